Source: an optimization exercise on an open RTL-to-GDS flow (aim: a short achievable clock period and few clock cycles). Production flows keep margins and buffers that such runs may drop.
RTL that was checked went through simulation tests only; none was proved equivalent to the original.
Runs are listed by start time; runs that overlapped did not see each other's results, and the first one shown may already differ from the original design.
Not every run is shown, and edits may drop behaviour that the tests do not exercise.
The RTL of runs 2 to 5 and 8 was laid out without a check of its function.
Power figures rest on the tool's default switching activity, not on a simulated workload.

`flow/run.sh`:
```
#!/bin/bash
# synth_recipe.tcl (not shown) runs the flow's synth.tcl, then flattens the netlist and writes it again
# the make line also repeats each setting of config.mk as NAME=value (left out here)
make -C /OpenROAD-flow-scripts/flow DESIGN_CONFIG=/design/flow/config.mk WORK_HOME=/design/flow/orfs CLKGATE_MAP_FILE= SYNTH_SCRIPT=/design/flow/synth_recipe.tcl finish
```
`flow/config.mk`:
```
export PLATFORM = sky130hd
export DESIGN_NAME = Pipelined_CPU
export DESIGN_NICKNAME = Pipelined_CPU
export VERILOG_FILES = /design/flow/design.v
export SDC_FILE = /design/flow/constraint.sdc
export NUM_CORES = 4
export LEC_CHECK = 0
export CAP_MARGIN = 20
export CORE_MARGIN = 2
export CORE_UTILIZATION = 40
export SLEW_MARGIN = 20
```
`flow/constraint.sdc`:
```
create_clock -name core_clock -period 9.0 [get_ports {clk}]
set_input_delay 1.8000 -clock core_clock [delete_from_list [all_inputs] [get_ports {clk}]]
set_output_delay 1.8000 -clock core_clock [all_outputs]
set_load 0.01 [all_outputs]
```
`flow/design.v`:
```
`timescale 1ns / 1ps
module ALU(
    input [31:0] num1,
    input [31:0] num2,
	 input [31:0] pc,
    input [10:0] ALU_op,
    output reg[31:0] out,
	 output reg[0:0] branch
    );
	always@(*)begin
		branch = 1'b0;
		out    = 32'd0;
		case(ALU_op[6:0])
			7'b0110111 : out = num2;  
			7'b0010111 : out = pc + num2;  
			7'b1101111, 7'b1100111 : out = pc + 32'h00000004;  
			7'b0010011, 7'b0110011 :begin  
												case(ALU_op[9:7])
													3'b000 : begin
																	if(ALU_op[10]&ALU_op[5] == 1)begin
																		out = num1 - num2;
																	end
																	else begin
																		out = num1 + num2;
																	end
																end
													3'b010 : begin
																	if($signed(num1)<$signed(num2))begin
																		out = 1;
																	end
																	else begin
																		out = 0;
																	end
																end 
													3'b011 : begin
																	if(num1<num2)begin
																		out = 1;
																	end
																	else begin
																		out = 0;
																	end
																end
													3'b100 : out = num1^num2;
													3'b110 : out = num1|num2;
													3'b111 : out = num1&num2;
													3'b001 : out = num1<<num2[4:0];
													3'b101 : begin
																	if(ALU_op[10] == 0)begin
																		out = num1>>num2[4:0];
																	end
																	else begin
																		out = $signed(num1)>>>num2[4:0];
																	end
																end
												endcase
											end
			7'b0000011, 7'b0100011 : out = num1 + num2;  
			7'b1100011 : case(ALU_op[9:7])  
								3'b000:begin
											if(num1 == num2)begin
												branch = 1'b1;
											end
										 end
								3'b001:begin
											if(num1 != num2)begin
												branch = 1'b1;
											end
										 end
								3'b100:begin
											if($signed(num1) < $signed(num2))begin
												branch = 1'b1;
											end
										 end
								3'b101:begin
											if($signed(num1) >= $signed(num2))begin
												branch = 1'b1;
											end
										 end
								3'b110:begin
											if(num1 < num2)begin
												branch = 1'b1;
											end
										 end
								3'b111:begin
											if(num1 >= num2)begin
												branch = 1'b1;
											end
										 end
							endcase
		endcase
	end
endmodule
`timescale 1ns / 1ps
module Decoder(
    input [31:0] instr,
	 output reg[6:0] opcode, 
    output reg[4:0] rs1,
    output reg[4:0] rs2,
    output reg[4:0] rd,
    output reg[31:0] imm,
	 output reg[0:0] ALUsrc,
    output reg[10:0] alu_op  
    );
	always@(*)begin
		rd         = instr[11:7];
		rs1        = instr[19:15];
		rs2        = instr[24:20];
		opcode     = instr[6:0];
		alu_op     = {instr[30], instr[14:12], instr[6:0]};
		ALUsrc     = 1'b0;
		imm        = 32'd0;
		case(instr[6:0])
			7'b0110111             : imm = {instr[31:12], {12{1'b0}}};      
			7'b0010111             : imm = {instr[31:12], {12{1'b0}}};   
			7'b1101111             : imm = {{11{instr[31]}}, 
			                                    instr[31],
                         							instr[19:12],
															instr[20],
															instr[30:21],
															{1{1'b0}}};  
			7'b1100111             : imm = {{20{instr[31]}}, instr[31:20]};  
			7'b1100011             : begin   
												imm = { {19{instr[31]}},    
															 instr[31],
															 instr[7], 
															 instr[30:25], 
															 instr[11:8], 
															 {1{1'b0}}  };
												ALUsrc = 1'b1;
											 end
			7'b0000011, 7'b0010011 : imm = {{20{instr[31]}}, instr[31:20]};  
			7'b0100011             : imm = { {20{instr[31]}},   
															instr[31:25],
															instr[11:7] };
			7'b0110011             : ALUsrc = 1'b1;
		endcase
	end
endmodule
`timescale 1ns / 1ps
module we_generator(
    input [31:0] instr,
	 input [1:0] out,
	 input [31:0] rv2,
    output reg[3:0] we,
    output reg[31:0] dwdata
    );
	 always@(*)begin
		dwdata = rv2;
		we     = 4'b0000;
		case(instr[6:0])
			7'b0100011 : begin  
								case(instr[14:12])
								3'b000 : begin
											we = {out[1]&out[0], out[1]&~out[0],
								               ~out[1]&out[0], ~out[1]&~out[0] };
											dwdata = {rv2[7:0], rv2[7:0], rv2[7:0], rv2[7:0]};
											end
								3'b001 :	begin
											we = {out[1], out[1], ~out[1], ~out[1]};
											dwdata = {rv2[15:0], rv2[15:0]};
											end
								3'b010 : we = 4'b1111;
							   endcase
							 end
		endcase
	end
endmodule
`timescale 1ns / 1ps
module reg_write_generator(
    input [31:0] drdata,
	 input [31:0] alu_out,
	 input [31:0] instr,
	 output reg[31:0] indata,
	 output reg[0:0] Reg_Write
	 );
	always@(*)begin
		indata = alu_out;
		Reg_Write = 1'b0;
		case(instr[6:0])
			7'b0000011 : 	begin
								Reg_Write = 1'b1;
								case(instr[14:12])  
									3'b000 : begin
													case(alu_out[1:0])
														2'b00 : indata = {{24{drdata[7]}},  drdata[7:0]};
														2'b01 : indata = {{24{drdata[15]}}, drdata[15:8]};
														2'b10 : indata = {{24{drdata[23]}}, drdata[23:16]};
														2'b11 : indata = {{24{drdata[31]}}, drdata[31:24]};
													endcase
												end
									3'b001 : begin
													case(alu_out[1])
														1'b0 : indata = {{16{drdata[15]}}, drdata[15:0]};
														1'b1 : indata = {{16{drdata[31]}}, drdata[31:16]};
													endcase
												end
									3'b010 : begin
													indata = drdata;
												end
									3'b100 : begin
													case(alu_out[1:0])
														2'b00 : indata = {{24{1'b0}}, drdata[7:0]};
														2'b01 : indata = {{24{1'b0}}, drdata[15:8]};
														2'b10 : indata = {{24{1'b0}}, drdata[23:16]};
														2'b11 : indata = {{24{1'b0}}, drdata[31:24]};
													endcase
												end
									3'b101 : begin
													case(alu_out[1])
														1'b0 : indata = {{16{1'b0}}, drdata[15:0]};
														1'b1 : indata = {{16{1'b0}}, drdata[31:16]};
													endcase
												end			
								endcase
								end
			7'b0010011, 7'b0110011,
			7'b0110111, 7'b0010111,
			7'b1101111, 7'b1100111 : Reg_Write = 1'b1;   
		endcase
	end
endmodule
`timescale 1ns / 1ps
module Register_file(
    input [4:0] rs1,
    input [4:0] rs2,
    input [4:0] rd,
    output[31:0] rv1,
    output[31:0] rv2,
    input [31:0] indata,
    input [0:0] we,
	 input [0:0] clk
    );
	reg [31:0] reg_file [31:0];
	assign rv1 = (rs1 == 5'd0) ? 32'd0 : reg_file[rs1];
	assign rv2 = (rs2 == 5'd0) ? 32'd0 : reg_file[rs2];
	always@(posedge clk)begin
		if((rd!=0)&&(we==1))begin
			reg_file[rd] <= indata;
		end
	end
endmodule
`timescale 1ns / 1ps
module Stall_signal_generator(
    input [31:0] instr2,
    input [31:0] instr1,
	 input [0:0] instr1_validity,
    output reg [0:0] stall
    );
	 always@(*)begin
		stall = 1'b0;
		if( instr1[6:0] == 7'b0000011 )begin  
			case(instr2[6:0])
				7'b0110011 : if(( instr2[19:15] == instr1[11:7] )  
				              ||( instr2[24:20] == instr1[11:7] ))
								 begin
									stall = (1'b1)&instr1_validity;
								 end
				7'b0010011 : if( instr2[19:15] == instr1[11:7] )begin  
									stall = (1'b1)&instr1_validity;
								 end
				7'b0100011 : if(( instr2[19:15] == instr1[11:7] )  
				              ||( instr2[24:20] == instr1[11:7] ))
								 begin
									stall = (1'b1)&instr1_validity;
								 end
				7'b1100011 : if(( instr2[19:15] == instr1[11:7] )  
				              ||( instr2[24:20] == instr1[11:7] ))
								 begin
									stall = (1'b1)&instr1_validity;
								 end
				7'b0000011 : if( instr2[19:15] == instr1[11:7] )begin  
									stall = (1'b1)&instr1_validity;
								 end
				7'b1100111 : if( instr2[19:15] == instr1[11:7] )begin  
									stall = (1'b1)&instr1_validity;
								 end
			endcase
		end
	 end
endmodule
`timescale 1ns / 1ps
module forward_signal_generator(
	 input [31:0] ex_instr1,
	 input [4:0] ex_rd,
    input [0:0] ex_validity,
    input [31:0] mem_instr1,
	 input [4:0] mem_rd,
    input [0:0] mem_validity,
	 input [31:0] instr2,
	 input [4:0] rs1,
	 input [4:0] rs2,
	 input [0:0] id_validity,
	 input [31:0] ex_instr2,
	 input [4:0] ex_rs1,
	 input [4:0] ex_rs2,
	 output reg [1:0] f_ex,
	 output reg [1:0] f_mem,
	 output reg [0:0] to_mem,  
	 output reg [1:0] str_fwd
 	 );
	 always@(*)begin
	 f_ex    = 2'b00;
	 f_mem   = 2'b00;
	 to_mem  = 1'b0;
	 str_fwd = 2'b00;
		case(ex_validity & (ex_rd != 5'd0))
			1'b1 : case( ex_instr1[6:0] ) 
						7'b0110011,
						7'b0010011,
						7'b0110111,
						7'b0010111,
						7'b1101111,
						7'b1100111 : case( instr2[6:0] ) 
											7'b0110011,
											7'b1100011	: begin   
																if( rs1 == ex_rd )begin
																	f_ex[1] = 1'b1;
																end
																if( rs2 == ex_rd )begin
																	f_ex[0] = 1'b1;
																end
															 end
											7'b0010011,
											7'b0000011	: begin   
																if( rs1 == ex_rd )begin
																	f_ex[1] = 1'b1;
																end
															 end
											7'b0100011 : begin  
																if( rs1 == ex_rd )begin
																	f_ex[1] = 1'b1;
																end
																if( rs2 == ex_rd )begin
																	str_fwd[1] = 1'b1;
																end
															 end
											7'b1100111 : begin  
																if( rs1 == ex_rd )begin
																	f_ex[1] = 1'b1;
																end
															 end
										 endcase
					 endcase
		endcase
		case(mem_validity & (mem_rd != 5'd0))
			1'b1 : case( mem_instr1[6:0] ) 
						7'b0110011,
						7'b0010011,
						7'b0110111,
						7'b0010111,
						7'b1101111,
						7'b1100111 : case( instr2[6:0] ) 
											7'b0110011,
											7'b1100011	: begin   
																if( rs1 == mem_rd )begin
																	f_mem[1] = (1'b1)^f_ex[1];
																end
																if( rs2 == mem_rd )begin
																	f_mem[0] = (1'b1)^f_ex[0];
																end
															 end
											7'b0010011,
											7'b0000011	: begin   
																if( rs1 == mem_rd )begin
																	f_mem[1] = (1'b1)^f_ex[1];
																end
															 end
											7'b0100011 : begin  
																if( rs1 == mem_rd )begin
																	f_mem[1] = (1'b1)^f_ex[1];
																end
																if( rs2 == mem_rd )begin
																	str_fwd[0] = (1'b1)^str_fwd[1];
																end
															 end
											7'b1100111	: begin   
																if( rs1 == mem_rd )begin
																	f_mem[1] = (1'b1)^f_ex[1];
																end
															 end
										 endcase
					   7'b0000011 : begin  
										 case(instr2[6:0])  
											7'b0110011,
											7'b1100011 : begin  
																if( rs1 == mem_rd )begin
																	f_mem[1] = (1'b1)^f_ex[1];
																end
																if( rs2 == mem_rd )begin
																	f_mem[0] = (1'b1)^f_ex[0];
																end
															 end
											7'b0010011 : begin  
																if( rs1 == mem_rd )begin
																	f_mem[1] = (1'b1)^f_ex[1];
																end
															 end
											7'b0100011 : begin  
																if( rs1 == mem_rd )begin
																	f_mem[1] = (1'b1)^f_ex[1];
																end
																if( rs2 == mem_rd )begin
																	str_fwd[0] = (1'b1)^str_fwd[1];
																end
															 end
											7'b0000011 : begin  
																if( rs1 == mem_rd)begin
																	f_mem[1] = (1'b1)^f_ex[1];
																end
															 end
											7'b1100111 : begin  
																if( rs1 == mem_rd)begin
																	f_mem[1] = (1'b1)^f_ex[1];
																end
															 end
										 endcase
										 end
					 endcase
		endcase
	 end
endmodule
`timescale 1ns / 1ps
module generate_next_PC(
    input [31:0] instr,
    input [31:0] pc,
    input [0:0] branch,
    input [31:0] id_instr,
	 input [31:0] alu_out,
	 input [31:0] id_pc,
	 input [0:0] id_validity,
	 output reg[0:0] wrong_jump,
	 output reg[0:0] jalr,
    output reg[31:0] next_PC
    );
	 always@(*)begin
		wrong_jump = 1'b0;
		jalr       = 1'b0;
		if(( id_instr[6:0] == 7'b1100011 )&&( branch == 1'b0 )&&(id_validity == 1'b1))begin
			next_PC    = id_pc + 32'h00000004;  
			wrong_jump = 1'b1;
		end
		else if(( id_instr[6:0] == 7'b1100111 )&&(id_validity == 1'b1))begin
			next_PC = alu_out;
			jalr    = 1'b1;
		end
		else begin
			next_PC = pc + 4;
			case(instr[6:0])
				7'b1101111 : next_PC = pc +      
															{{11{instr[31]}}, 
			                                    instr[31],
                         							instr[19:12],
															instr[20],
															instr[30:21],
															{1{1'b0}}};
				7'b1100111 : next_PC = pc + 32'h00000004;  
				7'b1100011 : next_PC = pc + { {19{instr[31]}},    
															 instr[31],    
															 instr[7],     
															 instr[30:25], 
															 instr[11:8], 
															 {1{1'b0}}  };
			endcase
		end
	 end
endmodule
`timescale 1ns / 1ps
module IF(
    input [31:0] pc,
	 input [31:0] idata,
	 input [0:0] clk,
	 output reg[31:0] instr,
	 output reg[31:0] pc_propogate,  
	 input [0:0] valid,
	 output reg[0:0] valid_propogate
	 );
	 always@(posedge clk)begin
		instr           <= idata;
		pc_propogate    <= pc;
		valid_propogate <= valid;
	 end
endmodule
`timescale 1ns / 1ps
module ID(
	 input [0:0] clk,
    input [31:0] instr,
    input [31:0] pc,
	 input [31:0] rv1_rf,  
	 input [31:0] rv2_rf,  
	output reg [4:0] rs1,
	output reg [4:0] rs2,
	 output reg[31:0] instr_propogate,
	 output reg[31:0] pc_propogate,
    output reg[10:0] alu_opcode,
    output reg[4:0]  rd,
    output reg[6:0]  opcode,
	 output reg[31:0] rv1,
	 output reg[31:0] rv2,
	 output reg[31:0] alu_in,
	 output reg[31:0] imm,
	 output reg[4:0] id_rs1,
	 output reg[4:0] id_rs2,
	input [0:0] valid,
	output reg[0:0] valid_propogate
    );
	 wire[10:0] walu_opcode;
    wire[4:0]  wrs1;
    wire[4:0]  wrs2;
    wire[4:0] wrd;
    wire[0:0] wALUsrc;
    wire[6:0] wopcode;
	 wire[31:0] wimm;
	 Decoder d1 (
    .instr(instr), 
    .opcode(wopcode), 
    .rs1(wrs1), 
    .rs2(wrs2), 
    .rd(wrd), 
    .imm(wimm), 
    .ALUsrc(wALUsrc), 
    .alu_op(walu_opcode)
    );
	 always@(*)begin
		rs1 = wrs1;
		rs2 = wrs2;
	 end
	always@(posedge clk)begin
	 instr_propogate <= instr;
	 pc_propogate    <= pc;
    alu_opcode      <= walu_opcode;
    rd              <= wrd;
    opcode          <= wopcode;
	 imm             <= wimm;
	 rv1             <= rv1_rf;
	 rv2             <= rv2_rf;
	 alu_in          <= ({32{wALUsrc}}&rv2_rf)|({32{~wALUsrc}}&wimm);
	 id_rs1          <= wrs1;
	 id_rs2          <= wrs2;
	 valid_propogate <= valid;
	end
endmodule
`timescale 1ns / 1ps
module EX(
	input [0:0] clk,
   input [31:0] instr,
   input [31:0] pc,
	input [31:0] num1,
   input [31:0] num2,
	input [31:0] rv2,
	input [31:0] imm,
   input [10:0] ALU_op,
	input [4:0]  rd,
   input [6:0]  opcode,
	input [4:0] rs1,
	input [4:0] rs2,
	output reg [31:0] alu_out_comb,
	output reg [31:0] alu_out,
	output reg [3:0]  we,
	output reg [31:0] daddr,
	output reg [31:0] dwdata,
	output reg[31:0] instr_propogate,
	output reg[31:0] pc_propogate,
	output reg[4:0] rd_propogate,
	output reg[0:0] branch,
	output reg[31:0] offset,
	output reg[4:0] ex_rs1,
	output reg[4:0] ex_rs2,
	input [0:0] valid,
	output reg[0:0] valid_propogate
    );
	wire [31:0] out;
	wire [0:0]  wbranch;
	 ALU a1 (
    .num1(num1), 
    .num2(num2),
	 .pc(pc),
    .ALU_op(ALU_op), 
    .out(out), 
    .branch(wbranch)
    );
	wire [3:0]wwe;
	wire [31:0]wdwdata;
	we_generator w1 (
    .instr(instr), 
    .out(out[1:0]), 
    .rv2(rv2), 
    .we(wwe), 
    .dwdata(wdwdata)
    );
	always@(*)begin
		offset  = imm;
		branch = wbranch;
		alu_out_comb = out;
		if( instr[6:0] == 7'b1100111 )begin
			alu_out_comb = (num1 + imm)&(32'hfffffffe);
		end
	end
	always@(posedge clk)begin
		instr_propogate <= instr;
		pc_propogate    <= pc;
		daddr           <= out;
		dwdata          <= wdwdata;
		we              <= wwe;
		alu_out         <= out;
		rd_propogate    <= rd;
		ex_rs1          <= rs1;
		ex_rs2          <= rs2;
		valid_propogate <= valid;
	end
endmodule
`timescale 1ns / 1ps
module MEM(
	 input [0:0] clk,
	 input [31:0] drdata,
	 input [31:0] alu_out,
    input [31:0] instr,
	 input [4:0] rd,
	 output reg[31:0]instr_propogate,
	 output reg[31:0]indata,
	 output reg[4:0]rd_propogate,
	 output reg[0:0]Reg_Write,
	 output reg[31:0] c_indata,
	 output reg[4:0]  c_rd,
	 output reg[0:0]  c_reg_write,
	input [0:0] valid,
	output reg[0:0] valid_propogate
    );
	wire [31:0] windata;
	wire [0:0] wReg_Write;
	reg_write_generator reg_gene (
    .drdata(drdata), 
    .alu_out(alu_out), 
    .instr(instr), 
    .indata(windata), 
    .Reg_Write(wReg_Write)
    );
	always@(*)begin
		c_indata    = windata;
		c_rd        = rd;
		c_reg_write = wReg_Write&valid;
	end
	always@(posedge clk)begin
		instr_propogate <= instr;
		indata          <= windata ;
		Reg_Write       <= wReg_Write&valid;
		rd_propogate    <= rd;
		valid_propogate <= valid;
	end
endmodule
`timescale 1ns / 1ps
module Pipelined_CPU(
input clk,
    input reset,
    output reg[31:0] iaddr,   
    input [31:0] idata,    
    output reg[31:0] daddr,   
    input [31:0] drdata,   
    output reg[31:0] dwdata,  
    output reg[3:0] we,       
    output reg[31:0] pc
    );
	wire [31:0] if_instr;
	wire [31:0] if_pc;
	wire [0:0] stall;
	wire [0:0] if_valid;
	wire [0:0] wrong_jump;  
	wire [0:0] jalr;  
	IF if_id (
    .pc(pc), 
    .idata(idata), 
    .clk(clk), 
    .instr(if_instr), 
    .pc_propogate(if_pc), 
    .valid( (~stall)&(~wrong_jump)&(~jalr) ), 
    .valid_propogate(if_valid)
    );
	 Stall_signal_generator stall_gen (
    .instr2(idata), 
    .instr1(if_instr),
	 .instr1_validity(if_valid),
    .stall(stall)
    );
	wire [4:0] rs1;
	wire [4:0] rs2;
	wire [4:0] rd;
	wire [31:0] rv1;
	wire [31:0] rv2;
	wire [31:0] indata;
	wire [1:0] f_ex;
	wire [1:0] f_mem;
	wire [0:0] to_mem;
	wire [31:0] mem_indata;
	wire [4:0] mem_rd;
	wire [0:0] mem_Reg_Write;
	wire [31:0] reg_indata;
	wire [4:0]  reg_rd;
	wire [0:0]  reg_write;
	Register_file reg_file (
    .rs1(rs1),   
    .rs2(rs2),   
    .rd(reg_rd),     
    .rv1(rv1),   
    .rv2(rv2),   
    .indata(reg_indata),  
    .we(reg_write),     
    .clk(clk)
    );
	wire [31:0] id_instr;
	wire [31:0] id_pc;
	wire [10:0] id_alu_opcode;
   wire [4:0]  id_rd;
   wire [6:0]  id_opcode;
	wire [31:0] id_rv1;
	wire [31:0] id_rv2;
	wire [31:0] id_alu_in;
	wire [0:0] id_valid;
	wire [31:0] id_imm;
	wire [4:0] id_rs1;
	wire [4:0] id_rs2;
	ID id_ex (
    .clk(clk), 
    .instr(if_instr), 
    .pc(if_pc), 
    .rv1_rf(rv1), 
    .rv2_rf(rv2), 
    .rs1(rs1), 
    .rs2(rs2), 
    .instr_propogate(id_instr), 
    .pc_propogate(id_pc), 
    .alu_opcode(id_alu_opcode), 
    .rd(id_rd), 
    .opcode(id_opcode), 
    .rv1(id_rv1), 
    .rv2(id_rv2), 
    .alu_in(id_alu_in),
	 .imm(id_imm),
	 .valid(if_valid&(~wrong_jump)&(~jalr)), 
    .valid_propogate(id_valid),
	 .id_rs1(id_rs1),
	 .id_rs2(id_rs2)
    );
	wire [31:0] ex_alu_out; 
   wire [3:0] ex_we; 
   wire [31:0] ex_daddr; 
   wire [31:0] ex_dwdata;
   wire [31:0] ex_instr; 
   wire [31:0] ex_pc; 
   wire [31:0] ex_rd;
	wire [0:0] ex_valid;
	wire [0:0] ex_branch;
	wire [31:0] ex_offset;
	wire [4:0] ex_rs1;
	wire [4:0] ex_rs2;
	wire [1:0] str_fwd;
	wire [31:0] ex_alu_out_comb;
	EX ex_mem (
    .clk(clk), 
    .instr(id_instr), 
    .pc(id_pc), 
    .num1( (ex_alu_out&{32{f_ex[1]}})|
           (mem_indata&{32{f_mem[1]}})|
			  (id_rv1&{32{(~f_ex[1]&~f_mem[1])}}) ), 
    .num2( (ex_alu_out&{32{f_ex[0]}})|
           (mem_indata&{32{f_mem[0]}})|
			  (id_alu_in&{32{(~f_ex[0]&~f_mem[0])}}) ),
	 .imm(id_imm),
    .rv2( ((id_rv2)&{32{~str_fwd[0]&~str_fwd[1]}})|((ex_alu_out)&{32{str_fwd[1]}})|((mem_indata)&{32{str_fwd[0]}})  ), 
    .ALU_op(id_alu_opcode), 
    .rd(id_rd), 
    .opcode(id_opcode),
	 .rs1(id_rs1),
	 .rs2(id_rs2),
	 .alu_out_comb(ex_alu_out_comb),
    .alu_out(ex_alu_out), 
    .we(ex_we), 
    .daddr(ex_daddr), 
    .dwdata(ex_dwdata), 
    .instr_propogate(ex_instr), 
    .pc_propogate(ex_pc), 
    .rd_propogate(ex_rd),
	 .branch(ex_branch), 
	 .offset(ex_offset),
	 .ex_rs1(ex_rs1),
	 .ex_rs2(ex_rs2),
	 .valid(id_valid), 
    .valid_propogate(ex_valid)
    );
	wire [31:0] mem_instr;
	wire [0:0] mem_valid;
	MEM mem_wb (
    .clk(clk), 
    .drdata(drdata), 
    .alu_out(ex_alu_out), 
    .instr(ex_instr), 
    .rd(ex_rd), 
    .instr_propogate(mem_instr), 
    .indata(mem_indata), 
    .rd_propogate(mem_rd), 
    .Reg_Write(mem_Reg_Write), 
	 .c_indata(reg_indata),
	 .c_rd(reg_rd),
	 .c_reg_write(reg_write),
    .valid(ex_valid), 
    .valid_propogate(mem_valid)
    );
	forward_signal_generator fwd_gen (
    .ex_instr1(ex_instr), 
    .ex_rd(ex_rd), 
    .ex_validity(ex_valid), 
    .mem_instr1(mem_instr), 
    .mem_rd(mem_rd), 
    .mem_validity(mem_valid), 
    .instr2(id_instr), 
    .rs1(id_rs1), 
    .rs2(id_rs2),
	 .id_validity(id_valid),
    .ex_instr2(ex_instr), 
    .ex_rs1(ex_rs1), 
    .ex_rs2(ex_rs2), 
    .f_ex(f_ex), 
    .f_mem(f_mem), 
    .to_mem(to_mem),
	 .str_fwd(str_fwd)
    );
	 wire [31:0] next_PC;
	generate_next_PC nexPC (
    .instr(idata), 
    .pc(pc), 
    .branch(ex_branch), 
    .id_instr(id_instr),
	 .alu_out(ex_alu_out_comb),
    .id_pc(id_pc),
	 .id_validity(id_valid),
	 .wrong_jump(wrong_jump),
	 .jalr(jalr),
    .next_PC(next_PC)
    );
	 always@(*)begin
		daddr  = ex_daddr;
		dwdata = ex_dwdata;
		we     = ex_we&{4{ex_valid}};
		iaddr  = pc;
	end
	 always@(posedge clk)begin
		if( reset == 1)begin
			pc <= 0;
		end
		else if((wrong_jump == 1)||(jalr == 1'b1))begin
			pc <= next_PC;
		end
		else if(stall == 1'b1)begin
			pc <= pc;
		end 
		else begin
			pc <= next_PC;
		end
	 end
endmodule
```
==> results.toml, run 1 <==
[worst_setup_path]
r2r_cells = 22
path_max_fanout = 39
regToRegStartpoint = "ex_mem.rd_propogate[0]"
reg2reg_slack_ns = 1.00
r2r_end = "pc[26]"
critPathCaptureType = "flip-flop"
arrival_ns = 8.67
worstSetupPathType = "reg -> reg"
crit_start = "ex_mem.rd_propogate[0]"
start_kind = "flip-flop"
crit_required_ns = 9.67

[yosys]
syn_inst = 5771
syn_avg_cell_area_um2 = 13.2
yosysUniqueCellTypes = 98
synth_common_cells = "edfxtp_1 (1,024), mux4_2 (647), nor2_1 (431)"
synth_area_leaders = "edfxtp_1 (40%), mux4_2 (19%), dfxtp_1 (11%)"
yosysSeqAreaShare_pct = 51.1
synthArstFlopShare_pct = 0
yosysWarningCount = 16
synth-main-ff-cell = "edfxtp_1"
ys_ff_latch = 1437
yosysTopAreaCell = "edfxtp_1"
synth_top_cell_area_share_pct = 40.2
syn-cell-area_mm2 = 0.0764
yosysMostFrequentCell = "edfxtp_1"
synth-edff-count = 1024

[timing]
slew_viol_final = 0
finClkSkew_ns = 0.0662
worst_slack_ns = 1.00
holdWs_ns = 0.315
hold_viol_final = 0
fin_crit_ns = 8.00
setup_tns_ns = 0
finalSetupViolations = 0
relSlewSlack_pct = 17.5
rsz0062_at_grt = "false"
layout_worst_path_cycle_share_pct = 88.8
fmaxAchievable_mhz = 125
tightest_slew_ns = 1.22

[place]
hpwl_um = 206000
gp_congestion = 1.04
dp.cells = 8267
dp_slack_ns = 1.15
io_buffers = 197
placed_cell_area_mm2 = 0.0817

[clock_tree]
post_cts.resized_instances = 0
clock_tree.buffer_depth = 3
hold_buffers = 0
cts_buffers = 157
clock-root-buffer = "clkbuf_16"
h-tree-depth = 4
cts_tree = "done"
postCtsSetupRepairBufs = 0
cts.reportedPaths.clkPinSlew_ns = 0.06
clk_latency_ns = 0.82
clock-sinks = 1437

[floorplanning]
fp-row-count = 160
fp.dieW_um = 441
fp.dieH_um = 441
coreArea_mm2 = 0.190
pin_count = 198
start_util_pct = 40.2
die_area_mm2 = 0.195

[cells_and_area]
syn_to_final_growth_pct = 14.0
drive_gt1_share_pct = 20.3
fin_cells = 8561
fin_util_pct = 45.9
nNetsFinal = 6176
fin_area_mm2 = 0.0871

[routing]
vias = 55341
wl_per_cell_um = 35.3
final_antenna_net_count = 0
viasPerCell = 6.46
first_pass_iters = 8
drtIter0Drc = 7635
wirelength_um = 302000
drc = 0

[pwr]
fin_total_pwr_mw = 16.1
peakVddDrop_mv = 0.160
power.density_mw_per_mm2 = 185
power_leakage_nw = 30.8

[outcome]
status = "complete, no violations"

[grt]
grt_max_degree = 96
grt.overflow.total = 0
grt_pass1_wl_um = 419000
grt_util_all_layers_pct = 30.7
first_global_vias = 54282
antenna_found_initial = 21

[min_path]
holdPathStages = 0
min_to = "id_ex.pc_propogate[17]"
hold_path.class = "reg -> reg"
min-delay-start = "if_id.pc_propogate[17]"

[flow_run]
cap_violations = 0
[how the worst max path moves through the flow]
stage | slack, ns | depth (start not counted) | to
floorplan | 2.87 | 19 | pc[31]
global placement | 1.18 | 22 | pc[26]
detailed placement | 1.15 | 23 | pc[26]
CTS | 1.13 | 23 | pc[26]
global route | 0.50 | 23 | pc[26]
finish | 1.00 | 22 | pc[26]
[flip-flops by register name, indices dropped and copies added, names as in the netlist, 7 cells and up]
register	flops
if_id.pc_propogate	32
mem_wb.indata	32
id_ex.rv2	32
mem_wb.instr_propogate	7
id_ex.imm	32
ex_mem.instr_propogate	11
id_ex.instr_propogate	10
ex_mem.dwdata	32
id_ex.rv1	32
pc	32
ex_mem.daddr	32
id_ex.alu_in	32
id_ex.pc_propogate	32
if_id.instr	32
reg_file.reg_file	1024
[area by class of cell]
type,instances,area (um^2)
diodes,4,10.0
clock buffers,199,4240
clock inverters,91,1120
fillers,16763,103000
inverters,152,576
multi-input cells,3787,35500
flip-flops and latches,1437,39100
well taps,2511,3140
repair buffers,380,3440
[critical path, stage by stage, from the launching register on]
cell	delay, ns
dfxtp_1	0.37
or2_1	0.52
o41ai_4	0.46
or4_4	0.52
nand2b_1	0.13
buf_4	0.28
o22a_1	0.28
o22ai_1	0.88
inv_1	0.33
ha_1	0.51
inv_1	0.16
nand3_1	0.11
nand4b_1	0.24
nor4_1	0.44
nor2_1	0.09
a41o_1	0.25
o211ai_1	0.36
buf_4	0.45
and2_1	0.19
buf_4	0.18
nand2_1	0.54
o221ai_1	0.43
a21oi_1	0.06
[cell usage in the layout (no fill, tap or decap), types with 29 or more instances in the layout]
master	instances
a211oi_1	56
a21o_1	92
a21oi_1	335
a221oi_1	29
a22oi_1	40
and2_1	41
and3_1	49
buf_4	174
clkbuf_1	31
clkbuf_16	161
clkdlybuf4s50_1	197
conb_1	32
dfxtp_1	402
edfxtp_1	1024
ha_1	190
inv_1	146
mux2i_1	177
mux4_2	647
nand2_1	331
nand3_1	93
nor2_1	381
nor2_4	39
nor3_1	67
o211ai_1	49
o21ai_0	263
o221ai_1	41
o22a_1	48
o22ai_1	91
xnor2_1	115
xor2_1	102
[logic make-up (layout without fill, tap and decap cells)]
logic type | count (synthesis) | in the layout | share of synthesized area, %
buf+inv | 578 | 822 | 3.17
other cells | 1 | 36 | 0.00491
flops | 1437 | 1437 | 51.1
fa+ha+maj | 195 | 195 | 3.24
xor+xnor | 217 | 217 | 2.49
compound gates | 1295 | 1295 | 11.0
mux | 856 | 856 | 21.9
simple gates | 1192 | 1192 | 7.16
[metal layers]
layer	vias up	GRT usage, %	routed length [um]
met5	-	0	80
met4	12	20.5	24100
met3	842	6.17	27800
met2	3262	48.4	140000
met1	28259	38.3	110000
li1	22966	-	-
[report_power, final]
part	total (mW)	switching [mW]	internal (mW)
clock network	6.71	2.82	3.89
logic	2.11	1.29	0.816
registers	7.31	0.166	7.15
total	16.1	4.28	11.9
Testbench counts, summed over its fixed seeds: cycles 64,819.
==> inputs of run 2 (changes only) <==
==> flow/design.v (replaced) <==
`timescale 1ns / 1ps
module Pipelined_CPU(
    input clk,
    input reset,
    output reg [31:0] iaddr,
    input [31:0] idata,
    output reg [31:0] daddr,
    input [31:0] drdata,
    output reg [31:0] dwdata,
    output reg [3:0] we,
    output reg [31:0] pc
    );
    reg [31:0] pc_r;
    reg        d_valid;
    reg [31:0] d_ir;
    reg [31:0] d_pc;
    reg        e_valid;
    reg [31:0] e_a;         
    reg [31:0] e_b;         
    reg [31:0] e_sd;        
    reg [31:0] e_imm;
    reg [31:0] e_pre;       
    reg [31:0] e_alt;       
    reg [4:0]  e_rd;
    reg        e_wen;
    reg        e_load;
    reg        e_store;
    reg        e_br;
    reg        e_jalr;
    reg        e_pred;
    reg [2:0]  e_f3;
    reg        e_sub;
    reg        e_arith;
    reg [8:0]  e_sel;       
    reg        e_fa1, e_fa2, e_fb1, e_fb2, e_fs1, e_fs2;
    reg        m_wen;
    reg        m_load;
    reg [4:0]  m_rd;
    reg [31:0] m_res;
    reg [2:0]  m_f3;
    reg        w_wen;
    reg [4:0]  w_rd;
    reg [31:0] w_res;
    reg [31:0] rf [1:31];
    wire [6:0] op = d_ir[6:0];
    wire [4:0] rs1 = d_ir[19:15];
    wire [4:0] rs2 = d_ir[24:20];
    wire [4:0] rd  = d_ir[11:7];
    wire [2:0] f3  = d_ir[14:12];
    wire is_lui   = (op == 7'b0110111);
    wire is_auipc = (op == 7'b0010111);
    wire is_jal   = (op == 7'b1101111);
    wire is_jalr  = (op == 7'b1100111);
    wire is_br    = (op == 7'b1100011);
    wire is_load  = (op == 7'b0000011);
    wire is_store = (op == 7'b0100011);
    wire is_alui  = (op == 7'b0010011);
    wire is_alur  = (op == 7'b0110011);
    wire use_rs1 = is_jalr | is_br | is_load | is_store | is_alui | is_alur;
    wire use_rs2 = is_br | is_store | is_alur;
    wire rs2_alu = is_br | is_alur;      
    wire wen     = (is_lui | is_auipc | is_jal | is_jalr | is_load | is_alui | is_alur) & (rd != 5'd0);
    wire [31:0] imm_i = {{20{d_ir[31]}}, d_ir[31:20]};
    wire [31:0] imm_s = {{20{d_ir[31]}}, d_ir[31:25], d_ir[11:7]};
    wire [31:0] imm_b = {{19{d_ir[31]}}, d_ir[31], d_ir[7], d_ir[30:25], d_ir[11:8], 1'b0};
    wire [31:0] imm_u = {d_ir[31:12], 12'd0};
    wire [31:0] imm_j = {{11{d_ir[31]}}, d_ir[31], d_ir[19:12], d_ir[20], d_ir[30:21], 1'b0};
    wire [31:0] imm = is_store ? imm_s :
                      (is_lui | is_auipc) ? imm_u : imm_i;
    wire [31:0] poff = is_br ? imm_b : is_jal ? imm_j : imm_u;
    wire [31:0] psum = d_pc + poff;
    wire [31:0] pc4  = d_pc + 32'd4;
    wire [31:0] rf1 = (rs1 == 5'd0) ? 32'd0 : rf[rs1];
    wire [31:0] rf2 = (rs2 == 5'd0) ? 32'd0 : rf[rs2];
    wire [31:0] rv1 = (w_wen && w_rd == rs1) ? w_res : rf1;
    wire [31:0] rv2 = (w_wen && w_rd == rs2) ? w_res : rf2;
    wire hz1 = use_rs1 && e_load && e_wen && (e_rd == rs1);
    wire hz2 = use_rs2 && e_load && e_wen && (e_rd == rs2);
    wire stall = d_valid && e_valid && (hz1 || hz2);
    wire pred = is_jal | (is_br & d_ir[31]);
    wire x1 = e_valid && e_wen;        
    wire x2 = m_wen;                   
    wire fa1 = use_rs1 && x1 && (e_rd == rs1);
    wire fa2 = use_rs1 && x2 && (m_rd == rs1) && !fa1;
    wire fr1 = use_rs2 && x1 && (e_rd == rs2);
    wire fr2 = use_rs2 && x2 && (m_rd == rs2) && !fr1;
    wire alu_sub = (is_alur & d_ir[30] & (f3 == 3'b000)) |
                   ((is_alur | is_alui) & (f3 == 3'b010 || f3 == 3'b011)) |
                   is_br;
    wire alu_op = is_alur | is_alui;
    wire [8:0] sel;
    assign sel[0] = (alu_op & f3 == 3'b000) | is_load | is_store;
    assign sel[1] = alu_op & f3 == 3'b010;
    assign sel[2] = alu_op & f3 == 3'b011;
    assign sel[3] = alu_op & f3 == 3'b100;
    assign sel[4] = alu_op & f3 == 3'b110;
    assign sel[5] = alu_op & f3 == 3'b111;
    assign sel[6] = alu_op & f3 == 3'b001;
    assign sel[7] = alu_op & f3 == 3'b101;
    assign sel[8] = is_lui | is_auipc | is_jal | is_jalr;
    wire [31:0] pre = is_lui ? imm_u : is_auipc ? psum : pc4;
    wire [31:0] a  = e_fa1 ? m_res : e_fa2 ? w_res : e_a;
    wire [31:0] b  = e_fb1 ? m_res : e_fb2 ? w_res : e_b;
    wire [31:0] sd = e_fs1 ? m_res : e_fs2 ? w_res : e_sd;
    wire [31:0] bx = e_sub ? ~b : b;
    wire [32:0] sum = {1'b0, a} + {1'b0, bx} + {32'd0, e_sub};
    wire        ltu = ~sum[32];
    wire        lts = (a[31] ^ b[31]) ? a[31] : sum[31];
    wire        eq  = (a == b);
    wire [31:0] sll = a << b[4:0];
    wire [31:0] srl = $signed({e_arith & a[31], a}) >>> b[4:0];
    wire [31:0] res =
        ({32{e_sel[0]}} & sum[31:0]) |
        ({32{e_sel[1]}} & {31'd0, lts}) |
        ({32{e_sel[2]}} & {31'd0, ltu}) |
        ({32{e_sel[3]}} & (a ^ b)) |
        ({32{e_sel[4]}} & (a | b)) |
        ({32{e_sel[5]}} & (a & b)) |
        ({32{e_sel[6]}} & sll) |
        ({32{e_sel[7]}} & srl) |
        ({32{e_sel[8]}} & e_pre);
    reg taken;
    always @(*) begin
        case (e_f3)
            3'b000: taken = eq;
            3'b001: taken = ~eq;
            3'b100: taken = lts;
            3'b101: taken = ~lts;
            3'b110: taken = ltu;
            3'b111: taken = ~ltu;
            default: taken = 1'b0;
        endcase
    end
    wire mispred = e_valid && e_br && (taken != e_pred);
    wire jump    = e_valid && e_jalr;
    wire ex_redirect = mispred || jump;
    wire [31:0] ex_target = e_jalr ? {sum[31:1], 1'b0} : e_alt;
    reg [3:0]  st_we;
    reg [31:0] st_data;
    always @(*) begin
        st_data = sd;
        st_we   = 4'b0000;
        case (e_f3)
            3'b000: begin
                st_we   = 4'b0001 << sum[1:0];
                st_data = {4{sd[7:0]}};
            end
            3'b001: begin
                st_we   = sum[1] ? 4'b1100 : 4'b0011;
                st_data = {2{sd[15:0]}};
            end
            3'b010: st_we = 4'b1111;
            default: st_we = 4'b0000;
        endcase
    end
    reg [31:0] ld;
    wire [1:0] la = m_res[1:0];
    always @(*) begin
        case (m_f3)
            3'b000: case (la)
                        2'b00: ld = {{24{drdata[7]}},  drdata[7:0]};
                        2'b01: ld = {{24{drdata[15]}}, drdata[15:8]};
                        2'b10: ld = {{24{drdata[23]}}, drdata[23:16]};
                        default: ld = {{24{drdata[31]}}, drdata[31:24]};
                    endcase
            3'b001: ld = la[1] ? {{16{drdata[31]}}, drdata[31:16]} : {{16{drdata[15]}}, drdata[15:0]};
            3'b100: case (la)
                        2'b00: ld = {24'd0, drdata[7:0]};
                        2'b01: ld = {24'd0, drdata[15:8]};
                        2'b10: ld = {24'd0, drdata[23:16]};
                        default: ld = {24'd0, drdata[31:24]};
                    endcase
            3'b101: ld = la[1] ? {16'd0, drdata[31:16]} : {16'd0, drdata[15:0]};
            default: ld = drdata;
        endcase
    end
    wire id_redirect = d_valid && pred && !stall;
    wire [31:0] pc_seq = stall ? pc_r : id_redirect ? psum : pc_r + 32'd4;
    wire [31:0] pc_next = ex_redirect ? ex_target : pc_seq;
    always @(*) begin
        iaddr  = pc_r;
        pc     = pc_r;
        daddr  = m_res;
    end
    always @(posedge clk) begin
        if (reset) pc_r <= 32'd0;
        else       pc_r <= pc_next;
        if (reset || ex_redirect || id_redirect)
            d_valid <= 1'b0;
        else if (!stall)
            d_valid <= 1'b1;
        if (!stall) begin
            d_ir <= idata;
            d_pc <= pc_r;
        end
        if (reset || ex_redirect || stall || !d_valid)
            e_valid <= 1'b0;
        else
            e_valid <= 1'b1;
        e_a     <= rv1;
        e_b     <= rs2_alu ? rv2 : imm;
        e_sd    <= rv2;
        e_imm   <= imm;
        e_pre   <= pre;
        e_alt   <= pred ? pc4 : psum;
        e_rd    <= rd;
        e_wen   <= wen;
        e_load  <= is_load;
        e_store <= is_store;
        e_br    <= is_br;
        e_jalr  <= is_jalr;
        e_pred  <= pred;
        e_f3    <= f3;
        e_sub   <= alu_sub;
        e_arith <= d_ir[30];
        e_sel   <= sel;
        e_fa1   <= fa1;
        e_fa2   <= fa2;
        e_fb1   <= fr1 & rs2_alu;
        e_fb2   <= fr2 & rs2_alu;
        e_fs1   <= fr1;
        e_fs2   <= fr2;
        m_wen  <= !reset && e_valid && e_wen;
        m_load <= e_load;
        m_rd   <= e_rd;
        m_res  <= res;
        m_f3   <= e_f3;
        we     <= (!reset && e_valid && e_store) ? st_we : 4'b0000;
        dwdata <= st_data;
        w_wen <= !reset && m_wen;
        w_rd  <= m_rd;
        w_res <= m_load ? ld : m_res;
        if (w_wen) rf[w_rd] <= w_res;
    end
endmodule
==> run 2 against run 1 <==
  * Power is 4.3% lower
  * Critical endpoint is now pc_r[16]
  * Critical path depth fell by 6
  * Via count decreased by 9.9%
  * Highest routed layer unchanged
  * Synthesized area is 5.7% lower
==> results.toml, run 2 <==
[clock_tree]
h-tree-depth = 4
clock-root-buffer = "clkbuf_16"
clock-sinks = 1407
cts_buffers = 152
cts_tree = "done"
clock_tree.buffer_depth = 3
post_cts.resized_instances = 0
hold_buffers = 0
postCtsSetupRepairBufs = 0
clk_latency_ns = 0.83
cts.reportedPaths.clkPinSlew_ns = 0.06

[cells_and_area]
final_cell_mix = "edfxtp_1 (1,056), mux4_2 (553), nand2_1 (431)"
syn_to_final_growth_pct = 13.3
drive_gt1_share_pct = 18.7
nNetsFinal = 5621
fin_util_pct = 45.7
largest_reg_flops = 992
final_common_cell = "edfxtp_1"
top_register = "rf"
n_fill_cell = 15706

[worst_setup_path]
start_kind = "flip-flop"
arrival_ns = 7.03
r2r_end = "pc_r[16]"
crit_required_ns = 9.74
r2r_cells = 16
worstSetupPathType = "reg -> reg"
critPathCaptureType = "flip-flop"
path_max_fanout = 32
cp_cell_sequence = "buf_4 -> mux2_2 -> mux2i_1 -> inv_1 -> ha_1 -> and3_1 -> nand2_1 -> or2_2 -> o22ai_1 -> nor3_1 -> mux2_2 -> a2111oi_2 -> o31a_1 -> buf_4 -> a2111oi_0 -> a211oi_1"
critPathSlowestCell = "o31a_1"
max_stage_delay_ns = 0.82
regToRegStartpoint = "e_fa2"
crit_start = "e_fa2"
reg2reg_slack_ns = 2.72

[min_path]
hold_path.class = "reg -> reg"
min_to = "m_load"
min-delay-start = "e_load"
holdPathStages = 0

[yosys]
synth_common_cells = "edfxtp_1 (1,056), mux4_2 (553), nand2_1 (432)"
syn_inst = 5369
yosysSeqAreaShare_pct = 53.8
synth_top_cell_area_share_pct = 44.0
synthArstFlopShare_pct = 0
ys_ff_latch = 1407
yosysTopAreaCell = "edfxtp_1"
synth_area_leaders = "edfxtp_1 (44%), mux4_2 (17%), dfxtp_1 (9.8%)"
yosysMostFrequentCell = "edfxtp_1"
synth-main-ff-cell = "edfxtp_1"
yosysUniqueCellTypes = 87
synth-edff-count = 1056
syn_avg_cell_area_um2 = 13.4
yosysWarningCount = 1
syn-cell-area_mm2 = 0.0721

[routing]
viasPerCell = 6.30
drtIter0Drc = 6127
wl_per_cell_um = 34.1
drc = 0
final_antenna_net_count = 0
wirelength_um = 270000
first_pass_iters = 8
vias = 49838

[pwr]
p_int_mw = 11.3
p_sw_mw = 4.16
power_leakage_nw = 28.5
pwr-share-comb_pct = 12.8
seqPwrFrac_pct = 46.5
power.density_mw_per_mm2 = 189
clockPowerShare_pct = 40.7
switching_share_pct = 26.9
peakVddDrop_mv = 0.183
fin_total_pwr_mw = 15.4

[floorplanning]
fp-row-count = 155
pin_count = 198
start_util_pct = 40.3
fp.dieW_um = 428
fp.dieH_um = 428
die_area_mm2 = 0.184
coreArea_mm2 = 0.179

[grt]
grt.overflow.total = 0
grt_pass1_wl_um = 375000
grt_max_degree = 111
grt_util_all_layers_pct = 28.9
antenna_found_initial = 12
first_global_vias = 48914

[timing]
layout_worst_path_cycle_share_pct = 69.8
relSlewSlack_pct = 10.5
hold_viol_final = 0
tightest_slew_ns = 1.34
fin_crit_ns = 6.28
rsz0062_at_grt = "false"
finalSetupViolations = 0
finClkSkew_ns = 0.0462
slew_viol_final = 0
fmaxAchievable_mhz = 159
setup_tns_ns = 0

[place]
gp_congestion = 1.01
hpwl_um = 176000
io_buffers = 197

[flow_run]
cap_violations = 0

[outcome]
status = "complete, no violations"
-- run 2: changes by cell type in the layout (fill, tap and decap cells not counted), moves of 34 or more --
cell,change
buf_4,-46
nor2_1,-38
ha_1,-62
mux2i_1,+178
mux4_2,-94
o221ai_1,-34
dfxtp_1,-84
xor2_1,-46
a211oi_1,+73
inv_1,-40
o22a_1,-48
nand2_1,+100
o22ai_1,-72
-- run 2: cell type report --
cell class                      instances  area (um^2)  share of cell area, %
Inverter                              112          422                  0.516
Clock buffer                          201         4190                   5.13
Sequential cell                      1407        38800                   47.5
Clock inverter                         78          813                  0.996
Timing Repair Buffer                  332         3070                   3.76
Antenna cell                            5         12.5                 0.0153
Tap cell                             2355         2950                   3.61
Multi-Input combinational cell       3420        31400                   38.5
-- run 2: how the worst max path moves through the flow --
stage	to	slack [ns]
2_1_floorplan	pc_r[16]	3.90
3_3_place_gp	pc_r[11]	2.79
3_5_place_dp	pc_r[16]	2.79
4_1_cts	pc_r[16]	2.80
5_1_grt	pc_r[11]	2.32
6_report	pc_r[16]	2.72
-- run 2: cell families (layout without fill, tap and decap cells) --
kind of cell / Yosys count / after routing / share of synthesized area (%)
xor+xnor: 148 / 148 / 1.80
buf+inv: 542 / 723 / 3.05
compound gates: 1090 / 1090 / 9.75
fa+ha+maj: 130 / 130 / 2.28
flops: 1407 / 1407 / 53.8
simple gates: 1126 / 1126 / 6.86
other cells: 0 / 5 / 0
mux: 926 / 926 / 22.5
-- run 2: worst max-delay path, delay by kind of cell (launching register included) --
kind            cells  cell delay, ns
compound gates      5            2.07
fa+ha+maj           1            0.59
flops               1            0.31
simple gates        4            0.82
buf+inv             3            1.02
mux                 3            1.35
-- run 2: power by group through the flow --
stage	registers [mW]	clock network, mW	logic [mW]
6_report	7.18	6.29	1.98
3_3_place_gp	7.31	0	1.96
4_1_cts	7.17	6.36	1.95
2_1_floorplan	7.23	0	1.18
5_1_grt	7.18	6.61	2.07
3_5_place_dp	7.31	0	1.94
-- run 2: layer usage --
| metal | global-route usage, % | share of wire [%] |
|---|---|---|
| met1 | 35.9 | 38 |
| met2 | 47.0 | 48 |
| met3 | 4.96 | 7.8 |
| met4 | 17.7 | 6.9 |
| met5 | 0 | 0.0074 |
-- run 2: stage by stage --
step           std cells  area (um^2)  setup slack (ns)  hold WS [ns]
2_1_floorplan       5369        72100              3.90         0.329
3_3_place_gp        7626        76600              2.79         0.371
3_5_place_dp        7626        76600              2.79         0.374
4_1_cts             7905        81600              2.80         0.381
5_1_grt             7906        81600              2.32         0.389
6_report            7910        81600              2.72         0.381
==> inputs of run 3 (changes only) <==
--- a/flow/config.mk
+++ b/flow/config.mk
@@ -7,2 +7,3 @@
 export LEC_CHECK = 0
+export ABC_CLOCK_PERIOD_IN_PS = 3000
 export CAP_MARGIN = 20
@@ -10,2 +11,3 @@
 export CORE_UTILIZATION = 40
+export SETUP_SLACK_MARGIN = 5
 export SLEW_MARGIN = 20
==> run 3 against run 2 <==
  * Still clean on timing, DRC and antenna
  * Sequential share of layout area shrank 2.1 points
  * Register-to-register slack gained 1.6 ns
  * Utilization grew 2.2 points
  * Sequential power is essentially flat
  * Global-route usage grew 0.78 points
  * Non-clock buffer count grew 160
  * Critical path type unchanged
  * Highest routed layer unchanged
==> results.toml, run 3 <==
[floorplanning]
pin_count = 198
fp.dieH_um = 428
die_area_mm2 = 0.184
coreArea_mm2 = 0.179
start_util_pct = 40.3
fp-row-count = 155
fp.dieW_um = 428

[timing]
finClkSkew_ns = 0.0417
slew_viol_final = 0
hold_viol_final = 0
tightest_slew_ns = 1.27
finalSetupViolations = 0
rsz0062_at_grt = "true"
fin_crit_ns = 4.68
relSlewSlack_pct = 14.8
fmaxAchievable_mhz = 214
layout_worst_path_cycle_share_pct = 52.0
setup_tns_ns = 0

[outcome]
status = "complete, no violations"

[pwr]
peakVddDrop_mv = 0.215
switching_share_pct = 26.5
seqPwrFrac_pct = 45.1
power.density_mw_per_mm2 = 186
p_sw_mw = 4.22
clockPowerShare_pct = 41.1
power_leakage_nw = 30.0
p_int_mw = 11.7
pwr-share-comb_pct = 13.8

[yosys]
yosysUniqueCellTypes = 87
yosysTopAreaCell = "edfxtp_1"
synth_compound_area_share_pct = 9.75
yosysWarningCount = 1
syn-cell-area_mm2 = 0.0721
yosysSeqAreaShare_pct = 53.8
synth_top_cell_area_share_pct = 44.0
synth-edff-count = 1056
yosys.area_share.simple_pct = 6.86
ys_ff_latch = 1407
synthAdderAreaFrac_pct = 2.28
synthMuxAreaShare_pct = 22.5
synth_xor_area_share_pct = 1.80
synth_top_family_by_area = "multiplexers"
synthArstFlopShare_pct = 0
syn_avg_cell_area_um2 = 13.4
synth-main-ff-cell = "edfxtp_1"
synth_area_leaders = "edfxtp_1 (44%), mux4_2 (17%), dfxtp_1 (9.8%)"
yosysMostFrequentCell = "edfxtp_1"
syn_inst = 5369
synth_common_cells = "edfxtp_1 (1,056), mux4_2 (553), nand2_1 (432)"

[grt]
grt_pass1_wl_um = 386000
first_global_vias = 50136
grt_util_all_layers_pct = 29.6
antenna_found_initial = 13
grt_max_degree = 139
grt.overflow.total = 0

[worst_setup_path]
crit_top_cell = "buf_12"
crit_required_ns = 9.68
worstSetupPathType = "reg -> reg"
path_max_fanout = 36
critPathSlowestCell = "dfxtp_4"
cp_cell_sequence = "buf_12 -> mux2_4 -> o21ai_4 -> buf_4 -> inv_2 -> buf_8 -> o221ai_2 -> nand3_2 -> a211oi_4 -> mux2_4 -> a2111oi_4 -> buf_4 -> o31ai_4 -> buf_12 -> buf_12 -> a211oi_1 -> a211oi_2"
arrival_ns = 5.35
r2r_cells = 17
critPathCaptureType = "flip-flop"
max_stage_delay_ns = 0.45
start_kind = "flip-flop"

[routing]
drc = 0
final_antenna_net_count = 0
wirelength_um = 278000
drtIter0Drc = 6620
wl_per_cell_um = 34.4
first_pass_iters = 6
viasPerCell = 6.39
vias = 51559

[cells_and_area]
final_common_cell = "edfxtp_1"
final_cell_mix = "edfxtp_1 (1,056), mux4_2 (553), nand2_1 (422)"
nNetsFinal = 5785
largest_reg_flops = 992
syn_to_final_growth_pct = 18.7
fin_util_pct = 47.8
top_register = "rf"
fin_area_mm2 = 0.0855
drive_gt1_share_pct = 25.8
n_fill_cell = 15437

[clock_tree]
clock-sinks = 1407
clk_latency_ns = 0.84
clock_tree.buffer_depth = 3
cts.reportedPaths.clkPinSlew_ns = 0.06
clock-root-buffer = "clkbuf_16"
cts_buffers = 155
h-tree-depth = 4
cts_tree = "done"

[flow_run]
cap_violations = 0

[min_path]
hold_path.class = "reg -> reg"
holdPathStages = 0

[place]
placed_cell_area_mm2 = 0.0769
gp_congestion = 1.04
io_buffers = 197
hpwl_um = 176000
## run 3: logic make-up (layout without fill, tap and decap cells)
logic type / count (synthesis) / in the layout
flops: 1407 / 1407
simple gates: 1126 / 1126
compound gates: 1090 / 1091
mux: 926 / 926
buf+inv: 542 / 884
xor+xnor: 148 / 148
fa+ha+maj: 130 / 130
other cells: 0 / 4
## run 3: final timing paths
check	from	endpoint	slack, ns
setup / recovery	e_fb2	pc_r[5]	4.32
setup reg to reg	e_fb2	pc_r[5]	4.32
hold / removal	e_load	m_load	0.39
hold reg to reg	e_load	m_load	0.39
## run 3: what timing repair did
| action | in CTS | in global routing |
|---|---|---|
| pin swaps | 72 | 86 |
| setup buffers | 97 | 49 |
| hold buffers | 0 | 0 |
| resized for setup | 275 | 138 |
| endpoints found under the setup margin | 177 | 151 |
| cloned | 15 | 1 |
## run 3: worst max-delay path: cells and delay by family (launching register included)
kind	cells	cell delay (ns)
AOI/OAI and AO/OA	7	1.73
DFF	1	0.45
muxes	2	0.67
buffers and inverters	7	1.43
and+or+nand+nor	1	0.19
## run 3: area by class of cell
class	instances	area, um^2	area share [%]
sequential	1407	38900	45.4
inverter	112	432	0.505
timing repair buffer	492	4900	5.73
clock inverter	80	891	1.04
antenna	4	10.0	0.0117
tap	2355	2950	3.45
multi-input combinational	3421	33200	38.8
clock buffer	200	4300	5.03
## run 3: metrics by stage
step / total power, mW / instances / setup WS, ns / hold WS [ns]
after CTS: 15.9 / 8017 / 4.36 / 0.390
final: 15.9 / 8071 / 4.32 / 0.394
after global routing: 16.3 / 8068 / 4.22 / 0.396
after global placement: 9.26 / 7624 / 2.97 / 0.367
after detailed placement: 9.25 / 7625 / 3.04 / 0.380
after floorplan: 8.43 / 5369 / 4.83 / 0.329
## run 3: power by group through the flow
stage	Combinational (mW)	Clock (mW)	Sequential [mW]
final	2.20	6.55	7.18
after global routing	2.28	6.87	7.18
after CTS	2.07	6.62	7.18
after detailed placement	1.94	0	7.32
after global placement	1.94	0	7.32
after floorplan	1.20	0	7.23
## run 3: layer usage
layer | vias to the layer above | GRT usage (%) | wire [um] | part of all wire (%)
met5 | - | 0 | 43 | 0.015
met4 | 6 | 17.7 | 19400 | 7.0
met3 | 734 | 5.57 | 24600 | 8.9
met2 | 2939 | 46.3 | 127000 | 46
met1 | 26459 | 38.5 | 106000 | 38
li1 | 21421 | - | - | -
==> inputs of run 4 (changes only) <==
==> flow/design.v (replaced) <==
`timescale 1ns / 1ps
module Pipelined_CPU(
    input clk,
    input reset,
    output reg [31:0] iaddr,
    input [31:0] idata,
    output reg [31:0] daddr,
    input [31:0] drdata,
    output reg [31:0] dwdata,
    output reg [3:0] we,
    output reg [31:0] pc
    );
    reg [31:0] pc_r;
    reg        d_valid;
    reg [31:0] d_ir;
    reg [31:0] d_pc;
    reg [31:0] d_pc4;
    reg [31:0] d_tb;        
    reg        d_pred;      
    reg        e_valid;
    reg [31:0] e_a;         
    reg [31:0] e_b;         
    reg [31:0] e_sd;        
    reg [31:0] e_pre;       
    reg [31:0] e_alt;       
    reg [4:0]  e_rd;
    reg        e_wen;       
    reg        e_load;
    reg        e_store;
    reg        e_ispre;
    reg        e_jalr;      
    reg [2:0]  e_f3;
    reg        e_sub;
    reg        e_arith;
    reg [7:0]  e_sel;       
    reg        e_m_eq, e_m_ne, e_m_lt, e_m_ge, e_m_ltu, e_m_geu;
    reg        e_am, e_aw, e_ar;
    reg        e_bm, e_bw, e_br;
    reg        e_sm, e_sw, e_sr;
    reg        m_wen;
    reg        m_load;
    reg [4:0]  m_rd;
    reg [31:0] m_res;
    reg [2:0]  m_f3;
    reg        w_wen;
    reg [4:0]  w_rd;
    reg [31:0] w_res;
    reg [31:0] rf [1:31];
    wire [6:0] op = d_ir[6:0];
    wire [4:0] rs1 = d_ir[19:15];
    wire [4:0] rs2 = d_ir[24:20];
    wire [4:0] rd  = d_ir[11:7];
    wire [2:0] f3  = d_ir[14:12];
    wire is_lui   = (op == 7'b0110111);
    wire is_auipc = (op == 7'b0010111);
    wire is_jal   = (op == 7'b1101111);
    wire is_jalr  = (op == 7'b1100111);
    wire is_br    = (op == 7'b1100011);
    wire is_load  = (op == 7'b0000011);
    wire is_store = (op == 7'b0100011);
    wire is_alui  = (op == 7'b0010011);
    wire is_alur  = (op == 7'b0110011);
    wire use_rs1 = is_jalr | is_br | is_load | is_store | is_alui | is_alur;
    wire use_rs2 = is_br | is_store | is_alur;
    wire rs2_alu = is_br | is_alur;      
    wire wen     = (is_lui | is_auipc | is_jal | is_jalr | is_load | is_alui | is_alur) & (rd != 5'd0);
    wire ispre   = is_lui | is_auipc | is_jal | is_jalr;
    wire [31:0] imm_i = {{20{d_ir[31]}}, d_ir[31:20]};
    wire [31:0] imm_s = {{20{d_ir[31]}}, d_ir[31:25], d_ir[11:7]};
    wire [31:0] imm   = is_store ? imm_s : imm_i;
    wire [19:0] auipc_hi = d_pc[31:12] + d_ir[31:12];
    wire [31:0] rf1 = (rs1 == 5'd0) ? 32'd0 : rf[rs1];
    wire [31:0] rf2 = (rs2 == 5'd0) ? 32'd0 : rf[rs2];
    wire w1 = w_wen && (w_rd == rs1);
    wire w2 = w_wen && (w_rd == rs2);
    wire [31:0] rv1 = w1 ? w_res : rf1;
    wire [31:0] rv2 = w2 ? w_res : rf2;
    wire x1a = e_wen && (e_rd == rs1);
    wire x2a = m_wen && (m_rd == rs1);
    wire x1b = e_wen && (e_rd == rs2);
    wire x2b = m_wen && (m_rd == rs2);
    wire stall = d_valid && e_load && ((use_rs1 && x1a) || (use_rs2 && x1b));
    wire jr_rdy = x1a ? e_ispre :
                  x2a ? !m_load :
                  ((rs1 == 5'd0) || w1);
    wire [31:0] jr_base = x1a ? e_pre : x2a ? m_res : (rs1 == 5'd0) ? 32'd0 : w_res;
    wire [31:0] jr_sum  = jr_base + imm_i;
    wire id_jr = d_valid && is_jalr && jr_rdy && !stall;
    wire alu_op  = is_alur | is_alui;
    wire alu_sub = is_alur & d_ir[30] & (f3 == 3'b000);
    wire [7:0] sel;
    assign sel[0] = (alu_op & f3 == 3'b000) | is_load | is_store;
    assign sel[1] = alu_op & f3 == 3'b010;
    assign sel[2] = alu_op & f3 == 3'b011;
    assign sel[3] = alu_op & f3 == 3'b100;
    assign sel[4] = alu_op & f3 == 3'b110;
    assign sel[5] = alu_op & f3 == 3'b111;
    assign sel[6] = alu_op & f3 == 3'b001;
    assign sel[7] = alu_op & f3 == 3'b101;
    wire [31:0] pre = is_lui ? {d_ir[31:12], 12'd0} :
                      is_auipc ? {auipc_hi, d_pc[11:0]} : d_pc4;
    wire bv = d_valid && is_br && !stall;
    wire mt = bv && !d_pred;    
    wire mn = bv && d_pred;     
    wire [31:0] a  = ({32{e_am}} & m_res) | ({32{e_aw}} & w_res) | ({32{e_ar}} & e_a);
    wire [31:0] b  = ({32{e_bm}} & m_res) | ({32{e_bw}} & w_res) | ({32{e_br}} & e_b);
    wire [31:0] sd = ({32{e_sm}} & m_res) | ({32{e_sw}} & w_res) | ({32{e_sr}} & e_sd);
    wire [31:0] bx = e_sub ? ~b : b;
    wire [32:0] sum = {1'b0, a} + {1'b0, bx} + {32'd0, e_sub};
    wire        eq   = (a == b);
    wire        cltu = (a < b);
    wire        clts = ($signed(a) < $signed(b));
    wire [31:0] sll = a << b[4:0];
    wire [31:0] srl = $signed({e_arith & a[31], a}) >>> b[4:0];
    wire [31:0] res =
        ({32{e_sel[0]}} & sum[31:0]) |
        ({32{e_sel[1]}} & {31'd0, clts}) |
        ({32{e_sel[2]}} & {31'd0, cltu}) |
        ({32{e_sel[3]}} & (a ^ b)) |
        ({32{e_sel[4]}} & (a | b)) |
        ({32{e_sel[5]}} & (a & b)) |
        ({32{e_sel[6]}} & sll) |
        ({32{e_sel[7]}} & srl) |
        ({32{e_ispre}}  & e_pre);
    wire mispred = (e_m_eq & eq) | (e_m_ne & ~eq) |
                   (e_m_lt & clts) | (e_m_ge & ~clts) |
                   (e_m_ltu & cltu) | (e_m_geu & ~cltu);
    wire jump    = e_valid && e_jalr;
    wire ex_redirect = mispred || jump;
    wire [31:0] ex_target = e_jalr ? {sum[31:1], 1'b0} : e_alt;
    reg [3:0]  st_we;
    reg [31:0] st_data;
    always @(*) begin
        st_data = sd;
        st_we   = 4'b0000;
        case (e_f3)
            3'b000: begin
                st_we   = 4'b0001 << sum[1:0];
                st_data = {4{sd[7:0]}};
            end
            3'b001: begin
                st_we   = sum[1] ? 4'b1100 : 4'b0011;
                st_data = {2{sd[15:0]}};
            end
            3'b010: st_we = 4'b1111;
            default: st_we = 4'b0000;
        endcase
    end
    reg [31:0] ld;
    wire [1:0] la = m_res[1:0];
    always @(*) begin
        case (m_f3)
            3'b000: case (la)
                        2'b00: ld = {{24{drdata[7]}},  drdata[7:0]};
                        2'b01: ld = {{24{drdata[15]}}, drdata[15:8]};
                        2'b10: ld = {{24{drdata[23]}}, drdata[23:16]};
                        default: ld = {{24{drdata[31]}}, drdata[31:24]};
                    endcase
            3'b001: ld = la[1] ? {{16{drdata[31]}}, drdata[31:16]} : {{16{drdata[15]}}, drdata[15:0]};
            3'b100: case (la)
                        2'b00: ld = {24'd0, drdata[7:0]};
                        2'b01: ld = {24'd0, drdata[15:8]};
                        2'b10: ld = {24'd0, drdata[23:16]};
                        default: ld = {24'd0, drdata[31:24]};
                    endcase
            3'b101: ld = la[1] ? {16'd0, drdata[31:16]} : {16'd0, drdata[15:0]};
            default: ld = drdata;
        endcase
    end
    wire f_jal = (idata[6:0] == 7'b1101111);
    wire f_br  = (idata[6:0] == 7'b1100011);
    wire f_pred = f_jal | (f_br & (idata[31] | idata[12]));
    wire [31:0] f_imm_j = {{11{idata[31]}}, idata[31], idata[19:12], idata[20], idata[30:21], 1'b0};
    wire [31:0] f_imm_b = {{19{idata[31]}}, idata[31], idata[7], idata[30:25], idata[11:8], 1'b0};
    wire [31:0] f_tj  = pc_r + f_imm_j;
    wire [31:0] f_tb  = pc_r + f_imm_b;
    wire [31:0] f_pc4 = pc_r + 32'd4;
    wire [31:0] f_target = idata[3] ? f_tj : f_tb;
    wire [31:0] pc_seq = stall ? pc_r :
                         id_jr ? {jr_sum[31:1], 1'b0} :
                         f_pred ? f_target : f_pc4;
    wire [31:0] pc_next = ex_redirect ? ex_target : pc_seq;
    always @(*) begin
        iaddr  = pc_r;
        pc     = pc_r;
        daddr  = m_res;
    end
    wire e_go = !reset && !ex_redirect && d_valid && !stall;
    always @(posedge clk) begin
        if (reset) pc_r <= 32'd0;
        else       pc_r <= pc_next;
        if (reset || ex_redirect || id_jr)
            d_valid <= 1'b0;
        else if (!stall)
            d_valid <= 1'b1;
        if (!stall) begin
            d_ir   <= idata;
            d_pc   <= pc_r;
            d_pc4  <= f_pc4;
            d_tb   <= f_tb;
            d_pred <= f_pred;
        end
        e_valid <= e_go;
        e_a     <= rv1;
        e_b     <= rs2_alu ? rv2 : imm;
        e_sd    <= rv2;
        e_pre   <= pre;
        e_alt   <= d_pred ? d_pc4 : d_tb;
        e_rd    <= rd;
        e_wen   <= e_go && wen;
        e_load  <= e_go && is_load;
        e_store <= e_go && is_store;
        e_ispre <= ispre;
        e_jalr  <= is_jalr && !jr_rdy;
        e_f3    <= f3;
        e_sub   <= alu_sub;
        e_arith <= d_ir[30];
        e_sel   <= sel;
        e_m_eq  <= e_go && ((mt && f3 == 3'b000) || (mn && f3 == 3'b001));
        e_m_ne  <= e_go && ((mt && f3 == 3'b001) || (mn && f3 == 3'b000));
        e_m_lt  <= e_go && ((mt && f3 == 3'b100) || (mn && f3 == 3'b101));
        e_m_ge  <= e_go && ((mt && f3 == 3'b101) || (mn && f3 == 3'b100));
        e_m_ltu <= e_go && ((mt && f3 == 3'b110) || (mn && f3 == 3'b111));
        e_m_geu <= e_go && ((mt && f3 == 3'b111) || (mn && f3 == 3'b110));
        e_am    <= use_rs1 && x1a;
        e_aw    <= use_rs1 && !x1a && x2a;
        e_ar    <= !(use_rs1 && (x1a || x2a));
        e_bm    <= rs2_alu && x1b;
        e_bw    <= rs2_alu && !x1b && x2b;
        e_br    <= !(rs2_alu && (x1b || x2b));
        e_sm    <= use_rs2 && x1b;
        e_sw    <= use_rs2 && !x1b && x2b;
        e_sr    <= !(use_rs2 && (x1b || x2b));
        m_wen  <= !reset && e_wen;
        m_load <= e_load;
        m_rd   <= e_rd;
        m_res  <= res;
        m_f3   <= e_f3;
        we     <= (!reset && e_store) ? st_we : 4'b0000;
        dwdata <= st_data;
        w_wen <= !reset && m_wen;
        w_rd  <= m_rd;
        w_res <= m_load ? ld : m_res;
        if (w_wen) rf[w_rd] <= w_res;
    end
endmodule
==> run 4 against run 3 <==
  * Synthesized area grew 7.7%
  * Still clean
  * Highest routed layer unchanged
  * Wire length grew 11%
  * Via count grew 13%
  * Sequential power grew 5.3%
  * Critical endpoint is now pc_r[28]
  * Clock-buffer cell count grew 32
==> results.toml, run 4 <==
[floorplanning]
fp.dieH_um = 444
pin_count = 198
start_util_pct = 40.3
fp.dieW_um = 444
fp-row-count = 161
die_area_mm2 = 0.198
coreArea_mm2 = 0.193

[pwr]
peakVddDrop_mv = 0.200
fin_total_pwr_mw = 16.9
power.density_mw_per_mm2 = 182
power_leakage_nw = 33.4

[clock_tree]
clock_tree.buffer_depth = 3
hold_buffers = 0
h-tree-depth = 4
clk_latency_ns = 0.84
cts_tree = "done"
clock-root-buffer = "clkbuf_16"
cts.reportedPaths.clkPinSlew_ns = 0.06
cts_buffers = 164
clock-sinks = 1476

[grt]
antenna_found_initial = 21
grt_max_degree = 128
use_met3_pct = 6.15
use_met1_pct = 43.4
use_met2_pct = 43.3
grt_util_all_layers_pct = 30.2
grt_pass1_wl_um = 423000
first_global_vias = 54931
grt.overflow.total = 0
top_usage_layer = "met1"

[worst_setup_path]
crit_family = "compound AO/OA/AOI/OAI gates"
crit_top_cell = "or4_4"
critPathSlowestCell = "or4_4"
critPathCaptureType = "flip-flop"
start_kind = "flip-flop"
crit_required_ns = 9.68
path_max_fanout = 6
cp_num_buf_inv = 1
arrival_ns = 5.59
cp_cell_sequence = "or4_4 -> buf_12 -> or2_4 -> nand2_1 -> nor2_1 -> a21oi_2 -> o21ai_1 -> ha_1 -> o21a_1 -> a2111oi_4 -> o21ai_2 -> a41oi_2 -> a21o_1 -> a311oi_2 -> a31oi_2 -> nor2b_4 -> or4_4 -> a31oi_4 -> or4_4 -> a21oi_1"
max_stage_delay_ns = 0.62
worstSetupPathType = "reg -> reg"

[cells_and_area]
final_common_cell = "edfxtp_1"
top_register = "rf"
final_cell_mix = "edfxtp_1 (1,118), mux4_2 (549), nand2_1 (525)"
nNetsFinal = 6592
fin_area_mm2 = 0.0926
drive_gt1_share_pct = 26.1
multi_input_area_mm2 = 0.0367
seq_area_mm2 = 0.0409
syn_to_final_growth_pct = 19.4
largest_reg_flops = 992
n_fill_cell = 16799

[timing]
layout_worst_path_cycle_share_pct = 54.5
slew_viol_final = 0
fmaxAchievable_mhz = 204
finClkSkew_ns = 0.0657
setup_tns_ns = 0
tightest_slew_ns = 1.30
worst_slack_ns = 4.10
rsz0062_at_grt = "true"
hold_viol_final = 0
fin_crit_ns = 4.90
relSlewSlack_pct = 12.4
finalSetupViolations = 0

[yosys]
synthArstFlopShare_pct = 0
syn_avg_cell_area_um2 = 12.9
syn-cell-area_mm2 = 0.0776
yosysWarningCount = 1
yosysUniqueCellTypes = 101
synth_area_leaders = "edfxtp_1 (43%), mux4_2 (16%), dfxtp_1 (9.2%)"
synth_top_cell_area_share_pct = 43.3
synth_common_cells = "edfxtp_1 (1,118), mux4_2 (549), nand2_1 (540)"
yosysTopAreaCell = "edfxtp_1"
syn_inst = 5999
synth-edff-count = 1118
synth-main-ff-cell = "edfxtp_1"
ys_ff_latch = 1476
yosysMostFrequentCell = "edfxtp_1"
yosysSeqAreaShare_pct = 52.5

[min_path]
hold_path.class = "reg -> reg"

[routing]
wirelength_um = 307000
viasPerCell = 6.49
drtIter0Drc = 9763
vias = 58257
final_antenna_net_count = 0
first_pass_iters = 11
wl_per_cell_um = 34.2
drc = 0

[outcome]
status = "complete, no violations"

[place]
hpwl_um = 194000
gp_congestion = 1.04
dp_slack_ns = 3.15
placed_cell_area_mm2 = 0.0827
io_buffers = 197

[flow_run]
cap_violations = 0
-- run 4: cell count changes in the layout (fill, tap and decap cells not counted), sizes merged, moves of 35 or more --
cell / previous run / this run
mux2i: 355 / 192
nand2: 432 / 541
buf: 291 / 393
ha: 128 / 220
o21ai: 254 / 343
nor2: 376 / 446
a222oi: 1 / 66
edfxtp: 1056 / 1118
mux2: 18 / 65
a22oi: 18 / 54
xnor2: 92 / 128
clkbuf: 202 / 237
-- run 4: per-layer routing --
metal	wire length, um	up-vias
met5	89	-
met4	17300	10
met3	35600	687
met2	131000	3950
met1	122000	29630
li1	-	23980
-- run 4: cell type report --
type                            instances  share of cell area, %
Multi-Input combinational cell       3917                   39.6
Tap cell                             2526                   3.41
Timing Repair Buffer                  599                   6.26
Sequential cell                      1476                   44.1
Clock inverter                         74                  0.957
Inverter                              143                  0.607
Antenna cell                           16                 0.0432
Clock buffer                          232                   4.96
-- run 4: repair_timing --
item,in CTS,in global routing
buffers inserted,154,64
resized for setup,269,208
pin swaps,110,103
gates cloned,14,7
endpoints found under the setup margin,134,87
-- run 4: worst paths after layout --
| check | startpoint | end | slack (ns) | cells after the start |
|---|---|---|---|---|
| worst min-delay path | e_load | m_load | 0.37 | 0 |
| worst min register to register | e_load | m_load | 0.37 | 0 |
| worst max-delay path | d_ir[16] | pc_r[28] | 4.10 | 20 |
| worst max register to register | d_ir[16] | pc_r[28] | 4.10 | 20 |
-- run 4: report_power, final --
part           switching, mW  total (mW)  internal [mW]
Clock                   2.93        6.87           3.94
Combinational           1.51        2.47          0.962
Sequential             0.163        7.56           7.39
-- run 4: per-stage QoR --
step | std cells | hold slack (ns) | utilization (%)
after floorplan | 5999 | 0.329 | -
after global placement | 8422 | 0.361 | 43.0
after detailed placement | 8422 | 0.351 | 43.0
after CTS | 8896 | 0.366 | 47.2
after global routing | 8975 | 0.371 | 48.1
final | 8983 | 0.373 | 48.1
-- run 4: cell families (layout without fill, tap and decap cells) --
| kind of cell | Yosys count | count (layout) | synth area share, % |
|---|---|---|---|
| compound gates | 1368 | 1369 | 11.7 |
| xor+xnor | 213 | 213 | 2.40 |
| fa+ha+maj | 225 | 225 | 3.68 |
| buf+inv | 616 | 1048 | 3.19 |
| flops | 1476 | 1476 | 52.5 |
| mux | 800 | 806 | 19.3 |
| other cells | 0 | 16 | 0 |
| simple gates | 1301 | 1304 | 7.30 |
==> inputs of run 5 (changes only) <==
==> flow/flow/run.sh (new file) <==
#!/bin/bash
set -euo pipefail
bash standard.sh SETUP_SLACK_MARGIN=6.2 finish > standard_make.log 2>&1
==> flow/standard.sh (new file) <==
#!/bin/bash
# synth_recipe.tcl (not shown) runs the flow's synth.tcl, then flattens the netlist and writes it again
# the make line also repeats each setting of config.mk as NAME=value (left out here)
make -C /OpenROAD-flow-scripts/flow DESIGN_CONFIG=/design/flow/config.mk WORK_HOME=/design/flow/orfs CLKGATE_MAP_FILE= SYNTH_SCRIPT=/design/flow/synth_recipe.tcl "${@:-finish}"
--- a/flow/config.mk
+++ b/flow/config.mk
@@ -11,3 +11,2 @@
 export CORE_UTILIZATION = 40
-export SETUP_SLACK_MARGIN = 5
 export SLEW_MARGIN = 20
removed: flow/run.sh
==> run 5 against run 4 <==
  * Still clean
  * Clock skew is 0.017 ns lower
  * Power is 4.0% higher
  * Synthesized cell count unchanged
  * Via count is 6.5% higher
  * Sequential cell count did not move
  * Combinational power increased by 21%
  * Utilization up 4.6 points
  * Clock power rose by 3%
  * Setup slack gained 0.067 ns
  * Wire length grew 11%
  * Critical path depth fell by 6
  * Clock-buffer cell count fell by 33
  * Largest cell class unchanged
  * Largest power group unchanged
==> results.toml, run 5 <==
[clock_tree]
h-tree-depth = 4
cts_tree = "done"
hold_buffers = 0
clk_latency_ns = 0.85
clock-root-buffer = "clkbuf_16"
cts_buffers = 161
cts.reportedPaths.clkPinSlew_ns = 0.06
clock_tree.buffer_depth = 3
clock-sinks = 1476

[cells_and_area]
largest_reg_flops = 992
top_register = "rf"
fin_area_mm2 = 0.101
fin_cells = 9446
final_cell_mix = "edfxtp_1 (1,118), mux4_2 (549), buf_4 (521)"
drive_gt1_share_pct = 39.0
syn_to_final_growth_pct = 30.7
nNetsFinal = 7050
final_common_cell = "edfxtp_1"

[worst_setup_path]
path_max_fanout = 6
critPathCaptureType = "flip-flop"
max_stage_delay_ns = 0.63
worstSetupPathType = "in -> reg"
critPathSlowestCell = "clkdlybuf4s50_1"
crit_required_ns = 9.70
start_kind = "primary input"
cp_cell_sequence = "clkdlybuf4s50_1 -> ha_1 -> a21o_1 -> a211oi_1 -> o211ai_1 -> nand3_1 -> a31oi_1 -> o21ai_1 -> a31oi_4 -> a31oi_1 -> xor2_1 -> nor2_1 -> a2111oi_2 -> a221oi_1"
crit_top_cell = "a31oi_1"
arrival_ns = 5.53

[timing]
fmaxAchievable_mhz = 207
finClkSkew_ns = 0.0491
rsz0062_at_grt = "true"
holdWs_ns = 0.368
hold_viol_final = 0
fin_crit_ns = 4.84
layout_worst_path_cycle_share_pct = 53.7
relSlewSlack_pct = 15.2
setup_tns_ns = 0
finalSetupViolations = 0
tightest_slew_ns = 1.27
slew_viol_final = 0

[place]
placed_cell_area_mm2 = 0.0831
hpwl_um = 197000
dp.cells = 8427
gp_congestion = 0.996
io_buffers = 197

[floorplanning]
fp-row-count = 161
start_util_pct = 40.3
die_area_mm2 = 0.198
fp.dieW_um = 444
coreArea_mm2 = 0.193
pin_count = 198
fp.dieH_um = 444

[routing]
drc = 0
drtIter0Drc = 10407
viasPerCell = 6.57
first_pass_iters = 12
vias = 62015
final_antenna_net_count = 0
wl_per_cell_um = 36.1
wirelength_um = 341000

[pwr]
power.density_mw_per_mm2 = 173
fin_total_pwr_mw = 17.6
power_leakage_nw = 37.5
peakVddDrop_mv = 0.174

[yosys]
yosysMostFrequentCell = "edfxtp_1"
synth-edff-count = 1118
yosysUniqueCellTypes = 101
synth_area_leaders = "edfxtp_1 (43%), mux4_2 (16%), dfxtp_1 (9.2%)"
synthArstFlopShare_pct = 0
yosysSeqAreaShare_pct = 52.5
synth_top_cell_area_share_pct = 43.3
yosysTopAreaCell = "edfxtp_1"
syn-cell-area_mm2 = 0.0776
synth-main-ff-cell = "edfxtp_1"
synth_common_cells = "edfxtp_1 (1,118), mux4_2 (549), nand2_1 (540)"
ys_ff_latch = 1476
syn_avg_cell_area_um2 = 12.9
syn_inst = 5999
yosysWarningCount = 1

[grt]
grt_max_degree = 77
antenna_found_initial = 21
grt.overflow.total = 0
grt_pass1_wl_um = 459000
grt_util_all_layers_pct = 33.2
first_global_vias = 58257

[min_path]
hold_path.class = "reg -> reg"

[flow_run]
cap_violations = 0

[outcome]
status = "complete, no violations"
-- run 5: worst paths after layout --
kind	from	endpoint	slack (ns)	depth (start not counted)
hold / removal	e_load	m_load	0.37	0
setup / recovery	idata[20]	pc_r[30]	4.16	14
setup reg to reg	d_ir[16]	pc_r[30]	4.27	21
hold reg to reg	e_load	m_load	0.37	0
-- run 5: cells by family after synthesis --
kind of cell	count (synthesis)	synth area share [%]
and+or+nand+nor	1301	7.30
muxes	800	19.3
buffers and inverters	616	3.19
DFF	1476	52.5
AOI/OAI and AO/OA	1368	11.7
xor gates and xnor gates	213	2.40
adders and majority gates	225	3.68
-- run 5: what timing repair did --
item	in CTS	in global routing
gates resized for setup	1553	507
pin swaps	219	151
endpoints found under the setup margin	537	935
gates cloned	57	28
setup buffers	426	183
-- run 5: metal layers --
| metal | routed length, um | global-route usage [%] | vias to the layer above |
|---|---|---|---|
| met1 | 129000 | 45.1 | 31430 |
| met5 | 103 | 0.195 | - |
| met2 | 144000 | 47.4 | 4733 |
| li1 | - | - | 24962 |
| met3 | 45600 | 9.57 | 880 |
| met4 | 22700 | 19.0 | 10 |
-- run 5: cell type report --
cell class                 instances  area, um^2
inverter                         143         604
clock inverter                   104        1190
tap                             2526        3160
sequential                      1476       41100
antenna                           21        52.6
timing repair buffer            1053       11800
clock buffer                     199        4450
fill                           15878       91100
multi-input combinational       3921       39100
timing repair inverter             3        33.8
-- run 5: where the power goes --
part / switching (mW) / total, mW / internal (mW)
logic: 1.76 / 2.98 / 1.22
clock network: 3.03 / 7.05 / 4.02
registers: 0.150 / 7.53 / 7.38
-- run 5: worst max-delay path: cells and delay by family --
kind | cells | cell delay (ns)
XOR/XNOR | 1 | 0.31
AND/OR/NAND/NOR | 2 | 0.24
AO/OA/AOI/OAI | 9 | 2.18
buffers and inverters | 1 | 0.63
adder cells (fa/ha/maj) | 1 | 0.37
-- run 5: stage by stage --
| step | worst slack [ns] | utilization [%] |
|---|---|---|
| 2_1_floorplan | 4.41 | - |
| 3_3_place_gp | 2.90 | 43.2 |
| 3_5_place_dp | 2.94 | 43.2 |
| 4_1_cts | 4.27 | 50.6 |
| 5_1_grt | 4.12 | 52.7 |
| 6_report | 4.16 | 52.7 |
==> inputs of run 6 (changes only) <==
==> flow/design.v (replaced) <==
`timescale 1ns / 1ps
module ks_add #(parameter W = 32) (
    input  [W-1:0] a,
    input  [W-1:0] b,
    input          cin,
    output [W-1:0] s,
    output         cout
    );
    reg [W-1:0] x, g, p, gn, pn, c;
    integer d;
    always @(*) begin
        x = a ^ b;
        g = a & b;
        g[0] = g[0] | (x[0] & cin);
        p = x;
        for (d = 1; d < W; d = d * 2) begin
            gn = g | (p & (g << d));
            pn = p & ((p << d) | ((1 << d) - 1));
            g = gn;
            p = pn;
        end
        c = {g[W-2:0], cin};
    end
    assign s = x ^ c;
    assign cout = g[W-1];
endmodule
module lt_tree #(parameter W = 32) (
    input  [W-1:0] a,
    input  [W-1:0] b,
    output         lt
    );
    reg [W-1:0] l, e;
    integer n, k;
    always @(*) begin
        l = ~a & b;
        e = ~(a ^ b);
        for (n = W / 2; n >= 1; n = n / 2) begin
            for (k = 0; k < n; k = k + 1) begin
                l[k] = l[2*k + 1] | (e[2*k + 1] & l[2*k]);
                e[k] = e[2*k + 1] & e[2*k];
            end
        end
    end
    assign lt = l[0];
endmodule
`timescale 1ns / 1ps
module Pipelined_CPU(
    input clk,
    input reset,
    output reg [31:0] iaddr,
    input [31:0] idata,
    output reg [31:0] daddr,
    input [31:0] drdata,
    output reg [31:0] dwdata,
    output reg [3:0] we,
    output reg [31:0] pc
    );
    reg [31:0] pc_r;
    reg        x_kill;      
    reg [31:0] x_a;         
    reg [31:0] x_b;         
    reg [31:0] x_sd;        
    reg [31:0] x_pre;       
    reg [31:0] x_alt;       
    reg [4:0]  x_rd;
    reg        x_wen;       
    reg        x_load;
    reg        x_store;
    reg        x_ispre;
    reg        x_jalr;
    reg [2:0]  x_f3;
    reg        x_sub;
    reg        x_arith;
    reg        x_sadd, x_sslt, x_ssltu, x_sxor, x_sor, x_sand, x_ssll, x_ssr;
    reg        x_m_eq, x_m_ne, x_m_lt, x_m_ge, x_m_ltu, x_m_geu;
    reg        x_fa, x_fb, x_fs;
    reg        m_wen;
    reg        m_load;
    reg [4:0]  m_rd;
    reg [31:0] m_res;
    reg [2:0]  m_f3;
    reg [31:0] daddr_r;
    reg        w_wen;
    reg [4:0]  w_rd;
    reg [31:0] w_res;
    reg [31:0] rf [1:31];
    wire ev = ~x_kill;
    wire [31:0] a  = x_fa ? m_res : x_a;
    wire [31:0] b  = x_fb ? m_res : x_b;
    wire [31:0] sd = x_fs ? m_res : x_sd;
    wire [31:0] bx = x_sub ? ~b : b;
    wire [31:0] sum;
    wire        sum_co;
    ks_add #(32) u_add (.a(a), .b(bx), .cin(x_sub), .s(sum), .cout(sum_co));
    wire        eq = ~|(a ^ b);
    wire        ltu, lts;
    lt_tree #(32) u_ltu (.a(a), .b(b), .lt(ltu));
    lt_tree #(32) u_lts (.a({~a[31], a[30:0]}), .b({~b[31], b[30:0]}), .lt(lts));
    wire [31:0] sll = a << b[4:0];
    wire [31:0] srl = $signed({x_arith & a[31], a}) >>> b[4:0];
    wire [31:0] other =
        ({32{x_sslt}}  & {31'd0, lts}) |
        ({32{x_ssltu}} & {31'd0, ltu}) |
        ({32{x_sxor}}  & (a ^ b)) |
        ({32{x_sor}}   & (a | b)) |
        ({32{x_sand}}  & (a & b)) |
        ({32{x_ssll}}  & sll) |
        ({32{x_ssr}}   & srl) |
        ({32{x_ispre}} & x_pre);
    wire [31:0] res = x_sadd ? sum : other;
    wire mispred = ev & ((x_m_eq & eq) | (x_m_ne & ~eq) |
                         (x_m_lt & lts) | (x_m_ge & ~lts) |
                         (x_m_ltu & ltu) | (x_m_geu & ~ltu));
    wire jump = ev & x_jalr;
    wire x_redirect = mispred | jump;
    wire [31:0] x_target = x_jalr ? {sum[31:1], 1'b0} : x_alt;
    reg [3:0]  st_we;
    reg [31:0] st_data;
    always @(*) begin
        st_data = sd;
        st_we   = 4'b0000;
        case (x_f3)
            3'b000: begin
                st_we   = 4'b0001 << sum[1:0];
                st_data = {4{sd[7:0]}};
            end
            3'b001: begin
                st_we   = sum[1] ? 4'b1100 : 4'b0011;
                st_data = {2{sd[15:0]}};
            end
            3'b010: st_we = 4'b1111;
            default: st_we = 4'b0000;
        endcase
    end
    reg [31:0] ld;
    wire [1:0] la = m_res[1:0];
    always @(*) begin
        case (m_f3)
            3'b000: case (la)
                        2'b00: ld = {{24{drdata[7]}},  drdata[7:0]};
                        2'b01: ld = {{24{drdata[15]}}, drdata[15:8]};
                        2'b10: ld = {{24{drdata[23]}}, drdata[23:16]};
                        default: ld = {{24{drdata[31]}}, drdata[31:24]};
                    endcase
            3'b001: ld = la[1] ? {{16{drdata[31]}}, drdata[31:16]} : {{16{drdata[15]}}, drdata[15:0]};
            3'b100: case (la)
                        2'b00: ld = {24'd0, drdata[7:0]};
                        2'b01: ld = {24'd0, drdata[15:8]};
                        2'b10: ld = {24'd0, drdata[23:16]};
                        default: ld = {24'd0, drdata[31:24]};
                    endcase
            3'b101: ld = la[1] ? {16'd0, drdata[31:16]} : {16'd0, drdata[15:0]};
            default: ld = drdata;
        endcase
    end
    wire [31:0] m_val = m_load ? ld : m_res;    
    wire [31:0] ir = idata;
    wire [6:0] op  = ir[6:0];
    wire [4:0] rs1 = ir[19:15];
    wire [4:0] rs2 = ir[24:20];
    wire [4:0] rd  = ir[11:7];
    wire [2:0] f3  = ir[14:12];
    wire is_lui   = (op == 7'b0110111);
    wire is_auipc = (op == 7'b0010111);
    wire is_jal   = (op == 7'b1101111);
    wire is_jalr  = (op == 7'b1100111);
    wire is_br    = (op == 7'b1100011);
    wire is_load  = (op == 7'b0000011);
    wire is_store = (op == 7'b0100011);
    wire is_alui  = (op == 7'b0010011);
    wire is_alur  = (op == 7'b0110011);
    wire use_rs1 = is_jalr | is_br | is_load | is_store | is_alui | is_alur;
    wire use_rs2 = is_br | is_store | is_alur;
    wire rs2_alu = is_br | is_alur;      
    wire wen     = (is_lui | is_auipc | is_jal | is_jalr | is_load | is_alui | is_alur) & (rd != 5'd0);
    wire ispre   = is_lui | is_auipc | is_jal | is_jalr;
    wire [31:0] imm_i = {{20{ir[31]}}, ir[31:20]};
    wire [31:0] imm_s = {{20{ir[31]}}, ir[31:25], ir[11:7]};
    wire [31:0] imm_b = {{19{ir[31]}}, ir[31], ir[7], ir[30:25], ir[11:8], 1'b0};
    wire [31:0] imm_j = {{11{ir[31]}}, ir[31], ir[19:12], ir[20], ir[30:21], 1'b0};
    wire [31:0] imm   = is_store ? imm_s : imm_i;
    wire [31:0] f_tj, f_tb, f_pc4;
    wire [19:0] auipc_hi;
    wire        f_c1, f_c2, f_c3, f_c4;
    ks_add #(32) u_tj (.a(pc_r), .b(imm_j), .cin(1'b0), .s(f_tj), .cout(f_c1));
    ks_add #(32) u_tb (.a(pc_r), .b(imm_b), .cin(1'b0), .s(f_tb), .cout(f_c2));
    ks_add #(30) u_p4 (.a(pc_r[31:2]), .b(30'd1), .cin(1'b0), .s(f_pc4[31:2]), .cout(f_c3));
    assign f_pc4[1:0] = pc_r[1:0];
    ks_add #(20) u_au (.a(pc_r[31:12]), .b(ir[31:12]), .cin(1'b0), .s(auipc_hi), .cout(f_c4));
    wire f_pred = is_jal | (is_br & (ir[31] | ir[12]));
    wire [31:0] f_target = ir[3] ? f_tj : f_tb;
    wire xw  = x_wen & ev;
    wire p1a = xw && (x_rd == rs1);
    wire p1b = xw && (x_rd == rs2);
    wire p2a = m_wen && (m_rd == rs1);
    wire p2b = m_wen && (m_rd == rs2);
    wire p3a = w_wen && (w_rd == rs1);
    wire p3b = w_wen && (w_rd == rs2);
    wire stall = x_load && ev && ((use_rs1 && p1a) || (use_rs2 && p1b));
    wire [31:0] rf1 = (rs1 == 5'd0) ? 32'd0 : rf[rs1];
    wire [31:0] rf2 = (rs2 == 5'd0) ? 32'd0 : rf[rs2];
    wire [31:0] rv1 = p2a ? m_val : p3a ? w_res : rf1;
    wire [31:0] rv2 = p2b ? m_val : p3b ? w_res : rf2;
    wire alu_op = is_alur | is_alui;
    wire bt = is_br & ~f_pred;    
    wire bn = is_br & f_pred;     
    wire [31:0] pre = is_lui ? {ir[31:12], 12'd0} :
                      is_auipc ? {auipc_hi, pc_r[11:0]} : f_pc4;
    wire [31:0] pc_seq  = stall ? pc_r : f_pred ? f_target : f_pc4;
    wire [31:0] pc_next = x_redirect ? x_target : pc_seq;
    always @(*) begin
        iaddr = pc_r;
        pc    = pc_r;
        daddr = daddr_r;
    end
    wire go = !reset && !stall;    
    always @(posedge clk) begin
        if (reset) pc_r <= 32'd0;
        else       pc_r <= pc_next;
        x_kill  <= x_redirect;
        x_a     <= rv1;
        x_b     <= rs2_alu ? rv2 : imm;
        x_sd    <= rv2;
        x_pre   <= pre;
        x_alt   <= f_pred ? f_pc4 : f_tb;
        x_rd    <= rd;
        x_wen   <= go && wen;
        x_load  <= go && is_load;
        x_store <= go && is_store;
        x_jalr  <= go && is_jalr;
        x_ispre <= ispre;
        x_f3    <= f3;
        x_sub   <= is_alur & ir[30] & (f3 == 3'b000);
        x_arith <= ir[30];
        x_sadd  <= (alu_op & f3 == 3'b000) | is_load | is_store;
        x_sslt  <= alu_op & f3 == 3'b010;
        x_ssltu <= alu_op & f3 == 3'b011;
        x_sxor  <= alu_op & f3 == 3'b100;
        x_sor   <= alu_op & f3 == 3'b110;
        x_sand  <= alu_op & f3 == 3'b111;
        x_ssll  <= alu_op & f3 == 3'b001;
        x_ssr   <= alu_op & f3 == 3'b101;
        x_m_eq  <= go && ((bt && f3 == 3'b000) || (bn && f3 == 3'b001));
        x_m_ne  <= go && ((bt && f3 == 3'b001) || (bn && f3 == 3'b000));
        x_m_lt  <= go && ((bt && f3 == 3'b100) || (bn && f3 == 3'b101));
        x_m_ge  <= go && ((bt && f3 == 3'b101) || (bn && f3 == 3'b100));
        x_m_ltu <= go && ((bt && f3 == 3'b110) || (bn && f3 == 3'b111));
        x_m_geu <= go && ((bt && f3 == 3'b111) || (bn && f3 == 3'b110));
        x_fa    <= use_rs1 && p1a;
        x_fb    <= rs2_alu && p1b;
        x_fs    <= use_rs2 && p1b;
        m_wen   <= !reset && xw;
        m_load  <= x_load;
        m_rd    <= x_rd;
        m_res   <= res;
        m_f3    <= x_f3;
        daddr_r <= sum;
        we      <= (!reset && x_store && ev) ? st_we : 4'b0000;
        dwdata  <= st_data;
        w_wen <= !reset && m_wen;
        w_rd  <= m_rd;
        w_res <= m_val;
        if (w_wen) rf[w_rd] <= w_res;
    end
endmodule
==> flow/run.sh (new file) <==
#!/bin/bash
# synth_recipe.tcl (not shown) runs the flow's synth.tcl, then flattens the netlist and writes it again
# the make line also repeats each setting of config.mk as NAME=value (left out here)
make -C /OpenROAD-flow-scripts/flow DESIGN_CONFIG=/design/flow/config.mk WORK_HOME=/design/flow/orfs CLKGATE_MAP_FILE= SYNTH_SCRIPT=/design/flow/synth_recipe.tcl finish
--- a/flow/config.mk
+++ b/flow/config.mk
@@ -11,2 +11,3 @@
 export CORE_UTILIZATION = 40
+export SETUP_SLACK_MARGIN = 5
 export SLEW_MARGIN = 20
removed: flow/flow/run.sh
removed: flow/standard.sh
==> run 6 against run 5 <==
  * Maximum frequency grew 19%
  * Via count shrank 16%
  * Sequential cell count shrank 111
  * Highest routed layer unchanged
  * Setup slack gained 0.79 ns
  * Final area shrank 15%
==> results.toml, run 6 <==
[yosys]
syn_inst = 5514
yosysTopAreaCell = "edfxtp_1"
syn-cell-area_mm2 = 0.0719
synth_area_leaders = "edfxtp_1 (41%), mux4_2 (17%), dfxtp_1 (10%)"
synth_common_cells = "edfxtp_1 (992), mux4_2 (549), nor2_1 (447)"
yosysSeqAreaShare_pct = 51.8
synth-edff-count = 992
synthArstFlopShare_pct = 0
syn_avg_cell_area_um2 = 13.0
yosysMostFrequentCell = "edfxtp_1"
synth_top_cell_area_share_pct = 41.4
yosysUniqueCellTypes = 86
synth-main-ff-cell = "edfxtp_1"
yosysWarningCount = 5
ys_ff_latch = 1365

[cells_and_area]
final_cell_mix = "edfxtp_1 (992), mux4_2 (549), nor2_1 (403)"
top_register = "rf"
n_fill_cell = 15378
fin_cells = 8169
largest_reg_flops = 992
nNetsFinal = 5947
final_common_cell = "edfxtp_1"
syn_to_final_growth_pct = 19.2
multi_input_area_mm2 = 0.0349
fin_util_pct = 48.0
seq_area_mm2 = 0.0373
fin_area_mm2 = 0.0857
drive_gt1_share_pct = 25.7

[routing]
viasPerCell = 6.36
highest_layer = "met5"
final_antenna_net_count = 0
drtIter0Drc = 6894
vias = 51981
drc = 0
dr_wl_met2_um = 127000
wirelength_um = 271000
drt-met1-wl_um = 100000
first_pass_iters = 6
wl_per_cell_um = 33.1
dr_wl_met3_um = 23900

[grt]
grt_max_degree = 129
grt_util_all_layers_pct = 28.5
first_global_vias = 50164
antenna_found_initial = 12
grt.overflow.total = 0
grt_pass1_wl_um = 375000

[floorplanning]
fp-row-count = 155
start_util_pct = 40.3
fp.dieW_um = 428
coreArea_mm2 = 0.179
fp.dieH_um = 428
die_area_mm2 = 0.183
pin_count = 198

[outcome]
status = "complete, no violations"

[timing]
tightest_slew_ns = 1.11
relSlewSlack_pct = 25.9
holdWs_ns = 0.348
worst_slack_ns = 4.95
slew_viol_final = 0
fin_crit_ns = 4.05
hold_viol_final = 0
finalSetupViolations = 0
layout_worst_path_cycle_share_pct = 45.0
setup_tns_ns = 0
rsz0062_at_grt = "true"
finClkSkew_ns = 0.0341
fmaxAchievable_mhz = 247

[worst_setup_path]
start_kind = "primary input"
worstSetupPathType = "in -> reg"
r2r_end = "pc_r[31]"
path_max_fanout = 128
regToRegStartpoint = "x_fb"
r2r_cells = 16
arrival_ns = 4.70
critPathCaptureType = "flip-flop"
reg2reg_slack_ns = 4.98
crit_required_ns = 9.65

[place]
dp_slack_ns = 3.05
dp.cells = 7736
placed_cell_area_mm2 = 0.0765
hpwl_um = 168000
io_buffers = 197
gp_congestion = 1.02

[pwr]
peakVddDrop_mv = 0.228
fin_total_pwr_mw = 15.7
power.density_mw_per_mm2 = 184
power_leakage_nw = 29.8

[flow_run]
cap_violations = 0

[clock_tree]
clock-root-buffer = "clkbuf_16"
clk_latency_ns = 0.82
cts_tree = "done"
clock-sinks = 1365
cts_buffers = 149
cts.reportedPaths.clkPinSlew_ns = 0.06
clock_tree.buffer_depth = 3
hold_buffers = 0
h-tree-depth = 4

[min_path]
min_to = "m_load"
min-delay-start = "x_load"
holdPathStages = 0
hold_path.class = "reg -> reg"
==> run 6: changes by cell type after synthesis, moves of 41 or more <==
cell,delta
a22oi_1,-41
a222oi_1,-54
edfxtp_1,-126
o21ai_0,-98
a21oi_1,+81
a211oi_1,-61
mux2i_1,+114
nand2_1,-207
==> run 6: cell families after synthesis <==
family                   Yosys count  share of synthesized area [%]
AO/OA/AOI/OAI                   1149                           10.0
XOR/XNOR                         184                           2.24
adder cells (fa/ha/maj)          187                           3.29
buffers and inverters            601                           3.38
flip-flops                      1365                           51.8
multiplexers                     918                           22.5
AND/OR/NAND/NOR                 1110                           6.82
==> run 6: critical path: stages <==
cell,delay (ns)
buf_16,0.18
buf_12,0.43
mux4_2,0.43
mux4_2,0.49
mux2i_1,0.51
o211ai_1,0.17
o21ai_0,0.16
o21ai_0,0.13
==> run 6: report_power, final <==
group / leakage (nW) / internal, mW / switching, mW
combinational: 15.2 / 1.11 / 1.57
sequential: 12.3 / 6.85 / 0.130
clock: 2.34 / 3.48 / 2.59
total: 29.8 / 11.4 / 4.29
==> run 6: cell type report <==
class                           instances  area share, %
Sequential cell                      1365           43.5
Multi-Input combinational cell       3550           40.7
Timing Repair Buffer                  460           5.99
Clock buffer                          201           4.89
Tap cell                             2355           3.44
Inverter                              166          0.769
Clock inverter                         65          0.682
Timing Repair inverter                  2         0.0263
Antenna cell                            5         0.0146
==> run 6: timing repair <==
| item | in CTS | in global routing |
|---|---|---|
| cloned | 15 | 12 |
| buffers inserted | 68 | 66 |
| setup endpoints to repair | 229 | 94 |
| endpoints found under the hold margin | 0 | 0 |
| resized for setup | 361 | 188 |
| pin swaps | 33 | 70 |
==> run 6: how the worst max path moves through the flow <==
stage,startpoint,to,cells after the start
2_1_floorplan,idata[22],pc_r[31],14
3_3_place_gp,x_fb,pc_r[27],16
3_5_place_dp,x_fb,pc_r[31],15
4_1_cts,x_fb,pc_r[31],17
5_1_grt,x_fb,pc_r[31],15
6_report,idata[21],x_b[22],8
==> run 6: metal layers <==
layer	up-vias	global-route usage, %
li1	21811	-
met1	26513	36.1
met2	2989	45.6
met3	662	5.45
met4	6	17.0
met5	-	0
Testbench counts for the RTL of run 6, summed over its fixed seeds: cycles 61,859.
==> inputs of run 7 (changes only) <==
==> flow/flow/run.sh (new file) <==
#!/bin/bash
set -euo pipefail
bash standard.sh SETUP_SLACK_MARGIN=6 finish > standard_make.log 2>&1
==> flow/standard.sh (new file) <==
#!/bin/bash
# synth_recipe.tcl (not shown) runs the flow's synth.tcl, then flattens the netlist and writes it again
# the make line also repeats each setting of config.mk as NAME=value (left out here)
make -C /OpenROAD-flow-scripts/flow DESIGN_CONFIG=/design/flow/config.mk WORK_HOME=/design/flow/orfs CLKGATE_MAP_FILE= SYNTH_SCRIPT=/design/flow/synth_recipe.tcl "${@:-finish}"
--- a/flow/config.mk
+++ b/flow/config.mk
@@ -7,3 +7,2 @@
 export LEC_CHECK = 0
-export ABC_CLOCK_PERIOD_IN_PS = 3000
 export CAP_MARGIN = 20
@@ -11,3 +10,2 @@
 export CORE_UTILIZATION = 40
-export SETUP_SLACK_MARGIN = 5
 export SLEW_MARGIN = 20
removed: flow/run.sh
==> run 7 against run 6 <==
  * Sequential power hardly changed
  * Critical path type is now reg -> reg
  * Highest routed layer unchanged
  * Still clean
  * Combinational power is 31% higher
  * Largest cell class is now multi-input combinational cells
  * Sequential cell count stayed put
==> results.toml, run 7 <==
[place]
gp_congestion = 1.01
io_buffers = 197
dp_slack_ns = 2.69
hpwl_um = 176000

[yosys]
yosys.area_share.simple_pct = 6.82
yosysSeqAreaShare_pct = 51.8
ys_ff_latch = 1365
synth_xor_area_share_pct = 2.24
yosysUniqueCellTypes = 86
synth-edff-count = 992
syn_avg_cell_area_um2 = 13.0
synth_top_cell_area_share_pct = 41.4
syn_inst = 5514
syn-cell-area_mm2 = 0.0719
synth_compound_area_share_pct = 10.0
yosysWarningCount = 5
synth_area_leaders = "edfxtp_1 (41%), mux4_2 (17%), dfxtp_1 (10%)"
synth-main-ff-cell = "edfxtp_1"
yosysMostFrequentCell = "edfxtp_1"
synthMuxAreaShare_pct = 22.5
yosysTopAreaCell = "edfxtp_1"
synthArstFlopShare_pct = 0
synth_top_family_by_area = "multiplexers"
synth_common_cells = "edfxtp_1 (992), mux4_2 (549), nor2_1 (447)"
synthAdderAreaFrac_pct = 3.29

[clock_tree]
cts.reportedPaths.clkPinSlew_ns = 0.07
hold_buffers = 0
clk_latency_ns = 0.85
clock-root-buffer = "clkbuf_16"
cts_tree = "done"
h-tree-depth = 4
clock_tree.buffer_depth = 3
cts_buffers = 149
clock-sinks = 1365

[min_path]
min_to = "m_load"
holdPathStages = 0
min-delay-start = "x_load"
hold_path.class = "reg -> reg"

[cells_and_area]
seq_area_mm2 = 0.0375
largest_reg_flops = 992
final_common_cell = "edfxtp_1"
drive_gt1_share_pct = 41.6
multi_input_area_mm2 = 0.0385
syn_to_final_growth_pct = 35.2
final_cell_mix = "edfxtp_1 (992), mux4_2 (549), buf_4 (374)"
n_fill_cell = 14155
nNetsFinal = 6489
top_register = "rf"

[floorplanning]
coreArea_mm2 = 0.179
pin_count = 198
start_util_pct = 40.3
fp-row-count = 155
fp.dieH_um = 428
fp.dieW_um = 428
die_area_mm2 = 0.183

[grt]
grt_max_degree = 63
grt.overflow.total = 0
first_global_vias = 55258
grt_pass1_wl_um = 431000
antenna_found_initial = 13
grt_util_all_layers_pct = 33.3

[routing]
wirelength_um = 316000
first_pass_iters = 10
vias = 56941
drtIter0Drc = 8261
final_antenna_net_count = 0
viasPerCell = 6.53
drc = 0
wl_per_cell_um = 36.2

[worst_setup_path]
critPathCaptureType = "flip-flop"
arrival_ns = 5.22
regToRegStartpoint = "x_fb"
reg2reg_slack_ns = 4.50
worstSetupPathType = "reg -> reg"
r2r_cells = 17
r2r_end = "pc_r[10]"
start_kind = "flip-flop"
crit_required_ns = 9.72
path_max_fanout = 8

[flow_run]
cap_violations = 0

[outcome]
status = "complete, no violations"

[timing]
tightest_slew_ns = 1.25
slew_viol_final = 0
fmaxAchievable_mhz = 222
finalSetupViolations = 0
setup_tns_ns = 0
relSlewSlack_pct = 15.9
hold_viol_final = 0
rsz0062_at_grt = "true"
layout_worst_path_cycle_share_pct = 50.0
fin_crit_ns = 4.50
finClkSkew_ns = 0.0620
worst_slack_ns = 4.50

[pwr]
peakVddDrop_mv = 0.209
power.density_mw_per_mm2 = 172
power_leakage_nw = 34.9
==> run 7: worst max-delay path, stage by stage (launching register included) <==
cell	delay, ns
dfxtp_4	0.38
buf_12	0.14
buf_12	0.11
buf_16	0.15
mux2i_4	0.32
ha_4	0.25
or4_4	0.58
nor4_4	0.29
buf_4	0.20
buf_6	0.11
a21oi_4	0.07
nor2_4	0.17
mux2i_4	0.10
buf_6	0.16
buf_8	0.15
o211ai_1	0.71
o211ai_1	0.31
a21oi_1	0.21
==> run 7: worst max path at each step <==
stage | startpoint | to | slack [ns] | depth (start not counted)
after CTS | x_fb | pc_r[15] | 5.07 | 19
final | x_fb | pc_r[10] | 4.50 | 17
after detailed placement | x_fb | pc_r[31] | 2.69 | 15
after floorplan | idata[22] | pc_r[31] | 4.87 | 14
after global placement | x_fb | pc_r[31] | 2.71 | 15
after global routing | x_fa | pc_r[10] | 4.49 | 19
==> run 7: cell type report <==
class / count / share of cell area [%]
multi-input cells: 3574 / 39.6
flip-flops and latches: 1365 / 38.6
repair buffers: 976 / 13.1
clock buffers: 191 / 4.14
well taps: 2355 / 3.03
clock inverters: 79 / 0.821
inverters: 166 / 0.662
repair inverters: 4 / 0.0592
diodes: 12 / 0.0309
==> run 7: cells by family (layout without fill, tap and decap cells) <==
kind of cell	after synthesis	after routing
mux	918	918
simple gates	1110	1134
other cells	0	12
compound gates	1149	1151
xor+xnor	184	184
buf+inv	601	1416
flops	1365	1365
fa+ha+maj	187	187
==> run 7: per-stage QoR <==
step | util [%] | total power [mW] | area (um^2) | hold WS [ns] | instances
after floorplan | - | 8.53 | 75100 | 0.331 | 5514
after global placement | 43.5 | 9.50 | 77700 | 0.357 | 7738
after detailed placement | 43.5 | 9.49 | 77800 | 0.354 | 7740
after CTS | 52.4 | 16.3 | 93600 | 0.366 | 8542
after global routing | 54.4 | 17.1 | 97200 | 0.381 | 8715
final | 54.4 | 16.7 | 97200 | 0.368 | 8722
==> run 7: timing repair <==
action                                  4_1_cts  5_1_grt
cloned                                      120       11
endpoints found under the setup margin      445      674
setup buffers                               412      156
gates resized for setup                    1628      503
hold endpoints to repair                      0        0
pin swaps                                   190      200
==> run 7: routing by layer <==
layer / global-route usage, % / wire length, um
met4: 25.1 / 30100
met5: 0 / 35
met3: 7.72 / 31700
met1: 39.8 / 111000
met2: 52.3 / 143000
==> run 7: report_power, final <==
part	internal, mW	total (mW)	switching [mW]
clock	3.47	6.16	2.69
sequential	6.85	7.00	0.151
combinational	1.60	3.52	1.92
total	11.9	16.7	4.76
==> inputs of run 8 (changes only) <==
--- a/flow/design.v
+++ b/flow/design.v
@@ -58,2 +58,3 @@
     reg [31:0] pc_r;
+    reg [31:0] pc_o;        
     reg        x_kill;      
@@ -63,2 +64,5 @@
     reg [31:0] x_pre;       
+    reg [31:0] x_pc;
+    reg [19:0] x_uimm;      
+    reg        x_auipc;
     reg [31:0] x_alt;       
@@ -76,2 +80,4 @@
     reg        x_fa, x_fb, x_fs;
+    reg        x_addi;
+    reg [31:0] x_nimm;
     reg        m_wen;
@@ -90,10 +96,21 @@
     wire [31:0] sd = x_fs ? m_res : x_sd;
-    wire [31:0] bx = x_sub ? ~b : b;
     wire [31:0] sum;
     wire        sum_co;
-    ks_add #(32) u_add (.a(a), .b(bx), .cin(x_sub), .s(sum), .cout(sum_co));
-    wire        eq = ~|(a ^ b);
-    wire        ltu, lts;
-    lt_tree #(32) u_ltu (.a(a), .b(b), .lt(ltu));
-    lt_tree #(32) u_lts (.a({~a[31], a[30:0]}), .b({~b[31], b[30:0]}), .lt(lts));
+    ks_add #(32) u_add (.a(a), .b(b), .cin(x_sub), .s(sum), .cout(sum_co));
+    wire eq_ab = ~|(x_a ^ x_b);
+    wire eq_mb = ~|(m_res ^ x_b);
+    wire eq_am = ~|(x_a ^ m_res);
+    wire ltu_ab, ltu_mb, ltu_am, lts_ab, lts_mb, lts_am;
+    lt_tree #(32) u_ltu_ab (.a(x_a),   .b(x_b),   .lt(ltu_ab));
+    lt_tree #(32) u_ltu_mb (.a(m_res), .b(x_b),   .lt(ltu_mb));
+    lt_tree #(32) u_ltu_am (.a(x_a),   .b(m_res), .lt(ltu_am));
+    lt_tree #(32) u_lts_ab (.a({~x_a[31], x_a[30:0]}),     .b({~x_b[31], x_b[30:0]}),     .lt(lts_ab));
+    lt_tree #(32) u_lts_mb (.a({~m_res[31], m_res[30:0]}), .b({~x_b[31], x_b[30:0]}),     .lt(lts_mb));
+    lt_tree #(32) u_lts_am (.a({~x_a[31], x_a[30:0]}),     .b({~m_res[31], m_res[30:0]}), .lt(lts_am));
+    wire eq  = x_fa ? (x_fb | eq_mb) : (x_fb ? eq_am : eq_ab);
+    wire ltu = x_fa ? (~x_fb & ltu_mb) : (x_fb ? ltu_am : ltu_ab);
+    wire lts = x_fa ? (~x_fb & lts_mb) : (x_fb ? lts_am : lts_ab);
+    wire [19:0] auipc_hi;
+    wire        auipc_co;
+    ks_add #(20) u_au (.a(x_pc[31:12]), .b(x_uimm), .cin(1'b0), .s(auipc_hi), .cout(auipc_co));
     wire [31:0] sll = a << b[4:0];
@@ -108,3 +125,4 @@
         ({32{x_ssr}}   & srl) |
-        ({32{x_ispre}} & x_pre);
+        ({32{x_ispre}} & x_pre) |
+        ({32{x_auipc}} & {auipc_hi, x_pc[11:0]});
     wire [31:0] res = x_sadd ? sum : other;
@@ -175,3 +193,3 @@
     wire wen     = (is_lui | is_auipc | is_jal | is_jalr | is_load | is_alui | is_alur) & (rd != 5'd0);
-    wire ispre   = is_lui | is_auipc | is_jal | is_jalr;
+    wire ispre   = is_lui | is_jal | is_jalr;
     wire [31:0] imm_i = {{20{ir[31]}}, ir[31:20]};
@@ -182,10 +200,26 @@
     wire [31:0] f_tj, f_tb, f_pc4;
-    wire [19:0] auipc_hi;
-    wire        f_c1, f_c2, f_c3, f_c4;
-    ks_add #(32) u_tj (.a(pc_r), .b(imm_j), .cin(1'b0), .s(f_tj), .cout(f_c1));
-    ks_add #(32) u_tb (.a(pc_r), .b(imm_b), .cin(1'b0), .s(f_tb), .cout(f_c2));
+    wire        f_c3;
+    wire [12:0] tb_lo;
+    wire [20:0] tj_lo;
+    wire [18:0] pb_inc, pb_dec;
+    wire [10:0] pj_inc, pj_dec;
+    wire        cb_lo, cj_lo, cb_i, cb_d, cj_i, cj_d;
+    ks_add #(13) u_tb (.a(pc_r[12:0]), .b(imm_b[12:0]), .cin(1'b0), .s(tb_lo), .cout(cb_lo));
+    ks_add #(21) u_tj (.a(pc_r[20:0]), .b(imm_j[20:0]), .cin(1'b0), .s(tj_lo), .cout(cj_lo));
+    ks_add #(19) u_bi (.a(pc_r[31:13]), .b(19'd1), .cin(1'b0), .s(pb_inc), .cout(cb_i));
+    ks_add #(19) u_bd (.a(pc_r[31:13]), .b({19{1'b1}}), .cin(1'b0), .s(pb_dec), .cout(cb_d));
+    ks_add #(11) u_ji (.a(pc_r[31:21]), .b(11'd1), .cin(1'b0), .s(pj_inc), .cout(cj_i));
+    ks_add #(11) u_jd (.a(pc_r[31:21]), .b({11{1'b1}}), .cin(1'b0), .s(pj_dec), .cout(cj_d));
+    wire [18:0] tb_hi = (ir[31] == cb_lo) ? pc_r[31:13] : cb_lo ? pb_inc : pb_dec;
+    wire [10:0] tj_hi = (ir[31] == cj_lo) ? pc_r[31:21] : cj_lo ? pj_inc : pj_dec;
+    assign f_tb = {tb_hi, tb_lo};
+    assign f_tj = {tj_hi, tj_lo};
     ks_add #(30) u_p4 (.a(pc_r[31:2]), .b(30'd1), .cin(1'b0), .s(f_pc4[31:2]), .cout(f_c3));
     assign f_pc4[1:0] = pc_r[1:0];
-    ks_add #(20) u_au (.a(pc_r[31:12]), .b(ir[31:12]), .cin(1'b0), .s(auipc_hi), .cout(f_c4));
-    wire f_pred = is_jal | (is_br & (ir[31] | ir[12]));
+    wire eqz_r = ~|(x_a ^ x_nimm);
+    wire eqz_m = ~|(m_res ^ x_nimm);
+    wire addi_zero = x_fa ? eqz_m : eqz_r;
+    wire fuse = is_br && (f3[2:1] == 2'b00) && x_addi && ev &&
+                (((rs1 == x_rd) && (rs2 == 5'd0)) || ((rs2 == x_rd) && (rs1 == 5'd0)));
+    wire f_pred = is_jal | (is_br & (fuse ? (addi_zero ^ f3[0]) : (ir[31] | ir[12])));
     wire [31:0] f_target = ir[3] ? f_tj : f_tb;
@@ -198,7 +232,21 @@
     wire p3b = w_wen && (w_rd == rs2);
-    wire stall = x_load && ev && ((use_rs1 && p1a) || (use_rs2 && p1b));
-    wire [31:0] rf1 = (rs1 == 5'd0) ? 32'd0 : rf[rs1];
-    wire [31:0] rf2 = (rs2 == 5'd0) ? 32'd0 : rf[rs2];
-    wire [31:0] rv1 = p2a ? m_val : p3a ? w_res : rf1;
-    wire [31:0] rv2 = p2b ? m_val : p3b ? w_res : rf2;
+    wire is_sub = is_alur & ir[30] & (f3 == 3'b000);
+    wire stall = (x_load && ev && ((use_rs1 && p1a) || (use_rs2 && p1b))) ||
+                 (is_sub && p1b);
+    wire [31:0] dec1 = 32'd1 << rs1;
+    wire [31:0] dec2 = 32'd1 << rs2;
+    wire        rfo1 = ~(p2a | p3a);
+    wire        rfo2 = ~(p2b | p3b);
+    reg  [31:0] rf1, rf2;
+    integer k;
+    always @(*) begin
+        rf1 = 32'd0;
+        rf2 = 32'd0;
+        for (k = 1; k < 32; k = k + 1) begin
+            rf1 = rf1 | ({32{dec1[k] & rfo1}} & rf[k]);
+            rf2 = rf2 | ({32{dec2[k] & rfo2}} & rf[k]);
+        end
+    end
+    wire [31:0] rv1 = rf1 | ({32{p2a}} & m_val) | ({32{p3a & ~p2a}} & w_res);
+    wire [31:0] rv2 = rf2 | ({32{p2b}} & m_val) | ({32{p3b & ~p2b}} & w_res);
     wire alu_op = is_alur | is_alui;
@@ -206,4 +254,3 @@
     wire bn = is_br & f_pred;     
-    wire [31:0] pre = is_lui ? {ir[31:12], 12'd0} :
-                      is_auipc ? {auipc_hi, pc_r[11:0]} : f_pc4;
+    wire [31:0] pre = is_lui ? {ir[31:12], 12'd0} : f_pc4;
     wire [31:0] pc_seq  = stall ? pc_r : f_pred ? f_target : f_pc4;
@@ -211,4 +258,4 @@
     always @(*) begin
-        iaddr = pc_r;
-        pc    = pc_r;
+        iaddr = pc_o;
+        pc    = pc_o;
         daddr = daddr_r;
@@ -219,7 +266,11 @@
         else       pc_r <= pc_next;
+        pc_o <= pc_next & {32{~reset}};
         x_kill  <= x_redirect;
         x_a     <= rv1;
-        x_b     <= rs2_alu ? rv2 : imm;
+        x_b     <= rs2_alu ? (rv2 ^ {32{is_sub}}) : imm;
         x_sd    <= rv2;
         x_pre   <= pre;
+        x_pc    <= pc_r;
+        x_uimm  <= ir[31:12];
+        x_auipc <= is_auipc;
         x_alt   <= f_pred ? f_pc4 : f_tb;
@@ -232,3 +283,5 @@
         x_f3    <= f3;
-        x_sub   <= is_alur & ir[30] & (f3 == 3'b000);
+        x_sub   <= is_sub;
+        x_addi  <= go && wen && is_alui && (f3 == 3'b000);
+        x_nimm  <= ~imm_i + 32'd1;
         x_arith <= ir[30];
==> flow/run.sh (new file) <==
#!/bin/bash
# synth_recipe.tcl (not shown) runs the flow's synth.tcl, then flattens the netlist and writes it again
# the make line also repeats each setting of config.mk as NAME=value (left out here)
make -C /OpenROAD-flow-scripts/flow DESIGN_CONFIG=/design/flow/config.mk WORK_HOME=/design/flow/orfs CLKGATE_MAP_FILE= SYNTH_SCRIPT=/design/flow/synth_recipe.tcl finish
--- a/flow/config.mk
+++ b/flow/config.mk
@@ -7,2 +7,3 @@
 export LEC_CHECK = 0
+export ABC_CLOCK_PERIOD_IN_PS = 3000
 export CAP_MARGIN = 20
@@ -10,2 +11,3 @@
 export CORE_UTILIZATION = 40
+export SETUP_SLACK_MARGIN = 5
 export SLEW_MARGIN = 20
removed: flow/flow/run.sh
removed: flow/standard.sh
==> run 8 against run 7 <==
  * Still clean on timing, DRC and antenna
  * First-iteration DRC count up 69%
  * Maximum frequency up 2.8%
  * Wire length up 26%
  * Sequential power up 9.6%
  * Via count up 20%
  * Global-route usage up 7.9 points
  * Synthesized area about the same
  * Non-clock buffer count down 145
  * Sequential cell count up 110
==> results.toml, run 8 <==
[yosys]
synth_area_leaders = "edfxtp_1 (41%), dfxtp_1 (13%), a22oi_1 (5.1%)"
syn_avg_cell_area_um2 = 11.3
synth_compound_area_share_pct = 20.8
syn_inst = 6346
synth_top_family_by_area = "compound AO/OA/AOI/OAI gates"
synthMuxAreaShare_pct = 3.12
synth_top_cell_area_share_pct = 41.4
synth-edff-count = 992
synth-main-ff-cell = "edfxtp_1"
synth_xor_area_share_pct = 2.89
yosysUniqueCellTypes = 90
syn-cell-area_mm2 = 0.0719
synth_common_cells = "edfxtp_1 (992), a22oi_1 (492), dfxtp_1 (483)"
yosysWarningCount = 9
ys_ff_latch = 1475
synthArstFlopShare_pct = 0
yosys.area_share.simple_pct = 10.2
yosysTopAreaCell = "edfxtp_1"
yosysSeqAreaShare_pct = 54.9
synthAdderAreaFrac_pct = 4.10
yosysMostFrequentCell = "edfxtp_1"

[timing]
setup_tns_ns = 0
fin_crit_ns = 4.38
fmaxAchievable_mhz = 228
rsz0062_at_grt = "true"
finalSetupViolations = 0
relSlewSlack_pct = 19.9
tightest_slew_ns = 1.17
finClkSkew_ns = 0.0751
hold_viol_final = 0
slew_viol_final = 0
layout_worst_path_cycle_share_pct = 48.7
worst_slack_ns = 4.62

[worst_setup_path]
path_max_fanout = 32
r2r_end = "pc_o[25]"
crit_start = "idata[22]"
r2r_cells = 10
crit_required_ns = 9.67
reg2reg_slack_ns = 4.81
start_kind = "primary input"
regToRegStartpoint = "pc_r[2]"
critPathCaptureType = "flip-flop"
arrival_ns = 5.05
worstSetupPathType = "in -> reg"

[cells_and_area]
nNetsFinal = 7173
final_cell_mix = "edfxtp_1 (992), a22oi_1 (453), buf_4 (419)"
top_register = "rf"
fin_util_pct = 51.6
largest_reg_flops = 992
drive_gt1_share_pct = 23.8
final_common_cell = "edfxtp_1"
syn_to_final_growth_pct = 28.2
fin_cells = 9379

[min_path]
min-delay-start = "x_load"
hold_path.class = "reg -> reg"
holdPathStages = 0
min_to = "m_load"

[routing]
wirelength_um = 398000
drc = 0
wl_per_cell_um = 42.5
first_pass_iters = 19
drtIter0Drc = 13930
viasPerCell = 7.27
final_antenna_net_count = 0
vias = 68162

[clock_tree]
cts_tree = "done"
cts_buffers = 158
clock-sinks = 1475
clock-root-buffer = "clkbuf_16"
h-tree-depth = 4
clock_tree.buffer_depth = 3
cts.reportedPaths.clkPinSlew_ns = 0.07
clk_latency_ns = 0.90

[floorplanning]
start_util_pct = 40.3
fp.dieH_um = 428
fp-row-count = 155
fp.dieW_um = 428
die_area_mm2 = 0.183
pin_count = 198
coreArea_mm2 = 0.179

[grt]
grt.overflow.total = 0
grt_util_all_layers_pct = 41.2
grt_pass1_wl_um = 525000
antenna_found_initial = 22
grt_max_degree = 56
first_global_vias = 63097

[place]
io_buffers = 197
dp.cells = 8631
hpwl_um = 232000
gp_congestion = 1.01
dp_slack_ns = 1.98

[flow_run]
cap_violations = 0

[outcome]
status = "complete, no violations"

[pwr]
peakVddDrop_mv = 0.181
power.density_mw_per_mm2 = 188
power_leakage_nw = 32.5
run 8: cell count changes in the layout (fill, tap and decap cells not counted), moves of 92 or more:
| cell | delta |
|---|---|
| a221oi_2 | +99 |
| clkdlybuf4s50_1 | +135 |
| a221oi_1 | +122 |
| ha_1 | +93 |
| nand3_1 | +92 |
| buf_6 | -176 |
| mux4_2 | -547 |
| nor2_1 | -118 |
| dfxtp_1 | +156 |
| a22o_1 | +205 |
| nand4_1 | +152 |
| a22oi_1 | +448 |
run 8: final cells by class:
type                            instances  area (um^2)
Multi-Input combinational cell       4201        34300
Clock inverter                         96         1130
Antenna cell                           13         32.5
Timing Repair inverter                  1         8.76
Timing Repair Buffer                  831         9090
Inverter                              208          836
Fill cell                           15291        86400
Tap cell                             2355         2950
Clock buffer                          199         4250
Sequential cell                      1475        39600
run 8: worst max-delay path: stages:
cell      delay [ns]
buf_6           0.10
buf_12          0.14
xor2_2          0.19
nor4_2          0.31
and3_4          0.31
buf_12          0.15
buf_12          0.13
nor4_4          0.05
buf_12          0.20
a222oi_1        0.62
nand4_1         0.23
a211o_4         0.42
xnor2_1         0.15
o21ai_1         0.08
run 8: kinds of logic after synthesis:
kind of cell | Yosys count
and+or+nand+nor | 1467
xor gates and xnor gates | 237
buffers and inverters | 683
muxes | 218
AOI/OAI and AO/OA | 2033
DFF | 1475
adders and majority gates | 233
run 8: power by group:
group          internal [mW]  switching, mW
Combinational           1.08           1.74
Clock                   3.88           2.99
Sequential              7.39          0.283
run 8: how the worst max path moves through the flow:
stage	end	slack, ns	cells past startpoint
3_3_place_gp	x_a[21]	2.07	12
6_report	x_b[23]	4.62	14
5_1_grt	x_b[17]	4.58	16
4_1_cts	pc_o[24]	4.84	16
2_1_floorplan	pc_o[27]	4.50	14
3_5_place_dp	x_a[21]	1.98	12
run 8: metal layers:
| metal | track usage [%] | vias up | part of all wire [%] |
|---|---|---|---|
| li1 | - | 26150 | - |
| met1 | 47.4 | 32841 | 33 |
| met2 | 59.5 | 6757 | 41 |
| met3 | 16.6 | 2381 | 15 |
| met4 | 35.6 | 33 | 12 |
| met5 | 0.260 | - | 0.12 |
run 8: what timing repair did:
| action | in CTS | in global routing |
|---|---|---|
| gates cloned | 31 | 10 |
| buffers inserted | 264 | 134 |
| pin swaps | 187 | 190 |
| hold buffers | 0 | 0 |
| gates resized for setup | 701 | 322 |
| setup endpoints to repair | 263 | 155 |
run 8: through the flow:
stage | instance area (um^2) | hold WS (ns) | total power [mW]
after CTS | 89300 | 0.362 | 17.1
after floorplan | 73900 | 0.324 | 8.84
after global routing | 92200 | 0.373 | 17.7
after detailed placement | 78000 | 0.355 | 10.0
final | 92200 | 0.368 | 17.4
after global placement | 78000 | 0.363 | 10.0
==> inputs of run 9 (changes only) <==
==> flow/design.v: back to that of run 6 <==
==> flow/flow/run.sh (new file) <==
#!/bin/bash
set -euo pipefail
bash standard.sh SETUP_SLACK_MARGIN=5.5 finish > standard_make.log 2>&1
==> flow/standard.sh (new file) <==
#!/bin/bash
# synth_recipe.tcl (not shown) runs the flow's synth.tcl, then flattens the netlist and writes it again
# the make line also repeats each setting of config.mk as NAME=value (left out here)
make -C /OpenROAD-flow-scripts/flow DESIGN_CONFIG=/design/flow/config.mk WORK_HOME=/design/flow/orfs CLKGATE_MAP_FILE= SYNTH_SCRIPT=/design/flow/synth_recipe.tcl "${@:-finish}"
--- a/flow/config.mk
+++ b/flow/config.mk
@@ -7,3 +7,2 @@
 export LEC_CHECK = 0
-export ABC_CLOCK_PERIOD_IN_PS = 3000
 export CAP_MARGIN = 20
@@ -11,3 +10,2 @@
 export CORE_UTILIZATION = 40
-export SETUP_SLACK_MARGIN = 5
 export SLEW_MARGIN = 20
removed: flow/run.sh
==> run 9 against run 8 <==
  * Sequential power down 9.0%
  * Setup slack better by 0.31 ns
  * Still clean
  * Clock skew down 0.0021 ns
  * Sequential share of layout area down 2.2 points
  * Critical path depth up 4
  * Via count down 20%
  * Utilization down 0.18 points
  * Die area about the same
==> results.toml, run 9 <==
[worst_setup_path]
max_stage_delay_ns = 0.45
arrival_ns = 4.77
start_kind = "flip-flop"
cp_cell_sequence = "buf_12 -> buf_12 -> mux2i_4 -> buf_6 -> ha_4 -> nor4_4 -> nand3_2 -> a21oi_4 -> a2111oi_4 -> a31o_4 -> nand3b_1 -> mux2i_4 -> o21ai_4 -> buf_6 -> inv_8 -> buf_6 -> mux2_4 -> a211oi_2"
path_max_fanout = 5
worstSetupPathType = "reg -> reg"
crit_required_ns = 9.70
crit_top_cell = "buf_6"
crit_family = "multiplexers"
cp_num_buf_inv = 6
regToRegStartpoint = "x_fb"
crit_start = "x_fb"
critPathSlowestCell = "dfxtp_4"
critPathCaptureType = "flip-flop"

[grt]
antenna_found_initial = 11
first_global_vias = 52802
grt_util_all_layers_pct = 30.9
grt.overflow.total = 0
grt_pass1_wl_um = 403000
grt_max_degree = 63

[timing]
setup_tns_ns = 0
relSlewSlack_pct = 19.2
slew_viol_final = 0
fin_crit_ns = 4.07
layout_worst_path_cycle_share_pct = 45.2
finalSetupViolations = 0
hold_viol_final = 0
fmaxAchievable_mhz = 246
holdWs_ns = 0.367
finClkSkew_ns = 0.0731
rsz0062_at_grt = "true"
worst_slack_ns = 4.93
tightest_slew_ns = 1.21

[floorplanning]
fp.dieH_um = 428
coreArea_mm2 = 0.179
pin_count = 198
start_util_pct = 40.3
fp.dieW_um = 428
die_area_mm2 = 0.183
fp-row-count = 155

[pwr]
fin_total_pwr_mw = 16.5
power_leakage_nw = 32.8
power.density_mw_per_mm2 = 180
peakVddDrop_mv = 0.179

[cells_and_area]
n_fill_cell = 14735
nNetsFinal = 6249
multi_input_area_mm2 = 0.0369
top_register = "rf"
fin_util_pct = 51.4
final_common_cell = "edfxtp_1"
seq_area_mm2 = 0.0374
final_cell_mix = "edfxtp_1 (992), mux4_2 (549), nor2_1 (383)"
largest_reg_flops = 992
syn_to_final_growth_pct = 27.7
drive_gt1_share_pct = 33.9

[yosys]
synthArstFlopShare_pct = 0
synthAdderAreaFrac_pct = 3.29
syn_inst = 5514
yosysUniqueCellTypes = 86
yosysTopAreaCell = "edfxtp_1"
synth_top_family_by_area = "multiplexers"
yosysSeqAreaShare_pct = 51.8
synth-edff-count = 992
synth_common_cells = "edfxtp_1 (992), mux4_2 (549), nor2_1 (447)"
syn-cell-area_mm2 = 0.0719
synth-main-ff-cell = "edfxtp_1"
yosys.area_share.simple_pct = 6.82
syn_avg_cell_area_um2 = 13.0
synth_xor_area_share_pct = 2.24
synth_area_leaders = "edfxtp_1 (41%), mux4_2 (17%), dfxtp_1 (10%)"
yosysMostFrequentCell = "edfxtp_1"
ys_ff_latch = 1365
synth_compound_area_share_pct = 10.0
yosysWarningCount = 5
synthMuxAreaShare_pct = 22.5
synth_top_cell_area_share_pct = 41.4

[clock_tree]
clk_latency_ns = 0.80
clock-sinks = 1365
cts_buffers = 151
clock_tree.buffer_depth = 3
h-tree-depth = 4
cts_tree = "done"
clock-root-buffer = "clkbuf_16"
hold_buffers = 0
cts.reportedPaths.clkPinSlew_ns = 0.06

[min_path]
hold_path.class = "reg -> reg"
min-delay-start = "x_load"

[routing]
drc = 0
final_antenna_net_count = 0
drtIter0Drc = 7722
vias = 54456
wl_per_cell_um = 35.0
wirelength_um = 297000
viasPerCell = 6.42
first_pass_iters = 6

[outcome]
status = "complete, no violations"

[place]
dp_slack_ns = 2.49
hpwl_um = 173000
gp_congestion = 1.04
io_buffers = 197

[flow_run]
cap_violations = 0
==> run 9: changes by cell type in the layout (fill, tap and decap cells not counted), sizes merged, moves of 110 or more <==
cell    previous run  this run
a21oi            250       423
a221oi           252        40
a22o             215         8
a22oi            492        13
dfxtp            483       373
mux2i            189       308
mux4               2       549
nand4            173        21
nor2             326       449
==> run 9: final timing paths <==
| kind | end | slack (ns) | depth (start not counted) |
|---|---|---|---|
| hold / removal | m_load | 0.37 | 0 |
| setup / recovery | pc_r[15] | 4.93 | 18 |
| hold reg to reg | m_load | 0.37 | 0 |
| setup reg to reg | pc_r[15] | 4.93 | 18 |
==> run 9: kinds of logic (layout without fill, tap and decap cells) <==
kind of cell               after synthesis  count (layout)
AOI/OAI and AO/OA                     1149            1151
xor gates and xnor gates               184             184
adders and majority gates              187             187
buffers and inverters                  601            1194
DFF                                   1365            1365
muxes                                  918             919
other                                    0               5
and+or+nand+nor                       1110            1117
==> run 9: final cells by class <==
class | count | share of cell area, %
Tap cell | 2355 | 3.21
Timing Repair Buffer | 750 | 9.69
Clock buffer | 195 | 4.49
Clock inverter | 79 | 0.944
Timing Repair inverter | 4 | 0.0654
Inverter | 166 | 0.716
Multi-Input combinational cell | 3558 | 40.1
Antenna cell | 5 | 0.0136
Sequential cell | 1365 | 40.7
==> run 9: what timing repair did <==
action,in CTS,in global routing
setup endpoints to repair,338,190
gates resized for setup,831,360
buffers inserted,240,135
pin swaps,170,162
cloned,58,20
==> run 9: worst register-to-register path: stages, from the launching register on <==
cell	delay, ns
dfxtp_4	0.45
buf_12	0.16
buf_12	0.11
mux2i_4	0.33
buf_6	0.16
ha_4	0.21
nor4_4	0.32
nand3_2	0.20
a21oi_4	0.21
a2111oi_4	0.06
a31o_4	0.29
nand3b_1	0.24
mux2i_4	0.34
o21ai_4	0.10
buf_6	0.15
inv_8	0.07
buf_6	0.11
mux2_4	0.30
a211oi_2	0.17
==> run 9: per-stage QoR <==
stage          cells  instance area, um^2
2_1_floorplan   5514                73900
3_3_place_gp    7745                77000
3_5_place_dp    7745                77000
4_1_cts         8317                88700
5_1_grt         8474                91900
6_report        8477                91900
==> run 9: layer usage <==
metal | vias up | GRT usage (%) | share of wire, %
met1 | 27666 | 38.6 | 36
met4 | 4 | 19.1 | 7.6
met3 | 852 | 6.38 | 9.6
li1 | 22429 | - | -
met2 | 3505 | 49.2 | 47
met5 | - | 0 | 0.0078
==> run 9: power by group <==
part / switching (mW) / total (mW) / internal, mW
registers: 0.139 / 6.98 / 6.84
clock network: 2.68 / 6.32 / 3.63
logic: 1.80 / 3.21 / 1.41
Testbench counts for the RTL of run 9, summed over its fixed seeds: cycles 61,859.
==> inputs of run 10 (changes only) <==
==> flow/flow/run.sh (replaced) <==
#!/bin/bash
set -euo pipefail
bash standard.sh SETUP_SLACK_MARGIN=5.25 finish > standard_make.log 2>&1
==> run 10 against run 9 <==
  * Clock-buffer cell count down 4
  * Via count down 0.80%
  * Critical endpoint is now pc_r[27]
  * Non-clock buffer count down 148
  * Synthesized area unchanged
  * Still clean on timing, DRC and antenna
==> results.toml, run 10 <==
[grt]
grt.overflow.total = 0
grt_max_degree = 123
antenna_found_initial = 12
grt_pass1_wl_um = 393000
grt_util_all_layers_pct = 29.9
first_global_vias = 51851

[timing]
rsz0062_at_grt = "true"
setup_tns_ns = 0
fmaxAchievable_mhz = 239
slew_viol_final = 0
finClkSkew_ns = 0.0467
hold_viol_final = 0
layout_worst_path_cycle_share_pct = 46.5
finalSetupViolations = 0
fin_crit_ns = 4.18
tightest_slew_ns = 1.14
relSlewSlack_pct = 23.9
holdWs_ns = 0.368

[worst_setup_path]
crit_required_ns = 9.64
critPathSlowestCell = "mux2i_2"
crit_top_cell = "a2111oi_2"
critPathCaptureType = "flip-flop"
cp_num_buf_inv = 4
cp_cell_sequence = "mux2i_2 -> ha_1 -> nor4_4 -> nand3_2 -> a21oi_2 -> a2111oi_2 -> a31o_4 -> nand3b_1 -> buf_4 -> mux2i_4 -> buf_6 -> buf_12 -> buf_8 -> o21ai_1 -> o32ai_2 -> a2111oi_2"
r2r_cells = 16
crit_cells = 16
reg2reg_slack_ns = 4.82
r2r_end = "pc_r[27]"
crit_family = "compound AO/OA/AOI/OAI gates"
crit_start = "x_fa"
max_stage_delay_ns = 0.59
start_kind = "flip-flop"
crit_path_end = "pc_r[27]"
regToRegStartpoint = "x_fa"
path_max_fanout = 7
arrival_ns = 4.83
worstSetupPathType = "reg -> reg"

[floorplanning]
fp.dieW_um = 428
pin_count = 198
fp-row-count = 155
die_area_mm2 = 0.183
fp.dieH_um = 428
coreArea_mm2 = 0.179
start_util_pct = 40.3

[yosys]
synth_area_leaders = "edfxtp_1 (41%), mux4_2 (17%), dfxtp_1 (10%)"
synth_top_cell_area_share_pct = 41.4
synthAdderAreaFrac_pct = 3.29
syn_inst = 5514
synth-edff-count = 992
syn_avg_cell_area_um2 = 13.0
yosys.area_share.simple_pct = 6.82
yosysSeqAreaShare_pct = 51.8
yosysMostFrequentCell = "edfxtp_1"
ys_ff_latch = 1365
syn-cell-area_mm2 = 0.0719
synthMuxAreaShare_pct = 22.5
synth_top_family_by_area = "multiplexers"
synth_compound_area_share_pct = 10.0
synthArstFlopShare_pct = 0
yosysWarningCount = 5
yosysTopAreaCell = "edfxtp_1"
synth_common_cells = "edfxtp_1 (992), mux4_2 (549), nor2_1 (447)"
synth_xor_area_share_pct = 2.24
synth-main-ff-cell = "edfxtp_1"
yosysUniqueCellTypes = 86

[clock_tree]
cts.reportedPaths.clkPinSlew_ns = 0.06
clock-root-buffer = "clkbuf_16"
cts_buffers = 147
clk_latency_ns = 0.80
hold_buffers = 0
cts_tree = "done"
h-tree-depth = 4
clock-sinks = 1365
clock_tree.buffer_depth = 3

[flow_run]
cap_violations = 0

[cells_and_area]
n_fill_cell = 15127
final_cell_mix = "edfxtp_1 (992), mux4_2 (549), nor2_1 (396)"
largest_reg_flops = 992
seq_area_mm2 = 0.0374
multi_input_area_mm2 = 0.0355
top_register = "rf"
drive_gt1_share_pct = 29.5
fin_util_pct = 49.3
syn_to_final_growth_pct = 22.5
nNetsFinal = 6096
final_common_cell = "edfxtp_1"

[routing]
vias = 54018
drtIter0Drc = 7817
first_pass_iters = 8
drc = 0
final_antenna_net_count = 0
viasPerCell = 6.49
wirelength_um = 284000
wl_per_cell_um = 34.1

[pwr]
peakVddDrop_mv = 0.212
power.density_mw_per_mm2 = 181
power_leakage_nw = 31.0

[place]
io_buffers = 197
hpwl_um = 167000
gp_congestion = 1.05

[min_path]
hold_path.class = "reg -> reg"

[outcome]
status = "complete, no violations"
## run 10: cell counts after synthesis
No cell type changed its count.
## run 10: how the worst min path moves through the flow
stage,from,end,depth (start not counted)
after floorplan,x_load,m_load,0
after global placement,x_load,m_load,0
after detailed placement,x_load,m_load,0
after CTS,x_load,m_load,0
after global routing,x_load,m_load,0
final,x_load,m_load,0
## run 10: metrics by stage
step / cells / area (um^2) / setup WS, ns / power, mW
2_1_floorplan: 5514 / 73500 / 4.87 / 8.45
3_3_place_gp: 7765 / 77000 / 2.02 / 9.41
3_5_place_dp: 7765 / 77000 / 2.31 / 9.41
4_1_cts: 8202 / 86000 / 4.99 / 15.7
5_1_grt: 8323 / 88100 / 4.82 / 16.3
6_report: 8327 / 88100 / 4.82 / 15.9
## run 10: power by group
part           switching, mW  internal [mW]  total [mW]
clock                   2.64           3.46        6.10
combinational           1.66           1.20        2.86
sequential             0.137           6.85        6.98
total                   4.44           11.5        15.9
## run 10: cell families (layout without fill, tap and decap cells)
| kind of cell | count (synthesis) | count (layout) |
|---|---|---|
| mux | 918 | 918 |
| simple gates | 1110 | 1117 |
| flops | 1365 | 1365 |
| buf+inv | 601 | 1041 |
| compound gates | 1149 | 1152 |
| other cells | 0 | 8 |
| fa+ha+maj | 187 | 187 |
| xor+xnor | 184 | 184 |
## run 10: final cells by class
class	count	area share, %
Tap cell	2355	3.34
Sequential cell	1365	42.4
Timing Repair Buffer	602	7.65
Multi-Input combinational cell	3558	40.3
Clock inverter	79	0.900
Timing Repair inverter	3	0.0497
Inverter	166	0.741
Clock buffer	191	4.58
Antenna cell	8	0.0227
## run 10: what timing repair did
action,4_1_cts,5_1_grt
endpoints found under the hold margin,0,0
endpoints found under the setup margin,310,157
buffers inserted,128,104
pin swaps,105,102
gates resized for setup,525,212
gates cloned,39,12
## run 10: metal layers
layer | track usage [%] | share of wire (%)
met3 | 6.16 | 10
met2 | 46.8 | 46
met5 | 0 | 0.012
met4 | 18.1 | 7.7
met1 | 38.1 | 36
==> inputs of run 11 (changes only) <==
--- a/flow/design.v
+++ b/flow/design.v
@@ -76,2 +76,5 @@
     reg        x_fa, x_fb, x_fs;
+    reg        x_addi;
+    reg [31:0] x_nimm;
+    reg [19:0] x_pre_p1, x_pre_m1;
     reg        m_wen;
@@ -189,3 +192,19 @@
     ks_add #(20) u_au (.a(pc_r[31:12]), .b(ir[31:12]), .cin(1'b0), .s(auipc_hi), .cout(f_c4));
-    wire f_pred = is_jal | (is_br & (ir[31] | ir[12]));
+    wire [19:0] pc_hi_m1, au_p1, au_m1, lui_p1, lui_m1, pc4_p1, pc4_m1;
+    wire        cx1, cx2, cx3, cx4, cx5, cx6, cx7;
+    ks_add #(20) u_pcm (.a(pc_r[31:12]), .b({20{1'b1}}), .cin(1'b0), .s(pc_hi_m1), .cout(cx1));
+    ks_add #(20) u_aup (.a(pc_r[31:12]), .b(ir[31:12]),  .cin(1'b1), .s(au_p1),    .cout(cx2));
+    ks_add #(20) u_aum (.a(pc_hi_m1),    .b(ir[31:12]),  .cin(1'b0), .s(au_m1),    .cout(cx3));
+    ks_add #(20) u_lup (.a(ir[31:12]),   .b(20'd1),      .cin(1'b0), .s(lui_p1),   .cout(cx4));
+    ks_add #(20) u_lum (.a(ir[31:12]),   .b({20{1'b1}}), .cin(1'b0), .s(lui_m1),   .cout(cx5));
+    ks_add #(20) u_p4p (.a(f_pc4[31:12]), .b(20'd1),      .cin(1'b0), .s(pc4_p1),   .cout(cx6));
+    ks_add #(20) u_p4m (.a(f_pc4[31:12]), .b({20{1'b1}}), .cin(1'b0), .s(pc4_m1),   .cout(cx7));
+    wire [19:0] pre_p1 = is_lui ? lui_p1 : is_auipc ? au_p1 : pc4_p1;
+    wire [19:0] pre_m1 = is_lui ? lui_m1 : is_auipc ? au_m1 : pc4_m1;
+    wire eqz_r = ~|(x_a ^ x_nimm);
+    wire eqz_m = ~|(m_res ^ x_nimm);
+    wire addi_zero = x_fa ? eqz_m : eqz_r;
+    wire fuse = is_br && (f3[2:1] == 2'b00) && x_addi && ev &&
+                (((rs1 == x_rd) && (rs2 == 5'd0)) || ((rs2 == x_rd) && (rs1 == 5'd0)));
+    wire f_pred = is_jal | (is_br & (fuse ? (addi_zero ^ f3[0]) : (ir[31] | ir[12])));
     wire [31:0] f_target = ir[3] ? f_tj : f_tb;
@@ -208,3 +227,9 @@
                       is_auipc ? {auipc_hi, pc_r[11:0]} : f_pc4;
-    wire [31:0] pc_seq  = stall ? pc_r : f_pred ? f_target : f_pc4;
+    wire        jf = is_jalr && x_ispre && p1a;
+    wire [11:0] jf_lo;
+    wire        jf_c;
+    ks_add #(12) u_jf (.a(x_pre[11:0]), .b(ir[31:20]), .cin(1'b0), .s(jf_lo), .cout(jf_c));
+    wire [19:0] jf_hi = (ir[31] == jf_c) ? x_pre[31:12] : jf_c ? x_pre_p1 : x_pre_m1;
+    wire [31:0] jf_target = {jf_hi, jf_lo[11:1], 1'b0};
+    wire [31:0] pc_seq  = stall ? pc_r : jf ? jf_target : f_pred ? f_target : f_pc4;
     wire [31:0] pc_next = x_redirect ? x_target : pc_seq;
@@ -224,2 +249,6 @@
         x_pre   <= pre;
+        x_pre_p1 <= pre_p1;
+        x_pre_m1 <= pre_m1;
+        x_addi  <= go && wen && is_alui && (f3 == 3'b000);
+        x_nimm  <= ~imm_i + 32'd1;
         x_alt   <= f_pred ? f_pc4 : f_tb;
@@ -229,3 +258,3 @@
         x_store <= go && is_store;
-        x_jalr  <= go && is_jalr;
+        x_jalr  <= go && is_jalr && !jf;
         x_ispre <= ispre;
==> flow/run.sh (new file) <==
#!/bin/bash
# synth_recipe.tcl (not shown) runs the flow's synth.tcl, then flattens the netlist and writes it again
# the make line also repeats each setting of config.mk as NAME=value (left out here)
make -C /OpenROAD-flow-scripts/flow DESIGN_CONFIG=/design/flow/config.mk WORK_HOME=/design/flow/orfs CLKGATE_MAP_FILE= SYNTH_SCRIPT=/design/flow/synth_recipe.tcl finish
--- a/flow/config.mk
+++ b/flow/config.mk
@@ -7,2 +7,3 @@
 export LEC_CHECK = 0
+export ABC_CLOCK_PERIOD_IN_PS = 3000
 export CAP_MARGIN = 20
@@ -10,2 +11,3 @@
 export CORE_UTILIZATION = 40
+export SETUP_SLACK_MARGIN = 5
 export SLEW_MARGIN = 20
removed: flow/flow/run.sh
removed: flow/standard.sh
==> run 11 against run 10 <==
  * Cell count is 14% higher
  * Sequential share of layout area is 2.0 points lower
  * Via count is 12% higher
  * Wire length is 14% higher
  * Worst hold slack worse by 0.010 ns
  * Maximum frequency is 3.8% lower
  * Die area is 9.7% higher
  * Critical path depth is 1 higher
  * Combinational power is about 10% higher
==> results.toml, run 11 <==
[routing]
vias = 60685
wirelength_um = 323000
drtIter0Drc = 8029
first_pass_iters = 10
wl_per_cell_um = 33.9
final_antenna_net_count = 0
drc = 0
viasPerCell = 6.37

[clock_tree]
clock_tree.buffer_depth = 3
clk_latency_ns = 0.86
h-tree-depth = 4
clock-root-buffer = "clkbuf_16"
cts.reportedPaths.clkPinSlew_ns = 0.06
cts_buffers = 157
cts_tree = "done"
clock-sinks = 1435

[yosys]
yosysUniqueCellTypes = 89
syn-cell-area_mm2 = 0.0789
yosysSeqAreaShare_pct = 49.0
yosysWarningCount = 6
synthArstFlopShare_pct = 0
ys_ff_latch = 1435
syn_inst = 6488
synth_common_cells = "edfxtp_1 (992), mux4_2 (545), a21oi_1 (509)"
synth-edff-count = 992
yosysMostFrequentCell = "edfxtp_1"
yosysTopAreaCell = "edfxtp_1"
synth_top_cell_area_share_pct = 37.7
synth-main-ff-cell = "edfxtp_1"
syn_avg_cell_area_um2 = 12.2
synth_area_leaders = "edfxtp_1 (38%), mux4_2 (16%), dfxtp_1 (11%)"

[grt]
grt_max_degree = 86
grt_pass1_wl_um = 445000
antenna_found_initial = 13
grt_util_all_layers_pct = 31.3
first_global_vias = 59099
grt.overflow.total = 0

[floorplanning]
fp.dieW_um = 448
fp.dieH_um = 448
start_util_pct = 40.1
fp-row-count = 163
coreArea_mm2 = 0.197
die_area_mm2 = 0.201
pin_count = 198

[worst_setup_path]
worstSetupPathType = "reg -> reg"
crit_path_end = "pc_r[22]"
arrival_ns = 5.08
crit_required_ns = 9.73
regToRegStartpoint = "x_fb"
path_max_fanout = 6
reg2reg_slack_ns = 4.65
crit_start = "x_fb"
r2r_end = "pc_r[22]"
r2r_cells = 17
critPathCaptureType = "flip-flop"
start_kind = "flip-flop"

[min_path]
hold_path.class = "reg -> reg"
min-delay-start = "x_load"

[outcome]
status = "complete, no violations"

[timing]
fin_crit_ns = 4.35
hold_viol_final = 0
finClkSkew_ns = 0.0921
finalSetupViolations = 0
rsz0062_at_grt = "true"
layout_worst_path_cycle_share_pct = 48.3
slew_viol_final = 0
tightest_slew_ns = 1.18
setup_tns_ns = 0
relSlewSlack_pct = 20.2
fmaxAchievable_mhz = 230

[cells_and_area]
largest_reg_flops = 992
syn_to_final_growth_pct = 21.3
top_register = "rf"
nNetsFinal = 7056
final_cell_mix = "edfxtp_1 (992), mux4_2 (545), a21oi_1 (458)"
drive_gt1_share_pct = 26.1
final_common_cell = "edfxtp_1"
fin_util_pct = 48.7
fin_area_mm2 = 0.0958

[place]
hpwl_um = 207000
io_buffers = 197
gp_congestion = 1.05
placed_cell_area_mm2 = 0.0840

[flow_run]
cap_violations = 0

[pwr]
power_leakage_nw = 34.2
power.density_mw_per_mm2 = 181
peakVddDrop_mv = 0.220
==> run 11: where the power goes <==
| part | total, mW | switching [mW] | internal (mW) |
|---|---|---|---|
| sequential | 7.39 | 0.205 | 7.19 |
| combinational | 3.15 | 1.86 | 1.29 |
| clock | 6.76 | 2.87 | 3.89 |
| total | 17.3 | 4.94 | 12.4 |
==> run 11: stage by stage <==
stage / setup slack (ns) / hold WS [ns] / instances / power (mW)
after global routing: 4.55 / 0.369 / 9520 / 17.7
after CTS: 4.77 / 0.356 / 9449 / 17.1
after detailed placement: 2.73 / 0.342 / 8982 / 10.1
after global placement: 2.80 / 0.346 / 8979 / 10.1
after floorplan: 4.04 / 0.331 / 6488 / 9.01
final: 4.65 / 0.358 / 9524 / 17.3
==> run 11: final cells by class <==
type                    instances  area (um^2)
fillers                     17075       101000
multi-input cells            4363        40700
flip-flops and latches       1435        38700
repair buffers                601         6920
clock buffers                 221         4430
well taps                    2640         3300
clock inverters                68         1000
inverters                     191          747
diodes                          4         10.0
repair inverters                1         7.51
==> run 11: how the worst min path moves through the flow <==
stage,end,depth (start not counted)
detailed placement,m_load,0
global route,m_load,0
global placement,m_load,0
CTS,m_load,0
floorplan,m_load,0
finish,m_load,0
==> run 11: metal layers <==
layer  track usage [%]  vias to the layer above  part of all wire, %
met2              48.8                     3817                   45
met3              6.50                      973                  9.7
met5                 0                        -               0.0065
met4              21.7                        4                  8.6
met1              38.9                    30502                   37
li1                  -                    25389                    -
==> run 11: worst max-delay path, cell delays in order (launching register included) <==
cell,delay (ns)
dfxtp_4,0.39
buf_12,0.13
buf_16,0.14
mux2i_4,0.29
ha_4,0.25
nor4_4,0.33
nand4_1,0.23
or4b_4,0.56
o211ai_1,0.44
mux2i_1,0.30
buf_4,0.15
buf_6,0.08
and4_4,0.29
buf_6,0.14
nor2_4,0.04
buf_12,0.15
o221a_4,0.11
a22o_1,0.17
==> run 11: cell families (layout without fill, tap and decap cells) <==
logic type               Yosys count  in the layout  synth area share, %
AO/OA/AOI/OAI                   1455           1457                 11.6
XOR/XNOR                         383            383                 4.25
adder cells (fa/ha/maj)          240            240                 3.87
buffers and inverters            696           1082                 3.60
flip-flops                      1435           1435                 49.0
multiplexers                     846            846                 19.5
other                              0              4                    0
AND/OR/NAND/NOR                 1433           1437                 8.23
==> run 11: what timing repair did <==
action,4_1_cts,5_1_grt
hold buffers,0,0
endpoints found under the setup margin,277,160
setup buffers,144,61
pin swaps,115,110
gates cloned,34,9
endpoints found under the hold margin,0,0
gates resized for setup,530,213
Testbench counts for the RTL of run 11, summed over its fixed seeds: cycles 59,984.
==> inputs of run 12 (changes only) <==
--- a/flow/design.v
+++ b/flow/design.v
@@ -58,2 +58,3 @@
     reg [31:0] pc_r;
+    reg [31:0] pc_o;        
     reg        x_kill;      
@@ -236,4 +237,4 @@
     always @(*) begin
-        iaddr = pc_r;
-        pc    = pc_r;
+        iaddr = pc_o;
+        pc    = pc_o;
         daddr = daddr_r;
@@ -244,2 +245,3 @@
         else       pc_r <= pc_next;
+        pc_o <= pc_next & {32{~reset}};
         x_kill  <= x_redirect;
==> flow/flow/run.sh (new file) <==
#!/bin/bash
set -euo pipefail
bash standard.sh SETUP_SLACK_MARGIN=5.5 finish > standard_make.log 2>&1
==> flow/standard.sh (new file) <==
#!/bin/bash
# synth_recipe.tcl (not shown) runs the flow's synth.tcl, then flattens the netlist and writes it again
# the make line also repeats each setting of config.mk as NAME=value (left out here)
make -C /OpenROAD-flow-scripts/flow DESIGN_CONFIG=/design/flow/config.mk WORK_HOME=/design/flow/orfs CLKGATE_MAP_FILE= SYNTH_SCRIPT=/design/flow/synth_recipe.tcl "${@:-finish}"
--- a/flow/config.mk
+++ b/flow/config.mk
@@ -7,3 +7,2 @@
 export LEC_CHECK = 0
-export ABC_CLOCK_PERIOD_IN_PS = 3000
 export CAP_MARGIN = 20
@@ -11,3 +10,2 @@
 export CORE_UTILIZATION = 40
-export SETUP_SLACK_MARGIN = 5
 export SLEW_MARGIN = 20
removed: flow/run.sh
==> run 12 against run 11 <==
  * Still clean on timing, DRC and antenna
  * Die area is 2.1% higher
  * Sequential power up 8.3%
  * Worst hold slack better by 0.036 ns
  * Critical path type unchanged
  * Critical endpoint is now m_res[30]
  * Highest routed layer unchanged
==> results.toml, run 12 <==
[outcome]
status = "complete, no violations"

[timing]
fin_crit_ns = 4.23
slew_viol_final = 0
setup_tns_ns = 0
hold_viol_final = 0
finClkSkew_ns = 0.0628
tightest_slew_ns = 1.14
layout_worst_path_cycle_share_pct = 47.0
fmaxAchievable_mhz = 237
rsz0062_at_grt = "true"
relSlewSlack_pct = 23.5
finalSetupViolations = 0

[worst_setup_path]
worstSetupPathType = "reg -> reg"
cp_num_buf_inv = 6
max_stage_delay_ns = 0.46
crit_required_ns = 9.71
start_kind = "flip-flop"
path_max_fanout = 7
critPathSlowestCell = "dfxtp_4"
critPathCaptureType = "flip-flop"
crit_family = "compound AO/OA/AOI/OAI gates"
r2r_cells = 16
arrival_ns = 4.93
regToRegStartpoint = "x_fb"
crit_top_cell = "buf_4"
cp_cell_sequence = "buf_8 -> buf_4 -> mux2i_4 -> buf_4 -> xnor2_1 -> ha_1 -> a21o_1 -> o311a_1 -> o311a_1 -> o31ai_4 -> buf_6 -> a311o_1 -> o211ai_1 -> buf_4 -> buf_4 -> mux2_4"
r2r_end = "m_res[30]"
reg2reg_slack_ns = 4.77

[pwr]
peakVddDrop_mv = 0.158
power_leakage_nw = 38.1
fin_total_pwr_mw = 21.8
power.density_mw_per_mm2 = 209

[routing]
vias = 65246
first_pass_iters = 6
viasPerCell = 6.51
wl_per_cell_um = 34.6
wirelength_um = 347000
drtIter0Drc = 9449
drc = 0
final_antenna_net_count = 0

[floorplanning]
fp-row-count = 164
die_area_mm2 = 0.205
start_util_pct = 40.3
fp.dieW_um = 453
pin_count = 198
coreArea_mm2 = 0.200
fp.dieH_um = 453

[yosys]
syn_inst = 6632
yosysMostFrequentCell = "edfxtp_1"
yosysSeqAreaShare_pct = 48.8
synth_top_cell_area_share_pct = 37.0
syn_avg_cell_area_um2 = 12.2
synth_area_leaders = "edfxtp_1 (37%), mux4_2 (15%), dfxtp_1 (12%)"
ys_ff_latch = 1467
synth-edff-count = 992
yosysWarningCount = 6
yosysUniqueCellTypes = 101
synth-main-ff-cell = "edfxtp_1"
synth_common_cells = "edfxtp_1 (992), mux4_2 (550), nand2_1 (511)"
syn-cell-area_mm2 = 0.0806
yosysTopAreaCell = "edfxtp_1"
synthArstFlopShare_pct = 0

[clock_tree]
clock-sinks = 1467
cts_tree = "done"
hold_buffers = 0
clock_tree.buffer_depth = 3
clk_latency_ns = 0.87
h-tree-depth = 4
cts_buffers = 158
cts.reportedPaths.clkPinSlew_ns = 0.07
clock-root-buffer = "clkbuf_16"

[min_path]
hold_path.class = "reg -> reg"
holdPathStages = 0
min_to = "m_rd[3]"
min-delay-start = "x_rd[3]"

[grt]
antenna_found_initial = 10
first_global_vias = 63149
grt_max_degree = 77
grt.overflow.total = 0
grt_util_all_layers_pct = 32.7
grt_pass1_wl_um = 478000

[cells_and_area]
n_fill_cell = 16602
syn_to_final_growth_pct = 29.7
final_cell_mix = "edfxtp_1 (992), mux4_2 (550), nand2_1 (446)"
final_common_cell = "edfxtp_1"
largest_reg_flops = 992
nNetsFinal = 7537
top_register = "rf"
drive_gt1_share_pct = 33.9

[place]
io_buffers = 197
gp_congestion = 1.03
hpwl_um = 209000

[flow_run]
cap_violations = 0
==> run 12: cell types whose count changed in the layout (fill, tap and decap cells not counted), moves of 38 or more <==
cell / change
o21ai_0: -38
buf_4: +173
clkdlybuf4s50_1: -138
buf_16: +48
dlygate4sd2_1: +135
ha_1: -41
mux2i_1: +55
nand2_2: +46
a21oi_1: -79
buf_6: +55
==> run 12: metrics by stage <==
stage          cell area (um^2)  hold WS [ns]  std cells  setup WS, ns  util, %
2_1_floorplan             82600         0.346       6632          4.04        -
3_3_place_gp              86500         0.387       9170          2.81     43.3
3_5_place_dp              86600         0.382       9170          2.81     43.3
4_1_cts                  101000         0.390       9860          4.91     50.7
5_1_grt                  105000         0.404      10020          4.71     52.3
6_report                 105000         0.394      10022          4.77     52.3
==> run 12: layout make-up <==
class | count | area (um^2) | area share, %
sequential | 1467 | 39400 | 37.7
timing repair buffer | 938 | 11300 | 10.8
antenna | 5 | 12.5 | 0.0120
clock inverter | 94 | 1230 | 1.18
multi-input combinational | 4471 | 44300 | 42.4
inverter | 195 | 807 | 0.772
tap | 2656 | 3320 | 3.18
clock buffer | 196 | 4240 | 4.06
==> run 12: cell families (layout without fill, tap and decap cells) <==
logic type | count (synthesis) | in the layout | share of synthesized area [%]
simple gates | 1479 | 1485 | 8.31
compound gates | 1467 | 1468 | 11.7
fa+ha+maj | 240 | 240 | 3.79
mux | 895 | 895 | 19.8
buf+inv | 701 | 1423 | 3.55
other cells | 0 | 5 | 0
flops | 1467 | 1467 | 48.8
xor+xnor | 383 | 383 | 4.17
==> run 12: how the worst max path moves through the flow <==
stage | slack, ns | start | depth (start not counted) | to
after floorplan | 4.04 | idata[20] | 16 | pc_o[23]
final | 4.77 | x_fb | 16 | m_res[30]
after global placement | 2.81 | idata[3] | 11 | pc_o[23]
after global routing | 4.71 | x_fb | 19 | pc_r[30]
after CTS | 4.91 | x_fb | 15 | pc_o[23]
after detailed placement | 2.81 | idata[3] | 11 | pc_o[23]
==> run 12: where the power goes <==
part           total [mW]  switching [mW]  internal, mW
combinational        6.92            3.89          3.03
sequential           8.00           0.456          7.54
clock                6.89            2.95          3.94
==> run 12: timing repair <==
action	CTS	global route
endpoints found under the setup margin	486	259
pin swaps	230	189
gates resized for setup	1209	375
cloned	77	13
buffers inserted	323	144
==> run 12: metal layers <==
layer / vias to the layer above / share of wire (%) / GRT usage, %
li1: 26648 / - / -
met1: 32739 / 35 / 39.8
met4: 4 / 9.1 / 23.5
met5: - / 0.0081 / 0
met3: 1237 / 10 / 7.07
met2: 4618 / 45 / 51.4
==> run 12: worst reg2reg max path, cell delays in order (launching register included) <==
cell and delay [ns]:
dfxtp_4 0.46, buf_8 0.16, buf_4 0.12, mux2i_4 0.31
buf_4 0.18, xnor2_1 0.06, ha_1 0.45, a21o_1 0.29
o311a_1 0.39, o311a_1 0.36, o31ai_4 0.25, buf_6 0.16
a311o_1 0.18, o211ai_1 0.11, buf_4 0.16, buf_4 0.15
mux2_4 0.31
Testbench counts for the RTL of run 12, summed over its fixed seeds: cycles 59,984.
==> inputs of run 13 (changes only) <==
--- a/flow/design.v
+++ b/flow/design.v
@@ -98,6 +98,15 @@
     ks_add #(32) u_add (.a(a), .b(bx), .cin(x_sub), .s(sum), .cout(sum_co));
-    wire        eq = ~|(a ^ b);
-    wire        ltu, lts;
-    lt_tree #(32) u_ltu (.a(a), .b(b), .lt(ltu));
-    lt_tree #(32) u_lts (.a({~a[31], a[30:0]}), .b({~b[31], b[30:0]}), .lt(lts));
+    wire eq_ab = ~|(x_a ^ x_b);
+    wire eq_mb = ~|(m_res ^ x_b);
+    wire eq_am = ~|(x_a ^ m_res);
+    wire ltu_ab, ltu_mb, ltu_am, lts_ab, lts_mb, lts_am;
+    lt_tree #(32) u_ltu_ab (.a(x_a),   .b(x_b),   .lt(ltu_ab));
+    lt_tree #(32) u_ltu_mb (.a(m_res), .b(x_b),   .lt(ltu_mb));
+    lt_tree #(32) u_ltu_am (.a(x_a),   .b(m_res), .lt(ltu_am));
+    lt_tree #(32) u_lts_ab (.a({~x_a[31], x_a[30:0]}),     .b({~x_b[31], x_b[30:0]}),     .lt(lts_ab));
+    lt_tree #(32) u_lts_mb (.a({~m_res[31], m_res[30:0]}), .b({~x_b[31], x_b[30:0]}),     .lt(lts_mb));
+    lt_tree #(32) u_lts_am (.a({~x_a[31], x_a[30:0]}),     .b({~m_res[31], m_res[30:0]}), .lt(lts_am));
+    wire eq  = x_fa ? (x_fb | eq_mb) : (x_fb ? eq_am : eq_ab);
+    wire ltu = x_fa ? (~x_fb & ltu_mb) : (x_fb ? ltu_am : ltu_ab);
+    wire lts = x_fa ? (~x_fb & lts_mb) : (x_fb ? lts_am : lts_ab);
     wire [31:0] sll = a << b[4:0];
==> run 13 against run 12 <==
  * First-iteration DRC count rose by 7.6%
  * Register-to-register slack improved by 0.17 ns
  * Utilization rose by 0.82 points
  * Final area rose by 3.7%
  * Combinational power fell by 41%
  * Power fell by 16%
  * Die area rose by 1.7%
  * Synthesized cell count rose by 3.2%
  * Global-route usage rose by 2.0 points
  * Highest routed layer unchanged
==> results.toml, run 13 <==
[cells_and_area]
n_fill_cell = 16796
top_register = "rf"
largest_reg_flops = 992
drive_gt1_share_pct = 36.4
final_common_cell = "edfxtp_1"
final_cell_mix = "edfxtp_1 (992), mux4_2 (560), nand2_1 (492)"
nNetsFinal = 7873
syn_to_final_growth_pct = 32.2

[yosys]
syn-cell-area_mm2 = 0.0820
synth_top_family_by_area = "multiplexers"
synth_common_cells = "edfxtp_1 (992), nand2_1 (574), mux4_2 (560)"
synthArstFlopShare_pct = 0
yosysUniqueCellTypes = 90
synth_area_leaders = "edfxtp_1 (36%), mux4_2 (15%), dfxtp_1 (12%)"
yosysWarningCount = 6
syn_inst = 6842
synth-edff-count = 992
synthMuxAreaShare_pct = 19.2
yosysMostFrequentCell = "edfxtp_1"
synth-main-ff-cell = "edfxtp_1"
synth_xor_area_share_pct = 4.15
ys_ff_latch = 1467
synth_compound_area_share_pct = 11.7
yosysTopAreaCell = "edfxtp_1"
yosysSeqAreaShare_pct = 47.9
synthAdderAreaFrac_pct = 4.73
synth_top_cell_area_share_pct = 36.3
yosys.area_share.simple_pct = 8.64
syn_avg_cell_area_um2 = 12.0

[grt]
grt_util_all_layers_pct = 34.7
grt_pass1_wl_um = 510000
first_global_vias = 65479
grt_max_degree = 69
grt.overflow.total = 0
antenna_found_initial = 11

[timing]
layout_worst_path_cycle_share_pct = 45.9
fin_crit_ns = 4.13
rsz0062_at_grt = "true"
tightest_slew_ns = 1.19
slew_viol_final = 0
finalSetupViolations = 0
fmaxAchievable_mhz = 242
hold_viol_final = 0
finClkSkew_ns = 0.0946
relSlewSlack_pct = 20.4
setup_tns_ns = 0

[worst_setup_path]
cp_cell_sequence = "buf_16 -> and2_4 -> fa_2 -> a211oi_2 -> o21a_1 -> or3_4 -> buf_6 -> nand3_4 -> buf_12 -> nand2_8 -> nand3_1 -> a31oi_1 -> o31ai_2 -> a211oi_1"
path_max_fanout = 6
crit_family = "compound AO/OA/AOI/OAI gates"
critPathCaptureType = "flip-flop"
worstSetupPathType = "in -> reg"
cp_num_buf_inv = 3
max_stage_delay_ns = 0.66
arrival_ns = 4.84
crit_required_ns = 9.71
start_kind = "primary input"
critPathSlowestCell = "a31oi_1"

[clock_tree]
clk_latency_ns = 0.88
clock-root-buffer = "clkbuf_16"
cts.reportedPaths.clkPinSlew_ns = 0.06
cts_tree = "done"
clock_tree.buffer_depth = 3
cts_buffers = 161
clock-sinks = 1467
h-tree-depth = 4

[routing]
first_pass_iters = 9
drtIter0Drc = 10166
final_antenna_net_count = 0
vias = 68705
wl_per_cell_um = 37.0
drc = 0
wirelength_um = 382000
viasPerCell = 6.65

[place]
gp_congestion = 1.02
hpwl_um = 220000
io_buffers = 197

[floorplanning]
fp-row-count = 166
fp.dieW_um = 457
die_area_mm2 = 0.209
fp.dieH_um = 457
pin_count = 198
coreArea_mm2 = 0.204
start_util_pct = 40.2

[pwr]
power_leakage_nw = 39.4
fin_total_pwr_mw = 18.4
peakVddDrop_mv = 0.176
power.density_mw_per_mm2 = 170

[min_path]
hold_path.class = "reg -> reg"

[outcome]
status = "complete, no violations"

[flow_run]
cap_violations = 0
run 13: final timing paths:
| kind | start | to | slack (ns) | cells after the start |
|---|---|---|---|---|
| setup / recovery | idata[20] | pc_r[30] | 4.87 | 14 |
| hold / removal | x_load | m_load | 0.37 | 0 |
| setup reg to reg | x_fb | pc_r[30] | 4.94 | 18 |
| hold reg to reg | x_load | m_load | 0.37 | 0 |
run 13: area by class of cell:
type / count / area (um^2) / area share, %
Multi-Input combinational cell: 4627 / 46700 / 43.1
Sequential cell: 1467 / 39500 / 36.5
Timing Repair Buffer: 1010 / 12400 / 11.5
Clock buffer: 212 / 4460 / 4.11
Tap cell: 2688 / 3360 / 3.10
Inverter: 233 / 945 / 0.872
Clock inverter: 85 / 921 / 0.850
Antenna cell: 7 / 17.5 / 0.0162
Timing Repair inverter: 1 / 8.76 / 0.00808
run 13: power by group:
part,switching (mW),total [mW],internal [mW]
sequential,0.241,7.57,7.33
clock,3.05,6.79,3.75
combinational,2.29,4.05,1.76
run 13: through the flow:
step                std cells  utilization, %  hold slack (ns)  cell area, um^2  setup slack [ns]
finish                  10330            53.1            0.375           108000              4.87
floorplan                6842               -            0.324            84200              4.23
global placement         9384            43.1            0.361            88000              2.90
global route            10328            53.1            0.374           108000              4.87
detailed placement       9384            43.1            0.363            88000              2.81
CTS                     10118            50.7            0.359           103000              5.02
run 13: cells by family after synthesis:
| logic type | after synthesis |
|---|---|
| AND/OR/NAND/NOR | 1564 |
| AO/OA/AOI/OAI | 1500 |
| flip-flops | 1467 |
| multiplexers | 864 |
| buffers and inverters | 753 |
| XOR/XNOR | 388 |
| adder cells (fa/ha/maj) | 306 |
run 13: routing by layer:
metal | routed length (um) | vias up | GRT usage [%]
li1 | - | 27703 | -
met5 | 64 | - | 0
met4 | 37300 | 8 | 27.1
met1 | 131000 | 34269 | 42.0
met2 | 169000 | 5253 | 53.0
met3 | 45000 | 1472 | 8.60
run 13: what timing repair did:
| item | in CTS | in global routing |
|---|---|---|
| buffers inserted | 360 | 165 |
| setup endpoints to repair | 475 | 281 |
| hold buffers | 0 | 0 |
| gates resized for setup | 1254 | 551 |
| pin swaps | 232 | 236 |
| gates cloned | 77 | 40 |
run 13: worst register-to-register path: stages (launching register included):
cell	delay [ns]
dfxtp_4	0.40
mux2i_4	0.21
buf_12	0.15
clkinv_8	0.05
buf_12	0.10
o32a_1	0.33
o31ai_4	0.13
fa_2	0.36
nand2b_4	0.18
a21oi_4	0.19
o22ai_4	0.12
o31ai_4	0.29
a221oi_4	0.12
o21ai_1	0.24
a311oi_2	0.18
xnor2_2	0.29
buf_6	0.19
a211oi_4	0.08
a211oi_1	0.34
Testbench counts for the RTL of run 13, summed over its fixed seeds: cycles 59,984.
==> inputs of run 14 (changes only) <==
--- a/flow/design.v
+++ b/flow/design.v
@@ -94,6 +94,5 @@
     wire [31:0] sd = x_fs ? m_res : x_sd;
-    wire [31:0] bx = x_sub ? ~b : b;
     wire [31:0] sum;
     wire        sum_co;
-    ks_add #(32) u_add (.a(a), .b(bx), .cin(x_sub), .s(sum), .cout(sum_co));
+    ks_add #(32) u_add (.a(a), .b(b), .cin(x_sub), .s(sum), .cout(sum_co));
     wire eq_ab = ~|(x_a ^ x_b);
@@ -227,3 +226,5 @@
     wire p3b = w_wen && (w_rd == rs2);
-    wire stall = x_load && ev && ((use_rs1 && p1a) || (use_rs2 && p1b));
+    wire is_sub = is_alur & ir[30] & (f3 == 3'b000);
+    wire stall = (x_load && ev && ((use_rs1 && p1a) || (use_rs2 && p1b))) ||
+                 (is_sub && p1b);
     wire [31:0] rf1 = (rs1 == 5'd0) ? 32'd0 : rf[rs1];
@@ -257,3 +258,3 @@
         x_a     <= rv1;
-        x_b     <= rs2_alu ? rv2 : imm;
+        x_b     <= rs2_alu ? (rv2 ^ {32{is_sub}}) : imm;
         x_sd    <= rv2;
@@ -272,3 +273,3 @@
         x_f3    <= f3;
-        x_sub   <= is_alur & ir[30] & (f3 == 3'b000);
+        x_sub   <= is_sub;
         x_arith <= ir[30];
==> run 14 against run 13 <==
  * Worst hold slack lost 0.016 ns
  * Combinational power shrank 2%
  * Critical path type unchanged
  * Die area shrank 0.86%
  * Sequential share of layout area grew 0.17 points
==> results.toml, run 14 <==
[worst_setup_path]
critPathCaptureType = "flip-flop"
cp_num_buf_inv = 3
crit_required_ns = 9.70
max_stage_delay_ns = 0.38
crit_top_cell = "buf_16"
worstSetupPathType = "in -> reg"
start_kind = "primary input"
path_max_fanout = 6
cp_cell_sequence = "buf_16 -> and2_4 -> fa_2 -> a211oi_4 -> o21a_1 -> o21ai_2 -> a41oi_4 -> buf_12 -> buf_16 -> mux2i_1 -> nand2_1 -> a21oi_4 -> a311oi_1 -> o22ai_1 -> a211oi_1"
critPathSlowestCell = "fa_2"
crit_family = "compound AO/OA/AOI/OAI gates"
arrival_ns = 4.76

[timing]
rsz0062_at_grt = "true"
fmaxAchievable_mhz = 247
layout_worst_path_cycle_share_pct = 45.1
fin_crit_ns = 4.06
relSlewSlack_pct = 19.2
finalSetupViolations = 0
slew_viol_final = 0
tightest_slew_ns = 1.21
finClkSkew_ns = 0.0809
hold_viol_final = 0
setup_tns_ns = 0

[floorplanning]
pin_count = 198
fp.dieW_um = 455
start_util_pct = 40.2
die_area_mm2 = 0.207
fp.dieH_um = 455
fp-row-count = 165
coreArea_mm2 = 0.202

[yosys]
synth-main-ff-cell = "edfxtp_1"
syn-cell-area_mm2 = 0.0813
yosysMostFrequentCell = "edfxtp_1"
synthMuxAreaShare_pct = 19.8
synth_area_leaders = "edfxtp_1 (37%), mux4_2 (16%), dfxtp_1 (12%)"
syn_inst = 6696
ys_ff_latch = 1467
synth_top_family_by_area = "multiplexers"
syn_avg_cell_area_um2 = 12.1
synthAdderAreaFrac_pct = 4.34
synth_compound_area_share_pct = 11.7
synth_top_cell_area_share_pct = 36.6
yosysUniqueCellTypes = 88
synth-edff-count = 992
yosysWarningCount = 6
synthArstFlopShare_pct = 0
synth_xor_area_share_pct = 4.15
yosysSeqAreaShare_pct = 48.3
synth_common_cells = "edfxtp_1 (992), mux4_2 (567), a21oi_1 (524)"
yosys.area_share.simple_pct = 8.10
yosysTopAreaCell = "edfxtp_1"

[pwr]
power_leakage_nw = 39.5
power.density_mw_per_mm2 = 170
fin_total_pwr_mw = 18.4
peakVddDrop_mv = 0.154

[grt]
antenna_found_initial = 27
grt_pass1_wl_um = 503000
grt.overflow.total = 0
first_global_vias = 64565
grt_max_degree = 73
grt_util_all_layers_pct = 34.7

[routing]
wirelength_um = 377000
vias = 68201
wl_per_cell_um = 36.9
viasPerCell = 6.69
first_pass_iters = 7
drc = 0
drtIter0Drc = 10557
final_antenna_net_count = 0

[cells_and_area]
top_register = "rf"
drive_gt1_share_pct = 37.6
n_fill_cell = 16430
nNetsFinal = 7718
final_common_cell = "edfxtp_1"
final_cell_mix = "edfxtp_1 (992), mux4_2 (567), buf_4 (451)"
syn_to_final_growth_pct = 32.8
largest_reg_flops = 992

[min_path]
hold_path.class = "reg -> reg"

[clock_tree]
cts_tree = "done"
cts.reportedPaths.clkPinSlew_ns = 0.07
cts_buffers = 159
clock-root-buffer = "clkbuf_16"
clk_latency_ns = 0.92
clock-sinks = 1467
hold_buffers = 0
clock_tree.buffer_depth = 3
h-tree-depth = 4

[place]
hpwl_um = 215000
io_buffers = 197
gp_congestion = 1.01

[flow_run]
cap_violations = 0

[outcome]
status = "complete, no violations"
## run 14: final cells by class
| type | instances | area, um^2 | area share, % |
|---|---|---|---|
| Antenna cell | 16 | 40.0 | 0.0371 |
| Clock buffer | 204 | 4340 | 4.02 |
| Clock inverter | 96 | 1100 | 1.02 |
| Inverter | 236 | 988 | 0.916 |
| Multi-Input combinational cell | 4494 | 45800 | 42.4 |
| Sequential cell | 1467 | 39600 | 36.7 |
| Tap cell | 2672 | 3340 | 3.10 |
| Timing Repair Buffer | 1017 | 12800 | 11.8 |
## run 14: where the power goes
group	internal [mW]	total [mW]	switching [mW]
sequential	7.33	7.57	0.240
combinational	1.75	3.97	2.22
clock	3.77	6.83	3.07
total	12.8	18.4	5.53
## run 14: logic make-up after synthesis
group / count (synthesis)
buffers and inverters: 737
muxes: 889
adders and majority gates: 277
AOI/OAI and AO/OA: 1515
and+or+nand+nor: 1430
xor gates and xnor gates: 381
DFF: 1467
## run 14: worst register-to-register path, cell delays in order (launching register included)
cell	delay, ns
dfxtp_4	0.48
buf_12	0.15
buf_16	0.14
mux2i_4	0.44
inv_1	0.11
ha_1	0.30
a2111o_1	0.42
o21ai_4	0.22
buf_6	0.13
o21ai_4	0.06
a31oi_4	0.21
o21ai_2	0.12
o41ai_2	0.23
xnor2_1	0.22
buf_4	0.33
a211oi_4	0.13
a211oi_1	0.23
## run 14: layer usage
| layer | wire, um | part of all wire (%) | track usage (%) |
|---|---|---|---|
| met2 | 168000 | 45 | 53.8 |
| met1 | 126000 | 34 | 41.1 |
| met4 | 37400 | 9.9 | 27.4 |
| met5 | 152 | 0.040 | 0 |
| met3 | 45100 | 12 | 9.02 |
## run 14: timing repair
action | in CTS | in global routing
gates cloned | 97 | 23
gates resized for setup | 1405 | 533
setup buffers | 347 | 190
pin swaps | 297 | 272
endpoints found under the setup margin | 494 | 259
## run 14: worst paths after layout
kind,from,cells past startpoint,slack (ns),to
max,idata[20],15,4.94,pc_r[20]
min,x_load,0,0.36,m_load
max reg2reg,x_fa,16,4.96,pc_r[20]
min reg2reg,x_load,0,0.36,m_load
## run 14: per-stage QoR
| stage | hold slack (ns) | setup slack, ns | utilization (%) | area (um^2) | std cells |
|---|---|---|---|---|---|
| finish | 0.359 | 4.94 | 53.4 | 108000 | 10202 |
| global route | 0.359 | 4.86 | 53.4 | 108000 | 10189 |
| CTS | 0.358 | 5.02 | 51.2 | 103000 | 9971 |
| detailed placement | 0.340 | 2.74 | 43.0 | 87000 | 9227 |
| global placement | 0.345 | 2.80 | 43.0 | 87000 | 9227 |
| floorplan | 0.331 | 4.27 | - | 83100 | 6696 |
Testbench counts for the RTL of run 14, summed over its fixed seeds: cycles 60,046.
==> inputs of run 15 (changes only) <==
--- a/flow/design.v
+++ b/flow/design.v
@@ -94,5 +94,8 @@
     wire [31:0] sd = x_fs ? m_res : x_sd;
-    wire [31:0] sum;
-    wire        sum_co;
-    ks_add #(32) u_add (.a(a), .b(b), .cin(x_sub), .s(sum), .cout(sum_co));
+    wire [31:0] s_ab, s_mb, s_am;
+    wire        c_ab, c_mb, c_am;
+    ks_add #(32) u_add_ab (.a(x_a),   .b(x_b),   .cin(x_sub), .s(s_ab), .cout(c_ab));
+    ks_add #(32) u_add_mb (.a(m_res), .b(x_b),   .cin(x_sub), .s(s_mb), .cout(c_mb));
+    ks_add #(32) u_add_am (.a(x_a),   .b(m_res), .cin(1'b0),  .s(s_am), .cout(c_am));
+    wire [31:0] sum = x_fa ? (x_fb ? {m_res[30:0], 1'b0} : s_mb) : (x_fb ? s_am : s_ab);
     wire eq_ab = ~|(x_a ^ x_b);
==> run 15 against run 14 <==
  * Highest routed layer unchanged
  * Cell count grew 9.0%
  * Global-route usage hardly changed
  * Combinational power grew 7.8%
  * Still clean on timing, DRC and antenna
  * First-iteration DRC count is 0.82% lower
  * Setup slack worse by 0.12 ns
  * Utilization is 0.93 points lower
==> results.toml, run 15 <==
[outcome]
status = "complete, no violations"

[timing]
finClkSkew_ns = 0.0725
setup_tns_ns = 0
hold_viol_final = 0
layout_worst_path_cycle_share_pct = 46.4
fin_crit_ns = 4.17
rsz0062_at_grt = "true"
tightest_slew_ns = 1.21
slew_viol_final = 0
relSlewSlack_pct = 19.0
fmaxAchievable_mhz = 240
worst_slack_ns = 4.83
finalSetupViolations = 0

[routing]
highest_layer = "met5"
viasPerCell = 6.54
wl_per_cell_um = 35.5
wirelength_um = 395000
first_pass_iters = 8
dr_wl_met2_um = 171000
drtIter0Drc = 10470
dr_wl_met3_um = 44200
drc = 0
drt-met1-wl_um = 144000
vias = 72718
final_antenna_net_count = 0

[clock_tree]
clock-sinks = 1467
clk_latency_ns = 0.87
cts.reportedPaths.clkPinSlew_ns = 0.06
cts_buffers = 160
cts_tree = "done"
clock_tree.buffer_depth = 3
h-tree-depth = 4
clock-root-buffer = "clkbuf_16"
hold_buffers = 0

[grt]
first_global_vias = 68781
grt_max_degree = 85
grt_pass1_wl_um = 535000
grt.overflow.total = 0
antenna_found_initial = 27
grt_util_all_layers_pct = 34.7

[place]
io_buffers = 197
dp.cells = 10165
dp_slack_ns = 2.93
gp_congestion = 1.02
hpwl_um = 239000

[yosys]
synth-edff-count = 992
synth_common_cells = "edfxtp_1 (992), a21oi_1 (635), nor2_1 (589)"
synth_xor_area_share_pct = 4.23
yosysSeqAreaShare_pct = 45.7
yosysWarningCount = 6
yosysTopAreaCell = "edfxtp_1"
ys_ff_latch = 1467
synthMuxAreaShare_pct = 18.0
syn_avg_cell_area_um2 = 11.5
synth_compound_area_share_pct = 13.4
yosysUniqueCellTypes = 99
syn_inst = 7455
yosysMostFrequentCell = "edfxtp_1"
synthAdderAreaFrac_pct = 5.50
yosys.area_share.simple_pct = 8.89
synth_top_cell_area_share_pct = 34.7
synth_area_leaders = "edfxtp_1 (35%), mux4_2 (15%), dfxtp_1 (11%)"
synth-main-ff-cell = "edfxtp_1"
synthArstFlopShare_pct = 0
syn-cell-area_mm2 = 0.0860
synth_top_family_by_area = "multiplexers"

[floorplanning]
fp.dieW_um = 468
start_util_pct = 40.1
fp.dieH_um = 468
pin_count = 198
fp-row-count = 170
coreArea_mm2 = 0.214
die_area_mm2 = 0.219

[cells_and_area]
nNetsFinal = 8580
drive_gt1_share_pct = 34.6
seq_area_mm2 = 0.0395
syn_to_final_growth_pct = 30.7
fin_util_pct = 52.5
final_common_cell = "edfxtp_1"
fin_cells = 11122
final_cell_mix = "edfxtp_1 (992), mux4_2 (561), buf_4 (540)"
n_fill_cell = 18034
largest_reg_flops = 992
top_register = "rf"
multi_input_area_mm2 = 0.0494

[pwr]
p_int_mw = 13.1
p_sw_mw = 5.68
clockPowerShare_pct = 37.2
seqPwrFrac_pct = 40.0
pwr-share-comb_pct = 22.8
fin_total_pwr_mw = 18.8
power.density_mw_per_mm2 = 167
peakVddDrop_mv = 0.201
power_leakage_nw = 40.8
switching_share_pct = 30.2

[worst_setup_path]
critPathCaptureType = "flip-flop"
crit_required_ns = 9.76
start_kind = "primary input"
worstSetupPathType = "in -> reg"
arrival_ns = 4.94
path_max_fanout = 6

[flow_run]
cap_violations = 0

[min_path]
hold_path.class = "reg -> reg"
[run 15: cell count changes after synthesis, moves of 53 or more]
| cell | delta |
|---|---|
| inv_1 | +83 |
| o21ai_0 | +60 |
| ha_1 | +91 |
| buf_2 | +53 |
| nor2_1 | +152 |
| a21oi_1 | +111 |
[run 15: worst max-delay path, cell delays in order]
cell and delay, ns:
buf_16 0.14, buf_4 0.15, buf_12 0.13, buf_12 0.12
buf_8 0.12, buf_16 0.15, buf_6 0.13, buf_12 0.12
mux4_2 0.42, mux4_2 0.50, nand2_2 0.11, nand2_4 0.10
a221oi_4 0.31, a21oi_4 0.11, xnor2_1 0.20, nand2_1 0.14
o21ai_2 0.15
[run 15: stage by stage]
stage | hold WS (ns) | cell area (um^2)
after CTS | 0.387 | 108000
final | 0.381 | 112000
after global routing | 0.396 | 112000
after global placement | 0.371 | 92100
after detailed placement | 0.375 | 92100
after floorplan | 0.331 | 87900
[run 15: worst paths after layout]
check	from	cells after the start	endpoint	slack [ns]
worst max-delay path	idata[20]	17	x_b[1]	4.83
worst min-delay path	x_load	0	m_load	0.38
worst max register to register	m_res[4]	16	pc_o[29]	5.01
worst min register to register	x_load	0	m_load	0.38
[run 15: logic make-up after synthesis]
family / after synthesis
buffers and inverters: 870
muxes: 841
adders and majority gates: 371
and+or+nand+nor: 1671
xor gates and xnor gates: 415
AOI/OAI and AO/OA: 1820
DFF: 1467
[run 15: final cells by class]
| cell class | instances | share of cell area (%) |
|---|---|---|
| repair inverters | 1 | 0.00445 |
| clock buffers | 209 | 3.89 |
| multi-input cells | 5119 | 44.0 |
| flip-flops and latches | 1467 | 35.2 |
| diodes | 7 | 0.0156 |
| clock inverters | 87 | 1.06 |
| well taps | 2838 | 3.16 |
| inverters | 321 | 1.24 |
| repair buffers | 1073 | 11.5 |
[run 15: power groups by stage]
stage	logic, mW	clock network (mW)	registers, mW
after global placement	3.17	0	7.65
final	4.28	7.00	7.53
after global routing	4.41	7.29	7.53
after detailed placement	3.17	0	7.66
after floorplan	1.89	0	7.62
after CTS	3.84	7.02	7.52
[run 15: what timing repair did]
| item | in CTS | in global routing |
|---|---|---|
| gates cloned | 77 | 19 |
| pin swaps | 246 | 290 |
| setup endpoints to repair | 461 | 298 |
| endpoints found under the hold margin | 0 | 0 |
| gates resized for setup | 1348 | 573 |
| setup buffers | 354 | 204 |
[run 15: metal layers]
| layer | global-route usage, % | up-vias |
|---|---|---|
| met4 | 23.8 | 14 |
| met5 | 0 | - |
| li1 | - | 29802 |
| met3 | 8.14 | 1287 |
| met1 | 44.2 | 36488 |
| met2 | 52.4 | 5127 |
Testbench counts for the RTL of run 15, summed over its fixed seeds: cycles 60,046.
==> inputs of run 16 (changes only) <==
--- a/flow/design.v
+++ b/flow/design.v
@@ -94,8 +94,6 @@
     wire [31:0] sd = x_fs ? m_res : x_sd;
-    wire [31:0] s_ab, s_mb, s_am;
-    wire        c_ab, c_mb, c_am;
-    ks_add #(32) u_add_ab (.a(x_a),   .b(x_b),   .cin(x_sub), .s(s_ab), .cout(c_ab));
-    ks_add #(32) u_add_mb (.a(m_res), .b(x_b),   .cin(x_sub), .s(s_mb), .cout(c_mb));
-    ks_add #(32) u_add_am (.a(x_a),   .b(m_res), .cin(1'b0),  .s(s_am), .cout(c_am));
-    wire [31:0] sum = x_fa ? (x_fb ? {m_res[30:0], 1'b0} : s_mb) : (x_fb ? s_am : s_ab);
+    wire [31:0] bx = x_sub ? ~b : b;
+    wire [31:0] sum;
+    wire        sum_co;
+    ks_add #(32) u_add (.a(a), .b(bx), .cin(x_sub), .s(sum), .cout(sum_co));
     wire eq_ab = ~|(x_a ^ x_b);
@@ -229,5 +227,3 @@
     wire p3b = w_wen && (w_rd == rs2);
-    wire is_sub = is_alur & ir[30] & (f3 == 3'b000);
-    wire stall = (x_load && ev && ((use_rs1 && p1a) || (use_rs2 && p1b))) ||
-                 (is_sub && p1b);
+    wire stall = x_load && ev && ((use_rs1 && p1a) || (use_rs2 && p1b));
     wire [31:0] rf1 = (rs1 == 5'd0) ? 32'd0 : rf[rs1];
@@ -261,3 +257,3 @@
         x_a     <= rv1;
-        x_b     <= rs2_alu ? (rv2 ^ {32{is_sub}}) : imm;
+        x_b     <= rs2_alu ? rv2 : imm;
         x_sd    <= rv2;
@@ -276,3 +272,3 @@
         x_f3    <= f3;
-        x_sub   <= is_sub;
+        x_sub   <= is_alur & ir[30] & (f3 == 3'b000);
         x_arith <= ir[30];
--- a/flow/config.mk
+++ b/flow/config.mk
@@ -9,3 +9,3 @@
 export CORE_MARGIN = 2
-export CORE_UTILIZATION = 40
+export CORE_UTILIZATION = 50
 export SLEW_MARGIN = 20
==> run 16 against run 15 <==
  * Global-route usage is 7.2 points higher
  * Critical endpoint is now pc_o[17]
  * Still clean
  * Utilization is 13 points higher
  * Sequential power is 0.7% higher
  * Largest cell class unchanged
  * Clock skew is 0.021 ns lower
==> results.toml, run 16 <==
[grt]
top_usage_layer = "met2"
grt_pass1_wl_um = 493000
grt_max_degree = 95
use_met3_pct = 10.3
grt_util_all_layers_pct = 41.9
antenna_found_initial = 12
use_met2_pct = 62.7
use_met1_pct = 53.1
grt.overflow.total = 0
first_global_vias = 63886

[place]
io_buffers = 197
placed_cell_area_mm2 = 0.0874
hpwl_um = 213000
gp_congestion = 1.04
dp_slack_ns = 2.98

[routing]
final_antenna_net_count = 0
drtIter0Drc = 10208
viasPerCell = 6.89
first_pass_iters = 10
wirelength_um = 363000
vias = 67488
drc = 0
wl_per_cell_um = 37.1

[floorplanning]
start_util_pct = 50.4
pin_count = 198
coreArea_mm2 = 0.163
die_area_mm2 = 0.167
fp.dieW_um = 409
fp-row-count = 148
fp.dieH_um = 409

[yosys]
synth_top_cell_area_share_pct = 36.3
syn_inst = 6842
ys_ff_latch = 1467
yosysMostFrequentCell = "edfxtp_1"
yosysUniqueCellTypes = 90
yosysTopAreaCell = "edfxtp_1"
synthArstFlopShare_pct = 0
yosysWarningCount = 6
synth-main-ff-cell = "edfxtp_1"
syn_avg_cell_area_um2 = 12.0
yosysSeqAreaShare_pct = 47.9
syn-cell-area_mm2 = 0.0820
synth_common_cells = "edfxtp_1 (992), nand2_1 (574), mux4_2 (560)"
synth_area_leaders = "edfxtp_1 (36%), mux4_2 (15%), dfxtp_1 (12%)"
synth-edff-count = 992

[timing]
worst_slack_ns = 4.98
relSlewSlack_pct = 19.4
fin_crit_ns = 4.02
hold_viol_final = 0
finClkSkew_ns = 0.0519
rsz0062_at_grt = "true"
tightest_slew_ns = 1.21
layout_worst_path_cycle_share_pct = 44.6
setup_tns_ns = 0
fmaxAchievable_mhz = 249
finalSetupViolations = 0
slew_viol_final = 0

[pwr]
p_int_mw = 13.0
pwr-share-comb_pct = 21.1
clockPowerShare_pct = 37.4
peakVddDrop_mv = 0.250
p_sw_mw = 5.30
seqPwrFrac_pct = 41.5
power.density_mw_per_mm2 = 171
switching_share_pct = 29.0
power_leakage_nw = 39.1

[worst_setup_path]
path_max_fanout = 6
start_kind = "flip-flop"
critPathCaptureType = "flip-flop"
crit_required_ns = 9.68
worstSetupPathType = "reg -> reg"
arrival_ns = 4.70

[cells_and_area]
drive_gt1_share_pct = 35.3
top_register = "rf"
final_common_cell = "edfxtp_1"
fin_area_mm2 = 0.107
largest_reg_flops = 992
n_fill_cell = 11861
fin_util_pct = 65.5
syn_to_final_growth_pct = 30.1
nNetsFinal = 7856
final_cell_mix = "edfxtp_1 (992), mux4_2 (560), nand2_1 (502)"

[clock_tree]
h-tree-depth = 4
clock-root-buffer = "clkbuf_16"
cts_tree = "done"
clock_tree.buffer_depth = 3
cts.reportedPaths.clkPinSlew_ns = 0.06
clk_latency_ns = 0.85
cts_buffers = 158
clock-sinks = 1467

[outcome]
status = "complete, no violations"

[flow_run]
cap_violations = 0

[min_path]
hold_path.class = "reg -> reg"
[run 16: what timing repair did]
item	CTS	global route
endpoints found under the hold margin	0	0
endpoints found under the setup margin	440	256
hold buffers	0	0
pin swaps	287	234
cloned	84	23
gates resized for setup	1212	443
setup buffers	367	157
[run 16: path summary, 6_finish.rpt]
check                           endpoint  cells past startpoint  slack [ns]     from
worst min-delay path            x_alt[0]                      0        0.37  pc_r[0]
worst max-delay path            pc_o[17]                     19        4.98     x_fb
worst max register to register  pc_o[17]                     19        4.98     x_fb
worst min register to register  x_alt[0]                      0        0.37  pc_r[0]
[run 16: power by group through the flow]
stage / registers (mW) / logic, mW / clock network, mW
global placement: 7.70 / 2.77 / 0
floorplan: 7.60 / 1.74 / 0
detailed placement: 7.70 / 2.78 / 0
finish: 7.58 / 3.85 / 6.83
global route: 7.58 / 3.99 / 7.12
CTS: 7.56 / 3.45 / 6.86
[run 16: layout make-up]
cell class,instances,area (um^2),area share (%)
antenna,6,15.0,0.0141
clock buffer,201,4340,4.07
clock inverter,84,1110,1.04
inverter,233,975,0.914
multi-input combinational,4628,45900,43.0
sequential,1467,39500,37.0
tap,2175,2720,2.55
timing repair buffer,994,12100,11.3
timing repair inverter,2,17.5,0.0164
[run 16: routing by layer]
layer | routed length (um) | vias up
met5 | 26 | -
met4 | 32700 | 4
met3 | 43000 | 1224
met2 | 159000 | 4994
met1 | 128000 | 33613
li1 | - | 27653
[run 16: cell families after synthesis]
group / Yosys count / share of synthesized area, %
simple gates: 1564 / 8.64
compound gates: 1500 / 11.7
flops: 1467 / 47.9
mux: 864 / 19.2
buf+inv: 753 / 3.66
xor+xnor: 388 / 4.15
fa+ha+maj: 306 / 4.73
[run 16: metrics by stage]
step                hold WS, ns  cells  power [mW]
global placement          0.368   8868        10.5
detailed placement        0.366   8868        10.5
finish                    0.374   9790        18.3
global route              0.388   9784        18.7
floorplan                 0.324   6842        9.34
CTS                       0.375   9604        17.9
[run 16: critical path, stage by stage, from the launching register on]
cell and delay [ns]:
dfxtp_4 0.35, buf_12 0.15, buf_6 0.13, mux2i_4 0.28, xnor2_2 0.16, ha_4 0.24
nand2_2 0.07, a31oi_1 0.04, a221o_2 0.43, a221o_1 0.43, buf_4 0.18, buf_6 0.11
buf_6 0.11, a41oi_4 0.16, o21bai_1 0.13, a21oi_2 0.20, xnor2_2 0.14, buf_6 0.17
a211oi_4 0.29, a211oi_2 0.08
Testbench counts for the RTL of run 16, summed over its fixed seeds: cycles 59,984.
==> inputs of run 17 (changes only) <==
--- a/flow/design.v
+++ b/flow/design.v
@@ -79,3 +79,2 @@
     reg [31:0] x_nimm;
-    reg [19:0] x_pre_p1, x_pre_m1;
     reg        m_wen;
@@ -94,6 +93,5 @@
     wire [31:0] sd = x_fs ? m_res : x_sd;
-    wire [31:0] bx = x_sub ? ~b : b;
     wire [31:0] sum;
     wire        sum_co;
-    ks_add #(32) u_add (.a(a), .b(bx), .cin(x_sub), .s(sum), .cout(sum_co));
+    ks_add #(32) u_add (.a(a), .b(b), .cin(x_sub), .s(sum), .cout(sum_co));
     wire eq_ab = ~|(x_a ^ x_b);
@@ -196,5 +194,18 @@
     wire [19:0] auipc_hi;
-    wire        f_c1, f_c2, f_c3, f_c4;
-    ks_add #(32) u_tj (.a(pc_r), .b(imm_j), .cin(1'b0), .s(f_tj), .cout(f_c1));
-    ks_add #(32) u_tb (.a(pc_r), .b(imm_b), .cin(1'b0), .s(f_tb), .cout(f_c2));
+    wire        f_c3, f_c4;
+    wire [12:0] tb_lo;
+    wire [20:0] tj_lo;
+    wire [18:0] pb_inc, pb_dec;
+    wire [10:0] pj_inc, pj_dec;
+    wire        cb_lo, cj_lo, cb_i, cb_d, cj_i, cj_d;
+    ks_add #(13) u_tb (.a(pc_r[12:0]), .b(imm_b[12:0]), .cin(1'b0), .s(tb_lo), .cout(cb_lo));
+    ks_add #(21) u_tj (.a(pc_r[20:0]), .b(imm_j[20:0]), .cin(1'b0), .s(tj_lo), .cout(cj_lo));
+    ks_add #(19) u_bi (.a(pc_r[31:13]), .b(19'd1), .cin(1'b0), .s(pb_inc), .cout(cb_i));
+    ks_add #(19) u_bd (.a(pc_r[31:13]), .b({19{1'b1}}), .cin(1'b0), .s(pb_dec), .cout(cb_d));
+    ks_add #(11) u_ji (.a(pc_r[31:21]), .b(11'd1), .cin(1'b0), .s(pj_inc), .cout(cj_i));
+    ks_add #(11) u_jd (.a(pc_r[31:21]), .b({11{1'b1}}), .cin(1'b0), .s(pj_dec), .cout(cj_d));
+    wire [18:0] tb_hi = (ir[31] == cb_lo) ? pc_r[31:13] : cb_lo ? pb_inc : pb_dec;
+    wire [10:0] tj_hi = (ir[31] == cj_lo) ? pc_r[31:21] : cj_lo ? pj_inc : pj_dec;
+    assign f_tb = {tb_hi, tb_lo};
+    assign f_tj = {tj_hi, tj_lo};
     ks_add #(30) u_p4 (.a(pc_r[31:2]), .b(30'd1), .cin(1'b0), .s(f_pc4[31:2]), .cout(f_c3));
@@ -202,13 +213,2 @@
     ks_add #(20) u_au (.a(pc_r[31:12]), .b(ir[31:12]), .cin(1'b0), .s(auipc_hi), .cout(f_c4));
-    wire [19:0] pc_hi_m1, au_p1, au_m1, lui_p1, lui_m1, pc4_p1, pc4_m1;
-    wire        cx1, cx2, cx3, cx4, cx5, cx6, cx7;
-    ks_add #(20) u_pcm (.a(pc_r[31:12]), .b({20{1'b1}}), .cin(1'b0), .s(pc_hi_m1), .cout(cx1));
-    ks_add #(20) u_aup (.a(pc_r[31:12]), .b(ir[31:12]),  .cin(1'b1), .s(au_p1),    .cout(cx2));
-    ks_add #(20) u_aum (.a(pc_hi_m1),    .b(ir[31:12]),  .cin(1'b0), .s(au_m1),    .cout(cx3));
-    ks_add #(20) u_lup (.a(ir[31:12]),   .b(20'd1),      .cin(1'b0), .s(lui_p1),   .cout(cx4));
-    ks_add #(20) u_lum (.a(ir[31:12]),   .b({20{1'b1}}), .cin(1'b0), .s(lui_m1),   .cout(cx5));
-    ks_add #(20) u_p4p (.a(f_pc4[31:12]), .b(20'd1),      .cin(1'b0), .s(pc4_p1),   .cout(cx6));
-    ks_add #(20) u_p4m (.a(f_pc4[31:12]), .b({20{1'b1}}), .cin(1'b0), .s(pc4_m1),   .cout(cx7));
-    wire [19:0] pre_p1 = is_lui ? lui_p1 : is_auipc ? au_p1 : pc4_p1;
-    wire [19:0] pre_m1 = is_lui ? lui_m1 : is_auipc ? au_m1 : pc4_m1;
     wire eqz_r = ~|(x_a ^ x_nimm);
@@ -227,3 +227,5 @@
     wire p3b = w_wen && (w_rd == rs2);
-    wire stall = x_load && ev && ((use_rs1 && p1a) || (use_rs2 && p1b));
+    wire is_sub = is_alur & ir[30] & (f3 == 3'b000);
+    wire stall = (x_load && ev && ((use_rs1 && p1a) || (use_rs2 && p1b))) ||
+                 (is_sub && p1b);
     wire [31:0] rf1 = (rs1 == 5'd0) ? 32'd0 : rf[rs1];
@@ -238,2 +240,6 @@
     wire        jf = is_jalr && x_ispre && p1a;
+    wire [19:0] x_pre_p1, x_pre_m1;
+    wire        jf_c1, jf_c2;
+    ks_add #(20) u_xpp (.a(x_pre[31:12]), .b(20'd1),      .cin(1'b0), .s(x_pre_p1), .cout(jf_c1));
+    ks_add #(20) u_xpm (.a(x_pre[31:12]), .b({20{1'b1}}), .cin(1'b0), .s(x_pre_m1), .cout(jf_c2));
     wire [11:0] jf_lo;
@@ -257,7 +263,5 @@
         x_a     <= rv1;
-        x_b     <= rs2_alu ? rv2 : imm;
+        x_b     <= rs2_alu ? (rv2 ^ {32{is_sub}}) : imm;
         x_sd    <= rv2;
         x_pre   <= pre;
-        x_pre_p1 <= pre_p1;
-        x_pre_m1 <= pre_m1;
         x_addi  <= go && wen && is_alui && (f3 == 3'b000);
@@ -272,3 +276,3 @@
         x_f3    <= f3;
-        x_sub   <= is_alur & ir[30] & (f3 == 3'b000);
+        x_sub   <= is_sub;
         x_arith <= ir[30];
--- a/flow/config.mk
+++ b/flow/config.mk
@@ -9,3 +9,3 @@
 export CORE_MARGIN = 2
-export CORE_UTILIZATION = 50
+export CORE_UTILIZATION = 40
 export SLEW_MARGIN = 20
==> run 17 against run 16 <==
  * Clock-buffer cell count down 2
  * Largest power group unchanged
  * Critical endpoint is now pc_r[31]
  * Still clean
  * Clock skew shrank 0.0031 ns
  * Combinational power is 14% lower
  * Maximum frequency fell by 0.17%
  * Power decreased by 5.4%
==> results.toml, run 17 <==
[outcome]
status = "complete, no violations"

[floorplanning]
fp.dieH_um = 442
pin_count = 198
coreArea_mm2 = 0.190
start_util_pct = 40.3
die_area_mm2 = 0.195
fp.dieW_um = 442
fp-row-count = 160

[timing]
setup_tns_ns = 0
rsz0062_at_grt = "true"
finClkSkew_ns = 0.0488
slew_viol_final = 0
tightest_slew_ns = 1.31
fmaxAchievable_mhz = 248
holdWs_ns = 0.396
fin_crit_ns = 4.02
relSlewSlack_pct = 12.4
layout_worst_path_cycle_share_pct = 44.7
hold_viol_final = 0
finalSetupViolations = 0

[worst_setup_path]
crit_required_ns = 9.72
crit_family = "compound AO/OA/AOI/OAI gates"
start_kind = "flip-flop"
cp_cell_sequence = "buf_4 -> bufbuf_16 -> mux2i_1 -> ha_1 -> a21oi_1 -> nand2_1 -> nor2_1 -> o2111ai_4 -> nand2_2 -> o211a_1 -> nand2b_1 -> o32ai_1 -> nand2_1 -> a311oi_1"
critPathSlowestCell = "mux2i_1"
arrival_ns = 4.74
critPathCaptureType = "flip-flop"
path_max_fanout = 18
max_stage_delay_ns = 0.81
crit_top_cell = "nand2_1"
worstSetupPathType = "reg -> reg"
cp_num_buf_inv = 2

[grt]
grt.overflow.total = 0
grt_max_degree = 69
grt_util_all_layers_pct = 32.8
antenna_found_initial = 11
first_global_vias = 58724
grt_pass1_wl_um = 456000

[place]
placed_cell_area_mm2 = 0.0820
hpwl_um = 195000
gp_congestion = 0.978
io_buffers = 197

[pwr]
power.density_mw_per_mm2 = 175
fin_total_pwr_mw = 17.3
peakVddDrop_mv = 0.220
power_leakage_nw = 35.3

[cells_and_area]
drive_gt1_share_pct = 34.6
syn_to_final_growth_pct = 28.8
final_common_cell = "edfxtp_1"
top_register = "rf"
final_cell_mix = "edfxtp_1 (992), mux4_2 (544), buf_4 (378)"
nNetsFinal = 6949
fin_area_mm2 = 0.0988
largest_reg_flops = 992

[routing]
viasPerCell = 6.57
first_pass_iters = 6
wl_per_cell_um = 35.9
wirelength_um = 334000
drc = 0
vias = 60949
drtIter0Drc = 8375
final_antenna_net_count = 0

[yosys]
syn-cell-area_mm2 = 0.0767
yosysTopAreaCell = "edfxtp_1"
synth-main-ff-cell = "edfxtp_1"
synth_top_cell_area_share_pct = 38.8
yosysWarningCount = 10
yosysSeqAreaShare_pct = 50.2
synthArstFlopShare_pct = 0
synth_area_leaders = "edfxtp_1 (39%), mux4_2 (16%), dfxtp_1 (11%)"
synth-edff-count = 992
syn_inst = 6119
ys_ff_latch = 1428
yosysUniqueCellTypes = 92
synth_common_cells = "edfxtp_1 (992), mux4_2 (544), a21oi_1 (504)"
yosysMostFrequentCell = "edfxtp_1"
syn_avg_cell_area_um2 = 12.5

[clock_tree]
clock_tree.buffer_depth = 3
clock-root-buffer = "clkbuf_16"
h-tree-depth = 4
cts_buffers = 152
clock-sinks = 1428
cts_tree = "done"
clk_latency_ns = 0.85
cts.reportedPaths.clkPinSlew_ns = 0.06

[min_path]
hold_path.class = "reg -> reg"

[flow_run]
cap_violations = 0
[run 17: changes by cell type in the layout (fill, tap and decap cells not counted), sizes merged, moves of 39 or more]
cell    previous run  this run
nand2            576       359
a211oi            89       148
dfxtp            475       436
o21ai            320       264
ha               299       226
buf              770       614
a21oi            463       506
xnor2            256       186
[run 17: kinds of logic (layout without fill, tap and decap cells)]
| kind of cell | count (synthesis) | after routing | share of synthesized area (%) |
|---|---|---|---|
| and+or+nand+nor | 1245 | 1254 | 7.51 |
| adders and majority gates | 232 | 232 | 3.84 |
| DFF | 1428 | 1428 | 50.2 |
| AOI/OAI and AO/OA | 1372 | 1372 | 11.3 |
| xor gates and xnor gates | 288 | 288 | 3.29 |
| muxes | 847 | 847 | 20.0 |
| other | 0 | 2 | 0 |
| buffers and inverters | 707 | 1349 | 3.83 |
[run 17: metrics by stage]
stage / util (%) / cells / setup WS [ns]
6_report: 51.9 / 9283 / 4.98
4_1_cts: 50.3 / 9119 / 5.10
2_1_floorplan: - / 6119 / 4.18
5_1_grt: 51.9 / 9281 / 4.92
3_3_place_gp: 43.0 / 8485 / 2.63
3_5_place_dp: 43.0 / 8485 / 2.57
[run 17: worst paths after layout]
path                start        to  slack [ns]  cells after the start
setup / recovery     x_fb  pc_r[31]        4.98                     14
hold / removal    m_rd[1]   w_rd[1]        0.40                      0
setup reg to reg     x_fb  pc_r[31]        4.98                     14
hold reg to reg   m_rd[1]   w_rd[1]        0.40                      0
[run 17: per-layer routing]
layer / track usage, % / wire length, um
met1: 40.2 / 118000
met2: 51.6 / 152000
met3: 6.89 / 34400
met4: 23.6 / 29000
met5: 0 / 75
[run 17: cell type report]
class	count	area [um^2]
multi-input cells	3993	40500
clock inverters	74	990
repair inverters	1	5.00
flip-flops and latches	1428	38700
fillers	15803	91500
inverters	233	933
clock buffers	199	4140
diodes	2	5.00
well taps	2511	3140
repair buffers	842	10400
[run 17: repair_timing]
action                     4_1_cts  5_1_grt
hold buffers                     0        0
pin swaps                      221      216
setup endpoints to repair      414      201
buffers inserted               273      140
resized for setup             1076      316
cloned                          88       21
[run 17: power by group]
group	leakage [nW]	total (mW)	internal (mW)	switching, mW
Sequential	12.7	7.33	7.14	0.188
Clock	2.48	6.62	3.86	2.76
Combinational	20.0	3.33	1.46	1.87
Total	35.3	17.3	12.5	4.82
Testbench counts for the RTL of run 17, summed over its fixed seeds: cycles 60,046.
==> inputs of run 18 (changes only) <==
==> flow/design.v: back to that of run 14 <==
--- a/flow/config.mk
+++ b/flow/config.mk
@@ -9,3 +9,3 @@
 export CORE_MARGIN = 2
-export CORE_UTILIZATION = 40
+export CORE_UTILIZATION = 55
 export SLEW_MARGIN = 20
==> run 18 against run 17 <==
  * Still clean
  * Cell count rose by 0.56%
  * Non-clock buffer count rose by 73
  * Combinational power is 11% higher
  * Worst hold slack worse by 0.043 ns
  * Wire length grew 5.8%
  * Final area rose by 6.1%
  * Synthesized cell count rose by 9.4%
  * Utilization increased by 19 points
  * Sequential cell count rose by 39
  * Critical path depth grew 1
  * Critical endpoint is now pc_o[26]
==> results.toml, run 18 <==
[place]
placed_cell_area_mm2 = 0.0860
hpwl_um = 205000
gp_congestion = 1.05
io_buffers = 197
dp.cells = 8473

[pwr]
peakVddDrop_mv = 0.196
power.density_mw_per_mm2 = 171
power_leakage_nw = 38.4

[cells_and_area]
syn_to_final_growth_pct = 29.0
final_cell_mix = "edfxtp_1 (992), mux4_2 (567), nand2_1 (408)"
fin_area_mm2 = 0.105
fin_util_pct = 71.2
top_register = "rf"
n_fill_cell = 9856
final_common_cell = "edfxtp_1"
nNetsFinal = 7615
fin_cells = 9335
drive_gt1_share_pct = 35.1
largest_reg_flops = 992

[yosys]
syn_inst = 6696
synth_top_cell_area_share_pct = 36.6
synth_compound_area_share_pct = 11.7
yosysTopAreaCell = "edfxtp_1"
yosys.area_share.simple_pct = 8.10
yosysSeqAreaShare_pct = 48.3
yosysMostFrequentCell = "edfxtp_1"
synth-main-ff-cell = "edfxtp_1"
synth-edff-count = 992
yosysUniqueCellTypes = 88
synthMuxAreaShare_pct = 19.8
synthArstFlopShare_pct = 0
synth_area_leaders = "edfxtp_1 (37%), mux4_2 (16%), dfxtp_1 (12%)"
synth_top_family_by_area = "multiplexers"
ys_ff_latch = 1467
syn_avg_cell_area_um2 = 12.1
syn-cell-area_mm2 = 0.0813
synth_xor_area_share_pct = 4.15
synth_common_cells = "edfxtp_1 (992), mux4_2 (567), a21oi_1 (524)"
synthAdderAreaFrac_pct = 4.34
yosysWarningCount = 6

[timing]
finalSetupViolations = 0
holdWs_ns = 0.353
fin_crit_ns = 4.04
relSlewSlack_pct = 17.2
fmaxAchievable_mhz = 247
hold_viol_final = 0
tightest_slew_ns = 1.23
setup_tns_ns = 0
rsz0062_at_grt = "true"
slew_viol_final = 0
layout_worst_path_cycle_share_pct = 44.9
finClkSkew_ns = 0.0526

[floorplanning]
coreArea_mm2 = 0.147
fp.dieW_um = 388
start_util_pct = 55.2
die_area_mm2 = 0.151
fp-row-count = 141
pin_count = 198
fp.dieH_um = 388

[flow_run]
cap_violations = 0

[clock_tree]
clock-root-buffer = "clkbuf_16"
cts_buffers = 155
clock-sinks = 1467
cts_tree = "done"
clk_latency_ns = 0.85
cts.reportedPaths.clkPinSlew_ns = 0.06
h-tree-depth = 4
clock_tree.buffer_depth = 3

[worst_setup_path]
reg2reg_slack_ns = 4.97
start_kind = "primary input"
r2r_cells = 21
path_max_fanout = 6
critPathCaptureType = "flip-flop"
r2r_end = "pc_o[31]"
crit_required_ns = 9.74
crit_start = "idata[20]"
regToRegStartpoint = "x_fb"
arrival_ns = 4.78
worstSetupPathType = "in -> reg"
crit_path_end = "pc_o[26]"

[outcome]
status = "complete, no violations"

[grt]
antenna_found_initial = 13
grt_max_degree = 73
grt_pass1_wl_um = 480000
first_global_vias = 63341
grt.overflow.total = 0
grt_util_all_layers_pct = 45.1

[routing]
drc = 0
final_antenna_net_count = 0
first_pass_iters = 9
wirelength_um = 353000
drtIter0Drc = 10127
vias = 67260
viasPerCell = 7.21
wl_per_cell_um = 37.8

[min_path]
hold_path.class = "reg -> reg"
-- run 18: changes by cell type after synthesis, sizes merged, moves of 18 or more --
cell	delta
a211oi	-22
a21o	+22
a21oi	+18
a221oi	+19
a31oi	+21
clkbuf	+38
dfxtp	+39
ha	+43
mux4	+23
nand2	+126
nor4	+19
o21ai	+60
xnor2	+49
xor2	+44
-- run 18: power by group --
| group | total, mW | switching [mW] | leakage (nW) | internal (mW) |
|---|---|---|---|---|
| registers | 7.57 | 0.234 | 13.3 | 7.33 |
| logic | 3.71 | 2.06 | 22.6 | 1.65 |
| clock network | 6.65 | 2.92 | 2.53 | 3.73 |
-- run 18: logic make-up after synthesis --
kind of cell               count (synthesis)
muxes                                    889
xor gates and xnor gates                 381
and+or+nand+nor                         1430
adders and majority gates                277
DFF                                     1467
buffers and inverters                    737
AOI/OAI and AO/OA                       1515
-- run 18: area by class of cell --
cell class              instances  area, um^2  area share [%]
well taps                    1930        2410            2.30
inverters                     236        1020           0.970
repair buffers                915       11500            11.0
multi-input cells            4495       45000            43.0
clock buffers                 202        4170            3.98
clock inverters                82        1090            1.04
diodes                          6        15.0          0.0143
flip-flops and latches       1467       39500            37.7
repair inverters                2        25.0          0.0239
-- run 18: timing repair --
action | CTS | global route
gates resized for setup | 1218 | 460
gates cloned | 82 | 16
pin swaps | 301 | 286
hold buffers | 0 | 0
setup endpoints to repair | 410 | 265
buffers inserted | 301 | 172
-- run 18: worst max-delay path, stage by stage --
cell and delay [ns]:
buf_16 0.13, and2_4 0.14, fa_2 0.38, a211oi_4 0.26
o21a_1 0.20, o21ai_2 0.10, a41oi_4 0.26, buf_6 0.20
buf_8 0.13, buf_12 0.10, buf_16 0.12, mux2i_1 0.09
a211oi_2 0.34, o22ai_2 0.15, a221oi_2 0.35
-- run 18: worst min-delay path by stage --
stage,startpoint,slack (ns),end,cells past startpoint
6_report,x_load,0.35,m_load,0
2_1_floorplan,x_load,0.33,m_load,0
5_1_grt,x_load,0.36,m_load,0
3_5_place_dp,x_load,0.34,m_load,0
4_1_cts,x_load,0.35,m_load,0
3_3_place_gp,x_load,0.34,m_load,0
-- run 18: through the flow --
step | total power [mW] | setup slack, ns
6_report | 17.9 | 4.96
4_1_cts | 17.5 | 5.02
3_3_place_gp | 10.4 | 2.81
2_1_floorplan | 9.32 | 4.27
3_5_place_dp | 10.4 | 2.84
5_1_grt | 18.3 | 4.91
-- run 18: per-layer routing --
metal / up-vias / track usage [%] / routed length [um]
met1: 33354 / 56.8 / 120000
met3: 1477 / 11.1 / 43400
met4: 6 / 32.1 / 34300
met2: 5451 / 68.4 / 155000
li1: 26972 / - / -
met5: - / 0 / 47
Testbench counts for the RTL of run 18, summed over its fixed seeds: cycles 60,046.
==> inputs of run 19 (changes only) <==
==> flow/design.v: back to that of run 17 <==
--- a/flow/config.mk
+++ b/flow/config.mk
@@ -9,3 +9,3 @@
 export CORE_MARGIN = 2
-export CORE_UTILIZATION = 55
+export CORE_UTILIZATION = 50
 export SLEW_MARGIN = 20
==> run 19 against run 18 <==
  * Cell count fell by 5.7%
  * Non-clock buffer count is 84 lower
  * Via count down 10%
  * Clock power down 3.9%
  * Maximum frequency about the same
  * Largest cell class unchanged
  * Largest power group unchanged
  * Highest routed layer unchanged
==> results.toml, run 19 <==
[routing]
drtIter0Drc = 8350
viasPerCell = 6.88
first_pass_iters = 8
final_antenna_net_count = 0
wl_per_cell_um = 37.2
vias = 60553
wirelength_um = 328000
drc = 0

[timing]
finalSetupViolations = 0
rsz0062_at_grt = "true"
hold_viol_final = 0
setup_tns_ns = 0
slew_viol_final = 0
holdWs_ns = 0.377
tightest_slew_ns = 1.30
finClkSkew_ns = 0.0333
fmaxAchievable_mhz = 247
relSlewSlack_pct = 12.0
fin_crit_ns = 4.05
layout_worst_path_cycle_share_pct = 45.0

[yosys]
synth_xor_area_share_pct = 3.29
yosysWarningCount = 10
synth_area_leaders = "edfxtp_1 (39%), mux4_2 (16%), dfxtp_1 (11%)"
synth_top_cell_area_share_pct = 38.8
yosysMostFrequentCell = "edfxtp_1"
yosysUniqueCellTypes = 92
syn_avg_cell_area_um2 = 12.5
syn_inst = 6119
syn-cell-area_mm2 = 0.0767
yosysSeqAreaShare_pct = 50.2
synthAdderAreaFrac_pct = 3.84
synth-main-ff-cell = "edfxtp_1"
synth_common_cells = "edfxtp_1 (992), mux4_2 (544), a21oi_1 (504)"
yosysTopAreaCell = "edfxtp_1"
ys_ff_latch = 1428
synth-edff-count = 992
synthArstFlopShare_pct = 0
synth_compound_area_share_pct = 11.3
synthMuxAreaShare_pct = 20.0
yosys.area_share.simple_pct = 7.51
synth_top_family_by_area = "multiplexers"

[cells_and_area]
syn_to_final_growth_pct = 27.5
nNetsFinal = 6942
top_register = "rf"
final_cell_mix = "edfxtp_1 (992), mux4_2 (544), a21oi_1 (394)"
final_common_cell = "edfxtp_1"
fin_cells = 8805
drive_gt1_share_pct = 33.5
largest_reg_flops = 992
fin_area_mm2 = 0.0978

[grt]
antenna_found_initial = 11
grt_max_degree = 68
grt_util_all_layers_pct = 39.6
grt.overflow.total = 0
grt_pass1_wl_um = 437000
first_global_vias = 57436

[worst_setup_path]
critPathCaptureType = "flip-flop"
r2r_end = "pc_r[30]"
start_kind = "primary input"
crit_start = "idata[8]"
path_max_fanout = 6
arrival_ns = 4.72
reg2reg_slack_ns = 5.08
regToRegStartpoint = "x_fb"
crit_required_ns = 9.67
worstSetupPathType = "in -> reg"
crit_path_end = "pc_o[17]"
r2r_cells = 15

[clock_tree]
hold_buffers = 0
cts.reportedPaths.clkPinSlew_ns = 0.06
clock-sinks = 1428
cts_tree = "done"
cts_buffers = 155
clock-root-buffer = "clkbuf_16"
clk_latency_ns = 0.83
clock_tree.buffer_depth = 3
h-tree-depth = 4

[outcome]
status = "complete, no violations"

[pwr]
peakVddDrop_mv = 0.275
power_leakage_nw = 35.0
power.density_mw_per_mm2 = 175

[place]
gp_congestion = 1.02
placed_cell_area_mm2 = 0.0814
dp.cells = 8005
hpwl_um = 188000
io_buffers = 197

[flow_run]
cap_violations = 0

[floorplanning]
pin_count = 198
fp-row-count = 143
fp.dieW_um = 396
start_util_pct = 50.5
die_area_mm2 = 0.157
coreArea_mm2 = 0.152
fp.dieH_um = 396

[min_path]
hold_path.class = "reg -> reg"
==> run 19: how the worst min path moves through the flow <==
stage	endpoint	depth (start not counted)	startpoint	slack [ns]
after floorplan	m_load	0	x_load	0.32
after global placement	m_load	0	x_load	0.36
after detailed placement	m_load	0	x_load	0.36
after CTS	m_load	0	x_load	0.38
after global routing	m_load	0	x_load	0.38
final	m_load	0	x_load	0.38
==> run 19: power breakdown <==
group          internal (mW)  switching (mW)
combinational           1.48            1.89
sequential              7.14           0.185
clock                   3.56            2.83
==> run 19: routing by layer <==
layer  routed length, um  GRT usage, %
met4               27500          25.0
met1              116000          51.0
met5                  51             0
met3               34200          7.25
met2              150000          62.2
==> run 19: cell type report <==
class                   count  area [um^2]
fillers                 11308        54300
inverters                 233          937
clock inverters            80          912
well taps                2030         2540
flip-flops and latches   1428        38600
clock buffers             198         4140
multi-input cells        3995        40100
diodes                     10         25.0
repair buffers            831        10500
==> run 19: cells by family (layout without fill, tap and decap cells) <==
family / count (synthesis) / in the layout
DFF: 1428 / 1428
xor gates and xnor gates: 288 / 288
adders and majority gates: 232 / 232
muxes: 847 / 847
other: 0 / 10
AOI/OAI and AO/OA: 1372 / 1372
and+or+nand+nor: 1245 / 1256
buffers and inverters: 707 / 1342
==> run 19: worst max-delay path: stages <==
cell and delay [ns]:
buf_12 0.12, ha_4 0.16, inv_2 0.05, fa_2 0.22, nor2b_4 0.06, o31ai_4 0.20
a21oi_2 0.12, o41ai_4 0.39, buf_6 0.16, buf_12 0.14, mux2i_4 0.25, xor2_2 0.19
nor2_2 0.06, a21oi_2 0.28, o21ai_2 0.11, a221oi_4 0.32, a211oi_2 0.09
==> run 19: repair_timing <==
action | CTS | global route
pin swaps | 183 | 235
endpoints found under the setup margin | 381 | 181
resized for setup | 892 | 397
cloned | 72 | 44
setup buffers | 218 | 178
==> run 19: through the flow <==
| step | worst slack [ns] | utilization [%] | power, mW |
|---|---|---|---|
| after CTS | 5.09 | 61.5 | 16.8 |
| after global placement | 2.61 | 53.5 | 9.95 |
| final | 4.95 | 64.3 | 17.1 |
| after floorplan | 4.18 | - | 8.88 |
| after detailed placement | 2.57 | 53.5 | 9.95 |
| after global routing | 4.91 | 64.3 | 17.5 |
Testbench counts for the RTL of run 19, summed over its fixed seeds: cycles 60,046.
==> inputs of run 20 (changes only) <==
--- a/flow/design.v
+++ b/flow/design.v
@@ -89,3 +89,5 @@
     reg [31:0] rf [1:31];
-    wire ev = ~x_kill;
+    reg        m_jump;
+    reg [31:0] m_jtarget;
+    wire ev = ~(x_kill | m_jump);
     wire [31:0] a  = x_fa ? m_res : x_a;
@@ -125,4 +127,4 @@
     wire jump = ev & x_jalr;
-    wire x_redirect = mispred | jump;
-    wire [31:0] x_target = x_jalr ? {sum[31:1], 1'b0} : x_alt;
+    wire x_redirect = mispred | m_jump;
+    wire [31:0] x_target = m_jump ? m_jtarget : x_alt;
     reg [3:0]  st_we;
@@ -262,2 +264,4 @@
         x_kill  <= x_redirect;
+        m_jump  <= !reset && jump;
+        m_jtarget <= {sum[31:1], 1'b0};
         x_a     <= rv1;
==> run 20 against run 19 <==
  * Clock skew is 0.0092 ns higher
  * Sequential power grew 2%
  * Non-clock buffer count down 16
  * Sequential cell count up 1
  * Still clean on timing, DRC and antenna
  * Wire length decreased by 1.1%
==> results.toml, run 20 <==
[outcome]
status = "complete, no violations"

[floorplanning]
start_util_pct = 50.3
fp.dieW_um = 395
die_area_mm2 = 0.156
fp-row-count = 143
coreArea_mm2 = 0.152
fp.dieH_um = 395
pin_count = 198

[place]
gp_congestion = 1.00
hpwl_um = 186000
placed_cell_area_mm2 = 0.0811
dp.cells = 7900
io_buffers = 197

[worst_setup_path]
arrival_ns = 4.81
critPathCaptureType = "flip-flop"
crit_required_ns = 9.67
start_kind = "primary input"
cp_cell_sequence = "buf_16 -> buf_16 -> fa_2 -> a211oi_4 -> o21ai_2 -> a2111oi_4 -> buf_4 -> o31ai_4 -> and4_4 -> a41oi_4 -> xnor2_1 -> a21oi_1 -> nor2_1 -> a2111oi_4 -> a211oi_1"
worstSetupPathType = "in -> reg"
path_max_fanout = 7
critPathSlowestCell = "fa_2"
max_stage_delay_ns = 0.42
reg2reg_slack_ns = 4.92

[yosys]
synth-edff-count = 992
ys_ff_latch = 1429
yosysSeqAreaShare_pct = 50.4
synth-main-ff-cell = "edfxtp_1"
yosysUniqueCellTypes = 89
syn_inst = 6010
syn-cell-area_mm2 = 0.0764
yosysTopAreaCell = "edfxtp_1"
synth_common_cells = "edfxtp_1 (992), mux4_2 (561), a21oi_1 (462)"
synth_top_cell_area_share_pct = 39.0
syn_avg_cell_area_um2 = 12.7
synthArstFlopShare_pct = 0
yosysMostFrequentCell = "edfxtp_1"
synth_area_leaders = "edfxtp_1 (39%), mux4_2 (17%), dfxtp_1 (11%)"
yosysWarningCount = 10

[timing]
finClkSkew_ns = 0.0424
slew_viol_final = 0
hold_viol_final = 0
fin_crit_ns = 4.14
setup_tns_ns = 0
layout_worst_path_cycle_share_pct = 46.0
finalSetupViolations = 0
tightest_slew_ns = 1.15
rsz0062_at_grt = "true"
relSlewSlack_pct = 23.3
fmaxAchievable_mhz = 242

[cells_and_area]
top_register = "rf"
fin_cells = 8694
fin_area_mm2 = 0.0978
largest_reg_flops = 992
final_common_cell = "edfxtp_1"
final_cell_mix = "edfxtp_1 (992), mux4_2 (561), a21oi_1 (375)"
syn_to_final_growth_pct = 27.9
n_fill_cell = 10994
nNetsFinal = 6835
multi_input_area_mm2 = 0.0397
drive_gt1_share_pct = 33.8
seq_area_mm2 = 0.0388

[routing]
first_pass_iters = 9
dr_wl_met2_um = 147000
final_antenna_net_count = 0
viasPerCell = 6.90
drtIter0Drc = 8348
drc = 0
dr_wl_met3_um = 33700
wirelength_um = 324000
drt-met1-wl_um = 115000
wl_per_cell_um = 37.3
vias = 60018
highest_layer = "met5"

[pwr]
power_leakage_nw = 35.2
fin_total_pwr_mw = 17.1
power.density_mw_per_mm2 = 175
peakVddDrop_mv = 0.175

[clock_tree]
hold_buffers = 0
clock-root-buffer = "clkbuf_16"
h-tree-depth = 4
cts_tree = "done"
clk_latency_ns = 0.83
cts_buffers = 156
clock-sinks = 1429
clock_tree.buffer_depth = 3
cts.reportedPaths.clkPinSlew_ns = 0.06

[grt]
grt_pass1_wl_um = 440000
grt_max_degree = 69
antenna_found_initial = 6
grt.overflow.total = 0
first_global_vias = 56728
grt_util_all_layers_pct = 40.1

[min_path]
hold_path.class = "reg -> reg"

[flow_run]
cap_violations = 0
==> run 20: cell families after synthesis <==
family / count (synthesis) / share of synthesized area [%]
XOR/XNOR: 279 / 3.20
multiplexers: 854 / 20.5
AND/OR/NAND/NOR: 1204 / 7.18
adder cells (fa/ha/maj): 232 / 3.86
AO/OA/AOI/OAI: 1341 / 11.3
buffers and inverters: 671 / 3.58
flip-flops: 1429 / 50.4
==> run 20: area by class of cell <==
| type | instances | area share, % |
|---|---|---|
| tap | 2030 | 2.60 |
| antenna | 1 | 0.00256 |
| clock inverter | 88 | 1.04 |
| multi-input combinational | 3919 | 40.7 |
| clock buffer | 196 | 4.39 |
| sequential | 1429 | 39.7 |
| timing repair buffer | 815 | 10.8 |
| inverter | 216 | 0.882 |
==> run 20: where the power goes <==
group / internal [mW] / switching [mW]
registers: 7.17 / 0.316
clock network: 3.80 / 2.87
logic: 1.36 / 1.64
total: 12.3 / 4.82
==> run 20: worst max-delay path: cells and delay by family <==
kind,cells,cell delay [ns]
AND/OR/NAND/NOR,2,0.36
buffers and inverters,3,0.48
XOR/XNOR,1,0.10
AO/OA/AOI/OAI,8,1.63
adder cells (fa/ha/maj),1,0.42
==> run 20: timing repair <==
| item | 4_1_cts | 5_1_grt |
|---|---|---|
| setup endpoints to repair | 409 | 231 |
| buffers inserted | 265 | 124 |
| pin swaps | 218 | 176 |
| gates resized for setup | 1024 | 340 |
| cloned | 90 | 30 |
==> run 20: final timing paths <==
path | cells after the start | to | start
setup / recovery | 15 | pc_o[31] | idata[21]
hold / removal | 0 | x_alt[0] | pc_r[0]
setup reg to reg | 15 | pc_o[30] | x_a[26]
hold reg to reg | 0 | x_alt[0] | pc_r[0]
==> run 20: through the flow <==
step / utilization [%] / hold WS, ns / setup WS [ns]
final: 64.4 / 0.368 / 4.86
after global routing: 64.4 / 0.385 / 4.75
after CTS: 62.1 / 0.366 / 4.88
after detailed placement: 53.4 / 0.358 / 2.72
after global placement: 53.4 / 0.358 / 2.79
after floorplan: - / 0.331 / 3.76
==> run 20: metal layers <==
metal	global-route usage [%]	up-vias
met2	61.9	4267
met1	51.7	30231
met3	7.55	1043
li1	-	24473
met4	27.2	4
met5	0	-
Testbench counts for the RTL of run 20, summed over its fixed seeds: cycles 60,046.
==> inputs of run 21 (changes only) <==
--- a/flow/design.v
+++ b/flow/design.v
@@ -64,2 +64,6 @@
     reg [31:0] x_pre;       
+    reg [31:0] x_pc;
+    reg [19:0] x_uimm;      
+    reg [19:0] x_uimm_m1;
+    reg        x_auipc;
     reg [31:0] x_alt;       
@@ -98,2 +102,7 @@
     ks_add #(32) u_add (.a(a), .b(b), .cin(x_sub), .s(sum), .cout(sum_co));
+    wire [19:0] auipc_hi, auipc_p1, auipc_m1;
+    wire        au_c0, au_c1, au_c2;
+    ks_add #(20) u_au   (.a(x_pc[31:12]), .b(x_uimm),    .cin(1'b0), .s(auipc_hi), .cout(au_c0));
+    ks_add #(20) u_au_p (.a(x_pc[31:12]), .b(x_uimm),    .cin(1'b1), .s(auipc_p1), .cout(au_c1));
+    ks_add #(20) u_au_m (.a(x_pc[31:12]), .b(x_uimm_m1), .cin(1'b0), .s(auipc_m1), .cout(au_c2));
     wire eq_ab = ~|(x_a ^ x_b);
@@ -121,3 +130,4 @@
         ({32{x_ssr}}   & srl) |
-        ({32{x_ispre}} & x_pre);
+        ({32{x_ispre}} & x_pre) |
+        ({32{x_auipc}} & {auipc_hi, x_pc[11:0]});
     wire [31:0] res = x_sadd ? sum : other;
@@ -188,3 +198,3 @@
     wire wen     = (is_lui | is_auipc | is_jal | is_jalr | is_load | is_alui | is_alur) & (rd != 5'd0);
-    wire ispre   = is_lui | is_auipc | is_jal | is_jalr;
+    wire ispre   = is_lui | is_jal | is_jalr;
     wire [31:0] imm_i = {{20{ir[31]}}, ir[31:20]};
@@ -195,3 +205,2 @@
     wire [31:0] f_tj, f_tb, f_pc4;
-    wire [19:0] auipc_hi;
     wire        f_c3, f_c4;
@@ -214,3 +223,2 @@
     assign f_pc4[1:0] = pc_r[1:0];
-    ks_add #(20) u_au (.a(pc_r[31:12]), .b(ir[31:12]), .cin(1'b0), .s(auipc_hi), .cout(f_c4));
     wire eqz_r = ~|(x_a ^ x_nimm);
@@ -239,5 +247,4 @@
     wire bn = is_br & f_pred;     
-    wire [31:0] pre = is_lui ? {ir[31:12], 12'd0} :
-                      is_auipc ? {auipc_hi, pc_r[11:0]} : f_pc4;
-    wire        jf = is_jalr && x_ispre && p1a;
+    wire [31:0] pre = is_lui ? {ir[31:12], 12'd0} : f_pc4;
+    wire        jf = is_jalr && (x_ispre || x_auipc) && p1a;
     wire [19:0] x_pre_p1, x_pre_m1;
@@ -248,4 +255,8 @@
     wire        jf_c;
-    ks_add #(12) u_jf (.a(x_pre[11:0]), .b(ir[31:20]), .cin(1'b0), .s(jf_lo), .cout(jf_c));
-    wire [19:0] jf_hi = (ir[31] == jf_c) ? x_pre[31:12] : jf_c ? x_pre_p1 : x_pre_m1;
+    wire [11:0] jb_lo = x_auipc ? x_pc[11:0] : x_pre[11:0];
+    wire [19:0] jb_hi = x_auipc ? auipc_hi : x_pre[31:12];
+    wire [19:0] jb_p1 = x_auipc ? auipc_p1 : x_pre_p1;
+    wire [19:0] jb_m1 = x_auipc ? auipc_m1 : x_pre_m1;
+    ks_add #(12) u_jf (.a(jb_lo), .b(ir[31:20]), .cin(1'b0), .s(jf_lo), .cout(jf_c));
+    wire [19:0] jf_hi = (ir[31] == jf_c) ? jb_hi : jf_c ? jb_p1 : jb_m1;
     wire [31:0] jf_target = {jf_hi, jf_lo[11:1], 1'b0};
@@ -270,2 +281,6 @@
         x_pre   <= pre;
+        x_pc    <= pc_r;
+        x_uimm  <= ir[31:12];
+        x_uimm_m1 <= ir[31:12] - 20'd1;
+        x_auipc <= is_auipc;
         x_addi  <= go && wen && is_alui && (f3 == 3'b000);
==> run 21 against run 20 <==
  * Largest cell class unchanged
  * Critical path depth shrank 3
  * Register-to-register slack improved by 0.07 ns
  * Still clean on timing, DRC and antenna
  * Critical path type unchanged
  * Setup slack improved by 0.073 ns
  * Synthesized area increased by 6.1%
  * Highest routed layer unchanged
  * Final area rose by 6.2%
  * Largest power group unchanged
==> results.toml, run 21 <==
[outcome]
status = "complete, no violations"

[clock_tree]
h-tree-depth = 4
cts_tree = "done"
cts_buffers = 163
clock-sinks = 1496
clock_tree.buffer_depth = 3
clk_latency_ns = 0.84
hold_buffers = 0
cts.reportedPaths.clkPinSlew_ns = 0.06
clock-root-buffer = "clkbuf_16"

[yosys]
ys_ff_latch = 1496
yosysUniqueCellTypes = 91
synth-main-ff-cell = "edfxtp_1"
yosysMostFrequentCell = "edfxtp_1"
synth_top_cell_area_share_pct = 36.7
synthArstFlopShare_pct = 0
syn-cell-area_mm2 = 0.0811
yosysTopAreaCell = "edfxtp_1"
synth_area_leaders = "edfxtp_1 (37%), mux4_2 (16%), dfxtp_1 (12%)"
yosysWarningCount = 10
syn_inst = 6716
yosysSeqAreaShare_pct = 49.2
synth-edff-count = 992
syn_avg_cell_area_um2 = 12.1
synth_common_cells = "edfxtp_1 (992), mux4_2 (559), a21oi_1 (520)"

[grt]
grt.overflow.total = 0
first_global_vias = 62605
grt_pass1_wl_um = 469000
antenna_found_initial = 15
grt_max_degree = 65
grt_util_all_layers_pct = 40.5

[floorplanning]
pin_count = 198
fp.dieH_um = 407
start_util_pct = 50.4
fp.dieW_um = 407
coreArea_mm2 = 0.161
fp-row-count = 147
die_area_mm2 = 0.165

[timing]
finClkSkew_ns = 0.0522
rsz0062_at_grt = "true"
slew_viol_final = 0
tightest_slew_ns = 1.22
layout_worst_path_cycle_share_pct = 45.2
fmaxAchievable_mhz = 246
finalSetupViolations = 0
setup_tns_ns = 0
relSlewSlack_pct = 18.1
holdWs_ns = 0.396
hold_viol_final = 0
fin_crit_ns = 4.07

[cells_and_area]
top_register = "rf"
nNetsFinal = 7564
largest_reg_flops = 992
drive_gt1_share_pct = 33.4
fin_area_mm2 = 0.104
syn_to_final_growth_pct = 27.9
final_common_cell = "edfxtp_1"
final_cell_mix = "edfxtp_1 (992), mux4_2 (559), a21oi_1 (426)"

[worst_setup_path]
critPathCaptureType = "flip-flop"
path_max_fanout = 19
arrival_ns = 4.80
start_kind = "primary input"
worstSetupPathType = "in -> reg"
crit_required_ns = 9.74

[routing]
viasPerCell = 6.84
wl_per_cell_um = 36.1
final_antenna_net_count = 0
drc = 0
wirelength_um = 344000
drtIter0Drc = 8610
vias = 65247
first_pass_iters = 10

[flow_run]
cap_violations = 0

[pwr]
peakVddDrop_mv = 0.219
power_leakage_nw = 38.1
power.density_mw_per_mm2 = 174

[place]
io_buffers = 197
hpwl_um = 206000
placed_cell_area_mm2 = 0.0858
gp_congestion = 1.03

[min_path]
hold_path.class = "reg -> reg"
[run 21: changes by cell type in the layout (fill, tap and decap cells not counted), sizes merged, moves of 33 or more]
cell    previous run  this run
dfxtp            437       504
nand2            348       481
inv              218       268
xnor2            192       228
xor2              87       122
o21ai            225       361
ha               226       259
a21oi            462       521
mux2              53        86
a211oi           139       105
buf              585       625
mux2i            240       155
[run 21: critical path, stage by stage]
cell and delay (ns):
clkdlybuf4s15_2 0.35, nor4_4 0.40, nand2_2 0.14, or3_4 0.38, nor4_4 0.29, or3_4 0.18, buf_12 0.20, nor2_4 0.08
nand2_4 0.19, a211oi_1 0.09, or3_4 0.37, a311oi_2 0.29
[run 21: per-layer routing]
layer,routed length (um),track usage [%],share of wire [%],up-vias
met1,116000,47.3,34,32549
li1,-,-,-,26867
met2,160000,64.8,47,4457
met5,70,0,0.020,-
met3,34600,9.47,10,1362
met4,33000,31.2,9.6,12
[run 21: cell families after synthesis]
logic type	synth area share [%]
and+or+nand+nor	8.33
AOI/OAI and AO/OA	12.0
xor gates and xnor gates	3.78
muxes	18.6
adders and majority gates	4.20
buffers and inverters	3.89
DFF	49.2
[run 21: timing repair]
action	4_1_cts	5_1_grt
setup buffers	251	159
cloned	86	22
setup endpoints to repair	380	230
pin swaps	251	279
gates resized for setup	1078	497
[run 21: worst paths after layout]
path            start  endpoint  slack (ns)  depth (start not counted)
max          idata[6]  pc_r[17]        4.93                         12
min           x_rd[1]   m_rd[1]        0.40                          0
max reg2reg   x_auipc  pc_r[17]        4.99                         16
min reg2reg   x_rd[1]   m_rd[1]        0.40                          0
[run 21: power by group]
part / internal [mW] / switching, mW / leakage, nW
Sequential: 7.48 / 0.315 / 13.3
Combinational: 1.42 / 1.80 / 22.1
Clock: 4.11 / 2.95 / 2.75
Total: 13.0 / 5.07 / 38.1
[run 21: area by class of cell]
type | instances | area, um^2
clock inverter | 76 | 1010
sequential | 1496 | 40100
timing repair buffer | 853 | 11000
multi-input combinational | 4447 | 43300
fill | 11961 | 57200
clock buffer | 225 | 4600
inverter | 270 | 1060
tap | 2160 | 2700
antenna | 7 | 17.5
[run 21: per-stage QoR]
step / power, mW / instances / utilization, % / worst slack [ns]
3_5_place_dp: 10.3 / 8707 / 53.3 / 2.63
5_1_grt: 18.5 / 9527 / 64.5 / 4.86
6_report: 18.1 / 9534 / 64.5 / 4.93
3_3_place_gp: 10.3 / 8707 / 53.3 / 2.72
4_1_cts: 17.7 / 9345 / 62.0 / 5.07
2_1_floorplan: 9.28 / 6716 / - / 3.94
Testbench counts for the RTL of run 21, summed over its fixed seeds: cycles 60,046.
==> inputs of run 22 (changes only) <==
==> flow/design.v: back to that of run 13 <==
==> flow/flow/run.sh (replaced) <==
#!/bin/bash
set -euo pipefail
bash standard.sh SETUP_SLACK_MARGIN=5.75 finish > standard_make.log 2>&1
==> run 22 against run 21 <==
  * Power grew 0.92%
  * Global-route usage is 2.6 points higher
  * Final area increased by 5.3%
  * Critical path type unchanged
  * Highest routed layer unchanged
  * Utilization grew 2.6 points
  * Clock skew fell by 0.014 ns
  * Clock-buffer cell count fell by 16
==> results.toml, run 22 <==
[clock_tree]
clock-sinks = 1467
hold_buffers = 0
cts.reportedPaths.clkPinSlew_ns = 0.06
h-tree-depth = 4
clk_latency_ns = 0.83
clock_tree.buffer_depth = 3
cts_buffers = 158
cts_tree = "done"
clock-root-buffer = "clkbuf_16"

[timing]
worst_slack_ns = 4.99
rsz0062_at_grt = "true"
slew_viol_final = 0
holdWs_ns = 0.366
finalSetupViolations = 0
fin_crit_ns = 4.01
setup_tns_ns = 0
hold_viol_final = 0
relSlewSlack_pct = 20.7
layout_worst_path_cycle_share_pct = 44.5
finClkSkew_ns = 0.0386
tightest_slew_ns = 1.18
fmaxAchievable_mhz = 250

[grt]
grt.overflow.total = 0
grt_util_all_layers_pct = 43.1
antenna_found_initial = 15
grt_pass1_wl_um = 506000
grt_max_degree = 65
first_global_vias = 65600

[worst_setup_path]
worstSetupPathType = "in -> reg"
crit_required_ns = 9.66
critPathSlowestCell = "a2111oi_2"
max_stage_delay_ns = 0.44
cp_num_buf_inv = 1
path_max_fanout = 14
critPathCaptureType = "flip-flop"
cp_cell_sequence = "buf_6 -> ha_1 -> a21oi_1 -> nor2b_1 -> a2111oi_2 -> o31ai_1 -> o21a_1 -> o221ai_4 -> a2111oi_4 -> or3_4 -> a31oi_4 -> a221oi_2"
start_kind = "primary input"
arrival_ns = 4.67
crit_family = "compound AO/OA/AOI/OAI gates"

[routing]
wl_per_cell_um = 37.7
dr_wl_met3_um = 43400
drc = 0
viasPerCell = 6.92
wirelength_um = 373000
final_antenna_net_count = 0
vias = 68380
drt-met1-wl_um = 131000
highest_layer = "met5"
dr_wl_met2_um = 165000
drtIter0Drc = 10037
first_pass_iters = 8

[outcome]
status = "complete, no violations"

[floorplanning]
coreArea_mm2 = 0.163
start_util_pct = 50.4
die_area_mm2 = 0.167
fp.dieH_um = 409
fp.dieW_um = 409
pin_count = 198
fp-row-count = 148

[cells_and_area]
syn_to_final_growth_pct = 33.2
fin_area_mm2 = 0.109
final_cell_mix = "edfxtp_1 (992), mux4_2 (560), nand2_1 (475)"
largest_reg_flops = 992
top_register = "rf"
drive_gt1_share_pct = 38.1
n_fill_cell = 11710
fin_cells = 9888
final_common_cell = "edfxtp_1"
nNetsFinal = 7944
fin_util_pct = 67.1

[pwr]
power.density_mw_per_mm2 = 167
power_leakage_nw = 40.0
fin_total_pwr_mw = 18.2
peakVddDrop_mv = 0.244

[place]
io_buffers = 197
gp_congestion = 1.03
placed_cell_area_mm2 = 0.0875
hpwl_um = 213000
dp_slack_ns = 2.94
dp.cells = 8855

[yosys]
yosysTopAreaCell = "edfxtp_1"
ys_ff_latch = 1467
syn_avg_cell_area_um2 = 12.0
syn_inst = 6842
yosysMostFrequentCell = "edfxtp_1"
synth-edff-count = 992
yosysSeqAreaShare_pct = 47.9
synth-main-ff-cell = "edfxtp_1"
synthArstFlopShare_pct = 0
yosysWarningCount = 6
syn-cell-area_mm2 = 0.0820
yosysUniqueCellTypes = 90
synth_area_leaders = "edfxtp_1 (36%), mux4_2 (15%), dfxtp_1 (12%)"
synth_common_cells = "edfxtp_1 (992), nand2_1 (574), mux4_2 (560)"
synth_top_cell_area_share_pct = 36.3

[min_path]
hold_path.class = "reg -> reg"

[flow_run]
cap_violations = 0
[run 22: power by group]
group	total [mW]	leakage [nW]	internal [mW]	switching, mW
Sequential	7.57	13.1	7.33	0.243
Clock	6.64	2.55	3.73	2.91
Combinational	4.03	24.3	1.82	2.21
Total	18.2	40.0	12.9	5.36
[run 22: cell families after synthesis]
kind of cell	synth area share (%)
buffers and inverters	3.66
AND/OR/NAND/NOR	8.64
AO/OA/AOI/OAI	11.7
adder cells (fa/ha/maj)	4.73
XOR/XNOR	4.15
flip-flops	47.9
multiplexers	19.2
[run 22: what timing repair did]
item	4_1_cts	5_1_grt
gates resized for setup	1525	498
setup buffers	433	164
pin swaps	291	285
gates cloned	117	18
setup endpoints to repair	487	312
[run 22: area by class of cell]
class / count / area, um^2 / share of cell area, %
antenna: 9 / 22.5 / 0.0206
sequential: 1467 / 39500 / 36.2
clock buffer: 209 / 4390 / 4.02
multi-input combinational: 4629 / 46800 / 42.9
tap: 2175 / 2720 / 2.49
inverter: 233 / 971 / 0.889
timing repair buffer: 1078 / 13800 / 12.7
timing repair inverter: 5 / 56.3 / 0.0515
clock inverter: 83 / 850 / 0.778
[run 22: final timing paths]
check             startpoint        to  slack [ns]  depth (start not counted)
setup / recovery   idata[31]  pc_o[29]        4.99                         12
hold / removal       pc_r[0]  x_alt[0]        0.37                          0
setup reg to reg        x_fb  pc_o[29]        5.03                         14
hold reg to reg      pc_r[0]  x_alt[0]        0.37                          0
[run 22: layer usage]
metal | global-route usage, % | vias to the layer above
met5 | 0 | -
met4 | 31.6 | 12
met3 | 9.64 | 1270
met2 | 65.0 | 5154
met1 | 54.7 | 34094
li1 | - | 27850
Testbench counts for the RTL of run 22, summed over its fixed seeds: cycles 59,984.
==> inputs of run 23 (changes only) <==
--- a/flow/design.v
+++ b/flow/design.v
@@ -79,3 +79,2 @@
     reg [31:0] x_nimm;
-    reg [19:0] x_pre_p1, x_pre_m1;
     reg        m_wen;
@@ -196,5 +195,18 @@
     wire [19:0] auipc_hi;
-    wire        f_c1, f_c2, f_c3, f_c4;
-    ks_add #(32) u_tj (.a(pc_r), .b(imm_j), .cin(1'b0), .s(f_tj), .cout(f_c1));
-    ks_add #(32) u_tb (.a(pc_r), .b(imm_b), .cin(1'b0), .s(f_tb), .cout(f_c2));
+    wire        f_c3, f_c4;
+    wire [12:0] tb_lo;
+    wire [20:0] tj_lo;
+    wire [18:0] pb_inc, pb_dec;
+    wire [10:0] pj_inc, pj_dec;
+    wire        cb_lo, cj_lo, cb_i, cb_d, cj_i, cj_d;
+    ks_add #(13) u_tb (.a(pc_r[12:0]), .b(imm_b[12:0]), .cin(1'b0), .s(tb_lo), .cout(cb_lo));
+    ks_add #(21) u_tj (.a(pc_r[20:0]), .b(imm_j[20:0]), .cin(1'b0), .s(tj_lo), .cout(cj_lo));
+    ks_add #(19) u_bi (.a(pc_r[31:13]), .b(19'd1), .cin(1'b0), .s(pb_inc), .cout(cb_i));
+    ks_add #(19) u_bd (.a(pc_r[31:13]), .b({19{1'b1}}), .cin(1'b0), .s(pb_dec), .cout(cb_d));
+    ks_add #(11) u_ji (.a(pc_r[31:21]), .b(11'd1), .cin(1'b0), .s(pj_inc), .cout(cj_i));
+    ks_add #(11) u_jd (.a(pc_r[31:21]), .b({11{1'b1}}), .cin(1'b0), .s(pj_dec), .cout(cj_d));
+    wire [18:0] tb_hi = (ir[31] == cb_lo) ? pc_r[31:13] : cb_lo ? pb_inc : pb_dec;
+    wire [10:0] tj_hi = (ir[31] == cj_lo) ? pc_r[31:21] : cj_lo ? pj_inc : pj_dec;
+    assign f_tb = {tb_hi, tb_lo};
+    assign f_tj = {tj_hi, tj_lo};
     ks_add #(30) u_p4 (.a(pc_r[31:2]), .b(30'd1), .cin(1'b0), .s(f_pc4[31:2]), .cout(f_c3));
@@ -202,13 +214,2 @@
     ks_add #(20) u_au (.a(pc_r[31:12]), .b(ir[31:12]), .cin(1'b0), .s(auipc_hi), .cout(f_c4));
-    wire [19:0] pc_hi_m1, au_p1, au_m1, lui_p1, lui_m1, pc4_p1, pc4_m1;
-    wire        cx1, cx2, cx3, cx4, cx5, cx6, cx7;
-    ks_add #(20) u_pcm (.a(pc_r[31:12]), .b({20{1'b1}}), .cin(1'b0), .s(pc_hi_m1), .cout(cx1));
-    ks_add #(20) u_aup (.a(pc_r[31:12]), .b(ir[31:12]),  .cin(1'b1), .s(au_p1),    .cout(cx2));
-    ks_add #(20) u_aum (.a(pc_hi_m1),    .b(ir[31:12]),  .cin(1'b0), .s(au_m1),    .cout(cx3));
-    ks_add #(20) u_lup (.a(ir[31:12]),   .b(20'd1),      .cin(1'b0), .s(lui_p1),   .cout(cx4));
-    ks_add #(20) u_lum (.a(ir[31:12]),   .b({20{1'b1}}), .cin(1'b0), .s(lui_m1),   .cout(cx5));
-    ks_add #(20) u_p4p (.a(f_pc4[31:12]), .b(20'd1),      .cin(1'b0), .s(pc4_p1),   .cout(cx6));
-    ks_add #(20) u_p4m (.a(f_pc4[31:12]), .b({20{1'b1}}), .cin(1'b0), .s(pc4_m1),   .cout(cx7));
-    wire [19:0] pre_p1 = is_lui ? lui_p1 : is_auipc ? au_p1 : pc4_p1;
-    wire [19:0] pre_m1 = is_lui ? lui_m1 : is_auipc ? au_m1 : pc4_m1;
     wire eqz_r = ~|(x_a ^ x_nimm);
@@ -241,2 +242,6 @@
     ks_add #(12) u_jf (.a(x_pre[11:0]), .b(ir[31:20]), .cin(1'b0), .s(jf_lo), .cout(jf_c));
+    wire [19:0] x_pre_p1, x_pre_m1;
+    wire        jf_c1, jf_c2;
+    ks_add #(20) u_xpp (.a(x_pre[31:12]), .b(20'd1),      .cin(1'b0), .s(x_pre_p1), .cout(jf_c1));
+    ks_add #(20) u_xpm (.a(x_pre[31:12]), .b({20{1'b1}}), .cin(1'b0), .s(x_pre_m1), .cout(jf_c2));
     wire [19:0] jf_hi = (ir[31] == jf_c) ? x_pre[31:12] : jf_c ? x_pre_p1 : x_pre_m1;
@@ -260,4 +265,2 @@
         x_pre   <= pre;
-        x_pre_p1 <= pre_p1;
-        x_pre_m1 <= pre_m1;
         x_addi  <= go && wen && is_alui && (f3 == 3'b000);
==> flow/flow/run.sh (replaced) <==
#!/bin/bash
set -euo pipefail
bash standard.sh SETUP_SLACK_MARGIN=5.5 finish > standard_make.log 2>&1
==> run 23 against run 22 <==
  * Still clean
  * Via count shrank 11%
  * Combinational power shrank 8.4%
  * Sequential power shrank 2%
  * Critical path type unchanged
  * Final area shrank 9.2%
  * Die area shrank 5.6%
  * Sequential share of layout area grew 2.8 points
  * Synthesized cell count shrank 12%
  * Register-to-register slack is essentially flat
  * Largest cell class unchanged
  * Utilization shrank 2.6 points
==> results.toml, run 23 <==
[timing]
fin_crit_ns = 4.15
finClkSkew_ns = 0.0602
fmaxAchievable_mhz = 241
rsz0062_at_grt = "true"
hold_viol_final = 0
relSlewSlack_pct = 19.8
layout_worst_path_cycle_share_pct = 46.1
finalSetupViolations = 0
slew_viol_final = 0
setup_tns_ns = 0
tightest_slew_ns = 1.19

[routing]
viasPerCell = 6.94
wl_per_cell_um = 37.2
first_pass_iters = 9
drtIter0Drc = 8621
final_antenna_net_count = 0
vias = 60898
wirelength_um = 326000
drc = 0

[outcome]
status = "complete, no violations"

[yosys]
synth_common_cells = "edfxtp_1 (992), mux4_2 (562), dfxtp_1 (436)"
yosysWarningCount = 10
yosysMostFrequentCell = "edfxtp_1"
synth_area_leaders = "edfxtp_1 (39%), mux4_2 (16%), dfxtp_1 (11%)"
yosysUniqueCellTypes = 83
synthArstFlopShare_pct = 0
yosysSeqAreaShare_pct = 49.8
syn_inst = 6048
ys_ff_latch = 1428
syn_avg_cell_area_um2 = 12.8
synth_top_cell_area_share_pct = 38.5
syn-cell-area_mm2 = 0.0773
synth-main-ff-cell = "edfxtp_1"
synth-edff-count = 992
yosysTopAreaCell = "edfxtp_1"

[grt]
grt_util_all_layers_pct = 39.4
grt.overflow.total = 0
grt_pass1_wl_um = 438000
grt_max_degree = 76
first_global_vias = 57239
antenna_found_initial = 3

[pwr]
peakVddDrop_mv = 0.178
power_leakage_nw = 36.1
fin_total_pwr_mw = 17.7
power.density_mw_per_mm2 = 178

[worst_setup_path]
critPathCaptureType = "flip-flop"
path_max_fanout = 5
worstSetupPathType = "in -> reg"
max_stage_delay_ns = 0.37
critPathSlowestCell = "a221oi_4"
arrival_ns = 4.87
cp_cell_sequence = "buf_16 -> buf_4 -> buf_8 -> buf_6 -> buf_4 -> ha_4 -> inv_2 -> nor2_2 -> a221oi_4 -> a21oi_4 -> buf_6 -> or2_2 -> a31oi_1 -> mux2i_2 -> o31a_1 -> o221a_1 -> a211oi_2"
crit_required_ns = 9.72
start_kind = "primary input"

[clock_tree]
h-tree-depth = 4
clock-sinks = 1428
clk_latency_ns = 0.85
cts_tree = "done"
clock_tree.buffer_depth = 3
clock-root-buffer = "clkbuf_16"
cts_buffers = 155
cts.reportedPaths.clkPinSlew_ns = 0.06

[floorplanning]
fp.dieW_um = 397
start_util_pct = 50.3
pin_count = 198
fp-row-count = 144
die_area_mm2 = 0.158
coreArea_mm2 = 0.154
fp.dieH_um = 397

[place]
io_buffers = 197
hpwl_um = 187000
gp_congestion = 1.05

[cells_and_area]
nNetsFinal = 6920
final_common_cell = "edfxtp_1"
drive_gt1_share_pct = 34.7
final_cell_mix = "edfxtp_1 (992), mux4_2 (562), buf_4 (358)"
top_register = "rf"
largest_reg_flops = 992
syn_to_final_growth_pct = 28.3

[flow_run]
cap_violations = 0

[min_path]
hold_path.class = "reg -> reg"
[run 23: cell count changes after synthesis, moves of 32 or more]
cell,before,now
nor2_1,453,359
o21ai_0,297,225
dfxtp_1,475,436
ha_1,299,256
nand3_1,114,71
nand2_1,574,364
xnor2_1,255,140
mux2_2,64,96
mux2i_1,239,299
[run 23: where the power goes]
part	switching, mW	internal [mW]	leakage (nW)	total (mW)
sequential	0.262	7.18	12.8	7.44
combinational	2.06	1.63	20.8	3.69
clock	2.87	3.67	2.53	6.54
[run 23: worst paths after layout]
check | from | depth (start not counted) | endpoint | slack, ns
max | idata[20] | 17 | pc_o[21] | 4.85
min | pc_r[0] | 0 | x_alt[0] | 0.40
max reg2reg | x_fb | 17 | pc_r[24] | 5.02
min reg2reg | pc_r[0] | 0 | x_alt[0] | 0.40
[run 23: layout make-up]
type	count	area [um^2]
well taps	2044	2560
flip-flops and latches	1428	38700
repair inverters	1	5.00
diodes	1	2.50
clock inverters	78	940
inverters	233	958
repair buffers	840	10400
fillers	11378	54700
multi-input cells	3934	41300
clock buffers	211	4340
[run 23: per-layer routing]
layer	vias up	global-route usage (%)	routed length (um)
li1	24692	-	-
met1	30698	49.3	113000
met2	4347	62.7	151000
met3	1157	7.44	33800
met4	4	26.5	28600
met5	-	0.151	22
[run 23: timing repair]
item | 4_1_cts | 5_1_grt
gates resized for setup | 942 | 465
hold buffers | 0 | 0
pin swaps | 174 | 178
setup buffers | 254 | 157
gates cloned | 67 | 36
endpoints found under the hold margin | 0 | 0
setup endpoints to repair | 427 | 260
[run 23: kinds of logic after synthesis]
kind of cell / Yosys count / share of synthesized area [%]
flip-flops: 1428 / 49.8
AO/OA/AOI/OAI: 1288 / 10.7
AND/OR/NAND/NOR: 1138 / 6.75
multiplexers: 958 / 21.7
buffers and inverters: 695 / 3.61
XOR/XNOR: 280 / 3.17
adder cells (fa/ha/maj): 261 / 4.27
[run 23: worst max-delay path: cells and delay by family]
| family | cells | cell delay (ns) |
|---|---|---|
| AND/OR/NAND/NOR | 2 | 0.34 |
| buffers and inverters | 7 | 0.91 |
| multiplexers | 1 | 0.13 |
| AO/OA/AOI/OAI | 6 | 1.45 |
| adder cells (fa/ha/maj) | 1 | 0.23 |
[run 23: through the flow]
stage | area (um^2) | hold slack (ns) | std cells | util (%) | worst slack, ns
final | 99200 | 0.398 | 8770 | 64.5 | 4.85
after global routing | 99200 | 0.397 | 8769 | 64.5 | 4.82
after CTS | 94800 | 0.396 | 8575 | 61.6 | 4.98
after detailed placement | 82100 | 0.380 | 7965 | 53.4 | 2.73
after global placement | 82100 | 0.388 | 7965 | 53.4 | 2.77
after floorplan | 78800 | 0.324 | 6048 | - | 3.99
Testbench counts for the RTL of run 23, summed over its fixed seeds: cycles 59,984.
==> inputs of run 24 (changes only) <==
==> flow/design.v: back to that of run 13 <==
--- a/flow/config.mk
+++ b/flow/config.mk
@@ -10,2 +10,3 @@
 export CORE_UTILIZATION = 50
+export PLACE_DENSITY = 0.7
 export SLEW_MARGIN = 20
==> run 24 against run 23 <==
  * Cell count up 13%
  * Global-route usage rose by 3.9 points
  * Critical path depth unchanged
  * Register-to-register slack got worse by 0.11 ns
  * Utilization rose by 2.0 points
  * Maximum frequency increased by 1.5%
  * Non-clock buffer count is 223 higher
  * Setup slack gained 0.060 ns
  * Critical path type is now reg -> reg
==> results.toml, run 24 <==
[pwr]
power_leakage_nw = 39.7
power.density_mw_per_mm2 = 171
fin_total_pwr_mw = 18.5
peakVddDrop_mv = 0.273

[yosys]
synth_area_leaders = "edfxtp_1 (36%), mux4_2 (15%), dfxtp_1 (12%)"
synth_top_family_by_area = "multiplexers"
yosysUniqueCellTypes = 90
yosysSeqAreaShare_pct = 47.9
syn_avg_cell_area_um2 = 12.0
synth_xor_area_share_pct = 4.15
synth-edff-count = 992
synth-main-ff-cell = "edfxtp_1"
yosysTopAreaCell = "edfxtp_1"
synth_top_cell_area_share_pct = 36.3
yosysWarningCount = 6
synth_compound_area_share_pct = 11.7
yosys.area_share.simple_pct = 8.64
synth_common_cells = "edfxtp_1 (992), nand2_1 (574), mux4_2 (560)"
synthAdderAreaFrac_pct = 4.73
syn_inst = 6842
ys_ff_latch = 1467
yosysMostFrequentCell = "edfxtp_1"
synthArstFlopShare_pct = 0
synthMuxAreaShare_pct = 19.2
syn-cell-area_mm2 = 0.0820

[worst_setup_path]
crit_cells = 17
crit_top_cell = "a21o_1"
crit_family = "compound AO/OA/AOI/OAI gates"
path_max_fanout = 7
cp_num_buf_inv = 4
arrival_ns = 4.77
worstSetupPathType = "reg -> reg"
crit_required_ns = 9.68
critPathSlowestCell = "ha_2"
cp_cell_sequence = "buf_12 -> buf_8 -> mux2i_4 -> xnor2_1 -> ha_2 -> a21o_1 -> a21o_1 -> a211oi_2 -> nor3_2 -> a211oi_4 -> buf_6 -> o22ai_4 -> a221oi_4 -> nor4b_2 -> a311oi_1 -> buf_4 -> a221oi_2"
reg2reg_slack_ns = 4.91
r2r_cells = 17
critPathCaptureType = "flip-flop"
max_stage_delay_ns = 0.37
start_kind = "flip-flop"

[grt]
antenna_found_initial = 18
grt_pass1_wl_um = 511000
grt_max_degree = 64
grt.overflow.total = 0
first_global_vias = 66744
grt_util_all_layers_pct = 43.4

[floorplanning]
fp-row-count = 148
coreArea_mm2 = 0.163
pin_count = 198
fp.dieH_um = 409
die_area_mm2 = 0.167
fp.dieW_um = 409
start_util_pct = 50.4

[timing]
tightest_slew_ns = 1.32
setup_tns_ns = 0
relSlewSlack_pct = 12.0
finClkSkew_ns = 0.0792
hold_viol_final = 0
holdWs_ns = 0.401
slew_viol_final = 0
layout_worst_path_cycle_share_pct = 45.5
finalSetupViolations = 0
rsz0062_at_grt = "true"
fin_crit_ns = 4.09
worst_slack_ns = 4.91
fmaxAchievable_mhz = 244

[place]
hpwl_um = 217000
dp.cells = 8876
io_buffers = 197
gp_congestion = 1.05
dp_slack_ns = 2.84
placed_cell_area_mm2 = 0.0874

[cells_and_area]
n_fill_cell = 11185
final_common_cell = "edfxtp_1"
top_register = "rf"
final_cell_mix = "edfxtp_1 (992), mux4_2 (560), nand2_1 (505)"
syn_to_final_growth_pct = 31.9
fin_area_mm2 = 0.108
nNetsFinal = 7929
fin_util_pct = 66.4
drive_gt1_share_pct = 36.6
largest_reg_flops = 992
fin_cells = 9880

[routing]
drt-met1-wl_um = 125000
viasPerCell = 7.27
highest_layer = "met5"
wl_per_cell_um = 39.6
vias = 71850
drc = 0
first_pass_iters = 9
dr_wl_met3_um = 56700
wirelength_um = 391000
dr_wl_met2_um = 165000
final_antenna_net_count = 0
drtIter0Drc = 11953

[clock_tree]
hold_buffers = 0
clock_tree.buffer_depth = 3
clock-sinks = 1467
cts_buffers = 157
cts.reportedPaths.clkPinSlew_ns = 0.06
h-tree-depth = 4
clk_latency_ns = 0.90
clock-root-buffer = "clkbuf_16"
cts_tree = "done"

[min_path]
hold_path.class = "reg -> reg"
holdPathStages = 0

[outcome]
status = "complete, no violations"

[flow_run]
cap_violations = 0
run 24: cell count changes after synthesis, sizes merged, moves of 39 or more:
cell / before / now
nand2: 364 / 574
xnor2: 140 / 256
nor2: 359 / 456
o21ai: 230 / 319
mux2i: 299 / 239
ha: 256 / 299
nand3: 71 / 114
dfxtp: 436 / 475
run 24: area by class of cell:
type                       instances  area [um^2]  area share (%)
multi-input combinational       4629        46400            42.9
sequential                      1467        39500            36.6
timing repair buffer            1063        13000            12.0
clock buffer                     204         4310            3.98
tap                             2175         2720            2.52
clock inverter                    83         1090            1.01
inverter                         233          950           0.878
timing repair inverter             6          100          0.0926
antenna                           20         50.0          0.0463
run 24: power breakdown:
group / switching, mW / leakage (nW) / internal [mW]
clock network: 3.06 / 2.60 / 3.81
registers: 0.243 / 13.1 / 7.33
logic: 2.28 / 24.0 / 1.77
total: 5.58 / 39.7 / 12.9
run 24: kinds of logic (layout without fill, tap and decap cells):
family / after synthesis / after routing
AOI/OAI and AO/OA: 1500 / 1500
adders and majority gates: 306 / 306
muxes: 864 / 864
other: 0 / 20
xor gates and xnor gates: 388 / 388
and+or+nand+nor: 1564 / 1571
DFF: 1467 / 1467
buffers and inverters: 753 / 1589
run 24: repair_timing:
action,in CTS,in global routing
buffers inserted,327,255
hold endpoints to repair,0,0
gates cloned,72,42
resized for setup,1189,610
pin swaps,240,279
endpoints found under the setup margin,466,282
run 24: worst paths after layout:
kind | start | to
hold reg to reg | x_load | m_load
setup reg to reg | x_fb | pc_o[31]
setup / recovery | x_fb | pc_o[31]
hold / removal | x_load | m_load
run 24: metal layers:
layer	vias up	global-route usage, %
li1	27753	-
met1	34964	52.2
met2	6915	63.3
met3	2206	13.8
met4	12	36.5
met5	-	0
Testbench counts for the RTL of run 24, summed over its fixed seeds: cycles 59,984.

==> separate check: timing with driven ports <==
In the flow no input, the clock included, has a driving cell. The finished layouts below were timed again as built, in two steps. Step 1 assumes that a clkbuf_16 drives the clock port and a buf_2 every other input. Step 2 also shifts input and output timing later by t, the mid clock arrival at the registers, as if the neighbouring blocks saw the same clock. Three values: ideal ports, drivers, drivers and shift; two values: the first two.
run	t, ns	setup WS [ns]	hold slack, ns	clock arrival spread, ns	worst data-port slew with drivers (ns)
run 1	0.865	1.005 / 1.005 / 1.005	0.315 / 0.315 / 0.315	0.067 / 0.068	0.07
run 2	0.903	2.716 / 2.716 / 2.716	0.381 / 0.381 / 0.381	0.046 / 0.047	0.28
run 3	0.916	4.322 / 4.322 / 4.168	0.394 / 0.394 / 0.394	0.044 / 0.043	0.26
run 4	0.893	4.098 / 4.098 / 3.494	0.373 / 0.373 / 0.373	0.081 / 0.081	0.11
run 5	0.915	4.164 / 4.226 / 3.310	0.368 / 0.368 / 0.368	0.051 / 0.051	0.07
run 6	0.877	4.951 / 4.725 / 3.848	0.348 / 0.348 / 0.348	0.043 / 0.044	0.33
run 7	0.895	4.497 / 4.497 / 4.127	0.368 / 0.368 / 0.368	0.063 / 0.063	0.42
run 8	0.949	4.621 / 4.599 / 3.650	0.368 / 0.368 / 0.368	0.078 / 0.078	0.22
run 9	0.853	4.934 / 4.884 / 4.031	0.367 / 0.367 / 0.367	0.073 / 0.073	0.41
run 10	0.864	4.819 / 4.814 / 3.950	0.368 / 0.368 / 0.368	0.048 / 0.048	0.35
run 11	0.908	4.653 / 4.653 / 3.797	0.358 / 0.358 / 0.358	0.093 / 0.093	0.24
run 12	0.925	4.774 / 4.774 / 3.897	0.394 / 0.394 / 0.394	0.077 / 0.076	0.28
run 13	0.923	4.871 / 4.641 / 3.718	0.375 / 0.375 / 0.375	0.097 / 0.098	0.54
run 14	0.964	4.943 / 4.635 / 3.672	0.359 / 0.359 / 0.359	0.102 / 0.101	0.50
run 15	0.921	4.827 / 4.681 / 3.760	0.381 / 0.381 / 0.381	0.079 / 0.079	0.49
run 16	0.918	4.983 / 4.859 / 3.940	0.374 / 0.374 / 0.374	0.053 / 0.053	0.52
run 17	0.911	4.976 / 4.790 / 3.878	0.396 / 0.396 / 0.396	0.054 / 0.055	0.50
run 18	0.907	4.955 / 4.811 / 3.904	0.353 / 0.353 / 0.353	0.055 / 0.054	0.46
run 19	0.902	4.952 / 4.814 / 3.912	0.377 / 0.377 / 0.377	0.034 / 0.034	0.48
run 20	0.899	4.862 / 4.733 / 3.834	0.368 / 0.368 / 0.368	0.047 / 0.047	0.40
run 21	0.891	4.935 / 4.849 / 3.958	0.396 / 0.396 / 0.396	0.053 / 0.053	0.39
run 22	0.903	4.994 / 4.860 / 3.957	0.366 / 0.366 / 0.366	0.040 / 0.040	0.36
run 23	0.900	4.849 / 4.746 / 3.846	0.398 / 0.398 / 0.398	0.070 / 0.070	0.32
run 24	0.950	4.909 / 4.695 / 3.746	0.401 / 0.401 / 0.401	0.089 / 0.089	0.52
After both steps every run listed still meets setup and hold. The setup slack of run 14, which loses most, moves by -0.308 ns with the drivers and by -1.271 ns with both steps.
